This is an optimization exercise on Yosys and OpenROAD, whose aim is small area, not a production implementation.
RTL that was checked went through simulation tests only; none was proved equivalent to the original.
Runs are listed by start time; runs that overlapped did not see each other's results, and the first one shown may already differ from the original design.
Not every run is shown, and edits may drop behaviour that the tests do not exercise.
No functional check of the RTL was part of runs 7, 11 and 13.
Power figures rest on the tool's default switching activity, not on a simulated workload.

$ cat constraint.sdc
create_clock -name core_clock -period 5.0 [get_ports {iClk}]
set_input_delay 1.0000 -clock core_clock [delete_from_list [all_inputs] [get_ports {iClk}]]
set_output_delay 1.0000 -clock core_clock [all_outputs]
set_load 0.01 [all_outputs]
$ cat config.mk
export PLATFORM = sky130hd
export DESIGN_NAME = uButterfly
export DESIGN_NICKNAME = uButterfly
export VERILOG_FILES = /design/flow/design.v
export SDC_FILE = /design/flow/constraint.sdc
export NUM_CORES = 4
export LEC_CHECK = 0
export CAP_MARGIN = 20
export CORE_MARGIN = 2
export CORE_UTILIZATION = 40
export SLEW_MARGIN = 20
$ cat run.sh
#!/bin/bash
# synth_recipe.tcl (not shown) runs the flow's synth.tcl, then flattens the netlist and writes it again
# the make line also repeats each setting of config.mk as NAME=value (left out here)
make -C /OpenROAD-flow-scripts/flow DESIGN_CONFIG=/design/flow/config.mk WORK_HOME=/design/flow/orfs CLKGATE_MAP_FILE= SYNTH_SCRIPT=/design/flow/synth_recipe.tcl finish
$ cat design.v
module parallelcnt (
    input wire iClk,
    input wire iRstN,
    input wire iA,
    input wire iB,
    output wire [1:0] oC
);
    assign oC = iA + iB;
endmodule
module cntwithen #(
    parameter BITWIDTH = 4  
) (
    input wire iClk,  
    input wire iRstN,  
    input wire iEn, 
    input wire iClr, 
    output reg [BITWIDTH - 1:0] oCnt
);
    always@(posedge iClk or negedge iRstN) begin
        if(~iRstN) begin
            oCnt <= 0;
        end else begin
            if(iClr) begin
                oCnt <= 0;
            end else begin
                oCnt <= oCnt + iEn;
            end
        end
    end
endmodule
module lsz # (
    parameter BITWIDTH = 4,
    parameter LOGBITWIDTH = $clog2(BITWIDTH)  
) (
    input wire [BITWIDTH - 1: 0] iGrey,  
    output wire [BITWIDTH - 1: 0] oOneHot,  
    output reg [LOGBITWIDTH - 1: 0] lszIdx  
);
    wire [BITWIDTH - 1: 0] tc;  
    genvar i;
    assign tc[0] = ~iGrey[0]; 
    generate 
        for (i = 1; i < BITWIDTH; i = i + 1) begin
            assign tc[i] = tc[i - 1] | ~iGrey[i];
        end
    endgenerate
    genvar j;
    assign oOneHot[0] = tc[0];
    generate 
        for(j = 1; j < BITWIDTH; j = j + 1) begin
            assign oOneHot[j] = tc[j - 1] ^ tc[j];
        end
    endgenerate
    always@(*) begin
        case(oOneHot)
            'd1 : lszIdx = 'd0;
            'd2 : lszIdx = 'd1;
            'd4 : lszIdx = 'd2;
            'd8 : lszIdx = 'd3;
            'd16 : lszIdx = 'd4;
            'd32 : lszIdx = 'd5;
            'd64 : lszIdx = 'd6;
            'd128 : lszIdx = 'd7;
            'd256 : lszIdx = 'd8;
            'd512 : lszIdx = 'd9;
            default : lszIdx = 'd0;
        endcase
    end
endmodule
module sobolrng_core #(
    parameter BITWIDTH = 8
) (
    input wire iClk,  
    input wire iRstN,  
    input wire iEn,
    input wire iClr,
    input wire [BITWIDTH - 1: 0] iOneHot,  
    input wire [BITWIDTH*BITWIDTH - 1: 0] dirVec,
    output reg [BITWIDTH - 1: 0] oRand  
);
    wire [BITWIDTH * BITWIDTH - 1: 0] orVec;
    wire [BITWIDTH - 1: 0] vec;
    assign orVec[BITWIDTH - 1: 0] = iOneHot[0] ? dirVec[BITWIDTH - 1: 0] : 0;
    genvar i;
    generate 
        for(i = 1; i < BITWIDTH; i = i + 1) begin
            assign orVec[(i+1)*BITWIDTH-1:i*BITWIDTH] = orVec[i*BITWIDTH-1:(i-1)*BITWIDTH] | (iOneHot[i] ? dirVec[(i+1)*BITWIDTH-1 : i*BITWIDTH] : 0);
        end
    endgenerate
    assign vec = orVec[BITWIDTH*BITWIDTH - 1: (BITWIDTH-1)*BITWIDTH];
    always@(posedge iClk or negedge iRstN) begin
        if(~iRstN) begin
            oRand <= 0;
        end else begin
            if(iClr) begin
                oRand <= 0;
            end else begin
                if(iEn) begin
                    oRand <= oRand ^ vec;
                end else begin 
                    oRand <= oRand;
                end 
            end 
        end
    end
endmodule
module sobolrng #(
    parameter BITWIDTH = 8
) (
    input wire iClk,  
    input wire iRstN,  
    input wire iEn, 
    input wire iClr, 
    output wire [BITWIDTH - 1: 0] sobolseq
);
    wire [BITWIDTH - 1: 0] cntNum;
    wire [BITWIDTH - 1: 0] oneHot;
    wire [BITWIDTH*BITWIDTH - 1: 0] dirVec;
    cntwithen #(
        .BITWIDTH(BITWIDTH)
    ) u_cntwithen (
        .iClk(iClk),
        .iRstN(iRstN),
        .iEn(iEn),
        .iClr(iClr),
        .oCnt(cntNum)
    );
    lsz #(
        .BITWIDTH(BITWIDTH)
    ) u_lsz (
        .iGrey(cntNum),
        .oOneHot(oneHot),
        .lszIdx()
    );
        assign dirVec[1*BITWIDTH-1 : 0*BITWIDTH] = 'd128;
        assign dirVec[2*BITWIDTH-1 : 1*BITWIDTH] = 'd64;
        assign dirVec[3*BITWIDTH-1 : 2*BITWIDTH] = 'd32;
        assign dirVec[4*BITWIDTH-1 : 3*BITWIDTH] = 'd16;
        assign dirVec[5*BITWIDTH-1 : 4*BITWIDTH] = 'd8;
        assign dirVec[6*BITWIDTH-1 : 5*BITWIDTH] = 'd4;
        assign dirVec[7*BITWIDTH-1 : 6*BITWIDTH] = 'd2;
        assign dirVec[8*BITWIDTH-1 : 7*BITWIDTH] = 'd1;
    sobolrng_core #(
        .BITWIDTH(BITWIDTH)
    ) u_sobolrng_core (
        .iClk(iClk),
        .iRstN(iRstN),
        .iEn(iEn),
        .iClr(iClr),
        .iOneHot(oneHot),
        .dirVec(dirVec),
        .oRand(sobolseq)
    );
endmodule
module uMUL_bi #(
    parameter BITWIDTH = 8
) (
    input wire iClk,
    input wire iRstN,
    input wire iA,
    input wire [BITWIDTH - 1: 0] iB,
    input wire loadB,
    input wire iClr,
    output reg oMult
);
    reg [BITWIDTH-1:0] iB_buff;  
    wire [BITWIDTH-1:0] sobolseqIn;
    wire [BITWIDTH-1:0] sobolseq;
    wire andTop;
    wire andBot;
    wire iA_inv = ~iA;
    always@(posedge iClk or negedge iRstN) begin
        if(~iRstN) begin
            iB_buff <= 0;
        end else begin
            if(loadB) begin
                iB_buff <= iB;
            end else begin
                iB_buff <= iB_buff;
            end
        end
    end
    sobolrng #(
        .BITWIDTH(BITWIDTH)
    ) u_sobolrngTop (
        .iClk(iClk),
        .iRstN(iRstN),
        .iEn(iA_inv), 
        .iClr(iClr),
        .sobolseq(sobolseqIn)
    );
    sobolrng #(
        .BITWIDTH(BITWIDTH)
    ) u_sobolrngBot (
        .iClk(iClk),
        .iRstN(iRstN),
        .iEn(iA), 
        .iClr(iClr),
        .sobolseq(sobolseq)
    );
    assign andTop = iA_inv & ~(iB_buff > sobolseqIn);
    assign andBot = iA & (iB_buff > sobolseq);
    always@(*) begin
        oMult <= andTop | andBot;
    end
endmodule
module uSADD #(
    parameter BINPUT = 2
) (
    input wire iClk,
    input wire iRstN, 
    input wire iA,
    input wire iB,
    output wire oC
);
    wire [BINPUT-1:0] PCout;
    reg [1:0] acc;
    parallelcnt u_parallelcnt (
        .iClk(iClk),
        .iRstN(iRstN),
        .iA(iA),
        .iB(iB),
        .oC(PCout)
    );
    always@(posedge iClk or negedge iRstN) begin
        if(~iRstN) begin
            acc <= 0;
        end else begin
            acc <= acc[0] + PCout;
        end
    end
    assign oC = acc[1];
endmodule
module uSSUB #(
    parameter BINPUT = 2
) (
    input wire iClk,
    input wire iRstN, 
    input wire iA,
    input wire iB,
    output wire oC
);
    wire [BINPUT-1:0] PCout;
    reg [1:0] acc;
    parallelcnt u_parallelcnt (
        .iClk(iClk),
        .iRstN(iRstN),
        .iA(iA),
        .iB(~iB),
        .oC(PCout)
    );
    always@(posedge iClk or negedge iRstN) begin
        if(~iRstN) begin
            acc <= 0;
        end else begin
            acc <= acc[0] + PCout;
        end
    end
    assign oC = acc[1];
endmodule
module uButterfly #(
    parameter BITWIDTH = 8,
              BINPUT = 2
) (
    input wire iClk,
    input wire iRstN,
    input wire loadW,
    input wire iClr,
    input wire iReal0,
    input wire iImg0,
    input wire iReal1,
    input wire iImg1,
    input wire [BITWIDTH-1:0] iwReal,
    input wire [BITWIDTH-1:0] iwImg,
    output wire oReal0,
    output wire oImg0,
    output wire oReal1,
    output wire oImg1
);
    wire eq_Real1_x_wReal;
    wire eq_Real1_x_wImg;
    wire eq_Img1_x_wReal;
    wire eq_Img1_x_wImg;
    wire scalerReal0;
    wire scalerImg0;
    wire real_eq;
    wire img_eq;
    reg biZero;
    always@(posedge iClk or negedge iRstN) begin
        if(~iRstN) begin 
            biZero <= 0;
        end else begin
            biZero <= ~biZero;
        end
    end
    uMUL_bi #(
        .BITWIDTH(BITWIDTH)
    )u_uMUL_bi_Real1_x_wReal (
        .iClk(iClk),
        .iRstN(iRstN),
        .iA(iReal1),
        .iB(iwReal),
        .loadB(loadW),
        .iClr(iClr),
        .oMult(eq_Real1_x_wReal)
    );
    uMUL_bi #(
        .BITWIDTH(BITWIDTH)
    ) u_uMUL_bi_Real1_x_wImg (
        .iClk(iClk),
        .iRstN(iRstN),
        .iA(iReal1),
        .iB(iwImg),
        .loadB(loadW),
        .iClr(iClr),
        .oMult(eq_Real1_x_wImg)
    );
    uMUL_bi #(
        .BITWIDTH(BITWIDTH)
    ) u_uMUL_bi_Img1_x_wReal (
        .iClk(iClk),
        .iRstN(iRstN),
        .iA(iImg1),
        .iB(iwReal),
        .loadB(loadW),
        .iClr(iClr),
        .oMult(eq_Img1_x_wReal)
    );
    uMUL_bi #(
        .BITWIDTH(BITWIDTH)
    ) u_uMUL_bi_Img1_x_wImg (
        .iClk(iClk),
        .iRstN(iRstN),
        .iA(iImg1),
        .iB(iwImg),
        .loadB(loadW),
        .iClr(iClr),
        .oMult(eq_Img1_x_wImg)
    );
    uSSUB #(
        .BINPUT(BINPUT)
    ) u_uSSUB_realeq (
        .iClk(iClk),
        .iRstN(iRstN),
        .iA(eq_Real1_x_wReal),
        .iB(eq_Img1_x_wImg),
        .oC(real_eq)
    );
    uSADD #(
        .BINPUT(BINPUT)
    ) u_uSADD_imgeq (
        .iClk(iClk),
        .iRstN(iRstN),
        .iA(eq_Real1_x_wImg),
        .iB(eq_Img1_x_wReal),
        .oC(img_eq) 
    );
    uSADD #(
        .BINPUT(BINPUT)
    ) u_uSADD_scalerReal (
        .iClk(iClk),
        .iRstN(iRstN),
        .iA(iReal0),
        .iB(biZero),
        .oC(scalerReal0)
    );
    uSADD #(
        .BINPUT(BINPUT)
    ) uSADD_scalerImg (
        .iClk(iClk),
        .iRstN(iRstN),
        .iA(iImg0),
        .iB(biZero),
        .oC(scalerImg0)
    );
    uSADD #(
        .BINPUT(BINPUT)
    ) u_uSADD_oReal0 (
        .iClk(iClk),
        .iRstN(iRstN),
        .iA(scalerReal0),
        .iB(real_eq),
        .oC(oReal0) 
    );
    uSADD #(
        .BINPUT(BINPUT)
    ) u_uSADD_oImg0 (
        .iClk(iClk),
        .iRstN(iRstN),
        .iA(scalerImg0),
        .iB(img_eq),
        .oC(oImg0) 
    );
    uSSUB #(
        .BINPUT(BINPUT)
    ) u_uSSUB_oReal1 (
        .iClk(iClk),
        .iRstN(iRstN),
        .iA(scalerReal0),
        .iB(real_eq),
        .oC(oReal1) 
    );
    uSSUB #(
        .BINPUT(BINPUT)
    ) u_uSSUB_oImg1 (
        .iClk(iClk),
        .iRstN(iRstN),
        .iA(scalerImg0),
        .iB(img_eq),
        .oC(oImg1) 
    );
endmodule
==> flow_summary.toml, run 1 <==
[sta]
tightestPinTransition_ns = 0.905
grt_setup_unrepaired = "false"
period_minus_slack_ns = 2.96
layout_setup_ws_ns = 2.04
min_period_over_period_pct = 59.1
max_freq_mhz = 338
relSlewSlack_pct = 39.5
finClkSkew_ns = 0.0128
slew_viol_final = 0
hold_viol = 0
tns_ns = 0
setup_viol = 0
whs_ns = 0.506

[pwr]
p_comb_share_pct = 12.4
ir_worst_vdd_v = 0.000219
p_leak_nw = 4.14
switching_share_pct = 26.3
power_density_nw_per_um2 = 336
clkPwrFrac_pct = 42.1
power_w = 0.00329
p_int_w = 0.00242
seqPwrFrac_pct = 45.4
power_switching_w = 0.000865

[finish]
mostFrequentLayoutCells = "161 x dfrtp_1, 87 x nor2_1, 80 x ha_1, 73 x inv_1, 55 x xnor2_1"
area_delta_synth_final_pct = 13.9
diodes = 0
final_cell_area_sq_um = 9790
drive_gt1_share_pct = 7.41
finalNetCount = 976
final_common_cell = "dfrtp_1"

[setup_path]
critPathKind = "in -> reg"
crit_fanout = 24
arrival_ns = 3.26
r2r_cells = 7
r2r-end = "u_uSADD_imgeq.acc[0]"
crit_path_end_kind = "flip-flop"
startpoint = "iImg1"
r2r_slack_ns = 2.63
worst_ep_required_time_ns = 5.31
reg2reg_from = "u_uMUL_bi_Real1_x_wImg.iB_buff[1]"
startpoint_type = "input pin"

[clocking]
ctsResizeCount = 0
cts_tree = "yes"
post_cts_buffers = 0
insertion_delay_ns = 0.43
cts_max_level = 4
cts.sinks = 161
clock_path_buffers = 2
clk_pin_slew_ns = 0.07
cts_root_buf = "clkbuf_16"
numCtsBuffers = 17
cts_hold_buf = 0

[run]
maxCapViolations = 0

[synthesis]
synth-seq-cells = 161
avgSynthCellArea_sq_um = 10.3
post_synth_instance_area_sq_um = 8600
synth_fp_nets = 945
synth_edf_count = 0
ys_warn_count = 7
synthCells = 833
synth.lib_cells_used.distinct = 40
ys_seq_area_share_pct = 46.9
synthFlopType = "dfrtp_1"
async_flop_share_pct = 100

[global_routing]
track_usage_pct = 16.3
grt_overflow = 0
grt_max_degree = 110
antenna_found_initial = 0
grt_pass1_vias = 6034
grt_pass1_wl_um = 29200

[drt]
wl_per_cell_um = 14.6
drtAntennaViolNets = 0
drtIter0Drc = 336
viasPerCell = 5.09
drt_first_pass_iters = 4
dr_total_vias = 5866
drc = 0
drt_wl_total_um = 16800

[hold_path]
min_path_cells = 1
min_path_type = "reg -> reg"

[floorplanning]
start_util_pct = 40.8
core_area_sq_um = 21100
boundaryPins = 28
die_x_um = 151
die_h_um = 151
dieArea_sq_um = 22700
row_count = 53

[placement]
placed_area_sq_um = 9170
place_congestion = 0.743
place_hpwl_um = 11300
port_buffers = 27
place_ws_ns = 1.54

[status]
status = "complete, no violations"
[routing by layer]
| metal | vias to the layer above | global-route usage (%) | share of wire, % |
|---|---|---|---|
| li1 | 2925 | - | - |
| met1 | 2860 | 21.6 | 49 |
| met2 | 68 | 26.9 | 47 |
| met3 | 13 | 3.45 | 2.7 |
| met4 | 0 | 4.49 | 1.0 |
| met5 | - | 0 | 0 |
[cell usage after synthesis (4+ instances only)]
cell type,count,share of area (%)
nand4b_1,4,0.41
nor3_1,15,0.87
a211oi_1,5,0.44
inv_1,73,3.2
nor2_1,87,3.8
o21a_1,4,0.35
nor2b_1,27,2.0
a21oi_1,48,2.8
nand3_1,27,1.6
ha_1,80,12
o21ai_0,44,2.6
o211ai_1,7,0.61
and3_1,7,0.51
nand2_1,23,1.0
clkbuf_1,14,0.61
dfrtp_1,161,47
xnor2_1,55,5.6
fa_1,8,1.9
xor2_1,24,2.4
a21o_1,5,0.44
buf_1,5,0.22
nor3b_1,17,1.5
mux2_2,14,1.8
nand4_1,21,1.5
or3_1,34,2.5
[cell type report]
type / instances / area, sq um
Clock inverter: 13 / 173
Timing Repair Buffer: 32 / 309
Sequential cell: 161 / 4030
Fill cell: 1988 / 11300
Multi-Input combinational cell: 578 / 4210
Clock buffer: 19 / 453
Tap cell: 275 / 344
Inverter: 74 / 278
[kinds of logic (layout without fill, tap and decap cells)]
group / count (synthesis) / in the layout / synth area share (%)
buffers and inverters: 94 / 138 / 4.19
DFF: 161 / 161 / 46.9
AOI/OAI and AO/OA: 120 / 120 / 7.89
xor gates and xnor gates: 79 / 79 / 8.05
adders and majority gates: 88 / 88 / 13.5
and+or+nand+nor: 277 / 277 / 17.7
muxes: 14 / 14 / 1.83
[how the worst min path moves through the flow]
stage                              to  slack (ns)              startpoint
6_report                       biZero        0.51                  biZero
3_5_place_dp                   biZero        0.51                  biZero
4_1_cts                        biZero        0.52                  biZero
5_1_grt        uSADD_scalerImg.acc[0]        0.54  uSADD_scalerImg.acc[0]
3_3_place_gp                   biZero        0.50                  biZero
2_1_floorplan                  biZero        0.48                  biZero
[power groups by stage]
stage | sequential, W | clock [W] | combinational, W
2_1_floorplan | 0.00150 | 0 | 0.000256
3_3_place_gp | 0.00152 | 0 | 0.000406
3_5_place_dp | 0.00152 | 0 | 0.000419
4_1_cts | 0.00150 | 0.00142 | 0.000420
5_1_grt | 0.00151 | 0.00147 | 0.000487
6_report | 0.00149 | 0.00139 | 0.000409
[metrics by stage]
step | utilization (%) | instances
floorplan | - | 833
global placement | 43.5 | 1120
detailed placement | 43.5 | 1120
CTS | 46.4 | 1152
global route | 46.4 | 1152
finish | 46.4 | 1152
[worst max-delay path, stage by stage]
cell and delay, ns:
clkdlybuf4s50_1 1.06, inv_1 0.31, ha_1 0.31, ha_1 0.22
nand3_1 0.11, xor2_1 0.18, nor2_1 0.06
==> run 2, diff against run 1 <==
==> design.v (replaced) <==
module uButterfly #(
    parameter BITWIDTH = 8,
              BINPUT = 2
) (
    input wire iClk,
    input wire iRstN,
    input wire loadW,
    input wire iClr,
    input wire iReal0,
    input wire iImg0,
    input wire iReal1,
    input wire iImg1,
    input wire [BITWIDTH-1:0] iwReal,
    input wire [BITWIDTH-1:0] iwImg,
    output wire oReal0,
    output wire oImg0,
    output wire oReal1,
    output wire oImg1
);
    reg biZero;
    reg [7:0] wReal, wImg;
    reg [8:0] cntR0, cntR1, cntI0, cntI1;    
    reg [1:0] accScR, accScI, accReq, accIeq;
    reg accR, accI;                           
    reg outR0, outR1, outI0, outI1;
    wire [8:0] selR = iReal1 ? cntR1 : cntR0;
    wire [8:0] selI = iImg1 ? cntI1 : cntI0;
    wire [7:0] randR, randI;
    genvar j;
    generate
        for (j = 0; j < 8; j = j + 1) begin : g_rand
            assign randR[j] = selR[7-j] ^ selR[8-j];
            assign randI[j] = selI[7-j] ^ selI[8-j];
        end
    endgenerate
    wire mRR = (wReal > randR) ^ ~iReal1;    
    wire mRI = (wImg  > randR) ^ ~iReal1;    
    wire mIR = (wReal > randI) ^ ~iImg1;     
    wire mII = (wImg  > randI) ^ ~iImg1;     
    wire [1:0] sumScR = accScR[0] + iReal0 + biZero;
    wire [1:0] sumScI = accScI[0] + iImg0 + biZero;
    wire [1:0] sumReq = accReq[0] + mRR + !mII;
    wire [1:0] sumIeq = accIeq[0] + mRI + mIR;
    wire scR = accScR[1];
    wire scI = accScI[1];
    wire req = accReq[1];
    wire ieq = accIeq[1];
    always @(posedge iClk or negedge iRstN) begin
        if (~iRstN) begin
            biZero <= 1'b0;
            wReal <= 8'd0;
            wImg <= 8'd0;
            cntR0 <= 9'd0;
            cntR1 <= 9'd0;
            cntI0 <= 9'd0;
            cntI1 <= 9'd0;
            accScR <= 2'd0;
            accScI <= 2'd0;
            accReq <= 2'd0;
            accIeq <= 2'd0;
            accR <= 1'b0;
            accI <= 1'b0;
            outR0 <= 1'b0;
            outR1 <= 1'b0;
            outI0 <= 1'b0;
            outI1 <= 1'b0;
        end else begin
            biZero <= ~biZero;
            if (loadW) begin
                wReal <= iwReal;
                wImg <= iwImg;
            end
            if (iClr) begin
                cntR0 <= 9'd0;
                cntR1 <= 9'd0;
                cntI0 <= 9'd0;
                cntI1 <= 9'd0;
            end else begin
                if (iReal1) cntR1 <= cntR1 + 9'd1;
                else        cntR0 <= cntR0 + 9'd1;
                if (iImg1)  cntI1 <= cntI1 + 9'd1;
                else        cntI0 <= cntI0 + 9'd1;
            end
            accScR <= sumScR;
            accScI <= sumScI;
            accReq <= sumReq;
            accIeq <= sumIeq;
            accR <= accR ^ scR ^ req;
            accI <= accI ^ scI ^ ieq;
            outR0 <= (scR & req) | (scR & accR) | (req & accR);
            outR1 <= (scR & !req) | (scR & (accR ^ biZero)) | (!req & (accR ^ biZero));
            outI0 <= (scI & ieq) | (scI & accI) | (ieq & accI);
            outI1 <= (scI & !ieq) | (scI & (accI ^ biZero)) | (!ieq & (accI ^ biZero));
        end
    end
    assign oReal0 = outR0;
    assign oReal1 = outR1;
    assign oImg0 = outI0;
    assign oImg1 = outI1;
endmodule
==> flow_summary.toml, run 2 <==
[status]
status = "complete, no violations"

[finish]
num-fill-cells = 945
drive_gt1_share_pct = 6.87
finalNetCount = 479
area_delta_synth_final_pct = 14.9
diodes = 0
final_common_cell = "dfrtp_1"
mostFrequentLayoutCells = "67 x dfrtp_1, 52 x nor2_1, 35 x xor2_1, 33 x xnor2_1, 32 x ha_1"
post-route-util_pct = 46.6

[floorplanning]
die_x_um = 105
core_area_sq_um = 10100
boundaryPins = 28
dieArea_sq_um = 11100
die_h_um = 105
start_util_pct = 40.6
row_count = 37

[synthesis]
synth.lib_cells_used.distinct = 38
async_flop_share_pct = 100
avgSynthCellArea_sq_um = 10.4
synth_fp_nets = 458
yosysTopAreaCell = "dfrtp_1"
synth-seq-cells = 67
netlist_top_cells_count = "67 x dfrtp_1, 52 x nor2_1, 35 x xor2_1, 33 x xnor2_1, 32 x ha_1"
synthTopCellsByArea = "dfrtp_1 41%, ha_1 9.7%, xor2_1 7.5%, xnor2_1 7.0%, nor2_1 4.7%"
synthDominantCellAreaShare_pct = 40.8
post_synth_instance_area_sq_um = 4110
synthCells = 396
ys_seq_area_share_pct = 40.8
synthFlopType = "dfrtp_1"
ys_warn_count = 1
synth_edf_count = 0
yosysMostFrequentCell = "dfrtp_1"

[clocking]
cts_hold_buf = 0
cts_tree = "yes"
cts_root_buf = "clkbuf_8"
insertion_delay_ns = 0.35
post_cts_buffers = 0
cts_max_level = 3
clock_path_buffers = 2
clk_pin_slew_ns = 0.07
numCtsBuffers = 9
ctsResizeCount = 0
cts.sinks = 67

[drt]
route.met2.wl_um = 3400
wl_met1_um = 3920
met3_length_um = 227
drtIter0Drc = 103
viasPerCell = 4.89
top_layer_used = "met4"
drtAntennaViolNets = 0
dr_total_vias = 2728
wl_per_cell_um = 13.9
drc = 0
drt_wl_total_um = 7750
drt_first_pass_iters = 4

[sta]
period_minus_slack_ns = 3.76
finClkSkew_ns = 0.00548
tns_ns = 0
relSlewSlack_pct = 42.6
tightestPinTransition_ns = 0.858
slew_viol_final = 0
hold_viol = 0
setup_viol = 0
grt_setup_unrepaired = "false"
max_freq_mhz = 266
min_period_over_period_pct = 75.3

[placement]
place_congestion = 0.804
port_buffers = 27
place_hpwl_um = 5720

[setup_path]
startpoint_type = "input pin"
startpoint = "iImg1"
reg2reg_from = "cntI1[3]"
r2r-end = "accIeq[0]"
r2r_slack_ns = 2.13
worst_ep_required_time_ns = 5.22
crit_path_end_kind = "flip-flop"
r2r_cells = 10
crit_fanout = 17
arrival_ns = 3.98
critPathKind = "in -> reg"

[pwr]
seqPwrFrac_pct = 42.6
p_leak_nw = 2.06
power_density_nw_per_um2 = 334
switching_share_pct = 26.2
p_int_w = 0.00116
p_comb_share_pct = 20.2
clkPwrFrac_pct = 37.2
ir_worst_vdd_v = 0.000152
power_switching_w = 0.000413

[hold_path]
min_path_type = "reg -> reg"
holdPathEnd = "accScI[0]"
min_path_cells = 1
hp-start = "accScI[0]"

[global_routing]
grt_overflow = 0
grt_max_degree = 40
antenna_found_initial = 0
grt_pass1_wl_um = 13300
grt_pass1_vias = 2734
track_usage_pct = 15.5

[run]
maxCapViolations = 0
run 2: final cells by class:
type                       instances  area (sq um)  area share, %
timing repair buffer              31           295           6.25
multi-input combinational        293          2240           47.5
clock inverter                     5           125           2.65
inverter                          15          82.6           1.75
clock buffer                      11           131           2.78
tap                              136           170           3.60
sequential                        67          1680           35.5
run 2: how the worst max path moves through the flow:
stage                endpoint  slack, ns  cells after the start
finish              accIeq[0]       1.24                     11
global route        accReq[0]       1.06                     12
CTS                 accIeq[0]       1.23                     11
detailed placement  accIeq[0]       0.86                     11
global placement    accIeq[0]       0.87                     11
floorplan           accReq[0]       1.58                     13
run 2: cells by family after synthesis:
| family | after synthesis | share of synthesized area, % |
|---|---|---|
| and+or+nand+nor | 113 | 12.7 |
| xor gates and xnor gates | 70 | 15.3 |
| DFF | 67 | 40.8 |
| AOI/OAI and AO/OA | 48 | 7.00 |
| adders and majority gates | 42 | 13.7 |
| buffers and inverters | 36 | 4.66 |
| muxes | 20 | 5.90 |
run 2: power by group through the flow:
| stage | Combinational, W | Sequential (W) | Clock [W] |
|---|---|---|---|
| floorplan | 0.000200 | 0.000679 | 0 |
| global placement | 0.000313 | 0.000682 | 0 |
| detailed placement | 0.000315 | 0.000683 | 0 |
| CTS | 0.000326 | 0.000674 | 0.000605 |
| global route | 0.000365 | 0.000684 | 0.000630 |
| finish | 0.000319 | 0.000672 | 0.000586 |
run 2: metrics by stage:
stage               power (W)  instances  hold slack (ns)  worst slack (ns)  instance area (sq um)
finish                0.00158        558            0.532              1.24                   4720
floorplan            0.000879        396            0.494              1.58                   4110
detailed placement   0.000998        542            0.510             0.856                   4470
global placement     0.000995        542            0.517             0.873                   4470
global route          0.00168        558            0.555              1.06                   4720
CTS                   0.00160        558            0.541              1.23                   4720
run 2: worst max-delay path, cell delays in order:
cell and delay, ns:
clkdlybuf4s50_1 0.68, buf_4 0.32, nand2_1 0.07, o21ai_1 0.15, ha_1 0.46, clkinv_16 0.06
maj3_2 0.29, a31oi_1 0.19, a311oi_2 0.06, xnor2_1 0.22, fa_1 0.46
run 2: layer usage:
| metal | vias up | GRT usage [%] |
|---|---|---|
| li1 | 1376 | - |
| met4 | 0 | 8.86 |
| met1 | 1305 | 21.4 |
| met3 | 12 | 2.72 |
| met2 | 35 | 23.0 |
| met5 | - | 0 |
==> run 3, diff against run 2 <==
--- a/config.mk
+++ b/config.mk
@@ -6,4 +6,5 @@
 export NUM_CORES = 4
 export LEC_CHECK = 0
+export ABC_AREA = 1
 export CAP_MARGIN = 20
 export CORE_MARGIN = 2
==> flow_summary.toml, run 3 <==
[synthesis]
avgSynthCellArea_sq_um = 8.47
ys_warn_count = 1
synth_fp_nets = 542
async_flop_share_pct = 100
synth-seq-cells = 67
netlist_top_cells_count = "106 x nand2_1, 67 x dfrtp_1, 57 x inv_1, 41 x o21ai_0, 38 x nor2_1"
synth_edf_count = 0
yosysTopAreaCell = "dfrtp_1"
yosysMostFrequentCell = "nand2_1"
synthDominantCellAreaShare_pct = 41.3
synthCells = 480
synthTopCellsByArea = "dfrtp_1 41%, ha_1 9.9%, nand2_1 9.8%, inv_1 5.3%, o21ai_0 5.0%"
synthFlopType = "dfrtp_1"
ys_seq_area_share_pct = 41.3
synth.lib_cells_used.distinct = 36
post_synth_instance_area_sq_um = 4060

[clocking]
cts_root_buf = "clkbuf_8"
post_cts_buffers = 0
numCtsBuffers = 9
cts_hold_buf = 0
ctsResizeCount = 0
cts_tree = "yes"
insertion_delay_ns = 0.36
cts_max_level = 3
cts.sinks = 67
clock_path_buffers = 2
clk_pin_slew_ns = 0.08

[drt]
wl_per_cell_um = 13.0
drtAntennaViolNets = 0
drc = 0
viasPerCell = 4.93
dr_total_vias = 3188
drtIter0Drc = 160
drt_first_pass_iters = 4
drt_wl_total_um = 8400

[finish]
diodes = 0
finalNetCount = 570
num-fill-cells = 1012
multi_input_area_sq_um = 2090
mostFrequentLayoutCells = "106 x nand2_1, 67 x dfrtp_1, 57 x inv_1, 41 x o21ai_0, 38 x nor2_1"
regArea_sq_um = 1680
final_common_cell = "nand2_1"
drive_gt1_share_pct = 8.77
post-route-util_pct = 47.3
area_delta_synth_final_pct = 14.4

[floorplanning]
core_area_sq_um = 9820
start_util_pct = 41.4
die_x_um = 105
dieArea_sq_um = 11000
boundaryPins = 28
row_count = 36
die_h_um = 105

[sta]
slew_viol_final = 0
finClkSkew_ns = 0.00628
tns_ns = 0
hold_viol = 0
relSlewSlack_pct = 32.4
period_minus_slack_ns = 3.93
grt_setup_unrepaired = "false"
tightestPinTransition_ns = 1.01
min_period_over_period_pct = 78.6
max_freq_mhz = 254
setup_viol = 0

[pwr]
p_leak_nw = 2.04
power_density_nw_per_um2 = 313
ir_worst_vdd_v = 0.000143

[placement]
place_hpwl_um = 6350
port_buffers = 27
place_congestion = 0.890

[global_routing]
track_usage_pct = 16.7
grt_pass1_wl_um = 14600
antenna_found_initial = 0
grt_overflow = 0
grt_max_degree = 37
grt_pass1_vias = 3110

[run]
maxCapViolations = 0

[setup_path]
crit_path_end_kind = "flip-flop"
crit_fanout = 28
critPathKind = "in -> reg"
startpoint_type = "input pin"
worst_ep_required_time_ns = 5.23
arrival_ns = 4.16

[status]
status = "complete, no violations"

[hold_path]
min_path_type = "reg -> reg"
run 3: final timing paths:
| check | from | end | slack (ns) | cells past startpoint |
|---|---|---|---|---|
| min | cntR0[6] | cntR0[7] | 0.46 | 1 |
| max | iReal1 | accIeq[0] | 1.07 | 10 |
| min reg2reg | cntR0[6] | cntR0[7] | 0.46 | 1 |
| max reg2reg | cntI0[2] | accReq[0] | 2.27 | 12 |
| min in group asynchronous | iRstN | cntI0[1] | 0.71 | 1 |
| max in group asynchronous | iRstN | cntR0[5] | 3.35 | 2 |
run 3: kinds of logic (layout without fill, tap and decap cells):
| family | after synthesis | after routing | share of synthesized area, % |
|---|---|---|---|
| compound gates | 76 | 76 | 9.85 |
| fa+ha+maj | 40 | 40 | 13.3 |
| flops | 67 | 67 | 41.3 |
| buf+inv | 72 | 105 | 7.42 |
| mux | 10 | 10 | 2.77 |
| simple gates | 196 | 196 | 21.3 |
| xor+xnor | 19 | 19 | 4.09 |
run 3: final cells by class:
type,count,share of cell area (%)
clock inverter,6,1.56
sequential,67,36.1
timing repair buffer,30,6.19
multi-input combinational,341,44.9
inverter,59,4.76
clock buffer,10,2.96
tap,133,3.58
run 3: stage by stage:
step | cells | worst slack (ns) | power (W) | instance area (sq um) | hold WS, ns
floorplan | 480 | 1.72 | 0.000864 | 4060 | 0.423
global placement | 630 | 0.783 | 0.000977 | 4440 | 0.436
detailed placement | 630 | 0.729 | 0.000986 | 4440 | 0.455
CTS | 646 | 1.10 | 0.00148 | 4650 | 0.458
global route | 646 | 0.767 | 0.00155 | 4650 | 0.488
finish | 646 | 1.07 | 0.00145 | 4650 | 0.457
run 3: routing by layer:
metal  share of wire [%]  routed length (um)  global-route usage, %
met2                  44                3710                   25.6
met3                 3.2                 268                   3.68
met5                   0                   0                      0
met4                 1.9                 160                   6.86
met1                  51                4260                   23.0
run 3: worst max-delay path, stage by stage:
cell,delay [ns]
clkdlybuf4s50_1,1.02
o21ai_0,0.31
xnor2_1,0.23
ha_1,0.32
nand2_1,0.07
nor2_1,0.16
nand3_1,0.09
o21ai_0,0.25
xor2_1,0.24
fa_1,0.46
run 3: power breakdown:
part           switching, W  internal, W  leakage (nW)  total [W]
Sequential        0.0000477     0.000616         0.859   0.000664
Clock              0.000230     0.000249         0.103   0.000479
Combinational      0.000164     0.000148          1.08   0.000311
==> run 4, diff against run 3 <==
--- a/design.v
+++ b/design.v
@@ -46,4 +46,19 @@
     wire req = accReq[1];
     wire ieq = accIeq[1];
+    function [8:0] step(input [8:0] c, input en, input clr);
+        integer i;
+        reg t;
+        begin
+            t = en;
+            for (i = 0; i < 9; i = i + 1) begin
+                step[i] = ~clr & (c[i] ^ t);
+                t = t & c[i];
+            end
+        end
+    endfunction
+    wire [8:0] nxtR0 = step(cntR0, ~iReal1, iClr);
+    wire [8:0] nxtR1 = step(cntR1, iReal1, iClr);
+    wire [8:0] nxtI0 = step(cntI0, ~iImg1, iClr);
+    wire [8:0] nxtI1 = step(cntI1, iImg1, iClr);
     always @(posedge iClk or negedge iRstN) begin
         if (~iRstN) begin
@@ -71,15 +86,8 @@
                 wImg <= iwImg;
             end
-            if (iClr) begin
-                cntR0 <= 9'd0;
-                cntR1 <= 9'd0;
-                cntI0 <= 9'd0;
-                cntI1 <= 9'd0;
-            end else begin
-                if (iReal1) cntR1 <= cntR1 + 9'd1;
-                else        cntR0 <= cntR0 + 9'd1;
-                if (iImg1)  cntI1 <= cntI1 + 9'd1;
-                else        cntI0 <= cntI0 + 9'd1;
-            end
+            cntR0 <= nxtR0;
+            cntR1 <= nxtR1;
+            cntI0 <= nxtI0;
+            cntI1 <= nxtI1;
             accScR <= sumScR;
             accScI <= sumScI;
==> flow/run.sh (new file) <==
#!/bin/bash
# Layout flow: the standard ORFS flow with three changes that only affect cell area:
#  - synthesis maps with an area-oriented ABC script (flow/area.abc) and without the
#    half/full-adder cells (flow/synth.tcl is synth_recipe.tcl with the ABC script swapped);
#  - ports are buffered with sky130_fd_sc_hd__buf_1 instead of the default delay buffer;
#  - CTS uses small clock buffers and inserts no dummy loads.
# Each tool's output goes to the ORFS logs under orfs/logs/; make's own output to make.log.
set -euo pipefail
W=$(pwd)
RESULTS=$W/orfs/results/$FLOW_PLATFORM/uButterfly/base
export MY_ABC_SCRIPT=$W/flow/area.abc
make -C "$FLOW_HOME" DESIGN_CONFIG="$W/config.mk" WORK_HOME="$W/orfs" CLKGATE_MAP_FILE= \
  SYNTH_SCRIPT="$W/flow/synth.tcl" ADDER_MAP_FILE= \
  BUFFER_PORTS_ARGS="-buffer_cell sky130_fd_sc_hd__buf_1" \
  CTS_ARGS="-sink_clustering_enable -repair_clock_nets -dont_use_dummy_load -buf_list {sky130_fd_sc_hd__clkbuf_2 sky130_fd_sc_hd__clkbuf_4}" \
  finish > "$W/make.log" 2>&1
: # left out here: write the final layout as DEF
==> flow/area.abc (new file) <==
strash
dc2
dch -f
amap
==> flow/synth.tcl (new file) <==
# The standard synthesis script, with the ABC mapping script replaced by MY_ABC_SCRIPT
proc synth {args} { yosys synth -nofsm -noshare {*}$args }
proc abc {args} {
  set i [lsearch -exact $args -script]
  if {$i >= 0 && [info exists ::env(MY_ABC_SCRIPT)]} {
    lset args [expr {$i + 1}] $::env(MY_ABC_SCRIPT)
  }
  yosys abc {*}$args
}
source $::env(SCRIPTS_DIR)/synth.tcl
# left out here: clear keep_hierarchy, flatten, clean up, hide names made inside functions, write 1_2_yosys.v
==> standard.sh (new file) <==
#!/bin/bash
# synth_recipe.tcl (not shown) runs the flow's synth.tcl, then flattens the netlist and writes it again
# the make line also repeats each setting of config.mk as NAME=value (left out here)
make -C /OpenROAD-flow-scripts/flow DESIGN_CONFIG=/design/flow/config.mk WORK_HOME=/design/flow/orfs CLKGATE_MAP_FILE= SYNTH_SCRIPT=/design/flow/synth_recipe.tcl "${@:-finish}"
--- a/config.mk
+++ b/config.mk
@@ -6,5 +6,4 @@
 export NUM_CORES = 4
 export LEC_CHECK = 0
-export ABC_AREA = 1
 export CAP_MARGIN = 20
 export CORE_MARGIN = 2
removed: run.sh
==> flow_summary.toml, run 4 <==
[synthesis]
synthCells = 425
muxShareOfSynthArea_pct = 0
synth.lib_cells_used.distinct = 27
async_flop_share_pct = 100
synthFlopType = "dfrtp_1"
synth-seq-cells = 67
synth_compound_area_share_pct = 24.7
synth-simple-area-share_pct = 19.4
netlist_top_cells_count = "75 x nor2_1, 70 x clkinv_1, 67 x dfrtp_1, 47 x nand2_1, 37 x o22ai_1"
ys_warn_count = 1
yosysTopAreaCell = "dfrtp_1"
synth-xor-area-share_pct = 0
ys_seq_area_share_pct = 48.3
synthDominantCellAreaShare_pct = 48.3
synth_fp_nets = 449
synth_top_family_by_area = "compound AO/OA/AOI/OAI gates"
synth_edf_count = 0
yosysMostFrequentCell = "nor2_1"
post_synth_instance_area_sq_um = 3470
avgSynthCellArea_sq_um = 8.16
synth_adder_area_share_pct = 0
synthTopCellsByArea = "dfrtp_1 48%, nor2_1 8.1%, clkinv_1 7.6%, o22ai_1 6.7%, nand2_1 5.1%"

[clocking]
cts_hold_buf = 0
clk_pin_slew_ns = 0.11
cts_tree = "yes"
clock_path_buffers = 2
ctsResizeCount = 0
insertion_delay_ns = 0.41
numCtsBuffers = 9
cts.sinks = 67
cts_root_buf = "clkbuf_4"
post_cts_buffers = 0
cts_max_level = 3

[sta]
tightestPinTransition_ns = 0.693
layout_setup_ws_ns = 1.23
setup_viol = 0
tns_ns = 0
finClkSkew_ns = 0.0368
slew_viol_final = 0
period_minus_slack_ns = 3.77
min_period_over_period_pct = 75.4
relSlewSlack_pct = 53.8
grt_setup_unrepaired = "false"
hold_viol = 0
max_freq_mhz = 265

[global_routing]
grt_max_degree = 38
grt_pass1_wl_um = 12900
track_usage_pct = 16.8
antenna_found_initial = 0
grt_overflow = 0
grt_pass1_vias = 2785

[setup_path]
crit_fanout = 10
r2r_cells = 14
path_cells = "buf_1 > clkinv_1 > o22ai_1 > clkinv_1 > o21ai_0 > clkinv_1 > a2111o_1 > a2111oi_0 > o31a_1 > o21ai_0 > nand2_1 > o21ai_0 > o21ai_0 > nor2_1 > a21oi_1"
crit_path_max_incr_delay_ns = 0.50
r2r-end = "accReq[0]"
crit_family = "compound AO/OA/AOI/OAI gates"
crit_path_end_kind = "flip-flop"
reg2reg_from = "cntI1[2]"
path_buf_inv = 4
worst_ep_required_time_ns = 5.30
cp.depth = 15
crit_top_cell = "o21ai_0"
worst_path_max_delay_cell = "a2111oi_0"
arrival_ns = 4.08
critPathKind = "in -> reg"
startpoint_type = "input pin"
r2r_slack_ns = 1.78

[finish]
post-route-util_pct = 45.9
final_cell_area_sq_um = 3810
finalNetCount = 492
mostFrequentLayoutCells = "75 x nor2_1, 70 x clkinv_1, 67 x dfrtp_1, 47 x nand2_1, 37 x o22ai_1"
num-fill-cells = 827
final_common_cell = "nor2_1"
area_delta_synth_final_pct = 9.77
drive_gt1_share_pct = 3.22
diodes = 0

[drt]
drtIter0Drc = 142
viasPerCell = 5.25
drtAntennaViolNets = 0
wl_per_cell_um = 13.1
drt_wl_total_um = 7490
dr_total_vias = 2999
drt_first_pass_iters = 4
drc = 0

[placement]
placed_area_sq_um = 3740
place_ws_ns = 0.821
place_hpwl_um = 5460
port_buffers = 27
place_congestion = 0.836

[floorplanning]
die_x_um = 97.1
core_area_sq_um = 8300
die_h_um = 97.1
row_count = 33
start_util_pct = 41.8
dieArea_sq_um = 9440
boundaryPins = 28

[pwr]
power_w = 0.00116
switching_share_pct = 32.2
clkPwrFrac_pct = 21.0
ir_worst_vdd_v = 0.000109
power_switching_w = 0.000375
p_comb_share_pct = 24.0
p_int_w = 0.000789
seqPwrFrac_pct = 55.0
power_density_nw_per_um2 = 306
p_leak_nw = 1.47

[hold_path]
holdPathEnd = "cntI0[8]"
hp-start = "cntI0[8]"
min_path_type = "reg -> reg"
min_path_cells = 1

[status]
status = "complete, no violations"

[run]
maxCapViolations = 0
-- run 4: cell types whose count changed after synthesis, moves of 25 or more --
cell and delta:
inv_1 -57, nand3_1 -25, nand2_1 -59, clkinv_1 +70, nor2_1 +37, ha_1 -32
o22ai_1 +37
-- run 4: worst max-delay path by stage --
stage | from | to | slack, ns
CTS | iImg1 | accReq[0] | 1.24
finish | iImg1 | accReq[0] | 1.23
detailed placement | iImg1 | accReq[0] | 0.82
global route | iImg1 | accReq[0] | 0.72
global placement | iReal1 | accIeq[1] | 1.01
floorplan | iImg1 | accReq[0] | 1.44
-- run 4: cell type report --
class / instances / area (sq um) / share of cell area [%]
Tap cell: 105 / 131 / 3.45
Sequential cell: 67 / 1680 / 44.0
Timing Repair Buffer: 32 / 140 / 3.68
Inverter: 70 / 263 / 6.90
Multi-Input combinational cell: 288 / 1530 / 40.2
Clock buffer: 9 / 67.6 / 1.77
-- run 4: worst register-to-register path: cells and delay by family, from the launching register on --
kind	cells	cell delay [ns]
flops	1	0.34
compound gates	9	2.24
simple gates	2	0.16
buf+inv	3	0.38
-- run 4: power groups by stage --
stage / Combinational [W] / Sequential (W) / Clock, W
after CTS: 0.000280 / 0.000640 / 0.000261
after global routing: 0.000319 / 0.000647 / 0.000285
final: 0.000279 / 0.000641 / 0.000245
after global placement: 0.000270 / 0.000650 / 0
after floorplan: 0.000189 / 0.000651 / 0
after detailed placement: 0.000279 / 0.000651 / 0
-- run 4: logic make-up after synthesis --
group | Yosys count
simple gates | 156
compound gates | 132
flops | 67
buf+inv | 70
-- run 4: per-stage QoR --
stage	std cells	hold slack, ns
after global placement	562	0.463
after floorplan	425	0.440
final	571	0.478
after detailed placement	562	0.468
after global routing	571	0.493
after CTS	571	0.480
-- run 4: metal layers --
| metal | vias to the layer above | track usage (%) | routed length [um] |
|---|---|---|---|
| met5 | - | 0 | 0 |
| met4 | 0 | 5.96 | 106 |
| met3 | 9 | 4.10 | 407 |
| met2 | 74 | 24.2 | 3080 |
| met1 | 1323 | 24.6 | 3890 |
| li1 | 1593 | - | - |
==> run 5, diff against run 4 <==
--- a/flow/run.sh
+++ b/flow/run.sh
@@ -13,5 +13,5 @@
   SYNTH_SCRIPT="$W/flow/synth.tcl" ADDER_MAP_FILE= \
   BUFFER_PORTS_ARGS="-buffer_cell sky130_fd_sc_hd__buf_1" \
-  CTS_ARGS="-sink_clustering_enable -repair_clock_nets -dont_use_dummy_load -buf_list {sky130_fd_sc_hd__clkbuf_2 sky130_fd_sc_hd__clkbuf_4}" \
+  CTS_ARGS="-sink_clustering_enable -repair_clock_nets -dont_use_dummy_load -sink_clustering_size 40 -sink_clustering_max_diameter 200 -buf_list {sky130_fd_sc_hd__clkbuf_8 sky130_fd_sc_hd__clkbuf_16}" \
   finish > "$W/make.log" 2>&1
 : # left out here: write the final layout as DEF
==> flow/area.abc (replaced) <==
strash
&get -n
&deepsyn -T 60
&put
dch -f
amap -F 50 -A 50
--- a/config.mk
+++ b/config.mk
@@ -9,3 +9,4 @@
 export CORE_MARGIN = 2
 export CORE_UTILIZATION = 40
+export GPL_TIMING_DRIVEN = 0
 export SLEW_MARGIN = 20
==> flow_summary.toml, run 5 <==
[synthesis]
synth_edf_count = 0
synthCells = 355
synthFlopType = "dfrtp_1"
post_synth_instance_area_sq_um = 3180
synth_fp_nets = 379
synthDominantCellAreaShare_pct = 52.7
async_flop_share_pct = 100
synth.lib_cells_used.distinct = 20
yosysMostFrequentCell = "nor2_1"
avgSynthCellArea_sq_um = 8.96
synthTopCellsByArea = "dfrtp_1 53%, nor2_1 8.4%, o22ai_1 7.1%, clkinv_1 4.4%, nor3_1 4.2%"
yosysTopAreaCell = "dfrtp_1"
ys_seq_area_share_pct = 52.7
netlist_top_cells_count = "71 x nor2_1, 67 x dfrtp_1, 37 x clkinv_1, 36 x o22ai_1, 27 x nor3_1"
ys_warn_count = 1
synth-seq-cells = 67

[floorplanning]
core_area_sq_um = 7730
die_x_um = 93.2
boundaryPins = 28
row_count = 32
start_util_pct = 41.2
die_h_um = 93.2
dieArea_sq_um = 8680

[setup_path]
startpoint = "iImg1"
crit_path_end_kind = "flip-flop"
worst_ep_required_time_ns = 5.22
startpoint_type = "input pin"
arrival_ns = 4.71
critPathKind = "in -> reg"
crit_fanout = 14
reg2reg_from = "cntI1[6]"

[finish]
multi_input_area_sq_um = 1370
drive_gt1_share_pct = 3.56
num-fill-cells = 724
area_delta_synth_final_pct = 12.7
post-route-util_pct = 46.4
mostFrequentLayoutCells = "71 x nor2_1, 67 x dfrtp_1, 36 x clkinv_1, 36 x o22ai_1, 27 x nor3_1"
diodes = 0
regArea_sq_um = 1680
final_common_cell = "nor2_1"
finalNetCount = 419

[clocking]
cts_hold_buf = 0
cts_tree = "yes"
cts_max_level = 3
clock_path_buffers = 2
clk_pin_slew_ns = 0.07
cts.sinks = 67
numCtsBuffers = 9
insertion_delay_ns = 0.33
cts_root_buf = "clkbuf_8"

[pwr]
p_leak_nw = 1.47
power_density_nw_per_um2 = 338
seqPwrFrac_pct = 53.1
switching_share_pct = 29.3
p_comb_share_pct = 19.5
p_int_w = 0.000859
power_switching_w = 0.000355
power_w = 0.00121
ir_worst_vdd_v = 0.000212
clkPwrFrac_pct = 27.4

[sta]
slew_viol_final = 0
setup_viol = 0
tightestPinTransition_ns = 0.708
tns_ns = 0
period_minus_slack_ns = 4.48
hold_viol = 0
max_freq_mhz = 223
relSlewSlack_pct = 52.8
finClkSkew_ns = 0.0125
layout_setup_ws_ns = 0.518
min_period_over_period_pct = 89.6
grt_setup_unrepaired = "false"

[drt]
drtAntennaViolNets = 0
drtIter0Drc = 124
viasPerCell = 5.43
drc = 0
wl_per_cell_um = 13.7
dr_total_vias = 2690
drt_wl_total_um = 6800
drt_first_pass_iters = 4

[global_routing]
grt_pass1_vias = 2601
grt_pass1_wl_um = 11900
grt_overflow = 0
grt_max_degree = 37
antenna_found_initial = 0
track_usage_pct = 17.3

[placement]
place_congestion = 0.863
place_hpwl_um = 4940
place_ws_ns = 0.115
port_buffers = 27

[run]
maxCapViolations = 0

[status]
status = "complete, no violations"

[hold_path]
hp-start = "cntI1[8]"
min_path_type = "reg -> reg"
-- run 5: cell types whose count changed in the layout (fill, tap and decap cells not counted), moves of 9 or more --
| cell | change |
|---|---|
| clkinv_1 | -34 |
| nand2_1 | -27 |
| o21ai_0 | -22 |
| nor3_1 | +16 |
| o22a_1 | +13 |
| a211oi_1 | -12 |
| and3_1 | +10 |
| clkbuf_4 | -9 |
| clkbuf_8 | +9 |
-- run 5: through the flow --
step / hold WS (ns) / cell area, sq um / std cells
2_1_floorplan: 0.440 / 3180 / 355
3_3_place_gp: 0.459 / 3410 / 484
3_5_place_dp: 0.467 / 3450 / 486
4_1_cts: 0.476 / 3580 / 495
5_1_grt: 0.481 / 3590 / 495
6_report: 0.468 / 3590 / 495
-- run 5: final cells by class --
| class | count | area share, % |
|---|---|---|
| flip-flops and latches | 67 | 46.8 |
| clock buffers | 9 | 3.45 |
| multi-input cells | 251 | 38.1 |
| well taps | 102 | 3.56 |
| inverters | 37 | 3.98 |
| repair buffers | 29 | 4.19 |
-- run 5: path summary, 6_finish.rpt --
check	to	slack, ns	depth (start not counted)
min in group asynchronous	cntI0[8]	0.49	1
worst min register to register	cntI1[8]	0.47	1
max in group asynchronous	wImg[6]	4.09	2
worst max-delay path	accReq[1]	0.52	17
worst max register to register	accReq[1]	1.99	15
worst min-delay path	cntI1[8]	0.47	1
-- run 5: repair_timing --
item / CTS / global route
buffers inserted: 0 / 0
endpoints found under the setup margin: 0 / 3
gates resized for setup: 0 / 2
-- run 5: critical path, stage by stage --
cell,delay [ns]
clkdlybuf4s15_1,0.63
clkinvlp_4,0.51
o22ai_1,0.38
nand2_1,0.08
o21ai_0,0.19
a21oi_1,0.12
a222oi_1,0.40
nor3_1,0.11
a221o_1,0.27
a222oi_1,0.22
o21bai_1,0.17
nand2_1,0.07
o21ai_0,0.13
nor2_1,0.09
a21o_1,0.17
nor2_1,0.12
nor2_1,0.05
-- run 5: cells by family (layout without fill, tap and decap cells) --
group                  after synthesis  count (layout)  synth area share [%]
AOI/OAI and AO/OA                  109             109                  23.1
buffers and inverters               37              75                  4.37
DFF                                 67              67                  52.7
and+or+nand+nor                    142             142                  19.9
-- run 5: power groups by stage --
stage               combinational, W  sequential [W]  clock [W]
finish                      0.000237        0.000644   0.000332
global route                0.000271        0.000652   0.000366
CTS                         0.000239        0.000644   0.000345
detailed placement          0.000238        0.000654          0
global placement            0.000224        0.000651          0
floorplan                   0.000158        0.000653          0
-- run 5: routing by layer --
layer	routed length [um]	track usage, %	share of wire, %
met3	257	4.43	3.8
met2	2930	25.5	43
met4	134	6.50	2.0
met5	0	0	0
met1	3470	24.5	51
==> run 6, diff against run 5 <==
--- a/flow/run.sh
+++ b/flow/run.sh
@@ -13,5 +13,5 @@
   SYNTH_SCRIPT="$W/flow/synth.tcl" ADDER_MAP_FILE= \
   BUFFER_PORTS_ARGS="-buffer_cell sky130_fd_sc_hd__buf_1" \
-  CTS_ARGS="-sink_clustering_enable -repair_clock_nets -dont_use_dummy_load -sink_clustering_size 40 -sink_clustering_max_diameter 200 -buf_list {sky130_fd_sc_hd__clkbuf_8 sky130_fd_sc_hd__clkbuf_16}" \
+  CTS_ARGS="-repair_clock_nets -dont_use_dummy_load -buf_list {sky130_fd_sc_hd__clkbuf_16}" \
   finish > "$W/make.log" 2>&1
 : # left out here: write the final layout as DEF
==> flow_summary.toml, run 6 <==
[floorplanning]
dieArea_sq_um = 8680
row_count = 32
die_x_um = 93.2
core_area_sq_um = 7730
boundaryPins = 28
die_h_um = 93.2
start_util_pct = 41.2

[synthesis]
yosysMostFrequentCell = "nor2_1"
synth_adder_area_share_pct = 0
synthDominantCellAreaShare_pct = 52.7
synth_fp_nets = 379
synth-xor-area-share_pct = 0
synth-simple-area-share_pct = 19.9
synth_edf_count = 0
ys_warn_count = 1
synth_top_family_by_area = "compound AO/OA/AOI/OAI gates"
synthFlopType = "dfrtp_1"
ys_seq_area_share_pct = 52.7
synth.lib_cells_used.distinct = 20
async_flop_share_pct = 100
post_synth_instance_area_sq_um = 3180
yosysTopAreaCell = "dfrtp_1"
avgSynthCellArea_sq_um = 8.96
synth_compound_area_share_pct = 23.1
netlist_top_cells_count = "71 x nor2_1, 67 x dfrtp_1, 37 x clkinv_1, 36 x o22ai_1, 27 x nor3_1"
synth-seq-cells = 67
synthTopCellsByArea = "dfrtp_1 53%, nor2_1 8.4%, o22ai_1 7.1%, clkinv_1 4.4%, nor3_1 4.2%"
synthCells = 355
muxShareOfSynthArea_pct = 0

[pwr]
p_comb_share_pct = 17.2
power_density_nw_per_um2 = 377
clkPwrFrac_pct = 36.4
ir_worst_vdd_v = 0.000193
switching_share_pct = 27.1
p_leak_nw = 1.52
seqPwrFrac_pct = 46.4
p_int_w = 0.00101
power_switching_w = 0.000376

[finish]
drive_gt1_share_pct = 3.56
final_common_cell = "nor2_1"
stdcell_count = 495
mostFrequentLayoutCells = "71 x nor2_1, 67 x dfrtp_1, 36 x clkinv_1, 36 x o22ai_1, 27 x nor3_1"
finalNetCount = 419
area_delta_synth_final_pct = 15.9
diodes = 0

[clocking]
cts_hold_buf = 0
numCtsBuffers = 9
cts_max_level = 3
clk_pin_slew_ns = 0.05
cts_root_buf = "clkbuf_16"
cts.sinks = 67
clock_path_buffers = 2
cts_tree = "yes"
insertion_delay_ns = 0.32

[sta]
tns_ns = 0
min_period_over_period_pct = 88.9
finClkSkew_ns = 0.0109
layout_setup_ws_ns = 0.553
relSlewSlack_pct = 54.7
max_freq_mhz = 225
slew_viol_final = 0
period_minus_slack_ns = 4.45
hold_viol = 0
tightestPinTransition_ns = 0.679
setup_viol = 0
grt_setup_unrepaired = "false"

[setup_path]
arrival_ns = 4.64
crit_path_end_kind = "flip-flop"
worst_path_max_delay_cell = "clkdlybuf4s15_1"
worst_ep_required_time_ns = 5.19
critPathKind = "in -> reg"
crit_fanout = 14
crit_path_max_incr_delay_ns = 0.58
crit_top_cell = "a21oi_1"
path_cells = "clkdlybuf4s15_1 > clkinvlp_4 > o22ai_1 > nand2_1 > o21ai_0 > a21oi_1 > a222oi_1 > nor3_1 > a221o_1 > a222oi_1 > o21bai_1 > nor2_1 > a21oi_1 > o21ai_0 > nor2_1 > a21oi_1"
startpoint_type = "input pin"

[drt]
dr_total_vias = 2718
drt_wl_total_um = 6840
drtIter0Drc = 127
drt_first_pass_iters = 4
drc = 0
wl_per_cell_um = 13.8
drtAntennaViolNets = 0
viasPerCell = 5.49

[placement]
dp_cells = 486
place_congestion = 0.863
place_ws_ns = 0.115
port_buffers = 27
place_hpwl_um = 4940

[global_routing]
antenna_found_initial = 0
track_usage_pct = 17.4
grt_overflow = 0
grt_pass1_vias = 2603
met3_usage_pct = 4.92
grt-busiest-layer = "met2"
grtUsageMet1_pct = 24.4
grt_pass1_wl_um = 12000
use_met2_pct = 25.9
grt_max_degree = 37

[hold_path]
min_path_type = "reg -> reg"

[status]
status = "complete, no violations"

[run]
maxCapViolations = 0
[run 6: cell count changes in the layout (fill, tap and decap cells not counted)]
cell	before	now
clkbuf_16	0	9
clkbuf_8	9	0
[run 6: power groups by stage]
| stage | clock (W) | sequential, W | combinational, W |
|---|---|---|---|
| after floorplan | 0 | 0.000653 | 0.000158 |
| after global placement | 0 | 0.000651 | 0.000224 |
| after detailed placement | 0 | 0.000654 | 0.000238 |
| after CTS | 0.000519 | 0.000645 | 0.000239 |
| after global routing | 0.000541 | 0.000653 | 0.000271 |
| final | 0.000506 | 0.000645 | 0.000239 |
[run 6: layout make-up]
class                           count  area, sq um
Tap cell                          102          128
Sequential cell                    67         1680
Timing Repair Buffer               29          150
Clock buffer                        9          225
Inverter                           37          143
Multi-Input combinational cell    251         1370
Fill cell                         714         4040
[run 6: final timing paths]
check	from	cells past startpoint	slack, ns	endpoint
max	iImg1	16	0.55	accIeq[0]
min	cntI1[8]	1	0.47	cntI1[8]
max reg2reg	cntI1[6]	14	1.97	accIeq[0]
min reg2reg	cntI1[8]	1	0.47	cntI1[8]
max in group asynchronous	iRstN	2	4.08	wImg[6]
min in group asynchronous	iRstN	1	0.51	cntI0[8]
[run 6: what timing repair did]
item                                   4_1_cts  5_1_grt
endpoints found under the hold margin        0        0
buffers inserted                             0        0
setup endpoints to repair                    0        4
resized for setup                            0        2
[run 6: kinds of logic (layout without fill, tap and decap cells)]
logic type             Yosys count  in the layout
AOI/OAI and AO/OA              109            109
buffers and inverters           37             75
and+or+nand+nor                142            142
DFF                             67             67
[run 6: through the flow]
| stage | instance area, sq um | power, W | utilization [%] | hold WS, ns |
|---|---|---|---|---|
| 4_1_cts | 3680 | 0.00140 | 47.6 | 0.475 |
| 5_1_grt | 3690 | 0.00147 | 47.7 | 0.486 |
| 3_3_place_gp | 3410 | 0.000875 | 44.1 | 0.459 |
| 2_1_floorplan | 3180 | 0.000810 | - | 0.440 |
| 3_5_place_dp | 3450 | 0.000892 | 44.7 | 0.467 |
| 6_report | 3690 | 0.00139 | 47.7 | 0.467 |
[run 6: worst max-delay path, delay by kind of cell]
family,cells,cell delay [ns]
AO/OA/AOI/OAI,10,2.15
buffers and inverters,2,1.07
AND/OR/NAND/NOR,4,0.42
[run 6: metal layers]
layer,part of all wire (%),wire [um]
met5,0,0
met4,0.34,23
met3,3.7,254
met2,45,3070
met1,51,3490
==> run 7, diff against run 6 <==
--- a/design.v
+++ b/design.v
@@ -46,19 +46,21 @@
     wire req = accReq[1];
     wire ieq = accIeq[1];
-    function [8:0] step(input [8:0] c, input en, input clr);
+    function [8:0] carries(input [8:0] c);
         integer i;
         reg t;
         begin
-            t = en;
+            t = 1'b1;
             for (i = 0; i < 9; i = i + 1) begin
-                step[i] = ~clr & (c[i] ^ t);
+                carries[i] = t;
                 t = t & c[i];
             end
         end
     endfunction
-    wire [8:0] nxtR0 = step(cntR0, ~iReal1, iClr);
-    wire [8:0] nxtR1 = step(cntR1, iReal1, iClr);
-    wire [8:0] nxtI0 = step(cntI0, ~iImg1, iClr);
-    wire [8:0] nxtI1 = step(cntI1, iImg1, iClr);
+    wire [8:0] carR = carries(selR);
+    wire [8:0] carI = carries(selI);
+    wire [8:0] nxtR0 = {9{~iClr}} & (cntR0 ^ ({9{~iReal1}} & carR));
+    wire [8:0] nxtR1 = {9{~iClr}} & (cntR1 ^ ({9{iReal1}} & carR));
+    wire [8:0] nxtI0 = {9{~iClr}} & (cntI0 ^ ({9{~iImg1}} & carI));
+    wire [8:0] nxtI1 = {9{~iClr}} & (cntI1 ^ ({9{iImg1}} & carI));
     always @(posedge iClk or negedge iRstN) begin
         if (~iRstN) begin
--- a/flow/run.sh
+++ b/flow/run.sh
@@ -13,5 +13,5 @@
   SYNTH_SCRIPT="$W/flow/synth.tcl" ADDER_MAP_FILE= \
   BUFFER_PORTS_ARGS="-buffer_cell sky130_fd_sc_hd__buf_1" \
-  CTS_ARGS="-repair_clock_nets -dont_use_dummy_load -buf_list {sky130_fd_sc_hd__clkbuf_16}" \
+  CTS_ARGS="-sink_clustering_enable -sink_clustering_size 70 -sink_clustering_max_diameter 500 -repair_clock_nets -dont_use_dummy_load -buf_list {sky130_fd_sc_hd__clkbuf_4}" \
   finish > "$W/make.log" 2>&1
 : # left out here: write the final layout as DEF
--- a/config.mk
+++ b/config.mk
@@ -8,5 +8,5 @@
 export CAP_MARGIN = 20
 export CORE_MARGIN = 2
-export CORE_UTILIZATION = 40
+export CORE_UTILIZATION = 65
 export GPL_TIMING_DRIVEN = 0
 export SLEW_MARGIN = 20
==> flow_summary.toml, run 7 <==
[finish]
post-route-util_pct = 74.8
mostFrequentLayoutCells = "73 x clkinv_1, 67 x dfrtp_1, 61 x nor2_1, 37 x o21ai_0, 33 x nand2_1"
finalNetCount = 450
area_delta_synth_final_pct = 9.24
drive_gt1_share_pct = 3.07
diodes = 0
final_common_cell = "clkinv_1"
num-fill-cells = 392
final_cell_area_sq_um = 3580

[sta]
min_period_over_period_pct = 82.8
grt_setup_unrepaired = "false"
tns_ns = 0
slew_viol_final = 0
period_minus_slack_ns = 4.14
max_freq_mhz = 242
relSlewSlack_pct = 46.7
whs_ns = 0.463
setup_viol = 0
finClkSkew_ns = 0.0310
tightestPinTransition_ns = 0.799
hold_viol = 0

[synthesis]
synth.lib_cells_used.distinct = 17
avgSynthCellArea_sq_um = 8.49
post_synth_instance_area_sq_um = 3280
netlist_top_cells_count = "73 x clkinv_1, 67 x dfrtp_1, 61 x nor2_1, 37 x o21ai_0, 33 x nand2_1"
synth-seq-cells = 67
ys_seq_area_share_pct = 51.2
synthCells = 386
synthFlopType = "dfrtp_1"
synthDominantCellAreaShare_pct = 51.2
synthTopCellsByArea = "dfrtp_1 51%, clkinv_1 8.4%, nor2_1 7.0%, a211oi_1 6.0%, o21ai_0 5.7%"
yosysTopAreaCell = "dfrtp_1"
yosysMostFrequentCell = "clkinv_1"
synth_edf_count = 0
async_flop_share_pct = 100
synth_fp_nets = 410
ys_warn_count = 1

[drt]
wl_per_cell_um = 12.5
drtAntennaViolNets = 0
dr_total_vias = 2730
drc = 0
drt_first_pass_iters = 5
drt_wl_total_um = 6120
drtIter0Drc = 160
viasPerCell = 5.56

[setup_path]
crit_family = "compound AO/OA/AOI/OAI gates"
startpoint_type = "input pin"
cp.depth = 16
path_buf_inv = 2
reg2reg_from = "cntR1[5]"
r2r_cells = 15
worst_path_max_delay_cell = "buf_1"
crit_end = "accReq[0]"
crit_top_cell = "a21oi_1"
arrival_ns = 4.42
r2r-end = "accReq[0]"
worst_ep_required_time_ns = 5.28
critPathKind = "in -> reg"
crit_path_end_kind = "flip-flop"
path_cells = "buf_1 > clkinv_1 > o22ai_1 > a21oi_1 > nor2_1 > a21oi_1 > a222oi_1 > nor3_1 > a221o_1 > a222oi_1 > o21bai_1 > nor2_1 > a21oi_1 > nor2_1 > a21oi_1 > o21ai_0"
crit_fanout = 15
startpoint = "iReal1"
r2r_slack_ns = 2.07
crit_path_max_incr_delay_ns = 0.46

[global_routing]
grt_pass1_vias = 2464
grt_max_degree = 32
grt_pass1_wl_um = 10700
track_usage_pct = 25.0
grt_overflow = 0
antenna_found_initial = 0

[clocking]
cts_tree = "yes"
numCtsBuffers = 9
ctsResizeCount = 0
post_cts_buffers = 0
clk_pin_slew_ns = 0.11
cts_max_level = 3
cts_hold_buf = 0
clock_path_buffers = 2
cts.sinks = 67
insertion_delay_ns = 0.39
cts_root_buf = "clkbuf_4"

[placement]
place_congestion = 0.795
port_buffers = 27
placed_area_sq_um = 3510
place_hpwl_um = 4630

[status]
status = "complete, no violations"

[hold_path]
min_path_type = "reg -> reg"

[floorplanning]
boundaryPins = 28
row_count = 25
core_area_sq_um = 4790
die_x_um = 75.0
dieArea_sq_um = 5620
start_util_pct = 68.4
die_h_um = 75.0

[run]
maxCapViolations = 0

[pwr]
power_switching_w = 0.000325
p_comb_share_pct = 19.6
p_int_w = 0.000770
power_density_nw_per_um2 = 306
clkPwrFrac_pct = 21.9
seqPwrFrac_pct = 58.5
switching_share_pct = 29.7
ir_worst_vdd_v = 0.000176
p_leak_nw = 1.40
## run 7: cell families after synthesis
family          Yosys count  synth area share, %
buf+inv                  73                 8.37
compound gates          142                 28.0
simple gates            104                 12.5
flops                    67                 51.2
## run 7: stage by stage
stage,power (W),cells,setup WS [ns]
final,0.00110,491,0.861
after global routing,0.00117,491,0.508
after detailed placement,0.000867,482,0.522
after global placement,0.000849,480,0.539
after CTS,0.00110,491,0.932
after floorplan,0.000791,386,1.57
## run 7: cell type report
cell class	count	area (sq um)	share of cell area, %
well taps	67	83.8	2.34
inverters	73	274	7.66
repair buffers	29	151	4.23
flip-flops and latches	67	1680	46.9
multi-input cells	246	1330	37.0
clock buffers	9	67.6	1.89
## run 7: worst min-delay path by stage
stage / start / to / slack, ns / depth (start not counted)
after floorplan: accIeq[1] / outI1 / 0.43 / 1
after global placement: accReq[1] / outR1 / 0.44 / 1
after detailed placement: accReq[1] / outR1 / 0.45 / 1
after CTS: accIeq[1] / outI1 / 0.45 / 1
after global routing: accIeq[1] / outI1 / 0.47 / 1
final: accIeq[1] / outI1 / 0.46 / 1
## run 7: power groups by stage
stage | combinational [W] | sequential (W) | clock, W
6_report | 0.000215 | 0.000641 | 0.000239
5_1_grt | 0.000250 | 0.000649 | 0.000271
4_1_cts | 0.000216 | 0.000641 | 0.000245
3_5_place_dp | 0.000215 | 0.000652 | 0
3_3_place_gp | 0.000200 | 0.000649 | 0
2_1_floorplan | 0.000139 | 0.000651 | 0
## run 7: routing by layer
layer | track usage, % | share of wire (%) | vias up
met5 | 0 | 0 | -
met4 | 8.93 | 1.5 | 0
met3 | 4.02 | 4.3 | 9
met2 | 40.0 | 46 | 66
met1 | 34.7 | 48 | 1227
li1 | - | - | 1428
==> run 8, diff against run 7 <==
--- a/design.v
+++ b/design.v
@@ -46,21 +46,19 @@
     wire req = accReq[1];
     wire ieq = accIeq[1];
-    function [8:0] carries(input [8:0] c);
+    function [8:0] step(input [8:0] c, input en, input clr);
         integer i;
         reg t;
         begin
-            t = 1'b1;
+            t = en;
             for (i = 0; i < 9; i = i + 1) begin
-                carries[i] = t;
+                step[i] = ~clr & (c[i] ^ t);
                 t = t & c[i];
             end
         end
     endfunction
-    wire [8:0] carR = carries(selR);
-    wire [8:0] carI = carries(selI);
-    wire [8:0] nxtR0 = {9{~iClr}} & (cntR0 ^ ({9{~iReal1}} & carR));
-    wire [8:0] nxtR1 = {9{~iClr}} & (cntR1 ^ ({9{iReal1}} & carR));
-    wire [8:0] nxtI0 = {9{~iClr}} & (cntI0 ^ ({9{~iImg1}} & carI));
-    wire [8:0] nxtI1 = {9{~iClr}} & (cntI1 ^ ({9{iImg1}} & carI));
+    wire [8:0] nxtR0 = step(cntR0, ~iReal1, iClr);
+    wire [8:0] nxtR1 = step(cntR1, iReal1, iClr);
+    wire [8:0] nxtI0 = step(cntI0, ~iImg1, iClr);
+    wire [8:0] nxtI1 = step(cntI1, iImg1, iClr);
     always @(posedge iClk or negedge iRstN) begin
         if (~iRstN) begin
--- a/config.mk
+++ b/config.mk
@@ -8,5 +8,5 @@
 export CAP_MARGIN = 20
 export CORE_MARGIN = 2
-export CORE_UTILIZATION = 65
+export CORE_UTILIZATION = 40
 export GPL_TIMING_DRIVEN = 0
 export SLEW_MARGIN = 20
==> flow_summary.toml, run 8 <==
[global_routing]
grt_max_degree = 37
grt-busiest-layer = "met2"
grt_overflow = 0
grtUsageMet1_pct = 24.5
grt_pass1_vias = 2591
grt_pass1_wl_um = 11900
use_met2_pct = 25.2
met3_usage_pct = 3.95
antenna_found_initial = 0
track_usage_pct = 17.4

[drt]
dr_total_vias = 2665
drtIter0Drc = 151
drt_wl_total_um = 6770
drtAntennaViolNets = 0
drc = 0
wl_per_cell_um = 13.7
viasPerCell = 5.38
drt_first_pass_iters = 4

[setup_path]
critPathKind = "in -> reg"
crit_fanout = 14
r2r_cells = 15
worst_ep_required_time_ns = 5.30
startpoint_type = "input pin"
arrival_ns = 4.76
crit_path_end_kind = "flip-flop"

[synthesis]
async_flop_share_pct = 100
ys_warn_count = 1
synth.lib_cells_used.distinct = 20
synth_edf_count = 0
synth_fp_nets = 379
synthFlopType = "dfrtp_1"
synthCells = 355
ys_seq_area_share_pct = 52.7
netlist_top_cells_count = "71 x nor2_1, 67 x dfrtp_1, 37 x clkinv_1, 36 x o22ai_1, 27 x nor3_1"
synthTopCellsByArea = "dfrtp_1 53%, nor2_1 8.4%, o22ai_1 7.1%, clkinv_1 4.4%, nor3_1 4.2%"
avgSynthCellArea_sq_um = 8.96
yosysTopAreaCell = "dfrtp_1"
yosysMostFrequentCell = "nor2_1"
post_synth_instance_area_sq_um = 3180
synth-seq-cells = 67
synthDominantCellAreaShare_pct = 52.7

[pwr]
power_density_nw_per_um2 = 319
clkPwrFrac_pct = 21.8
seqPwrFrac_pct = 57.1
power_w = 0.00113
power_switching_w = 0.000345
switching_share_pct = 30.6
p_leak_nw = 1.45
p_int_w = 0.000781
p_comb_share_pct = 21.1
ir_worst_vdd_v = 0.000156

[sta]
hold_viol = 0
slew_viol_final = 0
period_minus_slack_ns = 4.46
relSlewSlack_pct = 46.5
tns_ns = 0
setup_viol = 0
max_freq_mhz = 224
grt_setup_unrepaired = "false"
min_period_over_period_pct = 89.2
tightestPinTransition_ns = 0.802
finClkSkew_ns = 0.0226

[clocking]
insertion_delay_ns = 0.40
clk_pin_slew_ns = 0.10
clock_path_buffers = 2
cts_hold_buf = 0
numCtsBuffers = 9
cts_root_buf = "clkbuf_4"
cts_max_level = 3
cts.sinks = 67
cts_tree = "yes"

[finish]
finalNetCount = 419
area_delta_synth_final_pct = 10.8
diodes = 0
num-fill-cells = 734
final_common_cell = "nor2_1"
mostFrequentLayoutCells = "71 x nor2_1, 67 x dfrtp_1, 36 x clkinv_1, 36 x o22ai_1, 27 x nor3_1"
drive_gt1_share_pct = 3.56

[floorplanning]
dieArea_sq_um = 8680
start_util_pct = 41.2
row_count = 32
die_h_um = 93.2
die_x_um = 93.2
boundaryPins = 28
core_area_sq_um = 7730

[placement]
place_congestion = 0.863
place_hpwl_um = 4940
port_buffers = 27

[hold_path]
min_path_type = "in -> async"

[run]
maxCapViolations = 0

[status]
status = "complete, no violations"
run 8: cell types whose count changed after synthesis, moves of 10 or more:
| cell | change |
|---|---|
| a211oi_1 | -22 |
| nand2_1 | -13 |
| nor3_1 | +21 |
| clkinv_1 | -36 |
| a22o_1 | -12 |
| and3_1 | +10 |
| nor2_1 | +10 |
| o22a_1 | +11 |
| o21ai_0 | -25 |
run 8: metal layers:
metal,wire [um],vias to the layer above,share of wire [%]
li1,-,1371,-
met1,3470,1245,51
met2,2990,40,44
met3,246,9,3.6
met4,63,0,0.93
met5,0,-,0
run 8: logic make-up (layout without fill, tap and decap cells):
| kind of cell | count (synthesis) | after routing | synth area share (%) |
|---|---|---|---|
| simple gates | 142 | 142 | 19.9 |
| compound gates | 109 | 109 | 23.1 |
| flops | 67 | 67 | 52.7 |
| buf+inv | 37 | 75 | 4.37 |
run 8: path summary, 6_finish.rpt:
path	startpoint	to	slack, ns
setup / recovery	iImg1	accReq[1]	0.54
setup reg to reg	cntI1[6]	accReq[1]	1.94
min in group core_clock	cntI1[8]	cntI1[8]	0.47
hold / removal	iRstN	cntI0[8]	0.42
hold reg to reg	cntI1[8]	cntI1[8]	0.47
max in group asynchronous	iRstN	wImg[6]	4.16
run 8: critical path, stage by stage:
cell	delay, ns
buf_1	0.59
clkinvlp_4	0.55
o22ai_1	0.39
nand2_1	0.08
o21ai_0	0.19
a21oi_1	0.12
a222oi_1	0.43
nor3_1	0.11
a221o_1	0.27
a222oi_1	0.22
o21bai_1	0.17
nand2_1	0.07
o21ai_0	0.14
nor2_1	0.09
a21o_1	0.17
nor2_1	0.12
nor2_1	0.05
run 8: per-stage QoR:
step | instances | setup slack [ns] | utilization, % | hold slack [ns] | cell area [sq um]
2_1_floorplan | 355 | 1.52 | - | 0.440 | 3180
3_3_place_gp | 484 | 0.218 | 44.1 | 0.459 | 3410
3_5_place_dp | 486 | 0.115 | 44.7 | 0.467 | 3450
4_1_cts | 495 | 0.556 | 45.5 | 0.382 | 3520
5_1_grt | 495 | 0.0796 | 45.6 | 0.386 | 3520
6_report | 495 | 0.539 | 45.6 | 0.415 | 3520
run 8: final cells by class:
cell class / instances / area [sq um] / area share [%]
sequential: 67 / 1680 / 47.6
multi-input combinational: 251 / 1370 / 38.7
timing repair buffer: 29 / 144 / 4.08
inverter: 37 / 143 / 4.05
tap: 102 / 128 / 3.62
clock buffer: 9 / 67.6 / 1.92
run 8: power groups by stage:
stage / Combinational (W) / Sequential (W) / Clock, W
3_5_place_dp: 0.000238 / 0.000654 / 0
6_report: 0.000238 / 0.000643 / 0.000245
5_1_grt: 0.000270 / 0.000651 / 0.000277
4_1_cts: 0.000239 / 0.000643 / 0.000257
2_1_floorplan: 0.000158 / 0.000653 / 0
3_3_place_gp: 0.000224 / 0.000651 / 0
run 8: repair_timing:
item                       CTS  global route
hold endpoints to repair     0             0
resized for setup            0             1
setup buffers                0             0
setup endpoints to repair    0             2
==> run 9, diff against run 8 <==
--- a/flow/run.sh
+++ b/flow/run.sh
@@ -9,5 +9,5 @@
 W=$(pwd)
 RESULTS=$W/orfs/results/$FLOW_PLATFORM/uButterfly/base
-export MY_ABC_SCRIPT=$W/flow/area.abc
+export MY_ABC_SCRIPTS="$(ls $W/flow/a*.abc | tr "\n" " ")"
 make -C "$FLOW_HOME" DESIGN_CONFIG="$W/config.mk" WORK_HOME="$W/orfs" CLKGATE_MAP_FILE= \
   SYNTH_SCRIPT="$W/flow/synth.tcl" ADDER_MAP_FILE= \
==> flow/a0.abc (new file) <==
strash
dc2
dch -f
amap
==> flow/a1.abc (new file) <==
strash
&get -n
&deepsyn -T 40 -S 1
&put
dch -f
amap -F 50 -A 50
==> flow/a2.abc (new file) <==
strash
&get -n
&deepsyn -T 40 -S 2
&put
dch -f
amap -F 50 -A 50
==> flow/a3.abc (new file) <==
strash
&get -n
&deepsyn -T 40 -S 3
&put
dch -f
amap -F 50 -A 50
==> flow/a4.abc (new file) <==
strash
&get -n
&deepsyn -T 40 -S 4
&put
dch -f
amap -F 50 -A 50
==> flow/synth.tcl (replaced) <==
# The standard synthesis script (synth_recipe.tcl), except for ABC: each ABC script in
# MY_ABC_SCRIPTS maps the same netlist, and the mapping with the smallest cell area is kept.
# Every candidate's area goes to the synthesis log.
proc synth {args} { yosys synth -nofsm -noshare {*}$args }
proc abc {args} {
  set i [lsearch -exact $args -script]
  set lib [lindex $args [expr {[lsearch -exact $args -liberty] + 1}]]
  if {$i < 0 || ![info exists ::env(MY_ABC_SCRIPTS)]} {
    yosys abc {*}$args
    return
  }
  yosys design -save my_pre_abc
  set best ""
  set best_area 1e18
  set k 0
  foreach script $::env(MY_ABC_SCRIPTS) {
    yosys design -load my_pre_abc
    lset args [expr {$i + 1}] $script
    yosys abc {*}$args
    yosys tee -q -o $::env(OBJECTS_DIR)/my_abc_stat_$k.txt stat -liberty $lib
    set f [open $::env(OBJECTS_DIR)/my_abc_stat_$k.txt]
    set text [read $f]
    close $f
    regexp {Chip area for module[^:]*: *([0-9.]+)} $text -> area
    puts "MY_ABC candidate $k [file tail $script]: area $area"
    if {$area < $best_area} {
      set best_area $area
      set best $k
    }
    yosys design -save my_abc_$k
    incr k
  }
  puts "MY_ABC best candidate $best: area $best_area"
  yosys design -load my_abc_$best
}
source $::env(SCRIPTS_DIR)/synth.tcl
# left out here: clear keep_hierarchy, flatten, clean up, hide names made inside functions, write 1_2_yosys.v
removed: flow/area.abc
==> flow_summary.toml, run 9 <==
[clocking]
numCtsBuffers = 9
ctsResizeCount = 0
cts_hold_buf = 0
cts_tree = "yes"
cts.sinks = 67
clock_path_buffers = 2
insertion_delay_ns = 0.41
clk_pin_slew_ns = 0.11
post_cts_buffers = 0
cts_max_level = 3
cts_root_buf = "clkbuf_4"

[drt]
top_layer_used = "met4"
wl_per_cell_um = 13.3
drtAntennaViolNets = 0
wl_met1_um = 3250
met3_length_um = 213
viasPerCell = 5.34
drtIter0Drc = 145
dr_total_vias = 2644
drt_wl_total_um = 6600
drc = 0
route.met2.wl_um = 3070
drt_first_pass_iters = 5

[synthesis]
ys_seq_area_share_pct = 52.4
netlist_top_cells_count = "72 x nor2_1, 67 x dfrtp_1, 37 x clkinv_1, 32 x nand2_1, 23 x a21oi_1"
synth_fp_nets = 379
synth.lib_cells_used.distinct = 22
synth_edf_count = 0
async_flop_share_pct = 100
synthDominantCellAreaShare_pct = 52.4
synthTopCellsByArea = "dfrtp_1 52%, nor2_1 8.5%, a22o_1 4.7%, clkinv_1 4.3%, a211oi_1 3.8%"
yosysTopAreaCell = "dfrtp_1"
post_synth_instance_area_sq_um = 3200
synthCells = 355
synthFlopType = "dfrtp_1"
ys_warn_count = 1
synth-seq-cells = 67
avgSynthCellArea_sq_um = 9.01
yosysMostFrequentCell = "nor2_1"

[global_routing]
grt_pass1_vias = 2604
grt_overflow = 0
grt_max_degree = 37
track_usage_pct = 16.8
antenna_found_initial = 0
grt_pass1_wl_um = 11800

[floorplanning]
start_util_pct = 41.4
die_h_um = 93.4
boundaryPins = 28
die_x_um = 93.4
dieArea_sq_um = 8730
row_count = 32
core_area_sq_um = 7730

[pwr]
p_leak_nw = 1.39
ir_worst_vdd_v = 0.000136
switching_share_pct = 30.3
power_switching_w = 0.000336
power_density_nw_per_um2 = 313
p_comb_share_pct = 19.9
seqPwrFrac_pct = 57.7
clkPwrFrac_pct = 22.4
p_int_w = 0.000772

[sta]
min_period_over_period_pct = 85.5
slew_viol_final = 0
finClkSkew_ns = 0.0352
period_minus_slack_ns = 4.27
layout_setup_ws_ns = 0.727
grt_setup_unrepaired = "false"
max_freq_mhz = 234
relSlewSlack_pct = 47.2
tightestPinTransition_ns = 0.792
tns_ns = 0
whs_ns = 0.443
setup_viol = 0
hold_viol = 0

[finish]
mostFrequentLayoutCells = "72 x nor2_1, 67 x dfrtp_1, 37 x clkinv_1, 32 x nand2_1, 25 x buf_1"
drive_gt1_share_pct = 3.31
num-fill-cells = 753
final_common_cell = "nor2_1"
diodes = 0
multi_input_area_sq_um = 1380
finalNetCount = 419
area_delta_synth_final_pct = 10.6
final_cell_area_sq_um = 3540
regArea_sq_um = 1680

[setup_path]
worst_ep_required_time_ns = 5.28
crit_fanout = 15
crit_path_end_kind = "flip-flop"
startpoint_type = "input pin"
arrival_ns = 4.55
critPathKind = "in -> reg"

[placement]
place_hpwl_um = 4760
place_ws_ns = 0.371
place_congestion = 0.779
placed_area_sq_um = 3470
port_buffers = 27

[status]
status = "complete, no violations"

[run]
maxCapViolations = 0

[hold_path]
min_path_type = "in -> async"
==> run 9: cell count changes after synthesis, sizes merged, moves of 9 or more <==
cell    before  now
a211oi       4   16
o21ai       12   21
o22a        13    4
and3        10    0
a22o         0   17
o22ai       36   15
nand2       20   32
nor3        27   14
==> run 9: kinds of logic (layout without fill, tap and decap cells) <==
| logic type | count (synthesis) | after routing | synth area share [%] |
|---|---|---|---|
| AND/OR/NAND/NOR | 135 | 135 | 18.1 |
| flip-flops | 67 | 67 | 52.4 |
| AO/OA/AOI/OAI | 116 | 116 | 25.2 |
| buffers and inverters | 37 | 75 | 4.34 |
==> run 9: final cells by class <==
class,count,area share [%]
clock buffers,9,1.91
multi-input cells,251,39.1
inverters,37,3.93
flip-flops and latches,67,47.4
well taps,102,3.61
repair buffers,29,4.07
==> run 9: path summary, 6_finish.rpt <==
| path | from | end | slack, ns | depth (start not counted) |
|---|---|---|---|---|
| worst max-delay path | iImg1 | accReq[0] | 0.73 | 16 |
| max in group asynchronous | iRstN | wImg[5] | 3.85 | 3 |
| worst min register to register | cntR0[8] | cntR0[8] | 0.48 | 1 |
| worst min-delay path | iRstN | accScR[1] | 0.44 | 1 |
| min in group core_clock | cntR0[8] | cntR0[8] | 0.48 | 1 |
| worst max register to register | cntI1[6] | accReq[0] | 1.95 | 14 |
==> run 9: power by group through the flow <==
stage	Sequential [W]	Combinational [W]	Clock, W
floorplan	0.000649	0.000147	0
global placement	0.000648	0.000211	0
detailed placement	0.000650	0.000222	0
CTS	0.000640	0.000223	0.000257
global route	0.000648	0.000256	0.000281
finish	0.000639	0.000220	0.000249
==> run 9: routing by layer <==
metal | vias up | global-route usage [%]
li1 | 1369 | -
met1 | 1225 | 22.2
met2 | 40 | 27.2
met3 | 10 | 4.11
met4 | 0 | 5.39
met5 | - | 0
==> run 9: worst max-delay path: stages <==
cell      delay (ns)
buf_1           0.50
clkinv_1        0.47
a22o_1          0.33
o21ai_0         0.42
a21oi_1         0.13
a222oi_1        0.29
nor3_1          0.08
a221o_1         0.26
a222oi_1        0.20
o21bai_1        0.18
nor2_1          0.06
a21oi_1         0.18
nor2b_1         0.08
or2_0           0.24
nand2_1         0.06
o21ai_0         0.07
==> run 9: per-stage QoR <==
step	power, W	utilization (%)	cells
CTS	0.00112	45.8	495
global placement	0.000859	44.3	484
global route	0.00119	45.8	495
finish	0.00111	45.8	495
floorplan	0.000795	-	355
detailed placement	0.000872	44.9	486
==> run 10, diff against run 9 <==
--- a/config.mk
+++ b/config.mk
@@ -6,7 +6,7 @@
 export NUM_CORES = 4
 export LEC_CHECK = 0
-export CAP_MARGIN = 20
+export CAP_MARGIN = 0
 export CORE_MARGIN = 2
-export CORE_UTILIZATION = 40
+export CORE_UTILIZATION = 60
 export GPL_TIMING_DRIVEN = 0
-export SLEW_MARGIN = 20
+export SLEW_MARGIN = 0
==> flow_summary.toml, run 10 <==
[synthesis]
synthDominantCellAreaShare_pct = 52.4
synthCells = 355
netlist_top_cells_count = "72 x nor2_1, 67 x dfrtp_1, 37 x clkinv_1, 32 x nand2_1, 23 x a21oi_1"
yosysMostFrequentCell = "nor2_1"
ys_seq_area_share_pct = 52.4
synth_fp_nets = 379
synth.lib_cells_used.distinct = 22
avgSynthCellArea_sq_um = 9.01
async_flop_share_pct = 100
synthFlopType = "dfrtp_1"
synth-seq-cells = 67
yosysTopAreaCell = "dfrtp_1"
synth_edf_count = 0
post_synth_instance_area_sq_um = 3200
ys_warn_count = 1
synthTopCellsByArea = "dfrtp_1 52%, nor2_1 8.5%, a22o_1 4.7%, clkinv_1 4.3%, a211oi_1 3.8%"

[run]
maxCapViolations = 0

[setup_path]
worst_path_max_delay_cell = "buf_1"
worst_ep_required_time_ns = 5.28
crit_path_end_kind = "flip-flop"
r2r_cells = 14
r2r_slack_ns = 1.94
critPathKind = "in -> reg"
crit_fanout = 15
path_cells = "buf_1 > clkinv_1 > a22o_1 > o21ai_0 > a21oi_1 > a222oi_1 > nor3_1 > a221o_1 > a222oi_1 > o21bai_1 > nor2_1 > a21oi_1 > nor2b_1 > or2_0 > nand2_1 > o21ai_0"
path_buf_inv = 2
crit_family = "compound AO/OA/AOI/OAI gates"
r2r-end = "accReq[0]"
reg2reg_from = "cntI1[6]"
startpoint_type = "input pin"
crit_path_max_incr_delay_ns = 0.48
arrival_ns = 4.52

[clocking]
ctsResizeCount = 0
cts_max_level = 3
cts_hold_buf = 0
cts_root_buf = "clkbuf_4"
cts_tree = "yes"
post_cts_buffers = 0
cts.sinks = 67
insertion_delay_ns = 0.40
clock_path_buffers = 2
numCtsBuffers = 9
clk_pin_slew_ns = 0.10

[finish]
diodes = 0
finalNetCount = 418
final_common_cell = "nor2_1"
area_delta_synth_final_pct = 8.72
mostFrequentLayoutCells = "72 x nor2_1, 67 x dfrtp_1, 37 x clkinv_1, 32 x nand2_1, 25 x buf_1"
post-route-util_pct = 67.6
final_cell_area_sq_um = 3480
num-fill-cells = 431
drive_gt1_share_pct = 3.06
stdcell_count = 462

[global_routing]
use_met2_pct = 38.2
grt_pass1_vias = 2420
grt_overflow = 0
grt-busiest-layer = "met2"
grtUsageMet1_pct = 30.6
track_usage_pct = 23.5
grt_pass1_wl_um = 11000
met3_usage_pct = 5.29
grt_max_degree = 40
antenna_found_initial = 0

[placement]
place_congestion = 0.826
dp_cells = 453
port_buffers = 27
placed_area_sq_um = 3410
place_hpwl_um = 4560

[sta]
setup_viol = 0
slew_viol_final = 0
hold_viol = 0
period_minus_slack_ns = 4.24
min_period_over_period_pct = 84.8
max_freq_mhz = 236
tightestPinTransition_ns = 0.796
finClkSkew_ns = 0.0293
grt_setup_unrepaired = "false"
tns_ns = 0
relSlewSlack_pct = 46.9

[floorplanning]
boundaryPins = 28
row_count = 26
dieArea_sq_um = 5930
die_x_um = 77.0
die_h_um = 77.0
start_util_pct = 62.2
core_area_sq_um = 5140

[drt]
drc = 0
dr_total_vias = 2613
wl_per_cell_um = 14.0
drt_first_pass_iters = 5
drt_wl_total_um = 6450
drtIter0Drc = 188
drtAntennaViolNets = 0
viasPerCell = 5.66

[pwr]
ir_worst_vdd_v = 0.000221
power_w = 0.00111
power_density_nw_per_um2 = 319
p_leak_nw = 1.38

[hold_path]
min_path_type = "reg -> reg"
min_path_cells = 1
hp-start = "cntR0[8]"
holdPathEnd = "cntR0[8]"

[status]
status = "complete, no violations"
-- run 10: changes by cell type in the layout (fill, tap and decap cells not counted), sizes merged --
| cell | change |
|---|---|
| buf | -1 |
-- run 10: cell type report --
type / count / area, sq um / area share [%]
clock buffers: 9 / 67.6 / 1.94
inverters: 37 / 139 / 3.99
multi-input cells: 251 / 1380 / 39.8
flip-flops and latches: 67 / 1680 / 48.2
well taps: 70 / 87.6 / 2.52
repair buffers: 28 / 124 / 3.56
-- run 10: power breakdown --
group          leakage (nW)  internal, W  switching (W)  total, W
clock network        0.0414    0.0000838       0.000165  0.000249
registers             0.862     0.000601      0.0000394  0.000640
logic                 0.481    0.0000859       0.000133  0.000219
total                  1.38     0.000771       0.000338   0.00111
-- run 10: worst max path at each step --
stage | start | end | slack [ns] | depth (start not counted)
2_1_floorplan | iImg1 | accReq[0] | 1.59 | 15
3_3_place_gp | iImg1 | accReq[0] | 0.48 | 16
3_5_place_dp | iImg1 | accReq[0] | 0.38 | 16
4_1_cts | iImg1 | accReq[0] | 0.83 | 16
5_1_grt | iImg1 | accReq[0] | 0.28 | 16
6_report | iImg1 | accReq[0] | 0.76 | 16
-- run 10: stage by stage --
stage	setup slack (ns)	hold WS [ns]
3_5_place_dp	0.378	0.469
5_1_grt	0.278	0.510
4_1_cts	0.826	0.483
3_3_place_gp	0.478	0.460
2_1_floorplan	1.59	0.440
6_report	0.758	0.476
-- run 10: worst reg2reg max path, delay by kind of cell (launching register included) --
kind             cells  cell delay, ns
AO/OA/AOI/OAI        9            2.01
AND/OR/NAND/NOR      5            0.51
flip-flops           1            0.41
-- run 10: kinds of logic after synthesis --
| group | Yosys count | synth area share (%) |
|---|---|---|
| flops | 67 | 52.4 |
| compound gates | 116 | 25.2 |
| simple gates | 135 | 18.1 |
| buf+inv | 37 | 4.34 |
-- run 10: routing by layer --
layer	vias up	share of wire, %
li1	1367	-
met1	1180	47
met2	59	48
met3	7	3.5
met4	0	0.98
met5	-	0
==> run 11, diff against run 10 <==
--- a/design.v
+++ b/design.v
@@ -19,5 +19,6 @@
 );
     reg biZero;
-    reg [7:0] wReal, wImg;
+    reg [7:0] wReal, wImg;                    
+    reg wValid;
     reg [8:0] cntR0, cntR1, cntI0, cntI1;    
     reg [1:0] accScR, accScI, accReq, accIeq;
@@ -34,8 +35,8 @@
         end
     endgenerate
-    wire mRR = (wReal > randR) ^ ~iReal1;    
-    wire mRI = (wImg  > randR) ^ ~iReal1;    
-    wire mIR = (wReal > randI) ^ ~iImg1;     
-    wire mII = (wImg  > randI) ^ ~iImg1;     
+    wire mRR = (wValid & (wReal > randR)) ^ ~iReal1;    
+    wire mRI = (wValid & (wImg  > randR)) ^ ~iReal1;    
+    wire mIR = (wValid & (wReal > randI)) ^ ~iImg1;     
+    wire mII = (wValid & (wImg  > randI)) ^ ~iImg1;     
     wire [1:0] sumScR = accScR[0] + iReal0 + biZero;
     wire [1:0] sumScI = accScI[0] + iImg0 + biZero;
@@ -61,9 +62,14 @@
     wire [8:0] nxtI0 = step(cntI0, ~iImg1, iClr);
     wire [8:0] nxtI1 = step(cntI1, iImg1, iClr);
+    always @(posedge iClk) begin
+        if (loadW) begin
+            wReal <= iwReal;
+            wImg <= iwImg;
+        end
+    end
     always @(posedge iClk or negedge iRstN) begin
         if (~iRstN) begin
             biZero <= 1'b0;
-            wReal <= 8'd0;
-            wImg <= 8'd0;
+            wValid <= 1'b0;
             cntR0 <= 9'd0;
             cntR1 <= 9'd0;
@@ -82,8 +88,5 @@
         end else begin
             biZero <= ~biZero;
-            if (loadW) begin
-                wReal <= iwReal;
-                wImg <= iwImg;
-            end
+            if (loadW) wValid <= 1'b1;
             cntR0 <= nxtR0;
             cntR1 <= nxtR1;
==> flow/run.sh (replaced) <==
#!/bin/bash
# Layout flow: the standard ORFS flow with changes that only affect cell area:
#  - synthesis is synth_recipe.tcl, except that ABC maps the netlist once with each script
#    flow/a*.abc (area-oriented: deepsyn with a few seeds, then amap) and the smallest
#    mapping is kept (flow/synth.tcl); no half/full-adder cells (ADDER_MAP_FILE empty);
#  - ports are buffered with sky130_fd_sc_hd__buf_1 instead of the default delay buffer,
#    the reset port with a buf_4 (flow/pre_resize.tcl);
#  - CTS uses clkbuf_4 and inserts no dummy loads.
# Each tool's output goes to the ORFS logs under orfs/logs/; make's own output to make.log.
set -euo pipefail
W=$(pwd)
RESULTS=$W/orfs/results/$FLOW_PLATFORM/uButterfly/base
export MY_ABC_SCRIPTS="$(ls $W/flow/a*.abc | tr "\n" " ")"
make -C "$FLOW_HOME" DESIGN_CONFIG="$W/config.mk" WORK_HOME="$W/orfs" CLKGATE_MAP_FILE= \
  SYNTH_SCRIPT="$W/flow/synth.tcl" ADDER_MAP_FILE= \
  PRE_RESIZE_TCL="$W/flow/pre_resize.tcl" \
  BUFFER_PORTS_ARGS="-buffer_cell sky130_fd_sc_hd__buf_1" \
  CTS_ARGS="-sink_clustering_enable -sink_clustering_size 70 -sink_clustering_max_diameter 500 -repair_clock_nets -dont_use_dummy_load -buf_list {sky130_fd_sc_hd__clkbuf_4}" \
  finish > "$W/make.log" 2>&1
: # left out here: write the final layout as DEF
==> flow/a2.abc (replaced) <==
strash
&get -n
&deepsyn -T 60 -S 0
&put
dch -f
amap -F 50 -A 50
==> flow/a3.abc (replaced) <==
strash
&get -n
&deepsyn -T 60 -S 6
&put
dch -f
amap -F 50 -A 50
==> flow/pre_resize.tcl (new file) <==
# The reset port's buffer drives the reset pin of every flip-flop. Give it a buf_4, whose
# max capacitance covers that load, so repair_design adds no extra buffer to the net.
set rst_net [get_nets -of_objects [get_ports iRstN]]
foreach pin [get_pins -of_objects $rst_net -filter "direction == input"] {
  set inst [get_cells -of_objects $pin]
  puts "pre_resize: [get_full_name $inst] ([get_property $inst ref_name]) -> sky130_fd_sc_hd__buf_4"
  replace_cell $inst sky130_fd_sc_hd__buf_4
}
--- a/flow/synth.tcl
+++ b/flow/synth.tcl
@@ -17,5 +17,9 @@
     yosys design -load my_pre_abc
     lset args [expr {$i + 1}] $script
-    yosys abc {*}$args
+    if {[catch {yosys abc {*}$args} err]} {
+      puts "MY_ABC candidate $k [file tail $script]: failed: $err"
+      incr k
+      continue
+    }
     yosys tee -q -o $::env(OBJECTS_DIR)/my_abc_stat_$k.txt stat -liberty $lib
     set f [open $::env(OBJECTS_DIR)/my_abc_stat_$k.txt]
@@ -31,4 +35,5 @@
     incr k
   }
+  if {$best eq ""} { error "MY_ABC: every ABC candidate failed" }
   puts "MY_ABC best candidate $best: area $best_area"
   yosys design -load my_abc_$best
removed: flow/a4.abc
==> flow_summary.toml, run 11 <==
[synthesis]
synthCells = 326
synth-seq-cells = 68
async_flop_share_pct = 76.5
synthTopCellsByArea = "dfrtp_1 41%, edfxtp_1 15%, o21ai_0 6.0%, a21oi_1 5.9%, nor2_1 4.9%"
ys_seq_area_share_pct = 56.6
synth_fp_nets = 350
ys_warn_count = 1
avgSynthCellArea_sq_um = 9.65
netlist_top_cells_count = "52 x dfrtp_1, 41 x nor2_1, 38 x o21ai_0, 37 x a21oi_1, 36 x clkinv_1"
yosysMostFrequentCell = "dfrtp_1"
synth.lib_cells_used.distinct = 21
synth_edf_count = 16
yosysTopAreaCell = "dfrtp_1"
post_synth_instance_area_sq_um = 3150
synthFlopType = "dfrtp_1"
synthDominantCellAreaShare_pct = 41.4

[placement]
port_buffers = 27
place_congestion = 0.732

[floorplanning]
start_util_pct = 62.0
row_count = 26
die_h_um = 76.4
boundaryPins = 28
die_x_um = 76.4

[status]
failed_stage = "placement repair"
error = "[ERROR STA-0100] unsupported object type Port."
status = "aborted with a tool error"
[run 11: cell count changes after synthesis, sizes merged, moves of 6 or more]
cell    before  now
nor3b       10    0
edfxtp       0   16
a22oi        1    7
o21ai       21   38
nor3        14    3
dfrtp       67   52
a22o        17   10
nor2        72   41
a21oi       23   37
[run 11: logic make-up after synthesis]
family / share of synthesized area (%)
DFF: 56.6
AOI/OAI and AO/OA: 29.6
and+or+nand+nor: 9.51
buffers and inverters: 4.30
[run 11: power groups by stage]
stage / logic (W) / clock network [W] / registers [W]
after global placement: 0.000168 / 0 / 0.000673
after floorplan: 0.000112 / 0 / 0.000677
[run 11: worst max-delay path by stage]
| stage | slack (ns) | end | start | cells past startpoint |
|---|---|---|---|---|
| after global placement | 0.41 | accReq[0] | iReal1 | 17 |
| after floorplan | 1.52 | accReq[0] | iReal1 | 16 |
[run 11: metrics by stage]
stage	power, W	worst slack [ns]	instances
floorplan	0.000789	1.52	326
global placement	0.000840	0.409	423
==> run 12, diff against run 11 <==
--- a/design.v
+++ b/design.v
@@ -19,6 +19,5 @@
 );
     reg biZero;
-    reg [7:0] wReal, wImg;                    
-    reg wValid;
+    reg [7:0] wReal, wImg;
     reg [8:0] cntR0, cntR1, cntI0, cntI1;    
     reg [1:0] accScR, accScI, accReq, accIeq;
@@ -35,8 +34,8 @@
         end
     endgenerate
-    wire mRR = (wValid & (wReal > randR)) ^ ~iReal1;    
-    wire mRI = (wValid & (wImg  > randR)) ^ ~iReal1;    
-    wire mIR = (wValid & (wReal > randI)) ^ ~iImg1;     
-    wire mII = (wValid & (wImg  > randI)) ^ ~iImg1;     
+    wire mRR = (wReal > randR) ^ ~iReal1;    
+    wire mRI = (wImg  > randR) ^ ~iReal1;    
+    wire mIR = (wReal > randI) ^ ~iImg1;     
+    wire mII = (wImg  > randI) ^ ~iImg1;     
     wire [1:0] sumScR = accScR[0] + iReal0 + biZero;
     wire [1:0] sumScI = accScI[0] + iImg0 + biZero;
@@ -62,14 +61,9 @@
     wire [8:0] nxtI0 = step(cntI0, ~iImg1, iClr);
     wire [8:0] nxtI1 = step(cntI1, iImg1, iClr);
-    always @(posedge iClk) begin
-        if (loadW) begin
-            wReal <= iwReal;
-            wImg <= iwImg;
-        end
-    end
     always @(posedge iClk or negedge iRstN) begin
         if (~iRstN) begin
             biZero <= 1'b0;
-            wValid <= 1'b0;
+            wReal <= 8'd0;
+            wImg <= 8'd0;
             cntR0 <= 9'd0;
             cntR1 <= 9'd0;
@@ -88,5 +82,8 @@
         end else begin
             biZero <= ~biZero;
-            if (loadW) wValid <= 1'b1;
+            if (loadW) begin
+                wReal <= iwReal;
+                wImg <= iwImg;
+            end
             cntR0 <= nxtR0;
             cntR1 <= nxtR1;
==> flow_summary.toml, run 12 <==
[synthesis]
synth_edf_count = 0
synth.lib_cells_used.distinct = 20
synth_fp_nets = 379
synth-simple-area-share_pct = 19.9
synthCells = 355
yosysTopAreaCell = "dfrtp_1"
avgSynthCellArea_sq_um = 8.96
post_synth_instance_area_sq_um = 3180
synthFlopType = "dfrtp_1"
netlist_top_cells_count = "71 x nor2_1, 67 x dfrtp_1, 37 x clkinv_1, 36 x o22ai_1, 27 x nor3_1"
synthTopCellsByArea = "dfrtp_1 53%, nor2_1 8.4%, o22ai_1 7.1%, clkinv_1 4.4%, nor3_1 4.2%"
synth-xor-area-share_pct = 0
synth_top_family_by_area = "compound AO/OA/AOI/OAI gates"
synth-seq-cells = 67
async_flop_share_pct = 100
synth_adder_area_share_pct = 0
ys_seq_area_share_pct = 52.7
synthDominantCellAreaShare_pct = 52.7
ys_warn_count = 1
muxShareOfSynthArea_pct = 0
yosysMostFrequentCell = "nor2_1"
synth_compound_area_share_pct = 23.1

[floorplanning]
start_util_pct = 62.3
die_h_um = 76.8
row_count = 26
boundaryPins = 28
die_x_um = 76.8

[placement]
port_buffers = 27
place_congestion = 0.778

[status]
status = "aborted with a tool error"
failed_stage = "placement repair"
error = "[ERROR STA-0100] unsupported object type Port."
run 12: cell types whose count changed after synthesis, moves of 6 or more:
cell | previous run | this run
a211oi_1 | 17 | 4
a21oi_1 | 37 | 22
a22o_1 | 10 | 0
and2_0 | 0 | 6
and3_1 | 0 | 10
dfrtp_1 | 52 | 67
edfxtp_1 | 16 | 0
nand2_1 | 33 | 20
nor2_1 | 41 | 71
nor3_1 | 3 | 27
o21ai_0 | 38 | 12
o22a_1 | 3 | 13
o22ai_1 | 15 | 36
run 12: logic make-up after synthesis:
logic type	after synthesis
AO/OA/AOI/OAI	109
flip-flops	67
buffers and inverters	37
AND/OR/NAND/NOR	142
run 12: per-stage QoR:
step | instance area, sq um | hold WS [ns] | total power, W
floorplan | 3180 | 0.440 | 0.000810
global placement | 3370 | 0.459 | 0.000873
run 12: power groups by stage:
stage                   Combinational (W)  Sequential, W  Clock, W
after global placement           0.000221       0.000652         0
after floorplan                  0.000158       0.000653         0
run 12: how the worst max path moves through the flow:
| stage | start | to |
|---|---|---|
| 2_1_floorplan | iImg1 | accReq[0] |
| 3_3_place_gp | iReal1 | accReq[0] |
==> run 13, diff against run 12 <==
--- a/design.v
+++ b/design.v
@@ -19,5 +19,6 @@
 );
     reg biZero;
-    reg [7:0] wReal, wImg;
+    reg [7:0] wReal, wImg;                    
+    reg wValid;
     reg [8:0] cntR0, cntR1, cntI0, cntI1;    
     reg [1:0] accScR, accScI, accReq, accIeq;
@@ -34,8 +35,8 @@
         end
     endgenerate
-    wire mRR = (wReal > randR) ^ ~iReal1;    
-    wire mRI = (wImg  > randR) ^ ~iReal1;    
-    wire mIR = (wReal > randI) ^ ~iImg1;     
-    wire mII = (wImg  > randI) ^ ~iImg1;     
+    wire mRR = (wValid & (wReal > randR)) ^ ~iReal1;    
+    wire mRI = (wValid & (wImg  > randR)) ^ ~iReal1;    
+    wire mIR = (wValid & (wReal > randI)) ^ ~iImg1;     
+    wire mII = (wValid & (wImg  > randI)) ^ ~iImg1;     
     wire [1:0] sumScR = accScR[0] + iReal0 + biZero;
     wire [1:0] sumScI = accScI[0] + iImg0 + biZero;
@@ -61,9 +62,14 @@
     wire [8:0] nxtI0 = step(cntI0, ~iImg1, iClr);
     wire [8:0] nxtI1 = step(cntI1, iImg1, iClr);
+    always @(posedge iClk) begin
+        if (loadW) begin
+            wReal <= iwReal;
+            wImg <= iwImg;
+        end
+    end
     always @(posedge iClk or negedge iRstN) begin
         if (~iRstN) begin
             biZero <= 1'b0;
-            wReal <= 8'd0;
-            wImg <= 8'd0;
+            wValid <= 1'b0;
             cntR0 <= 9'd0;
             cntR1 <= 9'd0;
@@ -82,8 +88,5 @@
         end else begin
             biZero <= ~biZero;
-            if (loadW) begin
-                wReal <= iwReal;
-                wImg <= iwImg;
-            end
+            if (loadW) wValid <= 1'b1;
             cntR0 <= nxtR0;
             cntR1 <= nxtR1;
==> flow/pre_resize.tcl (replaced) <==
# The reset port's buffer drives the reset pin of every flip-flop. Give it a buf_4, whose
# max capacitance covers that load, so repair_design adds no extra buffer to the net.
set rst_net [[[ord::get_db_block] findBTerm iRstN] getNet]
foreach iterm [$rst_net getITerms] {
  if {[$iterm isInputSignal]} {
    set inst [get_cells [[$iterm getInst] getName]]
    puts "pre_resize: [get_full_name $inst] ([get_property $inst ref_name]) -> sky130_fd_sc_hd__buf_4"
    replace_cell $inst sky130_fd_sc_hd__buf_4
  }
}
==> flow_summary.toml, run 13 <==
[status]
status = "complete, no violations"

[floorplanning]
boundaryPins = 28
die_x_um = 76.4
row_count = 26
dieArea_sq_um = 5840
start_util_pct = 62.0
core_area_sq_um = 5070
die_h_um = 76.4

[finish]
mostFrequentLayoutCells = "52 x dfrtp_1, 41 x nor2_1, 38 x o21ai_0, 37 x a21oi_1, 36 x clkinv_1"
num-fill-cells = 424
area_delta_synth_final_pct = 8.27
finalNetCount = 388
final_common_cell = "dfrtp_1"
diodes = 0
drive_gt1_share_pct = 2.76

[clocking]
cts_hold_buf = 0
insertion_delay_ns = 0.40
cts_tree = "yes"
cts.sinks = 68
clock_path_buffers = 2
cts_max_level = 3
numCtsBuffers = 9
clk_pin_slew_ns = 0.11
post_cts_buffers = 0
ctsResizeCount = 0
cts_root_buf = "clkbuf_4"

[sta]
period_minus_slack_ns = 4.34
min_period_over_period_pct = 86.7
hold_viol = 0
grt_setup_unrepaired = "false"
finClkSkew_ns = 0.0233
setup_viol = 0
tns_ns = 0
tightestPinTransition_ns = 1.04
slew_viol_final = 0
max_freq_mhz = 231
relSlewSlack_pct = 30.7

[setup_path]
worst_path_max_delay_cell = "clkinv_1"
crit_top_cell = "o21ai_0"
critPathKind = "in -> reg"
arrival_ns = 4.66
startpoint_type = "input pin"
path_cells = "buf_1 > clkinv_1 > o22ai_1 > o21ai_0 > a221oi_1 > o21ai_0 > a222oi_1 > nor3_1 > a221o_1 > o211a_1 > o21ai_0 > nor2_1 > a21oi_1 > clkinv_1 > a22oi_1"
crit_path_max_incr_delay_ns = 0.50
crit_fanout = 14
worst_ep_required_time_ns = 5.33
crit_path_end_kind = "flip-flop"

[global_routing]
use_met2_pct = 38.2
grt_pass1_vias = 2536
antenna_found_initial = 0
grt_pass1_wl_um = 10700
grt_max_degree = 53
grt_overflow = 0
met3_usage_pct = 5.92
grt-busiest-layer = "met2"
grtUsageMet1_pct = 30.2
track_usage_pct = 23.3

[synthesis]
synthFlopType = "dfrtp_1"
avgSynthCellArea_sq_um = 9.65
yosysMostFrequentCell = "dfrtp_1"
netlist_top_cells_count = "52 x dfrtp_1, 41 x nor2_1, 38 x o21ai_0, 37 x a21oi_1, 36 x clkinv_1"
synth-seq-cells = 68
synthCells = 326
ys_warn_count = 1
synth_edf_count = 16
async_flop_share_pct = 76.5
ys_seq_area_share_pct = 56.6
yosysTopAreaCell = "dfrtp_1"
post_synth_instance_area_sq_um = 3150
synth.lib_cells_used.distinct = 21
synthTopCellsByArea = "dfrtp_1 41%, edfxtp_1 15%, o21ai_0 6.0%, a21oi_1 5.9%, nor2_1 4.9%"
synth_fp_nets = 350
synthDominantCellAreaShare_pct = 41.4

[drt]
drt_first_pass_iters = 4
viasPerCell = 5.78
wl_per_cell_um = 14.1
drc = 0
dr_total_vias = 2497
drtAntennaViolNets = 0
drt_wl_total_um = 6110
drtIter0Drc = 127

[placement]
place_congestion = 0.732
place_hpwl_um = 4290
port_buffers = 27

[pwr]
switching_share_pct = 28.1
power_density_nw_per_um2 = 318
p_comb_share_pct = 16.1
p_int_w = 0.000779
p_leak_nw = 1.29
power_w = 0.00108
clkPwrFrac_pct = 22.6
seqPwrFrac_pct = 61.3
ir_worst_vdd_v = 0.000193
power_switching_w = 0.000304

[run]
maxCapViolations = 0

[hold_path]
min_path_type = "reg -> reg"
==> run 13: cell count changes after synthesis, sizes merged, moves of 16 or more <==
cell / delta
edfxtp: +16
nor2: -30
o21ai: +26
nor3: -24
o22ai: -21
==> run 13: through the flow <==
stage	hold WS (ns)	instance area [sq um]	utilization, %	cells	setup WS [ns]
after floorplan	0.435	3150	-	326	1.52
after global placement	0.455	3330	65.7	423	0.409
after detailed placement	0.458	3340	65.8	423	0.297
after CTS	0.469	3410	67.1	432	0.719
after global routing	0.501	3410	67.1	432	0.250
final	0.472	3410	67.1	432	0.663
==> run 13: power by group through the flow <==
stage / clock network [W] / logic (W) / registers, W
after global routing: 0.000280 / 0.000200 / 0.000672
final: 0.000245 / 0.000174 / 0.000664
after floorplan: 0 / 0.000112 / 0.000677
after global placement: 0 / 0.000168 / 0.000673
after CTS: 0.000253 / 0.000176 / 0.000664
after detailed placement: 0 / 0.000176 / 0.000675
==> run 13: worst max-delay path: cells and delay by family <==
kind | cells | cell delay [ns]
compound gates | 10 | 2.42
simple gates | 2 | 0.14
buf+inv | 3 | 1.08
==> run 13: path summary, 6_finish.rpt <==
check	from	endpoint	slack, ns	depth (start not counted)
setup / recovery	iReal1	accReq[0]	0.66	15
hold / removal	cntI1[8]	cntI1[8]	0.47	1
setup reg to reg	cntR1[5]	accReq[0]	1.96	14
hold reg to reg	cntI1[8]	cntI1[8]	0.47	1
max in group asynchronous	iRstN	outI0	3.92	1
min in group asynchronous	iRstN	cntI1[2]	0.63	1
==> run 13: cells by family (layout without fill, tap and decap cells) <==
logic type	after synthesis	count (layout)	synth area share, %
compound gates	144	144	29.6
buf+inv	36	72	4.30
flops	68	68	56.6
simple gates	78	78	9.51
==> run 13: layer usage <==
layer	part of all wire (%)	wire length, um	up-vias
met4	0.92	56	0
met1	47	2880	1161
met3	4.7	288	7
met5	0	0	-
li1	-	-	1285
met2	47	2890	44
==> run 13: area by class of cell <==
| cell class | count | area (sq um) | share of cell area (%) |
|---|---|---|---|
| clock buffers | 9 | 67.6 | 1.98 |
| inverters | 36 | 135 | 3.97 |
| multi-input cells | 222 | 1230 | 36.1 |
| flip-flops and latches | 68 | 1780 | 52.3 |
| well taps | 70 | 87.6 | 2.57 |
| repair buffers | 27 | 105 | 3.09 |
==> run 14, diff against run 13 <==
--- a/design.v
+++ b/design.v
@@ -21,4 +21,5 @@
     reg [7:0] wReal, wImg;                    
     reg wValid;
+    reg cntValid;
     reg [8:0] cntR0, cntR1, cntI0, cntI1;    
     reg [1:0] accScR, accScI, accReq, accIeq;
@@ -47,5 +48,5 @@
     wire req = accReq[1];
     wire ieq = accIeq[1];
-    function [8:0] step(input [8:0] c, input en, input clr);
+    function [8:0] step(input [8:0] c, input en, input clr, input v);
         integer i;
         reg t;
@@ -53,14 +54,18 @@
             t = en;
             for (i = 0; i < 9; i = i + 1) begin
-                step[i] = ~clr & (c[i] ^ t);
-                t = t & c[i];
+                step[i] = ~clr & ((v & c[i]) ^ t);
+                t = t & v & c[i];
             end
         end
     endfunction
-    wire [8:0] nxtR0 = step(cntR0, ~iReal1, iClr);
-    wire [8:0] nxtR1 = step(cntR1, iReal1, iClr);
-    wire [8:0] nxtI0 = step(cntI0, ~iImg1, iClr);
-    wire [8:0] nxtI1 = step(cntI1, iImg1, iClr);
+    wire [8:0] nxtR0 = step(cntR0, ~iReal1, iClr, cntValid);
+    wire [8:0] nxtR1 = step(cntR1, iReal1, iClr, cntValid);
+    wire [8:0] nxtI0 = step(cntI0, ~iImg1, iClr, cntValid);
+    wire [8:0] nxtI1 = step(cntI1, iImg1, iClr, cntValid);
     always @(posedge iClk) begin
+        cntR0 <= nxtR0;
+        cntR1 <= nxtR1;
+        cntI0 <= nxtI0;
+        cntI1 <= nxtI1;
         if (loadW) begin
             wReal <= iwReal;
@@ -72,8 +77,5 @@
             biZero <= 1'b0;
             wValid <= 1'b0;
-            cntR0 <= 9'd0;
-            cntR1 <= 9'd0;
-            cntI0 <= 9'd0;
-            cntI1 <= 9'd0;
+            cntValid <= 1'b0;
             accScR <= 2'd0;
             accScI <= 2'd0;
@@ -89,8 +91,5 @@
             biZero <= ~biZero;
             if (loadW) wValid <= 1'b1;
-            cntR0 <= nxtR0;
-            cntR1 <= nxtR1;
-            cntI0 <= nxtI0;
-            cntI1 <= nxtI1;
+            cntValid <= 1'b1;
             accScR <= sumScR;
             accScI <= sumScI;
==> flow_summary.toml, run 14 <==
[setup_path]
path_cells = "buf_1 > clkinv_1 > o22ai_1 > nor2_1 > a21oi_1 > clkinv_1 > a211oi_1 > a221o_1 > a222oi_1 > o21ai_0 > o221ai_1 > a21oi_1 > nand2_1 > o21ai_0 > nor2_1 > a21o_1"
arrival_ns = 4.20
worst_ep_required_time_ns = 5.30
crit_path_end_kind = "flip-flop"
crit_path_max_incr_delay_ns = 0.48
startpoint_type = "input pin"
critPathKind = "in -> reg"
path_buf_inv = 3
worst_path_max_delay_cell = "clkinv_1"
crit_fanout = 13
crit_family = "compound AO/OA/AOI/OAI gates"

[placement]
place_congestion = 0.781
port_buffers = 27
dp_cells = 444
place_hpwl_um = 4380

[sta]
max_freq_mhz = 256
min_period_over_period_pct = 78.1
setup_viol = 0
relSlewSlack_pct = 49.5
hold_viol = 0
slew_viol_final = 0
finClkSkew_ns = 0.0254
tightestPinTransition_ns = 0.758
tns_ns = 0
period_minus_slack_ns = 3.90
grt_setup_unrepaired = "false"

[finish]
area_delta_synth_final_pct = 8.49
post-route-util_pct = 66.4
mostFrequentLayoutCells = "44 x nor2_1, 40 x clkinv_1, 37 x o21ai_0, 36 x a21oi_1, 36 x dfxtp_1"
drive_gt1_share_pct = 2.61
finalNetCount = 409
stdcell_count = 453
diodes = 0
final_common_cell = "nor2_1"

[synthesis]
post_synth_instance_area_sq_um = 3070
ys_seq_area_share_pct = 53.1
synthDominantCellAreaShare_pct = 23.5
ys_warn_count = 1
synthFlopType = "dfxtp_1"
synth_edf_count = 16
yosysTopAreaCell = "dfxtp_1"
yosysMostFrequentCell = "nor2_1"
synth.lib_cells_used.distinct = 29
synth-seq-cells = 69
synthTopCellsByArea = "dfxtp_1 24%, edfxtp_1 16%, dfrtp_1 14%, o21ai_0 6.0%, a21oi_1 5.9%"
netlist_top_cells_count = "44 x nor2_1, 40 x clkinv_1, 37 x o21ai_0, 36 x a21oi_1, 36 x dfxtp_1"
synthCells = 347
async_flop_share_pct = 24.6
synth_fp_nets = 371
avgSynthCellArea_sq_um = 8.83

[clocking]
insertion_delay_ns = 0.40
post_cts_buffers = 0
clock_path_buffers = 2
cts_tree = "yes"
clk_pin_slew_ns = 0.10
ctsResizeCount = 0
numCtsBuffers = 9
cts.sinks = 69
cts_hold_buf = 0
cts_max_level = 3
cts_root_buf = "clkbuf_4"

[pwr]
p_leak_nw = 1.15
ir_worst_vdd_v = 0.000225
power_w = 0.00109
power_density_nw_per_um2 = 329

[floorplanning]
die_h_um = 75.5
dieArea_sq_um = 5700
boundaryPins = 28
core_area_sq_um = 5010
die_x_um = 75.5
start_util_pct = 61.2
row_count = 26

[drt]
drt_wl_total_um = 6000
wl_per_cell_um = 13.2
drc = 0
drtIter0Drc = 169
drtAntennaViolNets = 0
viasPerCell = 5.66
dr_total_vias = 2565
drt_first_pass_iters = 5

[global_routing]
antenna_found_initial = 0
grt_pass1_wl_um = 9630
track_usage_pct = 22.6
grt_max_degree = 25
grt_pass1_vias = 2187
grt_overflow = 0

[status]
status = "complete, no violations"

[hold_path]
min_path_type = "in -> async"

[run]
maxCapViolations = 0
-- run 14: cell types whose count changed in the layout (fill, tap and decap cells not counted), moves of 3 or more --
| cell | change |
|---|---|
| dfrtp_1 | -35 |
| dfxtp_1 | +36 |
| o22ai_1 | +4 |
| a22o_1 | -7 |
| a211oi_1 | -8 |
| and3_1 | +4 |
| and2_0 | +5 |
| nor3_1 | +10 |
| a221oi_1 | +3 |
| clkinv_1 | +4 |
| nor2_1 | +3 |
-- run 14: cells by family after synthesis --
| kind of cell | Yosys count | share of synthesized area, % |
|---|---|---|
| flops | 69 | 53.1 |
| compound gates | 137 | 28.2 |
| other cells | 1 | 0.122 |
| simple gates | 100 | 13.7 |
| buf+inv | 40 | 4.90 |
-- run 14: cell type report --
cell class	instances	area, sq um
Multi-Input combinational cell	238	1290
Inverter	40	150
Fill cell	432	1680
Timing Repair Buffer	27	105
Clock buffer	9	67.6
Sequential cell	69	1630
Tap cell	70	87.6
-- run 14: worst paths after layout --
| check | from | endpoint | slack, ns | depth (start not counted) |
|---|---|---|---|---|
| max in group asynchronous | iRstN | cntValid | 4.35 | 1 |
| worst max register to register | cntValid | cntR0[8] | 2.26 | 5 |
| min in group core_clock | cntI1[6] | cntI1[6] | 0.47 | 2 |
| worst min register to register | cntI1[6] | cntI1[6] | 0.47 | 2 |
| worst max-delay path | iReal1 | accIeq[0] | 1.10 | 16 |
| worst min-delay path | iRstN | outR0 | 0.44 | 1 |
-- run 14: metal layers --
metal	track usage, %	up-vias	part of all wire [%]	routed length (um)
met4	9.36	0	1.2	74
met1	31.8	1153	50	3000
met3	3.97	6	4.0	241
met2	34.6	53	45	2680
met5	0	-	0	0
li1	-	1353	-	-
-- run 14: worst reg2reg max path: cells and delay by family (launching register included) --
kind	cells	cell delay (ns)
and+or+nand+nor	1	0.55
AOI/OAI and AO/OA	2	0.53
buffers and inverters	2	1.04
DFF	1	0.52
-- run 14: where the power goes --
group          leakage, nW  internal, W  switching [W]
Clock               0.0414    0.0000837       0.000162
Combinational        0.468    0.0000722       0.000112
Sequential           0.640     0.000629      0.0000350
-- run 14: metrics by stage --
| stage | setup slack [ns] | instance area [sq um] | hold WS, ns |
|---|---|---|---|
| finish | 1.10 | 3330 | 0.445 |
| detailed placement | 0.712 | 3260 | 0.456 |
| global route | 0.754 | 3330 | 0.453 |
| CTS | 1.11 | 3330 | 0.447 |
| floorplan | 1.78 | 3070 | 0.443 |
| global placement | 0.719 | 3250 | 0.451 |
==> run 15, diff against run 14 <==
--- a/flow/run.sh
+++ b/flow/run.sh
@@ -16,5 +16,5 @@
   PRE_RESIZE_TCL="$W/flow/pre_resize.tcl" \
   BUFFER_PORTS_ARGS="-buffer_cell sky130_fd_sc_hd__buf_1" \
-  CTS_ARGS="-sink_clustering_enable -sink_clustering_size 70 -sink_clustering_max_diameter 500 -repair_clock_nets -dont_use_dummy_load -buf_list {sky130_fd_sc_hd__clkbuf_4}" \
+  CTS_ARGS="-sink_clustering_enable -sink_clustering_size 70 -sink_clustering_max_diameter 500 -repair_clock_nets -dont_use_dummy_load -root_buf sky130_fd_sc_hd__clkbuf_8 -buf_list {sky130_fd_sc_hd__clkbuf_2}" \
   finish > "$W/make.log" 2>&1
 : # left out here: write the final layout as DEF
==> flow/a_s11.abc (new file) <==
strash
&get -n
&deepsyn -T 60 -S 11
&put
dch -f
amap -F 50 -A 50
==> flow/a_s8.abc (new file) <==
strash
&get -n
&deepsyn -T 60 -S 8
&put
dch -f
amap -F 50 -A 50
removed: flow/a1.abc
==> flow_summary.toml, run 15 <==
[status]
status = "complete, no violations"

[drt]
drt_wl_total_um = 5810
wl_per_cell_um = 12.8
dr_total_vias = 2533
drtAntennaViolNets = 0
drtIter0Drc = 173
drt_first_pass_iters = 5
viasPerCell = 5.59
drc = 0

[run]
maxCapViolations = 0

[setup_path]
critPathKind = "in -> reg"
crit_fanout = 14
r2r_cells = 14
arrival_ns = 4.60
r2r-end = "accIeq[0]"
reg2reg_from = "cntR1[7]"
worst_ep_required_time_ns = 5.22
r2r_slack_ns = 2.05
startpoint_type = "input pin"
startpoint = "iReal1"
crit_path_end_kind = "flip-flop"

[global_routing]
grt_max_degree = 19
antenna_found_initial = 0
grt_overflow = 0
grt_pass1_wl_um = 9690
track_usage_pct = 23.2
grt_pass1_vias = 2201

[synthesis]
post_synth_instance_area_sq_um = 3060
async_flop_share_pct = 24.6
synth-seq-cells = 69
avgSynthCellArea_sq_um = 8.83
netlist_top_cells_count = "50 x nor2_1, 43 x clkinv_1, 36 x dfxtp_1, 33 x a21oi_1, 33 x nand2_1"
synthDominantCellAreaShare_pct = 23.5
synth_fp_nets = 371
ys_seq_area_share_pct = 53.1
yosysTopAreaCell = "dfxtp_1"
synth_edf_count = 16
synthTopCellsByArea = "dfxtp_1 24%, edfxtp_1 16%, dfrtp_1 14%, nor2_1 6.1%, a21oi_1 5.4%"
yosysMostFrequentCell = "nor2_1"
synth.lib_cells_used.distinct = 31
ys_warn_count = 1
synthFlopType = "dfxtp_1"
synthCells = 347

[sta]
grt_setup_unrepaired = "false"
tns_ns = 0
max_freq_mhz = 228
period_minus_slack_ns = 4.39
finClkSkew_ns = 0.0142
setup_viol = 0
tightestPinTransition_ns = 0.803
whs_ns = 0.451
slew_viol_final = 0
relSlewSlack_pct = 46.5
hold_viol = 0
min_period_over_period_pct = 87.7

[floorplanning]
boundaryPins = 28
die_x_um = 75.5
row_count = 26
die_h_um = 75.5
dieArea_sq_um = 5690
core_area_sq_um = 5010
start_util_pct = 61.1

[hold_path]
hp-start = "cntR1[7]"
holdPathEnd = "cntR1[7]"
min_path_type = "reg -> reg"
min_path_cells = 2

[finish]
mostFrequentLayoutCells = "50 x nor2_1, 43 x clkinv_1, 36 x dfxtp_1, 33 x nand2_1, 33 x a21oi_1"
final_common_cell = "nor2_1"
diodes = 0
finalNetCount = 409
num-fill-cells = 421
drive_gt1_share_pct = 2.61
stdcell_count = 453
area_delta_synth_final_pct = 10.3

[placement]
place_congestion = 0.803
place_hpwl_um = 4220
dp_cells = 444
port_buffers = 27

[clocking]
insertion_delay_ns = 0.34
cts.sinks = 69
cts_root_buf = "clkbuf_8"
cts_hold_buf = 0
numCtsBuffers = 9
clock_path_buffers = 2
clk_pin_slew_ns = 0.06
ctsResizeCount = 0
cts_max_level = 3
cts_tree = "yes"
post_cts_buffers = 0

[pwr]
p_leak_nw = 1.14
power_density_nw_per_um2 = 340
ir_worst_vdd_v = 0.000217
[run 15: cell types whose count changed in the layout (fill, tap and decap cells not counted), sizes merged, moves of 3 or more]
cell / change
o21ai: -7
o22ai: +7
a22oi: -6
nor2: +6
nor3: -6
and2: -4
and3: -4
a21oi: -3
a31oi: +3
clkinv: +3
[run 15: per-layer routing]
metal | wire length [um] | up-vias | global-route usage [%] | share of wire [%]
met5 | 0 | - | 0 | 0
met4 | 131 | 0 | 13.3 | 2.3
met3 | 269 | 11 | 4.76 | 4.6
met2 | 2720 | 75 | 38.0 | 47
met1 | 2690 | 1097 | 28.5 | 46
li1 | - | 1350 | - | -
[run 15: layout make-up]
cell class,count,area [sq um],area share (%)
multi-input combinational,235,1270,37.7
timing repair buffer,27,105,3.11
clock buffer,9,124,3.67
inverter,43,161,4.78
tap,70,87.6,2.59
sequential,69,1630,48.1
[run 15: logic make-up after synthesis]
| family | synth area share [%] |
|---|---|
| buffers and inverters | 5.27 |
| AND/OR/NAND/NOR | 13.1 |
| flip-flops | 53.1 |
| AO/OA/AOI/OAI | 28.4 |
| other | 0.122 |
[run 15: through the flow]
stage	worst slack [ns]	area [sq um]	total power, W	utilization [%]
after floorplan	1.61	3060	0.000777	-
after global placement	0.417	3250	0.000822	64.9
after detailed placement	0.346	3260	0.000828	65.0
after CTS	0.684	3380	0.00116	67.5
after global routing	0.239	3380	0.00121	67.5
final	0.613	3380	0.00115	67.5
[run 15: how the worst max path moves through the flow]
stage	slack, ns	cells after the start	endpoint
after floorplan	1.61	14	accIeq[0]
after global placement	0.42	16	accReq[1]
after detailed placement	0.35	15	accIeq[0]
after CTS	0.68	15	accIeq[0]
after global routing	0.24	16	accReq[1]
final	0.61	15	accIeq[0]
[run 15: critical path, cell delays in order]
cell and delay [ns]:
buf_1 0.49, clkinv_1 0.53, o22ai_1 0.41, nor2_1 0.08
a21oi_1 0.29, a21oi_1 0.12, a222oi_1 0.30, nor3_1 0.08
a221o_1 0.26, a222oi_1 0.24, nor2_1 0.11, o21ai_0 0.26
nor2_1 0.10, a21oi_1 0.21, o21ai_0 0.12
[run 15: where the power goes]
group	total (W)	internal, W	leakage [nW]	switching, W
sequential	0.000659	0.000628	0.641	0.0000310
combinational	0.000157	0.0000599	0.433	0.0000966
clock	0.000333	0.000160	0.0647	0.000173
total	0.00115	0.000848	1.14	0.000300
==> run 16, diff against run 15 <==
--- a/flow/run.sh
+++ b/flow/run.sh
@@ -16,5 +16,5 @@
   PRE_RESIZE_TCL="$W/flow/pre_resize.tcl" \
   BUFFER_PORTS_ARGS="-buffer_cell sky130_fd_sc_hd__buf_1" \
-  CTS_ARGS="-sink_clustering_enable -sink_clustering_size 70 -sink_clustering_max_diameter 500 -repair_clock_nets -dont_use_dummy_load -root_buf sky130_fd_sc_hd__clkbuf_8 -buf_list {sky130_fd_sc_hd__clkbuf_2}" \
+  CTS_ARGS="-sink_clustering_enable -sink_clustering_size 70 -sink_clustering_max_diameter 500 -repair_clock_nets -dont_use_dummy_load -buf_list {sky130_fd_sc_hd__clkbuf_4}" \
   finish > "$W/make.log" 2>&1
 : # left out here: write the final layout as DEF
==> flow_summary.toml, run 16 <==
[synthesis]
netlist_top_cells_count = "50 x nor2_1, 43 x clkinv_1, 36 x dfxtp_1, 33 x a21oi_1, 33 x nand2_1"
synthCells = 347
synthTopCellsByArea = "dfxtp_1 24%, edfxtp_1 16%, dfrtp_1 14%, nor2_1 6.1%, a21oi_1 5.4%"
synth_edf_count = 16
avgSynthCellArea_sq_um = 8.83
post_synth_instance_area_sq_um = 3060
async_flop_share_pct = 24.6
yosysMostFrequentCell = "nor2_1"
ys_seq_area_share_pct = 53.1
synthFlopType = "dfxtp_1"
synth_fp_nets = 371
synthDominantCellAreaShare_pct = 23.5
synth.lib_cells_used.distinct = 31
yosysTopAreaCell = "dfxtp_1"
ys_warn_count = 1
synth-seq-cells = 69

[floorplanning]
start_util_pct = 61.1
boundaryPins = 28
die_x_um = 75.5
core_area_sq_um = 5010
die_h_um = 75.5
row_count = 26
dieArea_sq_um = 5690

[sta]
hold_viol = 0
max_freq_mhz = 234
period_minus_slack_ns = 4.26
whs_ns = 0.432
min_period_over_period_pct = 85.3
tightestPinTransition_ns = 0.823
layout_setup_ws_ns = 0.735
slew_viol_final = 0
relSlewSlack_pct = 45.1
grt_setup_unrepaired = "false"
setup_viol = 0
finClkSkew_ns = 0.0219
tns_ns = 0

[drt]
drt_wl_total_um = 5780
drtIter0Drc = 176
dr_total_vias = 2525
drt_first_pass_iters = 4
drc = 0
drtAntennaViolNets = 0
viasPerCell = 5.57
wl_per_cell_um = 12.8

[finish]
mostFrequentLayoutCells = "50 x nor2_1, 43 x clkinv_1, 36 x dfxtp_1, 33 x nand2_1, 33 x a21oi_1"
stdcell_count = 453
drive_gt1_share_pct = 2.61
diodes = 0
finalNetCount = 409
final_common_cell = "nor2_1"
post-route-util_pct = 66.3
area_delta_synth_final_pct = 8.50

[global_routing]
grt_pass1_wl_um = 9680
track_usage_pct = 23.1
grt_pass1_vias = 2212
antenna_found_initial = 0
grt_overflow = 0
grt_max_degree = 19

[setup_path]
path_buf_inv = 2
worst_ep_required_time_ns = 5.28
arrival_ns = 4.55
path_cells = "buf_1 > clkinv_1 > o22ai_1 > nor2_1 > a21oi_1 > a21oi_1 > a222oi_1 > nor3_1 > a221o_1 > a222oi_1 > nor2_1 > o21ai_0 > nor2_1 > a21oi_1 > o21ai_0"
crit_family = "compound AO/OA/AOI/OAI gates"
crit_fanout = 14
startpoint_type = "input pin"
critPathKind = "in -> reg"
worst_path_max_delay_cell = "clkinv_1"
crit_path_max_incr_delay_ns = 0.51
crit_path_end_kind = "flip-flop"

[clocking]
post_cts_buffers = 0
cts_max_level = 3
clk_pin_slew_ns = 0.10
cts_hold_buf = 0
cts_root_buf = "clkbuf_4"
cts_tree = "yes"
clock_path_buffers = 2
insertion_delay_ns = 0.40
cts.sinks = 69
numCtsBuffers = 9
ctsResizeCount = 0

[pwr]
p_leak_nw = 1.11
power_density_nw_per_um2 = 319
ir_worst_vdd_v = 0.000206

[placement]
place_congestion = 0.803
dp_cells = 444
place_ws_ns = 0.346
port_buffers = 27
place_hpwl_um = 4220

[status]
status = "complete, no violations"

[run]
maxCapViolations = 0

[hold_path]
min_path_type = "in -> async"
## run 16: changes by cell type in the layout (fill, tap and decap cells not counted)
cell	previous run	this run
clkbuf_8	9	0
clkbuf_4	0	9
## run 16: cells by family (layout without fill, tap and decap cells)
| logic type | count (synthesis) | in the layout | synth area share (%) |
|---|---|---|---|
| flip-flops | 69 | 69 | 53.1 |
| AO/OA/AOI/OAI | 135 | 135 | 28.4 |
| buffers and inverters | 43 | 79 | 5.27 |
| other | 1 | 1 | 0.122 |
| AND/OR/NAND/NOR | 99 | 99 | 13.1 |
## run 16: report_power, final
part	total, W	internal [W]	switching, W
combinational	0.000156	0.0000599	0.0000961
sequential	0.000658	0.000627	0.0000310
clock	0.000245	0.0000836	0.000162
## run 16: final timing paths
| path | slack, ns | cells past startpoint | start | end |
|---|---|---|---|---|
| min reg2reg | 0.46 | 2 | cntR1[7] | cntR1[7] |
| max in group asynchronous | 4.38 | 1 | iRstN | accIeq[0] |
| max reg2reg | 2.05 | 14 | cntR1[7] | accIeq[0] |
| max | 0.74 | 15 | iReal1 | accIeq[0] |
| min in group core_clock | 0.46 | 2 | cntR1[7] | cntR1[7] |
| min | 0.43 | 1 | iRstN | outR0 |
## run 16: cell type report
class / count / area (sq um)
clock buffer: 9 / 67.6
fill: 430 / 1690
inverter: 43 / 161
multi-input combinational: 235 / 1270
sequential: 69 / 1630
tap: 70 / 87.6
timing repair buffer: 27 / 105
## run 16: per-layer routing
metal | up-vias | GRT usage (%) | share of wire, %
met5 | - | 0 | 0
met4 | 0 | 13.3 | 1.8
met3 | 8 | 4.37 | 3.5
met2 | 55 | 38.0 | 48
met1 | 1107 | 28.4 | 47
li1 | 1355 | - | -
## run 16: metrics by stage
step / total power [W] / area, sq um
after floorplan: 0.000777 / 3060
after global placement: 0.000822 / 3250
after detailed placement: 0.000828 / 3260
after CTS: 0.00107 / 3320
after global routing: 0.00113 / 3320
final: 0.00106 / 3320
==> run 17, diff against run 16 <==
--- a/design.v
+++ b/design.v
@@ -18,11 +18,18 @@
     output wire oImg1
 );
-    reg biZero;
+    reg biZero;                               
     reg [7:0] wReal, wImg;                    
     reg wValid;
     reg cntValid;
     reg [8:0] cntR0, cntR1, cntI0, cntI1;    
-    reg [1:0] accScR, accScI, accReq, accIeq;
+    reg [1:0] accScR, accScI, accReq, accIeq;  
     reg accR, accI;                           
+    wire bz = cntValid & biZero;
+    wire [1:0] aScR = {2{cntValid}} & accScR;
+    wire [1:0] aScI = {2{cntValid}} & accScI;
+    wire [1:0] aReq = {2{cntValid}} & accReq;
+    wire [1:0] aIeq = {2{cntValid}} & accIeq;
+    wire aR = cntValid & accR;
+    wire aI = cntValid & accI;
     reg outR0, outR1, outI0, outI1;
     wire [8:0] selR = iReal1 ? cntR1 : cntR0;
@@ -40,12 +47,12 @@
     wire mIR = (wValid & (wReal > randI)) ^ ~iImg1;     
     wire mII = (wValid & (wImg  > randI)) ^ ~iImg1;     
-    wire [1:0] sumScR = accScR[0] + iReal0 + biZero;
-    wire [1:0] sumScI = accScI[0] + iImg0 + biZero;
-    wire [1:0] sumReq = accReq[0] + mRR + !mII;
-    wire [1:0] sumIeq = accIeq[0] + mRI + mIR;
-    wire scR = accScR[1];
-    wire scI = accScI[1];
-    wire req = accReq[1];
-    wire ieq = accIeq[1];
+    wire [1:0] sumScR = aScR[0] + iReal0 + bz;
+    wire [1:0] sumScI = aScI[0] + iImg0 + bz;
+    wire [1:0] sumReq = aReq[0] + mRR + !mII;
+    wire [1:0] sumIeq = aIeq[0] + mRI + mIR;
+    wire scR = aScR[1];
+    wire scI = aScI[1];
+    wire req = aReq[1];
+    wire ieq = aIeq[1];
     function [8:0] step(input [8:0] c, input en, input clr, input v);
         integer i;
@@ -64,4 +71,11 @@
     wire [8:0] nxtI1 = step(cntI1, iImg1, iClr, cntValid);
     always @(posedge iClk) begin
+        biZero <= ~bz;
+        accScR <= sumScR;
+        accScI <= sumScI;
+        accReq <= sumReq;
+        accIeq <= sumIeq;
+        accR <= aR ^ scR ^ req;
+        accI <= aI ^ scI ^ ieq;
         cntR0 <= nxtR0;
         cntR1 <= nxtR1;
@@ -75,13 +89,6 @@
     always @(posedge iClk or negedge iRstN) begin
         if (~iRstN) begin
-            biZero <= 1'b0;
             wValid <= 1'b0;
             cntValid <= 1'b0;
-            accScR <= 2'd0;
-            accScI <= 2'd0;
-            accReq <= 2'd0;
-            accIeq <= 2'd0;
-            accR <= 1'b0;
-            accI <= 1'b0;
             outR0 <= 1'b0;
             outR1 <= 1'b0;
@@ -89,17 +96,10 @@
             outI1 <= 1'b0;
         end else begin
-            biZero <= ~biZero;
             if (loadW) wValid <= 1'b1;
             cntValid <= 1'b1;
-            accScR <= sumScR;
-            accScI <= sumScI;
-            accReq <= sumReq;
-            accIeq <= sumIeq;
-            accR <= accR ^ scR ^ req;
-            accI <= accI ^ scI ^ ieq;
-            outR0 <= (scR & req) | (scR & accR) | (req & accR);
-            outR1 <= (scR & !req) | (scR & (accR ^ biZero)) | (!req & (accR ^ biZero));
-            outI0 <= (scI & ieq) | (scI & accI) | (ieq & accI);
-            outI1 <= (scI & !ieq) | (scI & (accI ^ biZero)) | (!ieq & (accI ^ biZero));
+            outR0 <= (scR & req) | (scR & aR) | (req & aR);
+            outR1 <= (scR & !req) | (scR & (aR ^ bz)) | (!req & (aR ^ bz));
+            outI0 <= (scI & ieq) | (scI & aI) | (ieq & aI);
+            outI1 <= (scI & !ieq) | (scI & (aI ^ bz)) | (!ieq & (aI ^ bz));
         end
     end
==> flow_summary.toml, run 17 <==
[global_routing]
grt_pass1_vias = 2316
grt_overflow = 0
antenna_found_initial = 0
grt_max_degree = 21
grt_pass1_wl_um = 9740
track_usage_pct = 22.8

[setup_path]
path_buf_inv = 3
crit_family = "compound AO/OA/AOI/OAI gates"
worst_path_max_delay_cell = "clkinv_1"
crit_path_end_kind = "flip-flop"
critPathKind = "in -> reg"
crit_path_max_incr_delay_ns = 0.51
crit_top_cell = "a21oi_1"
startpoint_type = "input pin"
arrival_ns = 4.54
crit_fanout = 15
worst_ep_required_time_ns = 5.32
path_cells = "buf_1 > clkinv_1 > o22ai_1 > nor2_1 > a21oi_1 > a21oi_1 > a222oi_1 > o21ai_0 > o21ai_0 > a21oi_1 > a21oi_1 > a21oi_1 > o21ai_0 > nor2_1 > a21oi_1 > clkinv_1 > a22oi_1"

[placement]
port_buffers = 27
place_hpwl_um = 4400
place_ws_ns = 0.443
place_congestion = 0.836

[clocking]
ctsResizeCount = 0
clock_path_buffers = 2
clk_pin_slew_ns = 0.10
insertion_delay_ns = 0.39
numCtsBuffers = 9
cts_hold_buf = 0
cts_max_level = 3
cts.sinks = 69
cts_tree = "yes"
cts_root_buf = "clkbuf_4"
post_cts_buffers = 0

[sta]
period_minus_slack_ns = 4.22
slew_viol_final = 0
relSlewSlack_pct = 24.5
finClkSkew_ns = 0.0200
tns_ns = 0
layout_setup_ws_ns = 0.783
tightestPinTransition_ns = 1.13
whs_ns = 0.395
min_period_over_period_pct = 84.3
setup_viol = 0
hold_viol = 0
grt_setup_unrepaired = "false"
max_freq_mhz = 237

[finish]
drive_gt1_share_pct = 2.53
multi_input_area_sq_um = 1320
num-fill-cells = 419
final_common_cell = "nor2_1"
finalNetCount = 422
regArea_sq_um = 1570
area_delta_synth_final_pct = 8.41
diodes = 0
mostFrequentLayoutCells = "52 x nor2_1, 47 x dfxtp_1, 42 x clkinv_1, 42 x nand2_1, 39 x o21ai_0"
post-route-util_pct = 68.6

[floorplanning]
die_h_um = 75.3
dieArea_sq_um = 5670
die_x_um = 75.3
boundaryPins = 28
row_count = 25
core_area_sq_um = 4820
start_util_pct = 63.3

[synthesis]
netlist_top_cells_count = "52 x nor2_1, 47 x dfxtp_1, 42 x clkinv_1, 42 x nand2_1, 39 x o21ai_0"
ys_seq_area_share_pct = 51.5
post_synth_instance_area_sq_um = 3050
synthDominantCellAreaShare_pct = 30.8
avgSynthCellArea_sq_um = 8.47
synth.lib_cells_used.distinct = 26
synth_fp_nets = 384
synthTopCellsByArea = "dfxtp_1 31%, edfxtp_1 16%, o21ai_0 6.4%, nor2_1 6.4%, o22ai_1 5.5%"
yosysMostFrequentCell = "nor2_1"
async_flop_share_pct = 8.70
synth_edf_count = 16
yosysTopAreaCell = "dfxtp_1"
synthFlopType = "dfxtp_1"
synth-seq-cells = 69
ys_warn_count = 1
synthCells = 360

[drt]
wl_per_cell_um = 12.7
drt_wl_total_um = 5900
dr_total_vias = 2606
viasPerCell = 5.63
drc = 0
drt_first_pass_iters = 5
drtIter0Drc = 205
drtAntennaViolNets = 0

[pwr]
p_leak_nw = 1.09
ir_worst_vdd_v = 0.000194
power_density_nw_per_um2 = 313

[status]
status = "complete, no violations"

[hold_path]
min_path_type = "in -> async"

[run]
maxCapViolations = 0
-- run 17: changes by cell type after synthesis, sizes merged, moves of 3 or more --
cell,delta
o32ai,+6
a22oi,+3
o221a,-3
o21ai,+9
nor3,-6
dfrtp,-11
nand2,+9
dfxtp,+11
-- run 17: where the power goes --
group | switching (W) | internal, W | total, W
Clock | 0.000161 | 0.0000837 | 0.000245
Combinational | 0.0000907 | 0.0000585 | 0.000149
Sequential | 0.0000274 | 0.000613 | 0.000640
Total | 0.000279 | 0.000755 | 0.00103
-- run 17: layer usage --
| metal | global-route usage (%) | vias to the layer above | share of wire, % |
|---|---|---|---|
| li1 | - | 1394 | - |
| met1 | 30.8 | 1125 | 49 |
| met2 | 36.1 | 74 | 44 |
| met3 | 4.76 | 13 | 5.3 |
| met4 | 9.16 | 0 | 1.7 |
| met5 | 0 | - | 0 |
-- run 17: final timing paths --
check | startpoint | to | slack (ns) | cells after the start
max | iReal1 | accReq[0] | 0.78 | 17
min | iRstN | outR0 | 0.40 | 1
max reg2reg | cntValid | cntI0[4] | 1.81 | 4
min reg2reg | cntI1[6] | cntI1[6] | 0.47 | 2
max in group asynchronous | iRstN | outI0 | 4.46 | 1
min in group core_clock | cntI1[6] | cntI1[6] | 0.47 | 2
-- run 17: area by class of cell --
type / instances / area share [%]
sequential: 69 / 47.5
multi-input combinational: 249 / 40.0
inverter: 42 / 4.77
timing repair buffer: 27 / 3.18
tap: 67 / 2.53
clock buffer: 9 / 2.04
-- run 17: stage by stage --
step | total power, W | cells | cell area, sq um
floorplan | 0.000754 | 360 | 3050
global placement | 0.000793 | 454 | 3240
detailed placement | 0.000801 | 454 | 3240
CTS | 0.00104 | 463 | 3310
global route | 0.00109 | 463 | 3310
finish | 0.00103 | 463 | 3310
-- run 17: logic make-up (layout without fill, tap and decap cells) --
family                 after synthesis  in the layout  synth area share [%]
AO/OA/AOI/OAI                      143            143                  29.5
XOR/XNOR                             1              1                 0.287
other                                1              1                 0.123
AND/OR/NAND/NOR                    104            104                  13.4
buffers and inverters               42             78                  5.17
flip-flops                          69             69                  51.5
==> run 18, diff against run 17 <==
--- a/design.v
+++ b/design.v
@@ -39,6 +39,11 @@
     generate
         for (j = 0; j < 8; j = j + 1) begin : g_rand
-            assign randR[j] = selR[7-j] ^ selR[8-j];
-            assign randI[j] = selI[7-j] ^ selI[8-j];
+            if (j == 0) begin : g_top
+                assign randR[j] = selR[8];
+                assign randI[j] = selI[8];
+            end else begin : g_low
+                assign randR[j] = selR[7-j] ^ selR[8-j];
+                assign randI[j] = selI[7-j] ^ selI[8-j];
+            end
         end
     endgenerate
@@ -60,8 +65,9 @@
         begin
             t = en;
-            for (i = 0; i < 9; i = i + 1) begin
+            for (i = 0; i < 8; i = i + 1) begin
                 step[i] = ~clr & ((v & c[i]) ^ t);
-                t = t & v & c[i];
+                if (i < 7) t = t & v & c[i];
             end
+            step[8] = ~clr & ((v & c[8]) ^ (t & ~(v & c[7])));
         end
     endfunction
==> flow_summary.toml, run 18 <==
[global_routing]
grt_max_degree = 24
antenna_found_initial = 0
grt_pass1_wl_um = 9340
grt_overflow = 0
grt_pass1_vias = 2214
track_usage_pct = 22.2

[clocking]
clk_pin_slew_ns = 0.12
cts_hold_buf = 0
cts_max_level = 3
post_cts_buffers = 0
insertion_delay_ns = 0.41
cts.sinks = 69
cts_tree = "yes"
clock_path_buffers = 2
cts_root_buf = "clkbuf_4"
ctsResizeCount = 0
numCtsBuffers = 9

[synthesis]
synthTopCellsByArea = "dfxtp_1 31%, edfxtp_1 16%, nor2_1 6.1%, o21ai_0 5.6%, dfrtp_1 4.9%"
synth.lib_cells_used.distinct = 31
synth_fp_nets = 367
synth-seq-cells = 69
ys_warn_count = 1
avgSynthCellArea_sq_um = 8.86
yosysTopAreaCell = "dfxtp_1"
async_flop_share_pct = 8.70
ys_seq_area_share_pct = 51.7
synthFlopType = "dfxtp_1"
post_synth_instance_area_sq_um = 3040
synthDominantCellAreaShare_pct = 31.0
synthCells = 343
synth_edf_count = 16
yosysMostFrequentCell = "nor2_1"
netlist_top_cells_count = "49 x nor2_1, 47 x dfxtp_1, 34 x nand2_1, 34 x o21ai_0, 32 x clkinv_1"

[placement]
port_buffers = 27
place_congestion = 0.852
place_hpwl_um = 4120
dp_cells = 437
placed_area_sq_um = 3230

[finish]
area_delta_synth_final_pct = 8.52
diodes = 0
mostFrequentLayoutCells = "48 x nor2_1, 47 x dfxtp_1, 34 x nand2_1, 34 x o21ai_0, 32 x clkinv_1"
finalNetCount = 405
final_cell_area_sq_um = 3300
stdcell_count = 446
drive_gt1_share_pct = 2.90
final_common_cell = "nor2_1"
post-route-util_pct = 68.5

[drt]
viasPerCell = 5.71
drtIter0Drc = 99
dr_total_vias = 2545
drc = 0
drt_first_pass_iters = 4
wl_per_cell_um = 13.0
drt_wl_total_um = 5800
drtAntennaViolNets = 0

[pwr]
seqPwrFrac_pct = 61.7
power_switching_w = 0.000282
p_leak_nw = 1.08
ir_worst_vdd_v = 0.000219
power_density_nw_per_um2 = 316
switching_share_pct = 27.1
p_int_w = 0.000760
clkPwrFrac_pct = 23.9
p_comb_share_pct = 14.4

[setup_path]
critPathKind = "in -> reg"
startpoint_type = "input pin"
worst_ep_required_time_ns = 5.29
crit_fanout = 15
crit_path_end_kind = "flip-flop"
arrival_ns = 4.47

[floorplanning]
die_h_um = 75.2
row_count = 25
die_x_um = 75.2
core_area_sq_um = 4820
boundaryPins = 28
start_util_pct = 63.1
dieArea_sq_um = 5650

[sta]
setup_viol = 0
period_minus_slack_ns = 4.18
hold_viol = 0
grt_setup_unrepaired = "false"
relSlewSlack_pct = 39.3
tns_ns = 0
finClkSkew_ns = 0.0285
max_freq_mhz = 239
whs_ns = 0.371
slew_viol_final = 0
min_period_over_period_pct = 83.5
tightestPinTransition_ns = 0.911

[status]
status = "complete, no violations"

[run]
maxCapViolations = 0

[hold_path]
min_path_type = "in -> async"
## run 18: final cells by class
class,instances,area [sq um]
multi-input cells,242,1350
clock buffers,9,67.6
well taps,67,83.8
fillers,411,1520
flip-flops and latches,69,1570
repair buffers,27,105
inverters,32,120
## run 18: path summary, 6_finish.rpt
check,startpoint,to,slack (ns),depth (start not counted)
max in group asynchronous,iRstN,wValid,4.49,1
worst min-delay path,iRstN,outR1,0.37,1
worst max register to register,cntI1[6],accReq[0],2.10,13
min in group core_clock,cntI0[4],cntI0[4],0.47,2
worst min register to register,cntI0[4],cntI0[4],0.47,2
worst max-delay path,iImg1,accReq[0],0.82,15
## run 18: kinds of logic after synthesis
group,after synthesis,share of synthesized area (%)
AOI/OAI and AO/OA,139,30.5
buffers and inverters,32,3.95
other,1,0.123
DFF,69,51.7
and+or+nand+nor,102,13.7
## run 18: worst max-delay path, stage by stage
cell	delay, ns
buf_1	0.37
clkinv_1	0.50
o22ai_1	0.42
a21oi_1	0.22
o22a_1	0.25
a222oi_1	0.34
nor3_1	0.09
a221o_1	0.27
o221a_1	0.13
o221a_1	0.25
nor2_1	0.09
a21oi_1	0.08
o21ai_0	0.23
nor2_1	0.09
a21o_1	0.15
## run 18: layer usage
layer / GRT usage [%] / wire (um) / vias up
met5: 0 / 0 / -
met4: 11.9 / 69 / 0
met3: 4.02 / 334 / 7
met2: 34.1 / 2560 / 58
met1: 30.0 / 2840 / 1125
li1: - / - / 1355
## run 18: power groups by stage
stage / clock network (W) / registers [W] / logic, W
6_report: 0.000249 / 0.000643 / 0.000150
3_3_place_gp: 0 / 0.000653 / 0.000144
2_1_floorplan: 0 / 0.000653 / 0.000104
4_1_cts: 0.000257 / 0.000642 / 0.000150
5_1_grt: 0.000272 / 0.000649 / 0.000171
3_5_place_dp: 0 / 0.000655 / 0.000149
## run 18: through the flow
step	total power, W	setup WS [ns]
after CTS	0.00105	0.851
after global placement	0.000797	0.471
after global routing	0.00109	0.511
after detailed placement	0.000803	0.459
final	0.00104	0.824
after floorplan	0.000758	1.44
==> run 19, diff against run 18 <==
==> flow/a_s13.abc (new file) <==
strash
&get -n
&deepsyn -T 60 -S 13
&put
dch -f
amap -F 50 -A 50
==> flow/a_s5.abc (new file) <==
strash
&get -n
&deepsyn -T 60 -S 5
&put
dch -f
amap -F 50 -A 50
==> flow_summary.toml, run 19 <==
[status]
status = "complete, no violations"

[sta]
finClkSkew_ns = 0.0285
min_period_over_period_pct = 83.5
relSlewSlack_pct = 39.3
grt_setup_unrepaired = "false"
setup_viol = 0
hold_viol = 0
slew_viol_final = 0
max_freq_mhz = 239
period_minus_slack_ns = 4.18
tightestPinTransition_ns = 0.911
tns_ns = 0

[setup_path]
crit_path_end_kind = "flip-flop"
arrival_ns = 4.47
critPathKind = "in -> reg"
worst_ep_required_time_ns = 5.29
startpoint_type = "input pin"
crit_fanout = 15

[synthesis]
synthFlopType = "dfxtp_1"
ys_seq_area_share_pct = 51.7
synth-seq-cells = 69
synth_edf_count = 16
avgSynthCellArea_sq_um = 8.86
synthDominantCellAreaShare_pct = 31.0
synth.lib_cells_used.distinct = 31
post_synth_instance_area_sq_um = 3040
synthTopCellsByArea = "dfxtp_1 31%, edfxtp_1 16%, nor2_1 6.1%, o21ai_0 5.6%, dfrtp_1 4.9%"
synthCells = 343
yosysTopAreaCell = "dfxtp_1"
netlist_top_cells_count = "49 x nor2_1, 47 x dfxtp_1, 34 x nand2_1, 34 x o21ai_0, 32 x clkinv_1"
yosysMostFrequentCell = "nor2_1"
ys_warn_count = 1
async_flop_share_pct = 8.70
synth_fp_nets = 367

[run]
maxCapViolations = 0

[clocking]
clock_path_buffers = 2
numCtsBuffers = 9
cts_tree = "yes"
post_cts_buffers = 0
insertion_delay_ns = 0.41
clk_pin_slew_ns = 0.12
cts_root_buf = "clkbuf_4"
cts.sinks = 69
ctsResizeCount = 0
cts_hold_buf = 0
cts_max_level = 3

[finish]
area_delta_synth_final_pct = 8.52
mostFrequentLayoutCells = "48 x nor2_1, 47 x dfxtp_1, 34 x nand2_1, 34 x o21ai_0, 32 x clkinv_1"
drive_gt1_share_pct = 2.90
diodes = 0
regArea_sq_um = 1570
multi_input_area_sq_um = 1350
final_common_cell = "nor2_1"
finalNetCount = 405
num-fill-cells = 411

[drt]
dr_total_vias = 2545
drt_wl_total_um = 5800
drtAntennaViolNets = 0
drt_first_pass_iters = 4
drc = 0
drtIter0Drc = 99
viasPerCell = 5.71
wl_per_cell_um = 13.0

[floorplanning]
row_count = 25
die_x_um = 75.2
start_util_pct = 63.1
dieArea_sq_um = 5650
die_h_um = 75.2
boundaryPins = 28
core_area_sq_um = 4820

[global_routing]
grt-busiest-layer = "met2"
antenna_found_initial = 0
use_met2_pct = 34.1
grt_max_degree = 24
grt_pass1_vias = 2214
met3_usage_pct = 4.02
grt_pass1_wl_um = 9340
grtUsageMet1_pct = 30.0
grt_overflow = 0
track_usage_pct = 22.2

[pwr]
seqPwrFrac_pct = 61.7
p_leak_nw = 1.08
power_switching_w = 0.000282
p_int_w = 0.000760
ir_worst_vdd_v = 0.000219
power_density_nw_per_um2 = 316
clkPwrFrac_pct = 23.9
switching_share_pct = 27.1
p_comb_share_pct = 14.4
power_w = 0.00104

[placement]
port_buffers = 27
place_congestion = 0.852
place_hpwl_um = 4120

[hold_path]
min_path_type = "in -> async"
==> run 19: cells by family (layout without fill, tap and decap cells) <==
family / count (synthesis) / after routing / share of synthesized area, %
buffers and inverters: 32 / 68 / 3.95
DFF: 69 / 69 / 51.7
AOI/OAI and AO/OA: 139 / 139 / 30.5
other: 1 / 1 / 0.123
and+or+nand+nor: 102 / 102 / 13.7
==> run 19: path summary, 6_finish.rpt <==
| check | from | end | slack, ns | depth (start not counted) |
|---|---|---|---|---|
| worst max register to register | cntI1[6] | accReq[0] | 2.10 | 13 |
| worst min register to register | cntI0[4] | cntI0[4] | 0.47 | 2 |
| max in group asynchronous | iRstN | wValid | 4.49 | 1 |
| worst min-delay path | iRstN | outR1 | 0.37 | 1 |
| worst max-delay path | iImg1 | accReq[0] | 0.82 | 15 |
| min in group core_clock | cntI0[4] | cntI0[4] | 0.47 | 2 |
==> run 19: worst max-delay path, cell delays in order <==
cell      delay, ns
buf_1          0.37
clkinv_1       0.50
o22ai_1        0.42
a21oi_1        0.22
o22a_1         0.25
a222oi_1       0.34
nor3_1         0.09
a221o_1        0.27
o221a_1        0.13
o221a_1        0.25
nor2_1         0.09
a21oi_1        0.08
o21ai_0        0.23
nor2_1         0.09
a21o_1         0.15
==> run 19: cell type report <==
type | count | area share (%)
clock buffers | 9 | 2.05
inverters | 32 | 3.64
multi-input cells | 242 | 40.9
flip-flops and latches | 69 | 47.6
well taps | 67 | 2.54
repair buffers | 27 | 3.19
==> run 19: power groups by stage <==
stage / logic (W) / registers [W] / clock network (W)
2_1_floorplan: 0.000104 / 0.000653 / 0
5_1_grt: 0.000171 / 0.000649 / 0.000272
4_1_cts: 0.000150 / 0.000642 / 0.000257
6_report: 0.000150 / 0.000643 / 0.000249
3_3_place_gp: 0.000144 / 0.000653 / 0
3_5_place_dp: 0.000149 / 0.000655 / 0
==> run 19: layer usage <==
layer	vias up	routed length, um
li1	1355	-
met1	1125	2840
met2	58	2560
met3	7	334
met4	0	69
met5	-	0
==> run 19: per-stage QoR <==
| stage | setup WS (ns) | utilization, % | hold WS [ns] | cells | area (sq um) |
|---|---|---|---|---|---|
| 3_3_place_gp | 0.471 | 66.9 | 0.452 | 437 | 3220 |
| 6_report | 0.824 | 68.5 | 0.371 | 446 | 3300 |
| 5_1_grt | 0.511 | 68.5 | 0.354 | 446 | 3300 |
| 3_5_place_dp | 0.459 | 67.0 | 0.460 | 437 | 3230 |
| 2_1_floorplan | 1.44 | - | 0.440 | 343 | 3040 |
| 4_1_cts | 0.851 | 68.4 | 0.352 | 446 | 3300 |

re-timing with driven ports:
Ports are ideal in the flow. The routed layouts listed here were re-timed in OpenROAD.
Step 1 (the two cells are an assumption about what drives the block):
set clk [get_ports {iClk}]
set_driving_cell -lib_cell sky130_fd_sc_hd__clkbuf_16 $clk
set_driving_cell -lib_cell sky130_fd_sc_hd__buf_2 [delete_from_list [all_inputs] $clk]
Step 2 also shifts input and output timing later by t, the mid clock arrival at the registers, as if the neighbouring blocks saw the same clock.
a / b / c = ideal / step 1 / step 2; a / b = the first two.
| run | shift t [ns] | slack for setup (ns) | latest minus earliest clock arrival (ns) | slew at the worst register clock pin (ns) |
|---|---|---|---|---|
| run 1 | 0.465 | 2.044 / 2.052 / 1.587 | 0.012 / 0.012 | 0.07 / 0.07 |
| run 2 | 0.378 | 1.236 / 1.239 / 0.861 | 0.006 / 0.007 | 0.07 / 0.07 |
| run 3 | 0.391 | 1.070 / 1.080 / 0.689 | 0.009 / 0.009 | 0.08 / 0.08 |
| run 4 | 0.416 | 1.229 / 1.231 / 0.815 | 0.036 / 0.037 | 0.11 / 0.11 |
| run 5 | 0.355 | 0.518 / 0.525 / 0.170 | 0.013 / 0.013 | 0.07 / 0.07 |
| run 6 | 0.348 | 0.553 / 0.562 / 0.215 | 0.011 / 0.011 | 0.05 / 0.05 |
| run 7 | 0.403 | 0.861 / 0.863 / 0.460 | 0.032 / 0.032 | 0.11 / 0.11 |
| run 8 | 0.415 | 0.539 / 0.541 / 0.126 | 0.024 / 0.024 | 0.11 / 0.11 |
| run 9 | 0.422 | 0.727 / 0.729 / 0.307 | 0.036 / 0.036 | 0.11 / 0.11 |
| run 10 | 0.410 | 0.758 / 0.759 / 0.348 | 0.030 / 0.029 | 0.11 / 0.11 |
| run 13 | 0.413 | 0.663 / 0.664 / 0.251 | 0.023 / 0.024 | 0.11 / 0.11 |
| run 14 | 0.413 | 1.096 / 1.085 / 0.672 | 0.025 / 0.025 | 0.11 / 0.11 |
| run 15 | 0.361 | 0.613 / 0.620 / 0.259 | 0.014 / 0.015 | 0.07 / 0.07 |
| run 16 | 0.420 | 0.735 / 0.740 / 0.320 | 0.022 / 0.022 | 0.10 / 0.10 |
| run 17 | 0.407 | 0.783 / 0.784 / 0.377 | 0.020 / 0.020 | 0.10 / 0.10 |
| run 18 | 0.419 | 0.824 / 0.821 / 0.402 | 0.032 / 0.032 | 0.12 / 0.12 |
| run 19 | 0.419 | 0.824 / 0.821 / 0.402 | 0.032 / 0.032 | 0.12 / 0.12 |
After both steps every run listed still meets setup and hold. For run 1, which loses most, drivers alone change the setup slack by +0.008 ns; drivers and shift together by -0.457 ns.
